Background: an optimization exercise with open tools, aiming at small area and a short achievable clock period. Do not read the settings as production practice.
In this exercise RTL edits were held to simulation tests only and were not proved equivalent to the original.
Order is by start time. A run may have started before the one above it ended, and the first run may already hold edits.
Some runs may be left out. An edit can pass the tests and still lose a function that they never use.

==> design/flow/design.v <==
`timescale 1ns / 1ps
package common;
    localparam REGISTER_FILE_SIZE = 32;  
    localparam logic [9:0] BEQ_INSTRUCTION = {3'b000, 7'b1100011};
    localparam logic [9:0] BNE_INSTRUCTION = {3'b001, 7'b1100011};
    localparam logic [9:0] BLT_INSTRUCTION = {3'b100, 7'b1100011};
    localparam logic [9:0] BGE_INSTRUCTION = {3'b101, 7'b1100011};
    localparam logic [9:0] BLTU_INSTRUCTION = {3'b110, 7'b1100011};
    localparam logic [9:0] BGEU_INSTRUCTION = {3'b111, 7'b1100011}; 
    typedef enum logic [3:0]
    {
        ALU_AND  = 4'b0000,       
        ALU_OR   = 4'b0001,
        ALU_XOR  = 4'b0010,
        ALU_ADD  = 4'b0011,               
        ALU_SUB = 4'b0100,
        ALU_SLT = 4'b0101,   
        ALU_SLTU = 4'b0110,  
        ALU_SLL = 4'b0111,   
        ALU_SRL = 4'b1000,   
        ALU_SRA = 4'b1001,   
        ALU_LUI = 4'b1010,
        B_BNE   = 4'b1011,  
        B_BLT   = 4'b1100,  
        B_BGE   = 4'b1101,  
        B_LTU   = 4'b1110,  
        B_GEU   = 4'b1111   
    } alu_op_type;
    typedef enum logic [1:0]
    {
        FORWARD_NONE,
        FORWARD_FROM_MEM,
        FORWARD_FROM_EX
    } forward_type;
    typedef enum logic [2:0]
    {
        NONE_TYPE,
        R_TYPE,
        I_TYPE,
        S_TYPE,
        B_TYPE,
        U_TYPE,
        J_TYPE
    } encoding_type;
    typedef struct packed
    {
        alu_op_type alu_op;
        encoding_type encoding;
        logic alu_src;
        logic mem_read;
        logic mem_write;
        logic reg_write;
        logic mem_to_reg;
        logic [1:0] mem_size;  
        logic mem_sign;
        logic is_branch;
    } control_type;
    typedef struct packed
    {
        logic [6:0] funct7;
        logic [4:0] rs2;
        logic [4:0] rs1;
        logic [2:0] funct3;
        logic [4:0] rd;
        logic [6:0] opcode;
    } instruction_type;
    typedef struct  packed
    {
        logic [31:0] pc;
        instruction_type instruction;
        logic decpompress_failed;
    } if_id_type;
    typedef struct packed
    {
        logic [4:0] reg_rs1_id;
        logic [4:0] reg_rs2_id;
        logic [4:0] reg_rd_id;
        logic [31:0] data1;
        logic [31:0] data2;
        logic [31:0] immediate_data;
        logic [31:0] pc;  
        control_type control;
        logic decpompress_failed;
        logic instruction_illegal;
    } id_ex_type;
    typedef struct packed
    {
        logic [4:0] reg_rd_id;
        control_type control;
        logic [31:0] alu_data;
        logic [31:0] pc;
        logic [31:0] memory_data;
    } ex_mem_type;
    typedef struct packed
    {
        logic [4:0] reg_rd_id;
        logic [31:0] memory_data;
        logic [31:0] alu_data;
        logic [31:0] pc;
        control_type control;
    } mem_wb_type;
    function [31:0] immediate_extension(instruction_type instruction, encoding_type inst_encoding);
        case (inst_encoding)
            I_TYPE: immediate_extension = { {20{instruction.funct7[6]}}, {instruction.funct7, instruction.rs2} };
            S_TYPE: immediate_extension = { {20{instruction.funct7[6]}}, {instruction.funct7, instruction.rd} };
            B_TYPE: immediate_extension = 
                { {20{instruction.funct7[6]}}, {instruction.funct7[6], instruction.rd[0], instruction.funct7[5:0], instruction.rd[4:1]}, 1'b0 };
            U_TYPE : immediate_extension = {instruction[31:12], 12'b0};
            J_TYPE : immediate_extension = { {12{instruction[31]}}, instruction[19:12], instruction[20], instruction[30:21], 1'b0 };
            default: immediate_extension = { {20{instruction.funct7[6]}}, {instruction.funct7, instruction.rs2} };
        endcase 
    endfunction
endpackage
`timescale 1ns / 1ps
import common::*;
module alu(
    input wire [3:0] control,
    input wire [31:0] left_operand, 
    input wire [31:0] right_operand,
    output logic zero_flag,
    output logic [31:0] result,
    output logic overflow
);
    logic [31:0] temp_result;
    always_comb begin
        case (control)
            ALU_AND:  temp_result = left_operand & right_operand;
            ALU_OR:   temp_result = left_operand | right_operand;
            ALU_XOR:  temp_result = left_operand ^ right_operand;
            ALU_ADD:  temp_result = left_operand + right_operand;
            ALU_SUB:  temp_result = left_operand - right_operand;
            ALU_SLT:  temp_result = ($signed(left_operand) < $signed(right_operand)) ? 32'b1 : 32'b0;
            ALU_SLTU: temp_result = (left_operand < right_operand) ? 32'b1 : 32'b0;
            ALU_SLL:  temp_result = left_operand << right_operand[4:0];
            ALU_SRL:  temp_result = left_operand >> right_operand[4:0];
            ALU_SRA:  temp_result = $signed(left_operand) >>> right_operand[4:0];
            ALU_LUI:  temp_result = right_operand; 
            B_BNE :   temp_result = !(left_operand != right_operand);
            B_BLT :   temp_result = !($signed (left_operand) < $signed (right_operand));
            B_BGE :   temp_result = !($signed (left_operand) >= $signed (right_operand));
            B_LTU :   temp_result = !(left_operand < right_operand);
            B_GEU :   temp_result = !(left_operand >= right_operand);
            default:  temp_result = 32'b0;
        endcase
    end
    always_comb begin
        if (control == ALU_ADD) begin
            overflow = (~(left_operand[31] ^ right_operand[31])) & (left_operand[31] ^ temp_result[31]);
        end
        else if (control == ALU_SUB) begin
            overflow = ((left_operand[31] ^ right_operand[31]) & (left_operand[31] ^ temp_result[31]));
        end
        else begin
            overflow = 1'b0;
        end
    end
    assign zero_flag = temp_result == 0 ? 1'b1 : 1'b0;
    assign result = temp_result;
endmodule
`timescale 1ns / 1ps
import common::*;
module control(
    input common::instruction_type instruction,
    output common::control_type control,
    output logic decode_failed
);  
    always_comb begin
        control = '0;
        decode_failed = 1'b0;
        case (instruction.opcode)
            7'b0110011: begin
                control.encoding = R_TYPE;
                control.reg_write = 1'b1;
                unique casez ({instruction.funct7[5], instruction.funct3})
                    4'b0_000: control.alu_op = ALU_ADD;
                    4'b1_000: control.alu_op = ALU_SUB;
                    4'b?_001: control.alu_op = ALU_SLL;
                    4'b?_010: control.alu_op = ALU_SLT;
                    4'b?_011: control.alu_op = ALU_SLTU;
                    4'b?_100: control.alu_op = ALU_XOR;
                    4'b0_101: control.alu_op = ALU_SRL;
                    4'b1_101: control.alu_op = ALU_SRA;
                    4'b?_110: control.alu_op = ALU_OR;
                    4'b?_111: control.alu_op = ALU_AND;
                    default:  decode_failed = 1'b1;
                endcase
            end
            7'b0010011: begin
                control.encoding = I_TYPE;
                control.reg_write = 1'b1;
                control.alu_src = 1'b1;
                unique casez ({instruction.funct7[5], instruction.funct3})
                    4'b?_000: control.alu_op = ALU_ADD;     
                    4'b?_001: control.alu_op = ALU_SLL;     
                    4'b?_010: control.alu_op = ALU_SLT;     
                    4'b?_011: control.alu_op = ALU_SLTU;    
                    4'b?_100: control.alu_op = ALU_XOR;     
                    4'b0_101: control.alu_op = ALU_SRL;     
                    4'b1_101: control.alu_op = ALU_SRA;     
                    4'b?_110: control.alu_op = ALU_OR;      
                    4'b?_111: control.alu_op = ALU_AND;     
                    default:  decode_failed = 1'b1;
                endcase
            end
            7'b0000011: begin
                control.encoding = I_TYPE;
                control.reg_write = 1'b1;
                control.alu_src = 1'b1;
                control.mem_read = 1'b1;
                control.mem_to_reg = 1'b1;
                control.alu_op = ALU_ADD;    
                unique casez (instruction.funct3)
                    3'b000: control.mem_size = 2'b00;  
                    3'b001: control.mem_size = 2'b01;  
                    3'b010: control.mem_size = 2'b10;  
                    3'b100: control.mem_size = 2'b00;  
                    3'b101: control.mem_size = 2'b01;  
                    default:  decode_failed = 1'b1;
                endcase
                unique casez (instruction.funct3)
                    3'b0??: control.mem_sign = 1'b1;  
                    3'b1??: control.mem_sign = 1'b0;  
                    default:  decode_failed = 1'b1;
                endcase
            end
            7'b1100111: begin
                control.encoding = I_TYPE;
                control.is_branch = 1'b1;
                control.reg_write = 1'b1;
                control.alu_op = ALU_ADD;  
            end
            7'b1101111: begin
                control.encoding = J_TYPE;
                control.is_branch = 1'b0;
                control.reg_write = 1'b1;
                control.alu_op = ALU_ADD;
            end
            7'b0100011: begin
                control.encoding = S_TYPE;
                control.alu_src = 1'b1;
                control.mem_write = 1'b1;
                control.alu_op = ALU_ADD;
                unique casez (instruction.funct3)
                    3'b000: control.mem_size = 2'b00;  
                    3'b001: control.mem_size = 2'b01;  
                    3'b010: control.mem_size = 2'b10;  
                    default:  decode_failed = 1'b1;
                endcase
            end
            7'b1100011: begin
                control.encoding = B_TYPE;
                control.is_branch = 1'b1;  
                control.reg_write = 1'b0;
                control.mem_write = 1'b0;
                unique casez ({instruction.funct3, instruction.opcode})
                    BEQ_INSTRUCTION: control.alu_op = ALU_SUB;  
                    BNE_INSTRUCTION: control.alu_op = B_BNE;  
                    BLT_INSTRUCTION: control.alu_op = B_BLT;  
                    BGE_INSTRUCTION: control.alu_op = B_BGE;
                    BLTU_INSTRUCTION: control.alu_op = B_LTU;
                    BGEU_INSTRUCTION: control.alu_op = B_GEU;
                    default:  decode_failed = 1'b1;
                endcase
            end
            7'b0110111: begin
                control.encoding = U_TYPE;
                control.reg_write = 1'b1;
                control.alu_src = 1'b1;
                control.alu_op = ALU_LUI;    
            end
            7'b0010111: begin
                control.encoding = U_TYPE;
                control.reg_write = 1'b1;
                control.alu_op = ALU_ADD;    
            end
            default: begin
                if (instruction == 32'h00001111 || instruction == 32'h00000000) begin
                    control = '0;
                end
                else begin
                    decode_failed = 1'b1;
                end
            end
        endcase
    end
endmodule
`timescale 1ns / 1ps
import common::*;
module register_file(
    input clk,
    input reset_n,
    input write_en,
    input [4:0] read1_id,
    input [4:0] read2_id,
    input [4:0] write_id,
    input [31:0] write_data,
    output logic [31:0] read1_data,
    output logic [31:0] read2_data
);
    logic [31:0] registers [0:REGISTER_FILE_SIZE-1] ;
    always_ff @(posedge clk) begin
        if (!reset_n) begin
            for (int i = 0; i < REGISTER_FILE_SIZE; i++)
                registers[i] <= '0;
        end 
        else if (write_en && write_id != 0) begin
            registers[write_id] <= write_data;     
        end
    end
    assign read1_data = (read1_id == 0) ? 32'b0 : 
                        (write_en && write_id == read1_id)? write_data:
                                                            registers[read1_id];
    assign read2_data = (read2_id == 0) ? 32'b0 : 
                        (write_en && write_id == read2_id)? write_data :
                                                            registers[read2_id];
endmodule
`timescale 1ns / 1ps
import common::*;
module decode_stage(
    input clk,
    input reset_n,
    input common::instruction_type instruction,
    input logic [31:0] pc_in,
    input logic write_en,
    input logic [4:0] write_id,
    input logic [31:0] write_data,
    output logic [4:0] reg_rd_id,
    output logic [31:0] read_data1,
    output logic [31:0] read_data2,
    output logic [31:0] immediate_data,
    output logic [31:0] pc_out,
    output logic instruction_illegal,
    output common::control_type control_signals
);
    logic decode_failed;
    logic reg_illegal;
    logic [31:0] rf_read_data1;
    logic [31:0] rf_read_data2;
    common::control_type controls;
    register_file rf_inst(
        .clk(clk),
        .reset_n(reset_n),
        .write_en(write_en),
        .read1_id(instruction.rs1),
        .read2_id(instruction.rs2),
        .write_id(write_id),
        .write_data(write_data),
        .read1_data(rf_read_data1),
        .read2_data(rf_read_data2)        
    );
    control inst_control(
        .instruction(instruction),
        .control(controls),
        .decode_failed(decode_failed)
    );
    always_comb begin: check_illegal_regs
        reg_illegal = 1'b0;
        if (((controls.encoding == R_TYPE||controls.encoding == I_TYPE||controls.encoding == U_TYPE||controls.encoding == J_TYPE) 
            && reg_rd_id == 0) || reg_rd_id >= REGISTER_FILE_SIZE) begin
            if(instruction.opcode != 7'b1100111 &&instruction != 32'b00000000_00000_00000_000_00000_0010011)
                reg_illegal = 1'b1;
        end
        if ((controls.encoding == R_TYPE||controls.encoding == I_TYPE||controls.encoding == S_TYPE
        ||controls.encoding == B_TYPE)&&instruction.rs1 >= REGISTER_FILE_SIZE) begin
            reg_illegal = 1'b1;
        end
        if ((controls.encoding == R_TYPE||controls.encoding == S_TYPE||controls.encoding == B_TYPE)
        && instruction.rs2 >= REGISTER_FILE_SIZE) begin
            reg_illegal = 1'b1;
        end
    end
    assign reg_rd_id = instruction.rd;
    assign read_data1 = rf_read_data1;
    assign read_data2 = rf_read_data2;
    assign immediate_data = common::immediate_extension(instruction, controls.encoding);
    assign control_signals = controls;
    assign pc_out = pc_in;
    assign instruction_illegal = decode_failed | reg_illegal;
endmodule
`timescale 1ns / 1ps
import common::*;
module execute_stage(
    input [31:0] data1,
    input [31:0] data2,
    input [31:0] immediate_data,
    input logic [31:0] pc_in,
    input common::control_type control_in,
    input logic [31:0] wb_forward_data,
    input logic [31:0] mem_forward_data,
    input common::forward_type forward_rs1,
    input common::forward_type forward_rs2,
    output common::control_type control_out,
    output logic [31:0] alu_data,
    output logic [31:0] memory_data,
    output logic pc_src,
    output logic [31:0] jalr_target_offset,
    output logic jalr_flag,
    output logic [31:0] pc_out,
    output logic overflow
);
    logic zero_flag;
    logic [31:0] alu_result;
    logic [31:0] left_operand;
    logic [31:0] right_operand;
    logic [31:0] data2_or_imm;
    logic [31:0] store_data;
    always_comb begin: operand_selector
        if (control_in.alu_src)
            data2_or_imm = immediate_data;
        else
            data2_or_imm = data2;
        case (forward_rs1)
            FORWARD_FROM_EX: left_operand = mem_forward_data;
            FORWARD_FROM_MEM: left_operand = wb_forward_data;
            default: left_operand = data1;
        endcase
        case (control_in.encoding)
            R_TYPE, S_TYPE, B_TYPE:
                case (forward_rs2)
                    FORWARD_FROM_EX: right_operand = mem_forward_data;
                    FORWARD_FROM_MEM: right_operand = wb_forward_data;
                    default: right_operand = data2_or_imm;
                endcase
            default: right_operand = data2_or_imm;  
        endcase
        if (control_in.encoding == S_TYPE)
            right_operand = data2_or_imm;  
        case (forward_rs2)
            FORWARD_FROM_EX: store_data = mem_forward_data;
            FORWARD_FROM_MEM: store_data = wb_forward_data;
            default: store_data = data2;
        endcase
    end
    always_comb begin: J_target_address
        alu_data = alu_result;
        jalr_flag = 1'b0;
        jalr_target_offset = '0;
        if (control_in.encoding == I_TYPE && control_in.is_branch) 
        begin
            alu_data = pc_in + 4;
            jalr_flag = 1'b1;
            jalr_target_offset = left_operand + immediate_data;
        end else if (control_in.encoding == J_TYPE)
            alu_data = pc_in + 4;
    end
    alu inst_alu(
        .control(control_in.alu_op),
        .left_operand(left_operand),
        .right_operand(right_operand),
        .zero_flag(zero_flag),
        .result(alu_result),
        .overflow(overflow)
    );
    assign control_out = control_in;
    assign memory_data = (control_in.encoding == S_TYPE) ? store_data : data2;  
    assign pc_src = (control_in.encoding == B_TYPE) ? (zero_flag) : 1'b0;   
    assign pc_out = pc_in;
endmodule
`timescale 1ns / 1ps
import common::*;
module instr_decompressor(
    input logic [15:0] c_instr,
    input is_compressed,
    output common::instruction_type decompressed_instr,
    output logic decompress_failed
);
    logic [6:0] funct7;
    logic [4:0] rs2;
    logic [4:0] rs1;
    logic [2:0] funct3;
    logic [4:0] rd;
    logic [6:0] opcode;
    always_comb begin
        funct7 = 7'b0;
        rs2 = 5'b0;
        rs1 = 5'b0;
        funct3 = 3'b0;
        rd = 5'b0;
        opcode = 7'b0;
        decompress_failed = 1'b0;
        if (is_compressed) begin
            case (c_instr[1:0])
                2'b00: begin
                    case (c_instr[15:13])
                        3'b010: begin
                            {funct7, rs2} = {5'b00000, c_instr[5], c_instr[12:10], c_instr[6], 2'b00};
                            rs1 = {2'b01, c_instr[9:7]};  
                            rd = {2'b01, c_instr[4:2]};  
                            funct3 = 3'b010;  
                            opcode = 7'b0000011;  
                        end
                        3'b110: begin
                            {funct7, rd} = {5'b00000, c_instr[5], c_instr[12:10], c_instr[6], 2'b00}; 
                            rs1 = {2'b01, c_instr[9:7]};  
                            rs2 = {2'b01, c_instr[4:2]};  
                            funct3 = 3'b010;  
                            opcode = 7'b0100011;  
                        end
                        default: begin
                            decompress_failed = 1'b1;
                        end
                    endcase
                end
                2'b01: begin
                    if (c_instr == 16'h1111) begin
                        funct7 = 7'b0000000;
                        rs2 = 5'b00000;
                        rs1 = 5'b00000;
                        funct3 = 3'b001;
                        rd = 5'b00010;
                        opcode = 7'b0010001;
                    end
                    else begin
                        case (c_instr[15:13])
                            3'b000: begin
                                funct7 = {{6{c_instr[12]}}, c_instr[12]};
                                rs2 = c_instr[6:2];
                                rs1 = c_instr[11:7];
                                funct3 = 3'b000;  
                                rd = c_instr[11:7];
                                opcode = 7'b0010011;  
                            end
                            3'b001: begin
                                funct7[6] = c_instr[12];  
                                {funct7[5:0], rs2[4:1]} = {c_instr[8], c_instr[10:9], c_instr[6], 
                                                            c_instr[7], c_instr[2], c_instr[11], c_instr[5:3]};  
                                rs2[0] = c_instr[12];  
                                {rs1, funct3} = {8{c_instr[12]}};
                                rd = 5'd1;  
                                opcode = 7'b1101111;  
                            end
                            3'b010: begin
                                funct7 = {{6{c_instr[12]}}, c_instr[12]};
                                rs2 = c_instr[6:2];
                                rs1 = 5'b0;  
                                funct3 = 3'b000;  
                                rd = c_instr[11:7];
                                opcode = 7'b0010011;  
                            end
                            3'b011: begin
                                if (c_instr[11:7] != 5'd2 && c_instr[11:7] != 5'd0)
                                begin
                                    {funct7, rs2, rs1, funct3} = {{14{c_instr[12]}}, c_instr[12], c_instr[6:2]};  
                                    rd = c_instr[11:7];
                                    opcode = 7'b0110111;  
                                end
                            end
                            3'b100: begin
                                unique casez (c_instr[12:10])
                                    3'b?00: begin
                                        funct7 = {6'b0, c_instr[12]};
                                        rs2 = c_instr[6:2];
                                        rs1 = {2'b01, c_instr[9:7]};  
                                        rd = {2'b01, c_instr[9:7]};  
                                        funct3 = 3'b101;  
                                        opcode = 7'b0010011;  
                                    end
                                    3'b?01: begin
                                        funct7 = {6'b01_0000, c_instr[12]};
                                        rs2 = c_instr[6:2];
                                        rs1 = {2'b01, c_instr[9:7]};  
                                        rd = {2'b01, c_instr[9:7]};  
                                        funct3 = 3'b101;  
                                        opcode = 7'b0010011;  
                                    end
                                    3'b?10: begin
                                        funct7 = {{6{c_instr[12]}}, c_instr[12]};
                                        rs2 = c_instr[6:2];
                                        rs1 = {2'b01, c_instr[9:7]};  
                                        rd = {2'b01, c_instr[9:7]};  
                                        funct3 = 3'b111;  
                                        opcode = 7'b0010011;  
                                    end
                                    3'b011: begin
                                        rs2 = {2'b01, c_instr[4:2]};  
                                        rs1 = {2'b01, c_instr[9:7]};  
                                        rd = {2'b01, c_instr[9:7]};  
                                        opcode = 7'b0110011;  
                                        unique casez (c_instr[6:5])
                                            2'b00: begin
                                                funct7 = 7'b0100000;
                                                funct3 = 3'b000;  
                                            end
                                            2'b01: begin
                                                funct7 = 7'b0000000;
                                                funct3 = 3'b100;  
                                            end
                                            2'b10: begin
                                                funct7 = 7'b0000000;
                                                funct3 = 3'b110;  
                                            end
                                            2'b11: begin
                                                funct7 = 7'b0000000;
                                                funct3 = 3'b111;  
                                            end
                                        endcase
                                    end
                                endcase
                            end
                            3'b101: begin
                                funct7[6] = c_instr[12];  
                                {funct7[5:0], rs2[4:1]} = {c_instr[8], c_instr[10:9], c_instr[6], 
                                                            c_instr[7], c_instr[2], c_instr[11], c_instr[5:3]};  
                                rs2[0] = c_instr[12];  
                                {rs1, funct3} = {8{c_instr[12]}};
                                rd = 5'd0;  
                                opcode = 7'b1101111;  
                            end
                            3'b110: begin
                                funct7[6] = c_instr[12];  
                                funct7[5:0] = {{2{c_instr[12]}}, c_instr[12], c_instr[6:5], c_instr[2]};  
                                rs2 = 5'b00000;  
                                rs1 = {2'b01, c_instr[9:7]};  
                                rd[4:1] = {c_instr[11:10], c_instr[4:3]};  
                                rd[0] = c_instr[12];  
                                funct3 = 3'b000;  
                                opcode = 7'b1100011;  
                            end
                            3'b111: begin
                                funct7[6] = c_instr[12];  
                                funct7[5:0] = {{2{c_instr[12]}}, c_instr[12], c_instr[6:5], c_instr[2]};  
                                rs2 = 5'b00000;  
                                rs1 = {2'b01, c_instr[9:7]};  
                                rd[4:1] = {c_instr[11:10], c_instr[4:3]};  
                                rd[0] = c_instr[12];  
                                funct3 = 3'b001;  
                                opcode = 7'b1100011;  
                            end
                            default: decompress_failed = 1'b1;
                        endcase
                    end
                end
                2'b10: begin
                    case (c_instr[15:13])
                        3'b000: begin
                            funct7 = {6'b0, c_instr[12]};
                            rs2 = c_instr[6:2];
                            rs1 = c_instr[11:7];
                            rd = c_instr[11:7];
                            funct3 = 3'b001;  
                            opcode = 7'b0010011;  
                        end
                        3'b100: begin
                            case (c_instr[12])
                                1'b0: begin
                                    if (c_instr[6:2] == 5'b00000)
                                    begin
                                        if (c_instr[11:7] != 5'b00000)
                                        begin
                                            funct7 = 7'b0000000;
                                            rs2 = 5'b00000;
                                            rs1 = c_instr[11:7];
                                            rd = 5'b00000;  
                                            funct3 = 3'b000;  
                                            opcode = 7'b1100111;  
                                        end
                                    end
                                    else begin
                                        funct7 = 7'b0000000;
                                        rs2 = c_instr[6:2];
                                        rs1 = 5'd0;  
                                        rd = c_instr[11:7];
                                        funct3 = 3'b000;  
                                        opcode = 7'b0110011;  
                                    end
                                end
                                1'b1: begin
                                    if (c_instr[6:2] == 5'b00000)
                                    begin
                                        if (c_instr[11:7] != 5'b00000)
                                        begin
                                            funct7 = 7'b0000000;
                                            rs2 = 5'b00000;
                                            rs1 = c_instr[11:7];
                                            rd = 5'd1;  
                                            funct3 = 3'b000;  
                                            opcode = 7'b1100111;  
                                        end
                                    end
                                    else begin
                                        if (c_instr[11:7] != 5'b00000 && c_instr[6:2] != 5'b00000)
                                        begin
                                            funct7 = 7'b0000000;
                                            rs2 = c_instr[6:2];
                                            rs1 = c_instr[11:7];
                                            rd = c_instr[11:7];
                                            funct3 = 3'b000;  
                                            opcode = 7'b0110011;  
                                        end
                                    end
                                end
                                default: begin
                                    decompress_failed = 1'b1;
                                end
                            endcase
                        end
                        default: begin
                            decompress_failed = 1'b1;
                        end
                    endcase
                end
            endcase
        end
    end
    assign decompressed_instr = {funct7, rs2, rs1, funct3, rd, opcode};
endmodule
`timescale 1ns / 1ps
import common::*;
module fetch_stage(
    input clk,
    input reset_n,
    input common::instruction_type data,
    input pc_src,
    input pc_write,
    input prediction,
    input [31:0] jalr_target_offset,
    input jalr_flag,
    input run_flag,
    output logic [31:0] address,
    output logic [31:0] pc_out,
    output common::instruction_type instruction_out, 
    output logic if_id_flush,
    output logic id_ex_flush,
    output logic decompress_failed,
    output logic run_finished_next,
    output logic is_conditional_branch
);
    logic [31:0] pc_next, pc_reg;
    logic [31:0] branch_offset0, branch_offset0_next;
    logic [31:0] branch_offset1;
    logic [31:0] pc_buff0, pc_buff0_next;
    logic [31:0] pc_buff1;
    logic [31:0] pc_recovery, pc_recovery_next;
    logic prediction_valid, prediction_valid_next;
    logic prediction_buff;
    logic mispredict_taken;  
    logic mispredict_not_taken;  
    logic [15:0] instr_buffer, instr_buffer_next;
    logic buffer_valid, buffer_valid_next;
    logic is_compressed;
    logic [31:0] current_instr;
    logic [31:0] instr_offset, instr_offset_next;
    logic [1:0] offset_cnt, offset_cnt_next;
    common::instruction_type decompressed_instr;
    common::instruction_type instr;
    common::encoding_type instr_type;
    logic if_id_flush_reg, id_ex_flush_reg;
    logic run_finished;
    logic [31:0] pc_normal, pc_branch, pc_mispred1, pc_mispred2;
    typedef enum {IDLE, DIRECT, USE_BUFFER} state_type;
    state_type state, state_next;
    always_ff @(posedge clk or negedge reset_n)
    begin
        if (!reset_n)
        begin
            pc_reg <= '0;
            pc_buff0 <= '0;
            pc_buff1 <= '0;
            pc_recovery <= '0;
            prediction_valid <= 1'b0;
            prediction_buff <= 1'b0;
            branch_offset0 <= '0;
            branch_offset1 <= '0;
            state <= IDLE;
            instr_buffer <= '0;
            buffer_valid <= 1'b0;
            instr_offset <= '0;
            offset_cnt <= 2'd0;
            run_finished <= 1'b0;
        end
        else begin
            pc_reg <= pc_next;
            pc_buff0 <= pc_buff0_next;
            pc_buff1 <= pc_buff0;
            pc_recovery <= pc_recovery_next;
            prediction_valid <= prediction_valid_next;
            prediction_buff <= prediction_valid;
            branch_offset0 <= branch_offset0_next;
            branch_offset1 <= branch_offset0;
            state <= state_next;
            instr_buffer <= instr_buffer_next;
            buffer_valid <= buffer_valid_next;
            instr_offset <= instr_offset_next;
            offset_cnt <= offset_cnt_next;
            run_finished <= run_finished_next;
        end
    end
    always_comb begin: flush_logic
        if_id_flush_reg = pc_src ^ prediction_buff || jalr_flag;
        id_ex_flush_reg = if_id_flush_reg;
    end
    always_comb begin: FSM_logic
        state_next = state;
        case (state)
            IDLE: begin
                if (run_flag)
                begin
                    if (data[1:0] != 2'b11 && data[17:16] == 2'b11)
                            state_next = USE_BUFFER;
                    else
                        state_next = DIRECT;
                end
                else
                    state_next = IDLE;  
            end
            DIRECT: begin
                case (pc_reg[1])
                    1'b0: begin
                        if (data[1:0] != 2'b11 && data[17:16] == 2'b11)
                            state_next = USE_BUFFER;
                        else
                            state_next = DIRECT;
                    end
                    1'b1: state_next = DIRECT;  
                endcase
                if (run_finished)
                    state_next = IDLE;  
            end
            USE_BUFFER: begin
                if (data[17:16] == 2'b11)  
                    state_next = USE_BUFFER;
                else
                    state_next = DIRECT;  
                if (run_finished)
                    state_next = IDLE;  
            end
        endcase
    end
    always_comb begin: buffer_logic
        current_instr = '0;
        instr_buffer_next = '0;
        buffer_valid_next = 1'b0;
        is_compressed = 1'b0;
        case (state)
            IDLE: begin
                current_instr = '0;
                instr_buffer_next = '0;
                buffer_valid_next = 1'b0;
                is_compressed = 1'b0;
            end
            DIRECT: begin
                case (pc_reg[1])
                    1'b0: begin
                        if (data[1:0] != 2'b11)  
                        begin
                            current_instr = {16'b0, data[15:0]};
                            is_compressed = 1'b1;
                            if (data[17:16] == 2'b11)  
                            begin
                                buffer_valid_next = 1'b1;
                                instr_buffer_next = data[31:16];
                            end
                        end
                        else
                            current_instr = data;  
                    end
                    1'b1: begin  
                        current_instr = {16'b0, data[31:16]};
                        is_compressed = 1'b1;
                    end
                endcase
            end
            USE_BUFFER: begin  
                current_instr = {data[15:0], instr_buffer};
                if (data[17:16] == 2'b11)  
                begin
                    buffer_valid_next = 1'b1;
                    instr_buffer_next = data[31:16];
                end
            end
        endcase
        if (if_id_flush_reg)
        begin
            current_instr = '0;
        end
        if (!pc_write)
            current_instr = '0;
    end
    instr_decompressor decompressor(
        .c_instr(current_instr[15:0]),
        .is_compressed(is_compressed && !if_id_flush_reg),  
        .decompressed_instr(decompressed_instr),
        .decompress_failed(decompress_failed)
    );
    always_comb begin: branch_offset_calc
        instr = is_compressed ? decompressed_instr : current_instr;
        case (instr.opcode)
            7'b1100011: instr_type = B_TYPE;
            7'b1101111: instr_type = J_TYPE;
            default: instr_type = R_TYPE;
        endcase
        branch_offset0_next = instr_type != R_TYPE ? common::immediate_extension(instr, instr_type) : 0;
        if (instr_type == B_TYPE) 
        begin
            offset_cnt_next = 2'd2;
            instr_offset_next = 0;
        end
        else if (offset_cnt > 0) begin
            offset_cnt_next = offset_cnt - 2'd1;
            instr_offset_next = is_compressed ? instr_offset + 32'd2 : instr_offset + 32'd4;
        end
        else begin
            offset_cnt_next = 2'd0;
            instr_offset_next = 0;
        end
    end
    always_comb begin: branch_predict_logic
        if (instr_type == B_TYPE || instr_type == J_TYPE)
            pc_buff0_next = pc_reg;
        else
            pc_buff0_next = 0;
        if (instr_type == B_TYPE)
            pc_recovery_next = pc_reg + (is_compressed ? 32'd2 : 32'd4);
        else
            pc_recovery_next = pc_recovery;
        if (instr_type == B_TYPE)
            prediction_valid_next = prediction;
        else
            prediction_valid_next = 1'b0;
        mispredict_taken = pc_src && !prediction_buff;
        mispredict_not_taken = !pc_src && prediction_buff;
    end
    always_comb begin: optimized_pc_update
        run_finished_next = run_finished;
        if (!pc_write) 
            pc_next = pc_reg;  
        else begin
            unique casez ({
                (state == IDLE),
                jalr_flag,
                (current_instr == 32'h00001111),
                mispredict_not_taken,
                (pc_src && prediction_buff && !prediction_valid),
                mispredict_taken,
                (instr_type == J_TYPE),
                (instr_type == B_TYPE)})
                8'b1???????: pc_next = 32'd0;
                8'b01??????: pc_next = jalr_target_offset;
                8'b001?????: begin
                    pc_next = 32'd0;  
                    run_finished_next = 1'b1;  
                end
                8'b0001????: pc_next = pc_recovery_next;
                8'b00001???: pc_next = pc_mispred1;
                8'b000001??: pc_next = pc_mispred2;  
                8'b0000001?: pc_next = pc_branch;
                8'b00000001: pc_next = prediction ? pc_branch : pc_normal;
                default: pc_next = pc_normal;
            endcase
        end
    end
    assign if_id_flush = if_id_flush_reg;
    assign id_ex_flush = id_ex_flush_reg;
    assign pc_out = pc_reg;
    assign address = (buffer_valid) ? pc_reg + 32'd2 : pc_reg;
    assign pc_normal = pc_reg + (is_compressed ? 32'd2 : 32'd4);
    assign pc_branch = pc_reg + branch_offset0_next;
    assign pc_mispred1 = pc_buff1 + branch_offset1 + instr_offset_next;
    assign pc_mispred2 = pc_buff1 + branch_offset1;
    assign instruction_out = is_compressed ? decompressed_instr : current_instr;
    assign is_conditional_branch = instr_type == B_TYPE;
endmodule
`timescale 1ns / 1ps
import common::*;
module forwarding_unit(
    input logic [4:0] rs1_id,
    input logic [4:0] rs2_id,
    input logic [4:0] rd_id_ex,
    input logic [4:0] rd_id_mem,
    input logic reg_write_ex,
    input logic reg_write_mem,
    output common::forward_type forward_rs1,
    output common::forward_type forward_rs2
);
    always_comb begin
        if (rd_id_ex != 0 && rd_id_ex == rs1_id && reg_write_ex) 
            forward_rs1 = FORWARD_FROM_EX;  
        else if (rd_id_mem != 0 && rd_id_mem == rs1_id && reg_write_mem)
            forward_rs1 = FORWARD_FROM_MEM;  
        else
            forward_rs1 = FORWARD_NONE;  
    end
    always_comb begin
        if (rd_id_ex != 0 && rd_id_ex == rs2_id && reg_write_ex) begin
            forward_rs2 = FORWARD_FROM_EX;  
        end 
        else if (rd_id_mem != 0 && rd_id_mem == rs2_id && reg_write_mem) begin
            forward_rs2 = FORWARD_FROM_MEM;  
        end 
        else begin
            forward_rs2 = FORWARD_NONE;  
        end
    end
endmodule
`timescale 1ns / 1ps
module gshare_predictor #(
    parameter GHR_BITS = 8,
    parameter BHT_SIZE = 256
    )(
    input logic clk,
    input logic reset_n,
    input logic [31:0] pc,
    input logic update,             
    input logic actual_taken,       
    output logic prediction         
    );
    logic [GHR_BITS - 1:0] ghr, ghr_d;   
    logic [1:0] bht [0:BHT_SIZE - 1];   
    logic [$clog2(BHT_SIZE) - 1:0] index; 
    logic [1:0] counter;   
    logic [7:0] pc_part;
    logic [31:0] pc_generating_branch;
    assign pc_part = pc[GHR_BITS + 1 : 2];  
    assign index = pc_part ^ ghr_d; 
    assign counter = bht[index];
    assign prediction = counter[1];
    always_ff @(posedge clk or negedge reset_n) begin
        if (!reset_n)
        begin
            ghr <= '0;
            ghr_d <= '0;
            for (int i = 0; i < BHT_SIZE; i ++) begin
                bht[i] <= 2'b01;  
            end
        end
        else begin
            ghr_d <= ghr;  
            if (update) begin
                ghr <= {ghr[GHR_BITS - 2 : 0], actual_taken};
                case (bht[index])
                    2'b00: bht[index] <= actual_taken ? 2'b01 : 2'b00;  
                    2'b01: bht[index] <= actual_taken ? 2'b10 : 2'b00;  
                    2'b10: bht[index] <= actual_taken ? 2'b11 : 2'b01;  
                    2'b11: bht[index] <= actual_taken ? 2'b11 : 2'b10;  
                endcase
            end
        end
    end
endmodule
`timescale 1ns / 1ps
import common::*;
module mem_stage(
    input clk,
    input reset_n,
    input [31:0] alu_data_in,
    input [31:0] memory_data_in,
    input common::control_type control_in,
    input logic [31:0] pc_in,
    output common::control_type control_out,
    output logic [31:0] memory_data_out,
    output logic [31:0] pc_out,
    output logic [31:0] alu_data_out,
    output logic [9:0] dmem_addr,
    output logic dmem_we,
    output logic dmem_re,
    output logic [31:0] dmem_wdata,
    output logic [1:0] dmem_size,
    output logic dmem_sign,
    input [31:0] dmem_rdata
);
    assign dmem_addr = alu_data_in[9:0];
    assign dmem_we = control_in.mem_write;
    assign dmem_re = control_in.mem_read;
    assign dmem_wdata = memory_data_in;
    assign dmem_size = control_in.mem_size;
    assign dmem_sign = control_in.mem_sign;
    assign memory_data_out = dmem_rdata;
    assign alu_data_out = alu_data_in;    
    assign control_out = control_in;
    assign pc_out = pc_in;
endmodule
`timescale 1ns / 1ps
module stall_unit(
    input logic [4:0] rs1_id,
    input logic [4:0] rs2_id,
    input logic [4:0] rd_id,
    input logic mem_read,
    input logic indication,
    output logic pc_write,
    output logic if_id_write,
    output logic id_ex_write,
    output logic id_ex_flush,
    output logic ex_mem_flush
    );
    always_comb begin
        if(mem_read && (rd_id != 0) && ((rd_id == rs1_id) || (rd_id == rs2_id))) begin
            pc_write = 0;
            if_id_write = 0;
            id_ex_write = 1;
            id_ex_flush = 1;
            ex_mem_flush = 0;
        end
        else if (indication) begin  
            pc_write = 0;
            if_id_write = 0;
            id_ex_write = 0;
            id_ex_flush = 0;
            ex_mem_flush = 1;
        end
        else begin
            pc_write = 1;
            if_id_write = 1;
            id_ex_write = 1;
            id_ex_flush = 0;
            ex_mem_flush = 0;
        end
    end
endmodule
`timescale 1ns / 1ps
import common::*;
module cpu(
    input clk,
    input reset_n,
    input start,
    output logic [7:0] imem_addr,
    input [31:0] imem_rdata,
    output logic [9:0] dmem_addr,
    output logic dmem_we,
    output logic dmem_re,
    output logic [31:0] dmem_wdata,
    output logic [1:0] dmem_size,
    output logic dmem_sign,
    input [31:0] dmem_rdata,
    output running,
    output indication
);
    logic run_flag;
    logic run_flag_next;
    logic run_finished;
    logic stall_pc_write;
    logic indication_trigger;
    logic indication_extended;
    logic indication_extended_next;
    logic pc_src;
    logic pc_write;  
    logic if_id_write;  
    logic id_ex_write;  
    logic if_id_flush;  
    logic id_ex_flush;  
    logic ex_mem_flush;  
    logic branch_id_ex_flush;  
    logic stall_id_ex_flush;  
    logic fetch_prediction;
    logic fetch_decpompress_failed;
    logic [31:0] fetch_read_address;
    logic [31:0] fetch_pc;
    logic [31:0] program_mem_read_data;
    logic [31:0] uncompressed_instr;
    logic [4:0] decode_reg_rd_id;
    logic [31:0] decode_data1;
    logic [31:0] decode_data2;
    logic [31:0] decode_pc_out;
    logic [31:0] decode_immediate_data;
    common::control_type decode_control;
    logic decode_instruction_illegal;
    logic [31:0] execute_alu_data;
    common::control_type execute_control;
    logic [31:0] execute_memory_data;
    logic [1:0] execute_forwardA;
    logic [1:0] execute_forwardB;
    logic [31:0] execute_pc_out;
    logic [31:0] execute_jalr_target_offset;
    logic execute_jalr_flag;
    logic execute_overflow;
    logic [31:0] memory_memory_data;
    logic [31:0] memory_alu_data;
    logic [31:0] memory_pc_out;
    common::control_type memory_control;
    logic [4:0] wb_reg_rd_id;
    logic [31:0] wb_result;
    logic wb_write_back_en;
    common::if_id_type if_id_reg;
    common::if_id_type if_id_reg_next;
    common::id_ex_type id_ex_reg;
    common::id_ex_type id_ex_reg_next;
    common::ex_mem_type ex_mem_reg;
    common::ex_mem_type ex_mem_reg_next;
    common::mem_wb_type mem_wb_reg;
    always_ff @(posedge clk or negedge reset_n) begin
        if (!reset_n) begin
            if_id_reg <= '0;
            id_ex_reg <= '0;
            ex_mem_reg <= '0;
            mem_wb_reg <= '0;
        end
        else begin
            if_id_reg <= if_id_reg_next;
            id_ex_reg <= id_ex_reg_next;
            ex_mem_reg <= ex_mem_reg_next;
            mem_wb_reg.reg_rd_id <= ex_mem_reg.reg_rd_id;
            mem_wb_reg.memory_data <= memory_memory_data;
            mem_wb_reg.alu_data <= memory_alu_data;
            mem_wb_reg.control <= memory_control;
            mem_wb_reg.pc <= memory_pc_out;
        end
    end
    always_comb begin
        if(if_id_write) begin
            if_id_reg_next.pc = fetch_pc;
            if_id_reg_next.instruction = uncompressed_instr;
            if_id_reg_next.decpompress_failed = fetch_decpompress_failed;
        end
        else if(if_id_flush) begin
            if_id_reg_next = '0;
        end
        else begin
            if_id_reg_next = if_id_reg;
        end
    end
    always_comb begin
        if(id_ex_write) begin
            id_ex_reg_next.reg_rs1_id = if_id_reg.instruction.rs1;
            id_ex_reg_next.reg_rs2_id = if_id_reg.instruction.rs2;
            id_ex_reg_next.reg_rd_id = decode_reg_rd_id;
            id_ex_reg_next.data1 = decode_data1;
            id_ex_reg_next.data2 = decode_data2;
            id_ex_reg_next.pc = decode_pc_out;
            id_ex_reg_next.immediate_data = decode_immediate_data;
            id_ex_reg_next.control = decode_control;
            id_ex_reg_next.decpompress_failed = if_id_reg.decpompress_failed;
            id_ex_reg_next.instruction_illegal = decode_instruction_illegal;
            if (id_ex_flush)
                id_ex_reg_next = '0;
        end
        else begin
            id_ex_reg_next = id_ex_reg;
        end
    end
    always_comb begin
        if(ex_mem_flush) begin
            ex_mem_reg_next = '0;
        end
        else begin
            ex_mem_reg_next.reg_rd_id = id_ex_reg.reg_rd_id;
            ex_mem_reg_next.control = execute_control;
            ex_mem_reg_next.alu_data = execute_alu_data;
            ex_mem_reg_next.memory_data = execute_memory_data;
            ex_mem_reg_next.pc = execute_pc_out;
        end
    end
    always_ff @(posedge clk or negedge reset_n) begin
        if (!reset_n) begin
            indication_extended <= 0;
        end
        else begin
            indication_extended <= indication_extended_next;
        end
    end
    always_comb begin
        if (indication_trigger) begin
            indication_extended_next = 1;
        end
        else begin
            indication_extended_next = indication_extended;
        end
    end
    always_ff @(posedge clk or negedge reset_n) begin
        if (!reset_n) begin
            run_flag <= 0;
        end
        else begin
            run_flag <= run_flag_next;
        end
    end
    always_comb begin
        if(start && run_finished == 0) begin
            run_flag_next = 1;
        end
        else if(run_finished == 1) begin
            run_flag_next = 0;
        end
        else begin
            run_flag_next = run_flag;
        end
    end
    fetch_stage inst_fetch_stage(
        .clk(clk), 
        .reset_n(reset_n),
        .data(program_mem_read_data),
        .pc_src(pc_src),
        .pc_write(pc_write),
        .prediction(fetch_prediction),
        .jalr_target_offset(execute_jalr_target_offset),
        .jalr_flag(execute_jalr_flag),
        .run_flag(run_flag),
        .address(fetch_read_address),
        .pc_out(fetch_pc),
        .instruction_out(uncompressed_instr),
        .if_id_flush(if_id_flush),
        .id_ex_flush(branch_id_ex_flush),
        .run_finished_next(run_finished),
        .decompress_failed(fetch_decpompress_failed)
    );
    decode_stage inst_decode_stage(
        .clk(clk), 
        .reset_n(reset_n),    
        .instruction(if_id_reg.instruction),
        .pc_in(if_id_reg.pc),
        .write_en(wb_write_back_en),
        .write_id(wb_reg_rd_id),        
        .write_data(wb_result),
        .reg_rd_id(decode_reg_rd_id),
        .read_data1(decode_data1),
        .read_data2(decode_data2),
        .immediate_data(decode_immediate_data),
        .pc_out(decode_pc_out),
        .instruction_illegal(decode_instruction_illegal),
        .control_signals(decode_control)
    );
    execute_stage inst_execute_stage(
        .data1(id_ex_reg.data1),
        .data2(id_ex_reg.data2),
        .immediate_data(id_ex_reg.immediate_data),
        .pc_in(id_ex_reg.pc),
        .control_in(id_ex_reg.control),
        .wb_forward_data(wb_result),
        .mem_forward_data(ex_mem_reg.alu_data),
        .forward_rs1(execute_forwardA),
        .forward_rs2(execute_forwardB),
        .control_out(execute_control),
        .alu_data(execute_alu_data),
        .memory_data(execute_memory_data),
        .jalr_target_offset(execute_jalr_target_offset),
        .jalr_flag(execute_jalr_flag),
        .pc_src(pc_src),
        .pc_out(execute_pc_out),
        .overflow(execute_overflow)
    );
    mem_stage inst_mem_stage(
        .clk(clk), 
        .reset_n(reset_n),
        .pc_in(ex_mem_reg.pc),
        .alu_data_in(ex_mem_reg.alu_data),
        .memory_data_in(ex_mem_reg.memory_data),
        .control_in(ex_mem_reg.control),
        .control_out(memory_control),
        .memory_data_out(memory_memory_data),
        .dmem_addr(dmem_addr),
        .dmem_we(dmem_we),
        .dmem_re(dmem_re),
        .dmem_wdata(dmem_wdata),
        .dmem_size(dmem_size),
        .dmem_sign(dmem_sign),
        .dmem_rdata(dmem_rdata),
        .alu_data_out(memory_alu_data),
        .pc_out(memory_pc_out)
    );
    forwarding_unit inst_forwarding_unit(
        .rs1_id(id_ex_reg.reg_rs1_id),
        .rs2_id(id_ex_reg.reg_rs2_id),
        .rd_id_ex(ex_mem_reg.reg_rd_id),
        .rd_id_mem(mem_wb_reg.reg_rd_id),
        .reg_write_ex(ex_mem_reg.control.reg_write),
        .reg_write_mem(mem_wb_reg.control.reg_write),
        .forward_rs1(execute_forwardA),
        .forward_rs2(execute_forwardB)
    );
    stall_unit inst_stall_unit(
        .rs1_id(if_id_reg.instruction.rs1),
        .rs2_id(if_id_reg.instruction.rs2),
        .rd_id(id_ex_reg.reg_rd_id),
        .mem_read(id_ex_reg.control.mem_read),
        .indication(indication),
        .pc_write(stall_pc_write),
        .if_id_write(if_id_write),
        .id_ex_write(id_ex_write),
        .id_ex_flush(stall_id_ex_flush),
        .ex_mem_flush(ex_mem_flush)
    );
    gshare_predictor inst_gshare_predictor(
        .clk(clk),
        .reset_n(reset_n),
        .pc(execute_pc_out),
        .update(execute_control.is_branch),
        .actual_taken(pc_src),
        .prediction(fetch_prediction)
    );
    assign program_mem_read_data = imem_rdata;
    assign imem_addr = fetch_read_address[9:2];
    assign running = run_flag;
    assign wb_reg_rd_id = mem_wb_reg.reg_rd_id;
    assign wb_write_back_en = mem_wb_reg.control.reg_write;
    assign wb_result = mem_wb_reg.control.mem_read ? mem_wb_reg.memory_data : mem_wb_reg.alu_data;
    assign id_ex_flush = branch_id_ex_flush | stall_id_ex_flush;
    assign indication_trigger = id_ex_reg.decpompress_failed | id_ex_reg.instruction_illegal | execute_overflow;
    assign indication = indication_trigger | indication_extended;
    assign pc_write = stall_pc_write & run_flag;
endmodule
==> design/flow/run.sh <==
#!/bin/bash
# synth_recipe.tcl (not shown) runs the flow's synth.tcl, then flattens the netlist and writes it again
# the make line also repeats each setting of config.mk as NAME=value (left out here)
make -C /OpenROAD-flow-scripts/flow DESIGN_CONFIG=/design/flow/config.mk WORK_HOME=/design/flow/orfs CLKGATE_MAP_FILE= SYNTH_SCRIPT=/design/flow/synth_recipe.tcl finish
==> design/flow/config.mk <==
export PLATFORM = sky130hd
export DESIGN_NAME = cpu
export DESIGN_NICKNAME = cpu
export VERILOG_FILES = /design/flow/design.v
export SDC_FILE = /design/flow/constraint.sdc
export NUM_CORES = 4
export LEC_CHECK = 0
export CAP_MARGIN = 20
export CORE_MARGIN = 2
export CORE_UTILIZATION = 40
export SLEW_MARGIN = 20
==> design/flow/constraint.sdc <==
create_clock -name core_clock -period 20.0 [get_ports {clk}]
set_input_delay 4.0000 -clock core_clock [delete_from_list [all_inputs] [get_ports {clk}]]
set_output_delay 4.0000 -clock core_clock [all_outputs]
set_load 0.01 [all_outputs]
==> impl_metrics.json, run 1 <==
{
  "start_util": 0.4025,
  "cp_slowest_cell": "dfrtp_1",
  "drtPass1Iterations": 9,
  "synth_async_sr_flop_share": 0.5246,
  "crit_path_max_fanout": 80,
  "fmax_mhz": 57.78,
  "fp.dieW_um": 561.7,
  "cts_tree": "built",
  "cap_violations": 0,
  "gp_congestion": 1.064,
  "postCtsSetupRepairBufs": 0,
  "cts_sinks": 2154,
  "clk_latency_ns": 0.96,
  "synth_cells": 11950,
  "wl_per_cell_um": 34.89,
  "synth.cell_area_mm2": 0.1244,
  "critPathRequiredTime_ns": 20.82,
  "r2r_cells": 56,
  "grt_util_all_layers": 0.3425,
  "maxSlewViolCount": 0,
  "synth_edf_count": 1024,
  "largest_reg_flops": 1024,
  "routed_via_density": 6.805,
  "port_buffers": 123,
  "setup_viol": 0,
  "ios": 124,
  "cts_resized": 0,
  "h-tree-depth": 4,
  "grt_pass1_wl_um": 779700,
  "clockBufferDepth": 4,
  "detail_route.wirelength_um": 556800,
  "holdPathEnd": "inst_fetch_stage.pc_buff1[25]$_DFF_PN0_",
  "slowest_delay_ns": 0.91,
  "hold_viol": 0,
  "yosys.area.top_type": "edfxtp_1",
  "fin_nets": 11920,
  "antenna_found_initial": 72,
  "cts_root_buf": "clkbuf_16",
  "yosysSeqAreaShare": 0.4770,
  "grt_max_degree": 254,
  "drive_gt1_frac": 0.1607,
  "cp.arrival_ns": 18.12,
  "cp-start-kind": "flop",
  "design.core.area_mm2": 0.3091,
  "final_antenna_net_count": 0,
  "fin_worst_skew_ns": 0.1162,
  "fp.dieH_um": 561.7,
  "status": "finished clean",
  "period_minus_slack_ns": 17.31,
  "avgSynthCellArea_um2": 10.42,
  "timing.critical_path.buf_inv": 6,
  "ys.flop_type": "edfxtp_1",
  "path_clk_slew_ns": 0.07,
  "ctsHoldBuffers": 0,
  "hold_path_class": "reg -> reg",
  "drc": 0,
  "synth-seq-cells": 2154,
  "die-area_mm2": 0.3155,
  "critical-path-top-delay-family": "compound AO/OA/AOI/OAI gates",
  "yosysWarnings": 12,
  "num_vias": 108600,
  "synth.distinct_cells": 102,
  "critical_path_class": "reg -> reg",
  "hpwl_um": 370000,
  "r2r_end": "inst_fetch_stage.pc_reg[30]$_DFFE_PN0N_",
  "yosys-top-cells-area": "edfxtp_1 25%, dfrtp_1 18%, mux4_2 10%, nor2_1 6.1%, dfstp_2 5.4%",
  "period_share": 0.8654,
  "synth.top_cell.area_share": 0.2471,
  "rows": 204,
  "setup_tns_ns": 0,
  "cp-end-kind": "flop",
  "worstHoldPathCells": 0,
  "r2r-start": "ex_mem_reg[101]$_DFF_PN0_",
  "rsz0062_at_grt": "no",
  "tightest_slew_ns": 1.282,
  "slew_headroom": 0.1456,
  "cts_inserted_buffers": 239,
  "grt_pass1_vias": 102300,
  "area_growth_pct": 11.39,
  "regToRegSetupSlack_ns": 2.69,
  "grt_overflow": 0,
  "drt_iter0_markers": 19230,
  "cpMostUsedCell": "a21oi_1",
  "min_from": "inst_fetch_stage.pc_buff0[25]$_DFF_PN0_"
}
-- stage by stage --
step	std cells	worst slack [ns]	utilization	hold slack [ns]	instance area, um^2
floorplan	11980	7.174	-	0.3312	124600
CTS	15910	3.189	0.4471	0.2992	138200
global route	15920	1.927	0.4481	0.3118	138500
global placement	15470	3.206	0.4211	0.3323	130200
detailed placement	15470	3.232	0.4212	0.3347	130200
finish	15960	2.693	0.4484	0.2930	138600
-- logic make-up (layout without fill, tap and decap cells) --
family,Yosys count,after routing,share of synthesized area
multiplexers,879,879,0.1290
buffers and inverters,1264,1088,0.04183
XOR/XNOR,273,273,0.01933
flip-flops,2154,2154,0.4770
AO/OA/AOI/OAI,3310,3310,0.1761
other,1,70,0.00003014
AND/OR/NAND/NOR,3814,3814,0.1311
adder cells (fa/ha/maj),250,250,0.02554
-- cell usage after synthesis, types with 37 or more instances --
master and n:
a211oi_1 107, a21o_1 76, a21oi_1 948, a221oi_1 55
a22o_1 89, a22oi_1 243, a31oi_1 56, and2_1 72
and3_1 52, buf_1 116, buf_2 68, buf_4 56
clkbuf_1 811, dfrtp_1 874, dfstp_2 256, edfxtp_1 1024
ha_1 242, inv_1 181, mux2_2 107, mux2i_1 202
mux4_2 569, nand2_1 878, nand2b_1 58, nand3_1 232
nand4_1 86, nor2_1 2006, nor2b_1 58, nor3_1 138
nor4_1 100, o211ai_1 129, o21a_1 37, o21ai_0 381
o221ai_1 70, o22ai_1 163, o31ai_1 633, xnor2_1 168
xor2_1 104
-- worst register-to-register path, delay by kind of cell, from the launching register on --
kind / cells / cell delay (ns)
compound gates: 29 / 8.26
simple gates: 15 / 4.38
buf+inv: 6 / 2.11
fa+ha+maj: 5 / 1.36
flops: 1 / 0.91
mux: 1 / 0.15
-- metal layers --
| layer | up-vias | track usage | share of wire |
|---|---|---|---|
| met4 | 38 | 0.1482 | 0.050 |
| li1 | 44130 | - | - |
| met2 | 8341 | 0.4740 | 0.41 |
| met1 | 54560 | 0.4784 | 0.39 |
| met3 | 1527 | 0.1248 | 0.15 |
| met5 | - | 0 | 0.00045 |
-- area by class of cell --
cell class,instances,area (um^2)
Multi-Input combinational cell,8560,61210
Antenna cell,36,90.09
Timing Repair Buffer,455,4018
Clock buffer,321,6679
Fill cell,28480,170500
Inverter,191,718.2
Tap cell,4120,5155
Clock inverter,121,1334
Sequential cell,2154,59390
-- cell usage in the layout, fill, tap and decap left out, drive strengths merged, types with 70 or more instances in the layout --
cell,count
nor3,139
dfrtp,874
o211ai,129
o221ai,70
xor2,104
nand2,878
nor2,2006
mux2,108
a22o,89
buf,329
xnor2,168
edfxtp,1024
inv,199
clkbuf,325
nand3,232
o21ai,404
a21o,76
o31ai,633
a211oi,107
a21oi,949
o22ai,163
clkdlybuf4s50,122
nor4,101
ha,242
clkinv,78
mux2i,202
and2,75
a22oi,243
dfstp,256
mux4,569
nand4,86
-- how the worst max path moves through the flow --
| stage | start | endpoint | slack [ns] | cells after the start |
|---|---|---|---|---|
| 2_1_floorplan | mem_wb_reg[116]$_DFF_PN0_ | inst_fetch_stage.pc_reg[30]$_DFFE_PN0N_ | 7.17 | 60 |
| 3_3_place_gp | ex_mem_reg[101]$_DFF_PN0_ | inst_fetch_stage.pc_reg[30]$_DFFE_PN0N_ | 3.21 | 53 |
| 3_5_place_dp | ex_mem_reg[101]$_DFF_PN0_ | inst_fetch_stage.pc_reg[30]$_DFFE_PN0N_ | 3.23 | 55 |
| 4_1_cts | ex_mem_reg[101]$_DFF_PN0_ | inst_fetch_stage.pc_reg[30]$_DFFE_PN0N_ | 3.19 | 55 |
| 5_1_grt | ex_mem_reg[101]$_DFF_PN0_ | inst_fetch_stage.pc_reg[30]$_DFFE_PN0N_ | 1.93 | 55 |
| 6_report | ex_mem_reg[101]$_DFF_PN0_ | inst_fetch_stage.pc_reg[30]$_DFFE_PN0N_ | 2.69 | 56 |
Power of run 1 is not shown: the default activity estimate is doubtful for this run.
==> inputs of run 2 (changes only) <==
==> design/flow/design.v (replaced) <==
`timescale 1ns / 1ps
module instr_decompressor(
    input logic [15:0] c_instr,
    output logic [31:0] decompressed_instr,
    output logic decompress_failed
);
    logic [6:0] funct7;
    logic [4:0] rs2;
    logic [4:0] rs1;
    logic [2:0] funct3;
    logic [4:0] rd;
    logic [6:0] opcode;
    always_comb begin
        funct7 = 7'b0;
        rs2 = 5'b0;
        rs1 = 5'b0;
        funct3 = 3'b0;
        rd = 5'b0;
        opcode = 7'b0;
        decompress_failed = 1'b0;
        begin
            case (c_instr[1:0])
                2'b00: begin
                    case (c_instr[15:13])
                        3'b010: begin
                            {funct7, rs2} = {5'b00000, c_instr[5], c_instr[12:10], c_instr[6], 2'b00};
                            rs1 = {2'b01, c_instr[9:7]};  
                            rd = {2'b01, c_instr[4:2]};  
                            funct3 = 3'b010;  
                            opcode = 7'b0000011;  
                        end
                        3'b110: begin
                            {funct7, rd} = {5'b00000, c_instr[5], c_instr[12:10], c_instr[6], 2'b00}; 
                            rs1 = {2'b01, c_instr[9:7]};  
                            rs2 = {2'b01, c_instr[4:2]};  
                            funct3 = 3'b010;  
                            opcode = 7'b0100011;  
                        end
                        default: begin
                            decompress_failed = 1'b1;
                        end
                    endcase
                end
                2'b01: begin
                    if (c_instr == 16'h1111) begin
                        funct7 = 7'b0000000;
                        rs2 = 5'b00000;
                        rs1 = 5'b00000;
                        funct3 = 3'b001;
                        rd = 5'b00010;
                        opcode = 7'b0010001;
                    end
                    else begin
                        case (c_instr[15:13])
                            3'b000: begin
                                funct7 = {{6{c_instr[12]}}, c_instr[12]};
                                rs2 = c_instr[6:2];
                                rs1 = c_instr[11:7];
                                funct3 = 3'b000;  
                                rd = c_instr[11:7];
                                opcode = 7'b0010011;  
                            end
                            3'b001: begin
                                funct7[6] = c_instr[12];  
                                {funct7[5:0], rs2[4:1]} = {c_instr[8], c_instr[10:9], c_instr[6], 
                                                            c_instr[7], c_instr[2], c_instr[11], c_instr[5:3]};  
                                rs2[0] = c_instr[12];  
                                {rs1, funct3} = {8{c_instr[12]}};
                                rd = 5'd1;  
                                opcode = 7'b1101111;  
                            end
                            3'b010: begin
                                funct7 = {{6{c_instr[12]}}, c_instr[12]};
                                rs2 = c_instr[6:2];
                                rs1 = 5'b0;  
                                funct3 = 3'b000;  
                                rd = c_instr[11:7];
                                opcode = 7'b0010011;  
                            end
                            3'b011: begin
                                if (c_instr[11:7] != 5'd2 && c_instr[11:7] != 5'd0)
                                begin
                                    {funct7, rs2, rs1, funct3} = {{14{c_instr[12]}}, c_instr[12], c_instr[6:2]};  
                                    rd = c_instr[11:7];
                                    opcode = 7'b0110111;  
                                end
                            end
                            3'b100: begin
                                casez (c_instr[12:10])
                                    3'b?00: begin
                                        funct7 = {6'b0, c_instr[12]};
                                        rs2 = c_instr[6:2];
                                        rs1 = {2'b01, c_instr[9:7]};  
                                        rd = {2'b01, c_instr[9:7]};  
                                        funct3 = 3'b101;  
                                        opcode = 7'b0010011;  
                                    end
                                    3'b?01: begin
                                        funct7 = {6'b01_0000, c_instr[12]};
                                        rs2 = c_instr[6:2];
                                        rs1 = {2'b01, c_instr[9:7]};  
                                        rd = {2'b01, c_instr[9:7]};  
                                        funct3 = 3'b101;  
                                        opcode = 7'b0010011;  
                                    end
                                    3'b?10: begin
                                        funct7 = {{6{c_instr[12]}}, c_instr[12]};
                                        rs2 = c_instr[6:2];
                                        rs1 = {2'b01, c_instr[9:7]};  
                                        rd = {2'b01, c_instr[9:7]};  
                                        funct3 = 3'b111;  
                                        opcode = 7'b0010011;  
                                    end
                                    3'b011: begin
                                        rs2 = {2'b01, c_instr[4:2]};  
                                        rs1 = {2'b01, c_instr[9:7]};  
                                        rd = {2'b01, c_instr[9:7]};  
                                        opcode = 7'b0110011;  
                                        casez (c_instr[6:5])
                                            2'b00: begin
                                                funct7 = 7'b0100000;
                                                funct3 = 3'b000;  
                                            end
                                            2'b01: begin
                                                funct7 = 7'b0000000;
                                                funct3 = 3'b100;  
                                            end
                                            2'b10: begin
                                                funct7 = 7'b0000000;
                                                funct3 = 3'b110;  
                                            end
                                            2'b11: begin
                                                funct7 = 7'b0000000;
                                                funct3 = 3'b111;  
                                            end
                                        endcase
                                    end
                                endcase
                            end
                            3'b101: begin
                                funct7[6] = c_instr[12];  
                                {funct7[5:0], rs2[4:1]} = {c_instr[8], c_instr[10:9], c_instr[6], 
                                                            c_instr[7], c_instr[2], c_instr[11], c_instr[5:3]};  
                                rs2[0] = c_instr[12];  
                                {rs1, funct3} = {8{c_instr[12]}};
                                rd = 5'd0;  
                                opcode = 7'b1101111;  
                            end
                            3'b110: begin
                                funct7[6] = c_instr[12];  
                                funct7[5:0] = {{2{c_instr[12]}}, c_instr[12], c_instr[6:5], c_instr[2]};  
                                rs2 = 5'b00000;  
                                rs1 = {2'b01, c_instr[9:7]};  
                                rd[4:1] = {c_instr[11:10], c_instr[4:3]};  
                                rd[0] = c_instr[12];  
                                funct3 = 3'b000;  
                                opcode = 7'b1100011;  
                            end
                            3'b111: begin
                                funct7[6] = c_instr[12];  
                                funct7[5:0] = {{2{c_instr[12]}}, c_instr[12], c_instr[6:5], c_instr[2]};  
                                rs2 = 5'b00000;  
                                rs1 = {2'b01, c_instr[9:7]};  
                                rd[4:1] = {c_instr[11:10], c_instr[4:3]};  
                                rd[0] = c_instr[12];  
                                funct3 = 3'b001;  
                                opcode = 7'b1100011;  
                            end
                            default: decompress_failed = 1'b1;
                        endcase
                    end
                end
                2'b10: begin
                    case (c_instr[15:13])
                        3'b000: begin
                            funct7 = {6'b0, c_instr[12]};
                            rs2 = c_instr[6:2];
                            rs1 = c_instr[11:7];
                            rd = c_instr[11:7];
                            funct3 = 3'b001;  
                            opcode = 7'b0010011;  
                        end
                        3'b100: begin
                            case (c_instr[12])
                                1'b0: begin
                                    if (c_instr[6:2] == 5'b00000)
                                    begin
                                        if (c_instr[11:7] != 5'b00000)
                                        begin
                                            funct7 = 7'b0000000;
                                            rs2 = 5'b00000;
                                            rs1 = c_instr[11:7];
                                            rd = 5'b00000;  
                                            funct3 = 3'b000;  
                                            opcode = 7'b1100111;  
                                        end
                                    end
                                    else begin
                                        funct7 = 7'b0000000;
                                        rs2 = c_instr[6:2];
                                        rs1 = 5'd0;  
                                        rd = c_instr[11:7];
                                        funct3 = 3'b000;  
                                        opcode = 7'b0110011;  
                                    end
                                end
                                1'b1: begin
                                    if (c_instr[6:2] == 5'b00000)
                                    begin
                                        if (c_instr[11:7] != 5'b00000)
                                        begin
                                            funct7 = 7'b0000000;
                                            rs2 = 5'b00000;
                                            rs1 = c_instr[11:7];
                                            rd = 5'd1;  
                                            funct3 = 3'b000;  
                                            opcode = 7'b1100111;  
                                        end
                                    end
                                    else begin
                                        if (c_instr[11:7] != 5'b00000 && c_instr[6:2] != 5'b00000)
                                        begin
                                            funct7 = 7'b0000000;
                                            rs2 = c_instr[6:2];
                                            rs1 = c_instr[11:7];
                                            rd = c_instr[11:7];
                                            funct3 = 3'b000;  
                                            opcode = 7'b0110011;  
                                        end
                                    end
                                end
                                default: begin
                                    decompress_failed = 1'b1;
                                end
                            endcase
                        end
                        default: begin
                            decompress_failed = 1'b1;
                        end
                    endcase
                end
            endcase
        end
    end
    assign decompressed_instr = {funct7, rs2, rs1, funct3, rd, opcode};
endmodule
`timescale 1ns / 1ps
module cpu(
    input clk,
    input reset_n,
    input start,
    output logic [7:0] imem_addr,
    input [31:0] imem_rdata,
    output logic [9:0] dmem_addr,
    output logic dmem_we,
    output logic dmem_re,
    output logic [31:0] dmem_wdata,
    output logic [1:0] dmem_size,
    output logic dmem_sign,
    input [31:0] dmem_rdata,
    output running,
    output indication
);
    localparam [3:0] ALU_AND = 4'd0, ALU_OR = 4'd1, ALU_XOR = 4'd2, ALU_ADD = 4'd3,
                     ALU_SUB = 4'd4, ALU_SLT = 4'd5, ALU_SLTU = 4'd6, ALU_SLL = 4'd7,
                     ALU_SRL = 4'd8, ALU_SRA = 4'd9, ALU_LUI = 4'd10, B_BNE = 4'd11,
                     B_BLT = 4'd12, B_BGE = 4'd13, B_LTU = 4'd14, B_GEU = 4'd15;
    localparam [2:0] E_NONE = 3'd0, E_R = 3'd1, E_I = 3'd2, E_S = 3'd3,
                     E_B = 3'd4, E_U = 3'd5, E_J = 3'd6;
    localparam [1:0] S_IDLE = 2'd0, S_DIRECT = 2'd1, S_BUF = 2'd2;
    logic run_flag, ind_ext;
    logic [31:0] pc_reg;
    logic [31:0] br_sum0, br_sum1;      
    logic [31:0] pc_recovery;
    logic prediction_valid, prediction_buff;
    logic [1:0] state;
    logic [15:0] instr_buffer;
    logic buffer_valid;
    logic [3:1] instr_offset;
    logic [1:0] offset_cnt;
    logic run_finished;
    logic [31:0] ifid_pc;
    logic [31:0] ifid_instr;
    logic ifid_dfail;
    logic [4:0] idex_rs1, idex_rs2, idex_rd;
    logic [31:0] idex_data1, idex_data2, idex_imm, idex_pc;
    logic [3:0] idex_alu_op;
    logic [2:0] idex_enc;
    logic idex_alu_src, idex_mem_read, idex_mem_write, idex_reg_write;
    logic [1:0] idex_mem_size;
    logic idex_mem_sign, idex_is_branch;
    logic idex_dfail, idex_illegal;
    logic [4:0] exmem_rd;
    logic exmem_mem_read, exmem_mem_write, exmem_reg_write;
    logic [1:0] exmem_mem_size;
    logic exmem_mem_sign;
    logic [31:0] exmem_alu, exmem_mdata;
    logic [4:0] memwb_rd;
    logic memwb_reg_write;
    logic [31:0] memwb_data;
    logic [31:0] wb_result;
    assign wb_result = memwb_data;
    logic fwd1_ex, fwd1_wb, fwd2_ex, fwd2_wb;
    assign fwd1_ex = exmem_rd != 0 && exmem_rd == idex_rs1 && exmem_reg_write;
    assign fwd1_wb = !fwd1_ex && memwb_rd != 0 && memwb_rd == idex_rs1 && memwb_reg_write;
    assign fwd2_ex = exmem_rd != 0 && exmem_rd == idex_rs2 && exmem_reg_write;
    assign fwd2_wb = !fwd2_ex && memwb_rd != 0 && memwb_rd == idex_rs2 && memwb_reg_write;
    logic [31:0] opa, opb, data2_or_imm, store_data;
    always_comb begin
        opa = fwd1_ex ? exmem_alu : fwd1_wb ? wb_result : idex_data1;
        data2_or_imm = idex_alu_src ? idex_imm : idex_data2;
        store_data = fwd2_ex ? exmem_alu : fwd2_wb ? wb_result : idex_data2;
        if ((idex_enc == E_R || idex_enc == E_B) && (fwd2_ex || fwd2_wb))
            opb = fwd2_ex ? exmem_alu : wb_result;
        else
            opb = data2_or_imm;
    end
    logic [31:0] add_res, sub_res, alu_res;
    logic eq, lts, ltu;
    assign add_res = opa + opb;
    assign sub_res = opa - opb;
    assign eq = opa == opb;
    assign ltu = opa < opb;
    assign lts = $signed(opa) < $signed(opb);
    always_comb begin
        case (idex_alu_op)
            ALU_AND:  alu_res = opa & opb;
            ALU_OR:   alu_res = opa | opb;
            ALU_XOR:  alu_res = opa ^ opb;
            ALU_ADD:  alu_res = add_res;
            ALU_SUB:  alu_res = sub_res;
            ALU_SLT:  alu_res = {31'b0, lts};
            ALU_SLTU: alu_res = {31'b0, ltu};
            ALU_SLL:  alu_res = opa << opb[4:0];
            ALU_SRL:  alu_res = opa >> opb[4:0];
            ALU_SRA:  alu_res = $signed(opa) >>> opb[4:0];
            ALU_LUI:  alu_res = opb;
            B_BNE:    alu_res = {31'b0, eq};
            B_BLT:    alu_res = {31'b0, !lts};
            B_BGE:    alu_res = {31'b0, lts};
            B_LTU:    alu_res = {31'b0, !ltu};
            default:  alu_res = {31'b0, ltu};    
        endcase
    end
    logic zero_flag;
    always_comb begin
        case (idex_alu_op)
            ALU_AND:  zero_flag = (opa & opb) == 0;
            ALU_SUB:  zero_flag = eq;
            B_BNE:    zero_flag = !eq;
            B_BLT:    zero_flag = lts;
            B_BGE:    zero_flag = !lts;
            B_LTU:    zero_flag = ltu;
            B_GEU:    zero_flag = !ltu;
            default:  zero_flag = alu_res == 0;
        endcase
    end
    logic overflow;
    always_comb begin
        if (idex_alu_op == ALU_ADD)
            overflow = ~(opa[31] ^ opb[31]) & (opa[31] ^ add_res[31]);
        else if (idex_alu_op == ALU_SUB)
            overflow = (opa[31] ^ opb[31]) & (opa[31] ^ sub_res[31]);
        else
            overflow = 1'b0;
    end
    logic jalr_flag, pc_src;
    logic [31:0] jalr_target, ex_alu_data, ex_mdata;
    assign jalr_flag = idex_enc == E_I && idex_is_branch;
    assign jalr_target = opa + idex_imm;
    assign ex_alu_data = (jalr_flag || idex_enc == E_J) ? idex_pc + 32'd4 : alu_res;
    assign ex_mdata = (idex_enc == E_S) ? store_data : idex_data2;
    assign pc_src = idex_enc == E_B && zero_flag;
    logic ind_trigger;
    assign ind_trigger = idex_dfail | idex_illegal | overflow;
    assign indication = ind_trigger | ind_ext;
    logic load_use;
    assign load_use = idex_mem_read && idex_rd != 0 &&
                      (idex_rd == ifid_instr[19:15] || idex_rd == ifid_instr[24:20]);
    logic stall_pc_write, if_id_write, id_ex_write, stall_id_ex_flush, ex_mem_flush;
    always_comb begin
        if (load_use) begin
            stall_pc_write = 0; if_id_write = 0; id_ex_write = 1; stall_id_ex_flush = 1; ex_mem_flush = 0;
        end else if (indication) begin
            stall_pc_write = 0; if_id_write = 0; id_ex_write = 0; stall_id_ex_flush = 0; ex_mem_flush = 1;
        end else begin
            stall_pc_write = 1; if_id_write = 1; id_ex_write = 1; stall_id_ex_flush = 0; ex_mem_flush = 0;
        end
    end
    logic pc_write, flush, zero_slot;
    assign pc_write = stall_pc_write & run_flag;
    assign flush = (pc_src ^ prediction_buff) | jalr_flag;
    assign zero_slot = flush | !pc_write;
    logic [7:0] ghr, ghr_d;
    logic [1:0] bht [0:255];
    logic [7:0] bht_index;
    logic [1:0] bht_cnt;
    logic prediction;
    assign bht_index = idex_pc[9:2] ^ ghr_d;
    assign bht_cnt = bht[bht_index];
    assign prediction = bht_cnt[1];
    logic [1:0] bht_new;
    always_comb begin
        case (bht_cnt)
            2'b00: bht_new = pc_src ? 2'b01 : 2'b00;
            2'b01: bht_new = pc_src ? 2'b10 : 2'b00;
            2'b10: bht_new = pc_src ? 2'b11 : 2'b01;
            default: bht_new = pc_src ? 2'b11 : 2'b10;
        endcase
    end
    always_ff @(posedge clk or negedge reset_n) begin
        if (!reset_n) begin
            ghr <= '0;
            ghr_d <= '0;
            for (int i = 0; i < 256; i++)
                bht[i] <= 2'b01;
        end else begin
            ghr_d <= ghr;
            if (idex_is_branch) begin
                ghr <= {ghr[6:0], pc_src};
                bht[bht_index] <= bht_new;
            end
        end
    end
    logic [31:0] data;
    assign data = imem_rdata;
    logic lo_c, hi_c;           
    assign lo_c = data[1:0] != 2'b11;
    assign hi_c = data[17:16] != 2'b11;
    logic [1:0] state_next;
    logic [15:0] ibuf_next;
    logic bv_next;
    logic is_c;
    logic [31:0] cur;           
    always_comb begin
        state_next = state;
        case (state)
            S_IDLE:   state_next = run_flag ? ((lo_c && !hi_c) ? S_BUF : S_DIRECT) : S_IDLE;
            S_DIRECT: begin
                state_next = (!pc_reg[1] && lo_c && !hi_c) ? S_BUF : S_DIRECT;
                if (run_finished) state_next = S_IDLE;
            end
            S_BUF: begin
                state_next = !hi_c ? S_BUF : S_DIRECT;
                if (run_finished) state_next = S_IDLE;
            end
            default: state_next = state;
        endcase
        cur = '0;
        ibuf_next = '0;
        bv_next = 1'b0;
        is_c = 1'b0;
        case (state)
            S_DIRECT: begin
                if (!pc_reg[1]) begin
                    if (lo_c) begin
                        cur = {16'b0, data[15:0]};
                        is_c = 1'b1;
                        if (!hi_c) begin
                            bv_next = 1'b1;
                            ibuf_next = data[31:16];
                        end
                    end else
                        cur = data;
                end else begin
                    cur = {16'b0, data[31:16]};
                    is_c = 1'b1;
                end
            end
            S_BUF: begin
                cur = {data[15:0], instr_buffer};
                if (!hi_c) begin
                    bv_next = 1'b1;
                    ibuf_next = data[31:16];
                end
            end
            default: ;
        endcase
    end
    logic [31:0] dec_instr;
    logic dec_failed;
    instr_decompressor decompressor(
        .c_instr(cur[15:0]),
        .decompressed_instr(dec_instr),
        .decompress_failed(dec_failed)
    );
    logic [31:0] raw_instr;
    logic raw_b, raw_j;
    logic [31:0] raw_imm;
    assign raw_instr = is_c ? dec_instr : cur;
    assign raw_b = raw_instr[6:0] == 7'b1100011;
    assign raw_j = raw_instr[6:0] == 7'b1101111;
    assign raw_imm = raw_j ? {{12{raw_instr[31]}}, raw_instr[19:12], raw_instr[20], raw_instr[30:21], 1'b0}
                           : {{20{raw_instr[31]}}, raw_instr[7], raw_instr[30:25], raw_instr[11:8], 1'b0};
    logic is_b, is_j;           
    assign is_b = raw_b & !zero_slot;
    assign is_j = raw_j & !zero_slot;
    logic [31:0] pc_plus2, pc_plus4, pc_normal, pc_branch;
    assign pc_plus2 = pc_reg + 32'd2;
    assign pc_plus4 = pc_reg + 32'd4;
    assign pc_normal = is_c ? pc_plus2 : pc_plus4;
    assign pc_branch = pc_reg + raw_imm;
    logic [1:0] offset_cnt_next;
    logic [3:1] instr_offset_next, raw_offset_next;
    logic [3:1] offset_inc;
    assign offset_inc = instr_offset + (is_c ? 3'd1 : 3'd2);
    always_comb begin
        if (raw_b) raw_offset_next = 3'd0;
        else if (offset_cnt != 0) raw_offset_next = offset_inc;
        else raw_offset_next = 3'd0;
        if (is_b) begin
            offset_cnt_next = 2'd2;
            instr_offset_next = 3'd0;
        end else if (offset_cnt != 0) begin
            offset_cnt_next = offset_cnt - 2'd1;
            instr_offset_next = offset_inc;
        end else begin
            offset_cnt_next = 2'd0;
            instr_offset_next = 3'd0;
        end
    end
    logic [31:0] pc_mispred1;
    assign pc_mispred1 = br_sum1 + {28'b0, raw_offset_next, 1'b0};
    logic end_raw;
    assign end_raw = cur == 32'h00001111;
    logic [31:0] pc_seq;
    always_comb begin
        if (end_raw) pc_seq = 32'd0;
        else if (prediction_buff && !prediction_valid) pc_seq = pc_mispred1;
        else if (raw_j) pc_seq = pc_branch;
        else if (raw_b && prediction) pc_seq = pc_branch;
        else pc_seq = pc_normal;
    end
    logic [31:0] pc_next;
    always_comb begin
        if (!pc_write) pc_next = pc_reg;
        else if (state == S_IDLE) pc_next = 32'd0;
        else if (jalr_flag) pc_next = jalr_target;
        else if (pc_src ^ prediction_buff) pc_next = prediction_buff ? pc_recovery : br_sum1;
        else pc_next = pc_seq;
    end
    logic run_finished_next;
    assign run_finished_next = run_finished |
        (pc_write && state != S_IDLE && !jalr_flag && !(pc_src ^ prediction_buff) && end_raw);
    always_ff @(posedge clk or negedge reset_n) begin
        if (!reset_n) begin
            pc_reg <= '0;
            br_sum0 <= '0;
            br_sum1 <= '0;
            pc_recovery <= '0;
            prediction_valid <= 1'b0;
            prediction_buff <= 1'b0;
            state <= S_IDLE;
            instr_buffer <= '0;
            buffer_valid <= 1'b0;
            instr_offset <= '0;
            offset_cnt <= '0;
            run_finished <= 1'b0;
        end else begin
            pc_reg <= pc_next;
            br_sum0 <= (is_b || is_j) ? pc_branch : 32'd0;
            br_sum1 <= br_sum0;
            if (is_b) pc_recovery <= pc_normal;
            prediction_valid <= is_b ? prediction : 1'b0;
            prediction_buff <= prediction_valid;
            state <= state_next;
            instr_buffer <= ibuf_next;
            buffer_valid <= bv_next;
            instr_offset <= instr_offset_next;
            offset_cnt <= offset_cnt_next;
            run_finished <= run_finished_next;
        end
    end
    assign imem_addr = buffer_valid ? pc_plus2[9:2] : pc_reg[9:2];
    logic [31:0] fetch_instr;
    logic fetch_dfail;
    assign fetch_instr = zero_slot ? 32'd0 : raw_instr;
    assign fetch_dfail = is_c & !flush & (!pc_write | dec_failed);
    always_ff @(posedge clk or negedge reset_n) begin
        if (!reset_n) begin
            run_flag <= 1'b0;
            ind_ext <= 1'b0;
        end else begin
            if (run_finished_next) run_flag <= 1'b0;
            else if (start) run_flag <= 1'b1;
            if (ind_trigger) ind_ext <= 1'b1;
        end
    end
    assign running = run_flag;
    logic [6:0] opcode;
    logic [2:0] funct3;
    logic f7b5;
    assign opcode = ifid_instr[6:0];
    assign funct3 = ifid_instr[14:12];
    assign f7b5 = ifid_instr[30];
    logic [3:0] c_alu_op;
    logic [2:0] c_enc;
    logic c_alu_src, c_mem_read, c_mem_write, c_reg_write, c_mem_sign, c_is_branch;
    logic [1:0] c_mem_size;
    logic decode_failed;
    always_comb begin
        c_alu_op = 4'd0; c_enc = E_NONE; c_alu_src = 0; c_mem_read = 0; c_mem_write = 0;
        c_reg_write = 0; c_mem_size = 2'b00; c_mem_sign = 0; c_is_branch = 0;
        decode_failed = 0;
        case (opcode)
            7'b0110011: begin
                c_enc = E_R; c_reg_write = 1;
                case (funct3)
                    3'b000: c_alu_op = f7b5 ? ALU_SUB : ALU_ADD;
                    3'b001: c_alu_op = ALU_SLL;
                    3'b010: c_alu_op = ALU_SLT;
                    3'b011: c_alu_op = ALU_SLTU;
                    3'b100: c_alu_op = ALU_XOR;
                    3'b101: c_alu_op = f7b5 ? ALU_SRA : ALU_SRL;
                    3'b110: c_alu_op = ALU_OR;
                    default: c_alu_op = ALU_AND;
                endcase
            end
            7'b0010011: begin
                c_enc = E_I; c_reg_write = 1; c_alu_src = 1;
                case (funct3)
                    3'b000: c_alu_op = ALU_ADD;
                    3'b001: c_alu_op = ALU_SLL;
                    3'b010: c_alu_op = ALU_SLT;
                    3'b011: c_alu_op = ALU_SLTU;
                    3'b100: c_alu_op = ALU_XOR;
                    3'b101: c_alu_op = f7b5 ? ALU_SRA : ALU_SRL;
                    3'b110: c_alu_op = ALU_OR;
                    default: c_alu_op = ALU_AND;
                endcase
            end
            7'b0000011: begin
                c_enc = E_I; c_reg_write = 1; c_alu_src = 1; c_mem_read = 1; c_alu_op = ALU_ADD;
                case (funct3)
                    3'b000, 3'b100: c_mem_size = 2'b00;
                    3'b001, 3'b101: c_mem_size = 2'b01;
                    3'b010: c_mem_size = 2'b10;
                    default: decode_failed = 1;
                endcase
                c_mem_sign = !funct3[2];
            end
            7'b1100111: begin
                c_enc = E_I; c_is_branch = 1; c_reg_write = 1; c_alu_op = ALU_ADD;
            end
            7'b1101111: begin
                c_enc = E_J; c_reg_write = 1; c_alu_op = ALU_ADD;
            end
            7'b0100011: begin
                c_enc = E_S; c_alu_src = 1; c_mem_write = 1; c_alu_op = ALU_ADD;
                case (funct3)
                    3'b000: c_mem_size = 2'b00;
                    3'b001: c_mem_size = 2'b01;
                    3'b010: c_mem_size = 2'b10;
                    default: decode_failed = 1;
                endcase
            end
            7'b1100011: begin
                c_enc = E_B; c_is_branch = 1;
                case (funct3)
                    3'b000: c_alu_op = ALU_SUB;
                    3'b001: c_alu_op = B_BNE;
                    3'b100: c_alu_op = B_BLT;
                    3'b101: c_alu_op = B_BGE;
                    3'b110: c_alu_op = B_LTU;
                    3'b111: c_alu_op = B_GEU;
                    default: decode_failed = 1;
                endcase
            end
            7'b0110111: begin
                c_enc = E_U; c_reg_write = 1; c_alu_src = 1; c_alu_op = ALU_LUI;
            end
            7'b0010111: begin
                c_enc = E_U; c_reg_write = 1; c_alu_op = ALU_ADD;
            end
            default: begin
                if (!(ifid_instr == 32'h00001111 || ifid_instr == 32'h00000000))
                    decode_failed = 1;
            end
        endcase
    end
    logic reg_illegal;
    assign reg_illegal = (c_enc == E_R || c_enc == E_I || c_enc == E_U || c_enc == E_J) &&
                         ifid_instr[11:7] == 5'd0 && opcode != 7'b1100111 &&
                         ifid_instr != 32'h00000013;
    logic [31:0] dec_imm;
    always_comb begin
        case (c_enc)
            E_S: dec_imm = {{20{ifid_instr[31]}}, ifid_instr[31:25], ifid_instr[11:7]};
            E_B: dec_imm = {{20{ifid_instr[31]}}, ifid_instr[31], ifid_instr[7], ifid_instr[30:25], ifid_instr[11:8], 1'b0};
            E_U: dec_imm = {ifid_instr[31:12], 12'b0};
            E_J: dec_imm = {{12{ifid_instr[31]}}, ifid_instr[19:12], ifid_instr[20], ifid_instr[30:21], 1'b0};
            default: dec_imm = {{20{ifid_instr[31]}}, ifid_instr[31:20]};
        endcase
    end
    logic [31:0] regs [1:31];
    always_ff @(posedge clk) begin
        if (!reset_n) begin
            for (int i = 1; i < 32; i++)
                regs[i] <= '0;
        end else if (memwb_reg_write && memwb_rd != 0) begin
            regs[memwb_rd] <= wb_result;
        end
    end
    logic [4:0] rs1, rs2;
    logic [31:0] rf1, rf2;
    assign rs1 = ifid_instr[19:15];
    assign rs2 = ifid_instr[24:20];
    assign rf1 = (rs1 == 0) ? 32'd0 : (memwb_reg_write && memwb_rd == rs1) ? wb_result : regs[rs1];
    assign rf2 = (rs2 == 0) ? 32'd0 : (memwb_reg_write && memwb_rd == rs2) ? wb_result : regs[rs2];
    always_ff @(posedge clk or negedge reset_n) begin
        if (!reset_n) begin
            ifid_pc <= '0;
            ifid_instr <= '0;
            ifid_dfail <= 1'b0;
        end else if (if_id_write) begin
            ifid_pc <= pc_reg;
            ifid_instr <= fetch_instr;
            ifid_dfail <= fetch_dfail;
        end else if (flush) begin
            ifid_pc <= '0;
            ifid_instr <= '0;
            ifid_dfail <= 1'b0;
        end
    end
    logic id_ex_flush;
    assign id_ex_flush = flush | stall_id_ex_flush;
    always_ff @(posedge clk or negedge reset_n) begin
        if (!reset_n) begin
            idex_rs1 <= '0; idex_rs2 <= '0; idex_rd <= '0;
            idex_data1 <= '0; idex_data2 <= '0; idex_imm <= '0; idex_pc <= '0;
            idex_alu_op <= '0; idex_enc <= '0; idex_alu_src <= 0; idex_mem_read <= 0;
            idex_mem_write <= 0; idex_reg_write <= 0; idex_mem_size <= '0; idex_mem_sign <= 0;
            idex_is_branch <= 0; idex_dfail <= 0; idex_illegal <= 0;
        end else if (id_ex_write) begin
            if (id_ex_flush) begin
                idex_rs1 <= '0; idex_rs2 <= '0; idex_rd <= '0;
                idex_data1 <= '0; idex_data2 <= '0; idex_imm <= '0; idex_pc <= '0;
                idex_alu_op <= '0; idex_enc <= '0; idex_alu_src <= 0; idex_mem_read <= 0;
                idex_mem_write <= 0; idex_reg_write <= 0; idex_mem_size <= '0; idex_mem_sign <= 0;
                idex_is_branch <= 0; idex_dfail <= 0; idex_illegal <= 0;
            end else begin
                idex_rs1 <= rs1; idex_rs2 <= rs2; idex_rd <= ifid_instr[11:7];
                idex_data1 <= rf1; idex_data2 <= rf2; idex_imm <= dec_imm; idex_pc <= ifid_pc;
                idex_alu_op <= c_alu_op; idex_enc <= c_enc; idex_alu_src <= c_alu_src;
                idex_mem_read <= c_mem_read; idex_mem_write <= c_mem_write;
                idex_reg_write <= c_reg_write; idex_mem_size <= c_mem_size; idex_mem_sign <= c_mem_sign;
                idex_is_branch <= c_is_branch; idex_dfail <= ifid_dfail;
                idex_illegal <= decode_failed | reg_illegal;
            end
        end
    end
    always_ff @(posedge clk or negedge reset_n) begin
        if (!reset_n) begin
            exmem_rd <= '0; exmem_mem_read <= 0; exmem_mem_write <= 0; exmem_reg_write <= 0;
            exmem_mem_size <= '0; exmem_mem_sign <= 0; exmem_alu <= '0; exmem_mdata <= '0;
        end else if (ex_mem_flush) begin
            exmem_rd <= '0; exmem_mem_read <= 0; exmem_mem_write <= 0; exmem_reg_write <= 0;
            exmem_mem_size <= '0; exmem_mem_sign <= 0; exmem_alu <= '0; exmem_mdata <= '0;
        end else begin
            exmem_rd <= idex_rd; exmem_mem_read <= idex_mem_read; exmem_mem_write <= idex_mem_write;
            exmem_reg_write <= idex_reg_write; exmem_mem_size <= idex_mem_size;
            exmem_mem_sign <= idex_mem_sign; exmem_alu <= ex_alu_data; exmem_mdata <= ex_mdata;
        end
    end
    always_ff @(posedge clk or negedge reset_n) begin
        if (!reset_n) begin
            memwb_rd <= '0; memwb_reg_write <= 0; memwb_data <= '0;
        end else begin
            memwb_rd <= exmem_rd; memwb_reg_write <= exmem_reg_write;
            memwb_data <= exmem_mem_read ? dmem_rdata : exmem_alu;
        end
    end
    assign dmem_addr = exmem_alu[9:0];
    assign dmem_we = exmem_mem_write;
    assign dmem_re = exmem_mem_read;
    assign dmem_wdata = exmem_mdata;
    assign dmem_size = exmem_mem_size;
    assign dmem_sign = exmem_mem_sign;
endmodule
==> run 2 against run 1 <==
Effect of this change: largest cell class unchanged; register-to-register slack gained 6.3 ns; cell count shrank 6.7%; global-route usage shrank 0.33 points; highest routed layer unchanged; critical path type is now reg -> out; via count shrank 9.2%; synthesized area shrank 4.9%; flip-flop and latch count shrank 108; core utilization grew 0.25 points; fmax grew 31%; worst setup slack gained 4.1 ns; routed wire length shrank 6.2%; count of clock-buffer cells in the layout shrank 6; hold slack gained 0.053 ns.
==> impl_metrics.json, run 2 <==
{
  "use_met2": 0.5027,
  "fin_worst_skew_ns": 0.1363,
  "min_from": "br_sum0[2]$_DFF_PN0_",
  "cp-start-kind": "flop",
  "fp.dieH_um": 547.9,
  "rows": 199,
  "postCtsSetupRepairBufs": 0,
  "drt_iter0_markers": 14540,
  "period_share": 0.6586,
  "critPathRequiredTime_ns": 16.00,
  "grt_pass1_vias": 95110,
  "fin_hold_ws_ns": 0.3458,
  "r2r-start": "exmem_rd[3]$_DFF_PN0_",
  "gp_congestion": 1.000,
  "yosys.area.top_type": "edfxtp_1",
  "port_buffers": 123,
  "ys.flop_type": "edfxtp_1",
  "dpl_cell_area_mm2": 0.1249,
  "grt_util_all_layers": 0.3392,
  "synth_mux_area_frac": 0.1558,
  "tightest_slew_ns": 1.381,
  "synthSimpleGateAreaFrac": 0.1551,
  "synth_edf_count": 1024,
  "synthAdderAreaFrac": 0.01946,
  "hpwl_um": 339500,
  "grt.met3_usage": 0.08813,
  "clockBufferDepth": 4,
  "h-tree-depth": 4,
  "cap_violations": 0,
  "drive_gt1_frac": 0.1910,
  "cp-endpoint": "indication",
  "synthTopCellsByCount": "1160 x nand2_1, 1041 x and2_1, 1024 x edfxtp_1",
  "busiest_layer": "met2",
  "synth_compound_area_frac": 0.1376,
  "routed_via_density": 6.627,
  "antenna_found_initial": 48,
  "grt_overflow": 0,
  "wl_per_cell_um": 35.08,
  "cts_sinks": 2046,
  "grt_max_degree": 186,
  "nFillCells": 27000,
  "synth_top_family_by_area": "multiplexers",
  "cp-end-kind": "output port",
  "r2r_end": "bht[207][1]$_DFFE_PN0P_",
  "yosysSeqAreaShare": 0.4787,
  "yosysWarnings": 3,
  "ctsHoldBuffers": 0,
  "cts_tree": "built",
  "die-area_mm2": 0.3002,
  "largest_reg_flops": 1024,
  "regToRegSetupSlack_ns": 8.95,
  "setup_tns_ns": 0,
  "synth-seq-cells": 2046,
  "final_cell_mix": "1158 x nand2_1, 1037 x and2_1, 1024 x edfxtp_1",
  "synth_async_sr_flop_share": 0.4995,
  "crit_path_max_fanout": 36,
  "synth_cells": 10970,
  "maxSlewViolCount": 0,
  "synth.distinct_cells": 106,
  "grt_use_met1": 0.4422,
  "rsz0062_at_grt": "no",
  "grt_pass1_wl_um": 732300,
  "setup_viol": 0,
  "synth-xor-area-share": 0.01671,
  "fmax_mhz": 75.92,
  "drc": 0,
  "layout_commonest_cell": "nand2_1",
  "num_vias": 98650,
  "final_antenna_net_count": 0,
  "yosys-top-cells-area": "edfxtp_1 26%, dfrtp_1 16%, mux4_2 9.4%, dfstp_2 5.7%, and2_1 5.5%",
  "start_util": 0.4024,
  "cp.arrival_ns": 9.17,
  "fin_ws_ns": 6.828,
  "area_growth_pct": 12.05,
  "critical_path_class": "reg -> out",
  "avgSynthCellArea_um2": 10.78,
  "fin_nets": 11000,
  "finalInstanceArea_mm2": 0.1326,
  "cts_root_buf": "clkbuf_16",
  "ios": 124,
  "synth.top_cell.area_share": 0.2599,
  "period_minus_slack_ns": 13.17,
  "place_ws_ns": 7.338,
  "cts_inserted_buffers": 224,
  "largest-register": "regs",
  "status": "finished clean",
  "drtPass1Iterations": 10,
  "detail_route.wirelength_um": 522200,
  "slew_headroom": 0.07676,
  "hold_viol": 0,
  "path_clk_slew_ns": 0.06,
  "hold_path_class": "reg -> reg",
  "cts_resized": 0,
  "critPathLaunch": "memwb_rd[2]$_DFF_PN0_",
  "synth.cell_area_mm2": 0.1183,
  "r2r_cells": 26,
  "fp.dieW_um": 547.9,
  "clk_latency_ns": 0.97,
  "design.core.area_mm2": 0.2941,
  "synth_most_common_cell": "nand2_1"
}
[run 2: cell count changes after synthesis, moves of 108 or more]
cell	previous run	this run
a21oi_1	948	552
and2_1	72	1041
dfrtp_1	874	766
mux2_2	107	374
nand2_1	878	1160
nor2_1	2006	644
o21ai_0	381	647
o31ai_1	633	26
[run 2: metal layers]
| layer | vias to the layer above | share of wire |
|---|---|---|
| met5 | - | 0.00042 |
| met4 | 34 | 0.076 |
| met3 | 1629 | 0.11 |
| met2 | 6660 | 0.43 |
| met1 | 49920 | 0.38 |
| li1 | 40410 | - |
[run 2: critical path, cell delays in order (launching register included)]
cell and delay, ns:
dfrtp_1 0.53, or3_1 0.79, o311ai_4 0.58, or4_4 0.24, a21o_1 0.12, buf_4 0.40
nand2_1 0.40, inv_2 0.40, ha_1 0.37, o21ai_0 0.18, a21oi_1 0.41, o211ai_1 0.32
o31ai_1 0.50, a21oi_1 0.34, o211ai_1 0.43, a31o_2 0.22, a21oi_1 0.10, xnor2_1 0.71
a2111oi_1 0.18, buf_4 0.22, nand2_1 0.24, clkdlybuf4s50_1 0.61
[run 2: metrics by stage]
stage	std cells	utilization
floorplan	11000	-
global placement	14450	0.4246
detailed placement	14450	0.4247
CTS	14870	0.4505
global route	14870	0.4508
finish	14890	0.4509
[run 2: layout make-up]
type	instances	area [um^2]	share of cell area
timing repair buffer	486	4085	0.03081
tap	3919	4903	0.03698
multi-input combinational	7837	58700	0.4427
inverter	162	608.1	0.004586
clock buffer	315	6444	0.04860
clock inverter	105	1122	0.008465
antenna	15	37.54	0.0002831
sequential	2046	56690	0.4276
[run 2: worst min-delay path by stage]
stage	end	cells past startpoint	slack, ns
6_report	br_sum1[2]$_DFF_PN0_	0	0.35
5_1_grt	br_sum1[2]$_DFF_PN0_	0	0.35
4_1_cts	br_sum1[2]$_DFF_PN0_	0	0.34
3_5_place_dp	br_sum1[22]$_DFF_PN0_	0	0.33
3_3_place_gp	br_sum1[10]$_DFF_PN0_	0	0.33
2_1_floorplan	br_sum1[0]$_DFF_PN0_	0	0.33
[run 2: cell families after synthesis]
group	after synthesis
simple gates	3722
compound gates	2512
flops	2046
mux	1166
buf+inv	1120
xor+xnor	224
fa+ha+maj	181
other cells	1
Power of run 2 is not shown: the default activity estimate is doubtful for this run.
==> inputs of run 3 (changes only) <==
--- a/design/flow/design.v
+++ b/design/flow/design.v
@@ -1,4 +1,38 @@
 `timescale 1ns / 1ps
+module add_fast #(parameter W = 32) (
+    input  logic [W-1:0] a,
+    input  logic [W-1:0] b,
+    input  logic cin,
+    output logic [W-1:0] sum,
+    output logic cout
+);
+    localparam L = $clog2(W + 1);
+    logic [W:0] g [0:L];
+    logic [W:0] p [0:L];
+    always_comb begin
+        g[0][0] = cin;
+        p[0][0] = 1'b0;
+        for (int i = 0; i < W; i++) begin
+            g[0][i+1] = a[i] & b[i];
+            p[0][i+1] = a[i] ^ b[i];
+        end
+        for (int l = 0; l < L; l++) begin
+            for (int i = 0; i <= W; i++) begin
+                if (((i >> l) & 1) == 1) begin
+                    g[l+1][i] = g[l][i] | (p[l][i] & g[l][((i >> l) << l) - 1]);
+                    p[l+1][i] = p[l][i] & p[l][((i >> l) << l) - 1];
+                end else begin
+                    g[l+1][i] = g[l][i];
+                    p[l+1][i] = p[l][i];
+                end
+            end
+        end
+        for (int i = 0; i < W; i++)
+            sum[i] = p[0][i+1] ^ g[L][i];
+        cout = g[L][W];
+    end
+endmodule
+`timescale 1ns / 1ps
 module instr_decompressor(
     input logic [15:0] c_instr,
     output logic [31:0] decompressed_instr,
@@ -301,10 +335,6 @@
     logic [31:0] wb_result;
     assign wb_result = memwb_data;
     logic fwd1_ex, fwd1_wb, fwd2_ex, fwd2_wb;
-    assign fwd1_ex = exmem_rd != 0 && exmem_rd == idex_rs1 && exmem_reg_write;
-    assign fwd1_wb = !fwd1_ex && memwb_rd != 0 && memwb_rd == idex_rs1 && memwb_reg_write;
-    assign fwd2_ex = exmem_rd != 0 && exmem_rd == idex_rs2 && exmem_reg_write;
-    assign fwd2_wb = !fwd2_ex && memwb_rd != 0 && memwb_rd == idex_rs2 && memwb_reg_write;
     logic [31:0] opa, opb, data2_or_imm, store_data;
     always_comb begin
         opa = fwd1_ex ? exmem_alu : fwd1_wb ? wb_result : idex_data1;
@@ -317,11 +347,12 @@
     end
     logic [31:0] add_res, sub_res, alu_res;
     logic eq, lts, ltu;
-    assign add_res = opa + opb;
-    assign sub_res = opa - opb;
+    logic add_co, sub_co, jalr_co;
+    add_fast #(32) u_alu_add (.a(opa), .b(opb), .cin(1'b0), .sum(add_res), .cout(add_co));
+    add_fast #(32) u_alu_sub (.a(opa), .b(~opb), .cin(1'b1), .sum(sub_res), .cout(sub_co));
     assign eq = opa == opb;
-    assign ltu = opa < opb;
-    assign lts = $signed(opa) < $signed(opb);
+    assign ltu = !sub_co;
+    assign lts = (opa[31] ^ opb[31]) ? opa[31] : sub_res[31];
     always_comb begin
         case (idex_alu_op)
             ALU_AND:  alu_res = opa & opb;
@@ -367,7 +398,7 @@
     logic jalr_flag, pc_src;
     logic [31:0] jalr_target, ex_alu_data, ex_mdata;
     assign jalr_flag = idex_enc == E_I && idex_is_branch;
-    assign jalr_target = opa + idex_imm;
+    add_fast #(32) u_jalr (.a(opa), .b(idex_imm), .cin(1'b0), .sum(jalr_target), .cout(jalr_co));
     assign ex_alu_data = (jalr_flag || idex_enc == E_J) ? idex_pc + 32'd4 : alu_res;
     assign ex_mdata = (idex_enc == E_S) ? store_data : idex_data2;
     assign pc_src = idex_enc == E_B && zero_flag;
@@ -485,13 +516,18 @@
         .decompress_failed(dec_failed)
     );
     logic [31:0] raw_instr;
-    logic raw_b, raw_j;
-    logic [31:0] raw_imm;
     assign raw_instr = is_c ? dec_instr : cur;
-    assign raw_b = raw_instr[6:0] == 7'b1100011;
-    assign raw_j = raw_instr[6:0] == 7'b1101111;
-    assign raw_imm = raw_j ? {{12{raw_instr[31]}}, raw_instr[19:12], raw_instr[20], raw_instr[30:21], 1'b0}
-                           : {{20{raw_instr[31]}}, raw_instr[7], raw_instr[30:25], raw_instr[11:8], 1'b0};
+    logic [31:0] instr32;       
+    logic [15:0] c16;           
+    assign instr32 = (state == S_BUF) ? {data[15:0], instr_buffer} : data;
+    assign c16 = pc_reg[1] ? data[31:16] : data[15:0];
+    logic slot32;               
+    assign slot32 = (state == S_BUF) || (state == S_DIRECT && !pc_reg[1] && !lo_c);
+    logic raw_b, raw_j;
+    assign raw_b = is_c ? (c16[1:0] == 2'b01 && c16[15:14] == 2'b11)
+                        : (slot32 && instr32[6:0] == 7'b1100011);
+    assign raw_j = is_c ? (c16[1:0] == 2'b01 && c16[14:13] == 2'b01)
+                        : (slot32 && instr32[6:0] == 7'b1101111);
     logic is_b, is_j;           
     assign is_b = raw_b & !zero_slot;
     assign is_j = raw_j & !zero_slot;
@@ -499,15 +535,32 @@
     assign pc_plus2 = pc_reg + 32'd2;
     assign pc_plus4 = pc_reg + 32'd4;
     assign pc_normal = is_c ? pc_plus2 : pc_plus4;
-    assign pc_branch = pc_reg + raw_imm;
+    logic [20:0] imm32;
+    logic [11:0] immc;
+    assign imm32 = instr32[3] ? {instr32[31], instr32[19:12], instr32[20], instr32[30:21], 1'b0}
+                              : {{9{instr32[31]}}, instr32[7], instr32[30:25], instr32[11:8], 1'b0};
+    assign immc = c16[14] ? {{4{c16[12]}}, c16[6:5], c16[2], c16[11:10], c16[4:3], 1'b0}
+                          : {c16[12], c16[8], c16[10:9], c16[6], c16[7], c16[2], c16[11], c16[5:3], 1'b0};
+    logic [20:0] t32_lo;
+    logic [11:0] tc_lo;
+    logic t32_co, tc_co;
+    add_fast #(21) u_add32 (.a(pc_reg[20:0]), .b(imm32), .cin(1'b0), .sum(t32_lo), .cout(t32_co));
+    add_fast #(12) u_addc (.a(pc_reg[11:0]), .b(immc), .cin(1'b0), .sum(tc_lo), .cout(tc_co));
+    logic [10:0] hi21_inc, hi21_dec, t32_hi;
+    logic [19:0] hi12_inc, hi12_dec, tc_hi;
+    logic inc_co0, inc_co1, dec_co0, dec_co1;
+    add_fast #(11) u_inc21 (.a(pc_reg[31:21]), .b(11'd0), .cin(1'b1), .sum(hi21_inc), .cout(inc_co0));
+    add_fast #(11) u_dec21 (.a(pc_reg[31:21]), .b({11{1'b1}}), .cin(1'b0), .sum(hi21_dec), .cout(dec_co0));
+    add_fast #(20) u_inc12 (.a(pc_reg[31:12]), .b(20'd0), .cin(1'b1), .sum(hi12_inc), .cout(inc_co1));
+    add_fast #(20) u_dec12 (.a(pc_reg[31:12]), .b({20{1'b1}}), .cin(1'b0), .sum(hi12_dec), .cout(dec_co1));
+    assign t32_hi = (t32_co == imm32[20]) ? pc_reg[31:21] : t32_co ? hi21_inc : hi21_dec;
+    assign tc_hi = (tc_co == immc[11]) ? pc_reg[31:12] : tc_co ? hi12_inc : hi12_dec;
+    assign pc_branch = is_c ? {tc_hi, tc_lo} : {t32_hi, t32_lo};
     logic [1:0] offset_cnt_next;
-    logic [3:1] instr_offset_next, raw_offset_next;
+    logic [3:1] instr_offset_next;
     logic [3:1] offset_inc;
     assign offset_inc = instr_offset + (is_c ? 3'd1 : 3'd2);
     always_comb begin
-        if (raw_b) raw_offset_next = 3'd0;
-        else if (offset_cnt != 0) raw_offset_next = offset_inc;
-        else raw_offset_next = 3'd0;
         if (is_b) begin
             offset_cnt_next = 2'd2;
             instr_offset_next = 3'd0;
@@ -519,10 +572,15 @@
             instr_offset_next = 3'd0;
         end
     end
-    logic [31:0] pc_mispred1;
-    assign pc_mispred1 = br_sum1 + {28'b0, raw_offset_next, 1'b0};
+    logic [31:0] mis_base, mis_p2, mis_p4, pc_mispred1;
+    logic mis_co0, mis_co1, mis_co2;
+    add_fast #(32) u_mis0 (.a(br_sum1), .b({28'b0, instr_offset, 1'b0}), .cin(1'b0), .sum(mis_base), .cout(mis_co0));
+    add_fast #(32) u_mis2 (.a(mis_base), .b(32'd2), .cin(1'b0), .sum(mis_p2), .cout(mis_co1));
+    add_fast #(32) u_mis4 (.a(mis_base), .b(32'd4), .cin(1'b0), .sum(mis_p4), .cout(mis_co2));
+    assign pc_mispred1 = (raw_b || offset_cnt == 0) ? br_sum1 : is_c ? mis_p2 : mis_p4;
     logic end_raw;
-    assign end_raw = cur == 32'h00001111;
+    assign end_raw = (state == S_DIRECT && (pc_reg[1] ? data[31:16] == 16'h1111 : data[15:0] == 16'h1111)) ||
+                     (state == S_BUF && data[15:0] == 16'h0000 && instr_buffer == 16'h1111);
     logic [31:0] pc_seq;
     always_comb begin
         if (end_raw) pc_seq = 32'd0;
@@ -762,6 +820,25 @@
             exmem_mem_sign <= idex_mem_sign; exmem_alu <= ex_alu_data; exmem_mdata <= ex_mdata;
         end
     end
+    logic [4:0] n_exmem_rd, n_idex_rs1, n_idex_rs2;
+    logic n_exmem_rw;
+    assign n_exmem_rd = ex_mem_flush ? 5'd0 : idex_rd;
+    assign n_exmem_rw = ex_mem_flush ? 1'b0 : idex_reg_write;
+    assign n_idex_rs1 = !id_ex_write ? idex_rs1 : id_ex_flush ? 5'd0 : rs1;
+    assign n_idex_rs2 = !id_ex_write ? idex_rs2 : id_ex_flush ? 5'd0 : rs2;
+    logic n_f1ex, n_f2ex;
+    assign n_f1ex = n_exmem_rd != 0 && n_exmem_rd == n_idex_rs1 && n_exmem_rw;
+    assign n_f2ex = n_exmem_rd != 0 && n_exmem_rd == n_idex_rs2 && n_exmem_rw;
+    always_ff @(posedge clk or negedge reset_n) begin
+        if (!reset_n) begin
+            fwd1_ex <= 0; fwd1_wb <= 0; fwd2_ex <= 0; fwd2_wb <= 0;
+        end else begin
+            fwd1_ex <= n_f1ex;
+            fwd2_ex <= n_f2ex;
+            fwd1_wb <= !n_f1ex && exmem_rd != 0 && exmem_rd == n_idex_rs1 && exmem_reg_write;
+            fwd2_wb <= !n_f2ex && exmem_rd != 0 && exmem_rd == n_idex_rs2 && exmem_reg_write;
+        end
+    end
     always_ff @(posedge clk or negedge reset_n) begin
         if (!reset_n) begin
             memwb_rd <= '0; memwb_reg_write <= 0; memwb_data <= '0;
==> run 3 against run 2 <==
Effect of this change: global-route usage is 0.61 points higher; die area grew 0.46%; flip-flop and latch count increased by 4; synthesized cell count rose by 1.9%; sequential share of layout area is 0.083 points lower; critical path type unchanged; non-clock buffer count increased by 2; hold slack lost 0.014 ns; worst setup slack improved by 0.045 ns; via count about the same; largest cell class unchanged; fmax grew 0.34%; count of clock-buffer cells in the layout rose by 7; design area is 0.39% higher.
==> impl_metrics.json, run 3 <==
{
  "final_cell_mix": "1420 x nand2_1, 1024 x edfxtp_1, 1006 x and2_1",
  "synth_async_sr_flop_share": 0.5005,
  "start_util": 0.4012,
  "clockBufferDepth": 4,
  "grt_pass1_wl_um": 742600,
  "cts_tree": "built",
  "slew_headroom": 0.1785,
  "drt_iter0_markers": 14250,
  "r2r-start": "fwd2_ex$_DFF_PN0_",
  "critPathLaunch": "fwd2_ex$_DFF_PN0_",
  "yosys.area.top_type": "edfxtp_1",
  "cts_inserted_buffers": 229,
  "antenna_found_initial": 42,
  "maxSlewViolCount": 0,
  "ys.flop_type": "edfxtp_1",
  "yosysWarnings": 18,
  "synthSimpleGateAreaFrac": 0.1594,
  "drive_gt1_frac": 0.1727,
  "fin_ws_ns": 6.873,
  "hpwl_um": 357000,
  "synth_edf_count": 1024,
  "largest-register": "regs",
  "synth-seq-cells": 2050,
  "multi_input_area_mm2": 0.05887,
  "cp.depth": 25,
  "place_inst": 14650,
  "rsz0062_at_grt": "no",
  "design.core.area_mm2": 0.2963,
  "fin_worst_skew_ns": 0.1155,
  "num_vias": 98570,
  "cp-start-kind": "flop",
  "fp.dieW_um": 549.1,
  "grt_overflow": 0,
  "wl_per_cell_um": 35.18,
  "synth_top_family_by_area": "simple AND/OR/NAND/NOR gates",
  "detail_route.wirelength_um": 531100,
  "tightest_slew_ns": 1.232,
  "synth.top_cell.area_share": 0.2587,
  "die-area_mm2": 0.3016,
  "synth_mux_area_frac": 0.1467,
  "grt_util_all_layers": 0.3453,
  "final_antenna_net_count": 0,
  "synthTopCellsByCount": "1424 x nand2_1, 1024 x edfxtp_1, 1005 x and2_1",
  "period_minus_slack_ns": 13.13,
  "synth_compound_area_frac": 0.1397,
  "port_buffers": 123,
  "cts_sinks": 2050,
  "cp_slowest_cell": "dfrtp_2",
  "gp_congestion": 1.004,
  "grt_max_degree": 141,
  "synth.distinct_cells": 101,
  "hold_viol": 0,
  "synthAdderAreaFrac": 0.02269,
  "cts_resized": 0,
  "yosysSeqAreaShare": 0.4774,
  "crit_path_max_fanout": 37,
  "drc": 0,
  "rows": 200,
  "ctsHoldBuffers": 0,
  "fmax_mhz": 76.18,
  "setup_tns_ns": 0,
  "cts_root_buf": "clkbuf_16",
  "place_ws_ns": 7.880,
  "area_growth_pct": 11.97,
  "cp-end-kind": "output port",
  "synth-xor-area-share": 0.01599,
  "largest_reg_flops": 1024,
  "fp.dieH_um": 549.1,
  "synth_most_common_cell": "nand2_1",
  "cp-endpoint": "indication",
  "layout_commonest_cell": "nand2_1",
  "critical_path_class": "reg -> out",
  "cp.arrival_ns": 9.13,
  "h-tree-depth": 4,
  "avgSynthCellArea_um2": 10.64,
  "period_share": 0.6563,
  "grt_pass1_vias": 95550,
  "critical-path-top-delay-family": "compound AO/OA/AOI/OAI gates",
  "nFillCells": 27600,
  "routed_via_density": 6.530,
  "drtPass1Iterations": 8,
  "synth_cells": 11180,
  "r2r_cells": 36,
  "timing.critical_path.buf_inv": 6,
  "path_clk_slew_ns": 0.06,
  "ios": 124,
  "layout.cells.non_filler": 15100,
  "slowest_delay_ns": 0.77,
  "regToRegSetupSlack_ns": 8.27,
  "clk_latency_ns": 0.96,
  "setup_viol": 0,
  "seq_area_mm2": 0.05680,
  "fin_nets": 11210,
  "yosys-top-cells-area": "edfxtp_1 26%, dfrtp_1 16%, mux4_2 11%, dfstp_2 5.7%, and2_1 5.3%",
  "synth.cell_area_mm2": 0.1189,
  "critPathRequiredTime_ns": 16.00,
  "cap_violations": 0,
  "hold_path_class": "reg -> reg",
  "r2r_end": "fwd1_wb$_DFF_PN0_",
  "status": "finished clean",
  "postCtsSetupRepairBufs": 0
}
## run 3: cell types whose count changed after synthesis, sizes merged, moves of 36 or more
cell / previous run / this run
a21oi: 553 / 458
a221oi: 138 / 64
and2: 1045 / 1009
mux2: 404 / 118
mux2i: 268 / 310
mux4: 494 / 577
nand2: 1160 / 1424
nand3: 316 / 234
nor2: 644 / 562
nor3: 160 / 245
o21ai: 722 / 964
## run 3: cells by family (layout without fill, tap and decap cells)
family	count (synthesis)	after routing
other	1	47
DFF	2050	2050
muxes	1005	1005
AOI/OAI and AO/OA	2626	2626
buffers and inverters	1173	1106
adders and majority gates	203	203
and+or+nand+nor	3902	3902
xor gates and xnor gates	217	217
## run 3: how the worst min path moves through the flow
stage / startpoint / depth (start not counted) / endpoint / slack, ns
final: br_sum0[12]$_DFF_PN0_ / 0 / br_sum1[12]$_DFF_PN0_ / 0.33
after global routing: br_sum0[13]$_DFF_PN0_ / 0 / br_sum1[13]$_DFF_PN0_ / 0.33
after CTS: br_sum0[13]$_DFF_PN0_ / 0 / br_sum1[13]$_DFF_PN0_ / 0.32
after detailed placement: br_sum0[1]$_DFF_PN0_ / 0 / br_sum1[1]$_DFF_PN0_ / 0.34
after global placement: br_sum0[16]$_DFF_PN0_ / 0 / br_sum1[16]$_DFF_PN0_ / 0.33
after floorplan: br_sum0[0]$_DFF_PN0_ / 0 / br_sum1[0]$_DFF_PN0_ / 0.33
## run 3: cell type report
class	instances	area share
inverters	187	0.005283
diodes	15	0.0002820
clock inverters	109	0.009344
multi-input cells	7985	0.4423
flip-flops and latches	2050	0.4267
clock buffers	322	0.04870
well taps	3939	0.03703
repair buffers	488	0.03033
## run 3: per-layer routing
layer / global-route usage / wire length, um / vias to the layer above
met4: 0.2001 / 36850 / 20
met2: 0.5288 / 236100 / 6383
met1: 0.4464 / 200000 / 49800
met3: 0.08354 / 57920 / 1461
met5: 0 / 156 / -
li1: - / - / 40910
## run 3: per-stage QoR
stage                     area, um^2  utilization  hold slack [ns]
final                         133100       0.4492           0.3315
after global routing          133100       0.4491           0.3276
after CTS                     133000       0.4489           0.3210
after detailed placement      125300       0.4228           0.3362
after global placement        125200       0.4227           0.3318
after floorplan               119000            -           0.3312
Power of run 3 is not shown: the default activity estimate is doubtful for this run.
==> inputs of run 4 (changes only) <==
--- a/design/flow/design.v
+++ b/design/flow/design.v
@@ -32,6 +32,21 @@
         cout = g[L][W];
     end
 endmodule
+module add_ripple #(parameter W = 8) (
+    input  logic [W-1:0] a,
+    input  logic [W-1:0] b,
+    input  logic cin,
+    output logic [W-1:0] sum
+);
+    logic [W:0] c;
+    always_comb begin
+        c[0] = cin;
+        for (int i = 0; i < W; i++) begin
+            sum[i] = a[i] ^ b[i] ^ c[i];
+            c[i+1] = (a[i] & b[i]) | (a[i] & c[i]) | (b[i] & c[i]);
+        end
+    end
+endmodule
 `timescale 1ns / 1ps
 module instr_decompressor(
     input logic [15:0] c_instr,
@@ -316,8 +331,8 @@
     logic [31:0] ifid_pc;
     logic [31:0] ifid_instr;
     logic ifid_dfail;
-    logic [4:0] idex_rs1, idex_rs2, idex_rd;
-    logic [31:0] idex_data1, idex_data2, idex_imm, idex_pc;
+    logic [4:0] idex_rd;
+    logic [31:0] ex_a, ex_b, ex_x, idex_pc;    
     logic [3:0] idex_alu_op;
     logic [2:0] idex_enc;
     logic idex_alu_src, idex_mem_read, idex_mem_write, idex_reg_write;
@@ -334,17 +349,9 @@
     logic [31:0] memwb_data;
     logic [31:0] wb_result;
     assign wb_result = memwb_data;
-    logic fwd1_ex, fwd1_wb, fwd2_ex, fwd2_wb;
-    logic [31:0] opa, opb, data2_or_imm, store_data;
-    always_comb begin
-        opa = fwd1_ex ? exmem_alu : fwd1_wb ? wb_result : idex_data1;
-        data2_or_imm = idex_alu_src ? idex_imm : idex_data2;
-        store_data = fwd2_ex ? exmem_alu : fwd2_wb ? wb_result : idex_data2;
-        if ((idex_enc == E_R || idex_enc == E_B) && (fwd2_ex || fwd2_wb))
-            opb = fwd2_ex ? exmem_alu : wb_result;
-        else
-            opb = data2_or_imm;
-    end
+    logic [31:0] opa, opb;
+    assign opa = ex_a;
+    assign opb = ex_b;
     logic [31:0] add_res, sub_res, alu_res;
     logic eq, lts, ltu;
     logic add_co, sub_co, jalr_co;
@@ -362,9 +369,9 @@
             ALU_SUB:  alu_res = sub_res;
             ALU_SLT:  alu_res = {31'b0, lts};
             ALU_SLTU: alu_res = {31'b0, ltu};
-            ALU_SLL:  alu_res = opa << opb[4:0];
-            ALU_SRL:  alu_res = opa >> opb[4:0];
-            ALU_SRA:  alu_res = $signed(opa) >>> opb[4:0];
+            ALU_SLL:  alu_res = shl_res;
+            ALU_SRL:  alu_res = shr_res;
+            ALU_SRA:  alu_res = shr_res;
             ALU_LUI:  alu_res = opb;
             B_BNE:    alu_res = {31'b0, eq};
             B_BLT:    alu_res = {31'b0, !lts};
@@ -373,6 +380,20 @@
             default:  alu_res = {31'b0, ltu};    
         endcase
     end
+    logic [31:0] sh_in, sh_out, shl_res, shr_res;
+    logic sh_left, sh_fill;
+    assign sh_left = idex_alu_op == ALU_SLL;
+    assign sh_fill = idex_alu_op == ALU_SRA && opa[31];
+    always_comb begin
+        for (int i = 0; i < 32; i++)
+            sh_in[i] = sh_left ? opa[31-i] : opa[i];
+    end
+    assign sh_out = $signed({sh_fill, sh_in}) >>> opb[4:0];
+    always_comb begin
+        for (int i = 0; i < 32; i++)
+            shl_res[i] = sh_out[31-i];
+    end
+    assign shr_res = sh_out;
     logic zero_flag;
     always_comb begin
         case (idex_alu_op)
@@ -398,9 +419,9 @@
     logic jalr_flag, pc_src;
     logic [31:0] jalr_target, ex_alu_data, ex_mdata;
     assign jalr_flag = idex_enc == E_I && idex_is_branch;
-    add_fast #(32) u_jalr (.a(opa), .b(idex_imm), .cin(1'b0), .sum(jalr_target), .cout(jalr_co));
+    add_fast #(32) u_jalr (.a(opa), .b(ex_x), .cin(1'b0), .sum(jalr_target), .cout(jalr_co));
     assign ex_alu_data = (jalr_flag || idex_enc == E_J) ? idex_pc + 32'd4 : alu_res;
-    assign ex_mdata = (idex_enc == E_S) ? store_data : idex_data2;
+    assign ex_mdata = ex_x;
     assign pc_src = idex_enc == E_B && zero_flag;
     logic ind_trigger;
     assign ind_trigger = idex_dfail | idex_illegal | overflow;
@@ -423,12 +444,12 @@
     assign flush = (pc_src ^ prediction_buff) | jalr_flag;
     assign zero_slot = flush | !pc_write;
     logic [7:0] ghr, ghr_d;
-    logic [1:0] bht [0:255];
+    logic [1:0] bht [0:255];      
     logic [7:0] bht_index;
     logic [1:0] bht_cnt;
     logic prediction;
     assign bht_index = idex_pc[9:2] ^ ghr_d;
-    assign bht_cnt = bht[bht_index];
+    assign bht_cnt = bht[bht_index] ^ 2'b01;
     assign prediction = bht_cnt[1];
     logic [1:0] bht_new;
     always_comb begin
@@ -444,12 +465,12 @@
             ghr <= '0;
             ghr_d <= '0;
             for (int i = 0; i < 256; i++)
-                bht[i] <= 2'b01;
+                bht[i] <= 2'b00;
         end else begin
             ghr_d <= ghr;
             if (idex_is_branch) begin
                 ghr <= {ghr[6:0], pc_src};
-                bht[bht_index] <= bht_new;
+                bht[bht_index] <= bht_new ^ 2'b01;
             end
         end
     end
@@ -532,8 +553,10 @@
     assign is_b = raw_b & !zero_slot;
     assign is_j = raw_j & !zero_slot;
     logic [31:0] pc_plus2, pc_plus4, pc_normal, pc_branch;
-    assign pc_plus2 = pc_reg + 32'd2;
-    assign pc_plus4 = pc_reg + 32'd4;
+    logic [31:2] pc_inc;
+    assign pc_inc = pc_reg[31:2] + 30'd1;
+    assign pc_plus4 = {pc_inc, pc_reg[1:0]};
+    assign pc_plus2 = pc_reg[1] ? {pc_inc, 1'b0, pc_reg[0]} : {pc_reg[31:2], 1'b1, pc_reg[0]};
     assign pc_normal = is_c ? pc_plus2 : pc_plus4;
     logic [20:0] imm32;
     logic [11:0] immc;
@@ -549,17 +572,19 @@
     logic [10:0] hi21_inc, hi21_dec, t32_hi;
     logic [19:0] hi12_inc, hi12_dec, tc_hi;
     logic inc_co0, inc_co1, dec_co0, dec_co1;
-    add_fast #(11) u_inc21 (.a(pc_reg[31:21]), .b(11'd0), .cin(1'b1), .sum(hi21_inc), .cout(inc_co0));
-    add_fast #(11) u_dec21 (.a(pc_reg[31:21]), .b({11{1'b1}}), .cin(1'b0), .sum(hi21_dec), .cout(dec_co0));
-    add_fast #(20) u_inc12 (.a(pc_reg[31:12]), .b(20'd0), .cin(1'b1), .sum(hi12_inc), .cout(inc_co1));
-    add_fast #(20) u_dec12 (.a(pc_reg[31:12]), .b({20{1'b1}}), .cin(1'b0), .sum(hi12_dec), .cout(dec_co1));
+    add_ripple #(11) u_inc21 (.a(pc_reg[31:21]), .b(11'd0), .cin(1'b1), .sum(hi21_inc));
+    add_ripple #(11) u_dec21 (.a(pc_reg[31:21]), .b({11{1'b1}}), .cin(1'b0), .sum(hi21_dec));
+    add_ripple #(20) u_inc12 (.a(pc_reg[31:12]), .b(20'd0), .cin(1'b1), .sum(hi12_inc));
+    add_ripple #(20) u_dec12 (.a(pc_reg[31:12]), .b({20{1'b1}}), .cin(1'b0), .sum(hi12_dec));
     assign t32_hi = (t32_co == imm32[20]) ? pc_reg[31:21] : t32_co ? hi21_inc : hi21_dec;
     assign tc_hi = (tc_co == immc[11]) ? pc_reg[31:12] : tc_co ? hi12_inc : hi12_dec;
     assign pc_branch = is_c ? {tc_hi, tc_lo} : {t32_hi, t32_lo};
     logic [1:0] offset_cnt_next;
     logic [3:1] instr_offset_next;
-    logic [3:1] offset_inc;
-    assign offset_inc = instr_offset + (is_c ? 3'd1 : 3'd2);
+    logic [3:1] offset_inc, offset_inc2, offset_inc4;
+    assign offset_inc2 = instr_offset + 3'd1;
+    assign offset_inc4 = instr_offset + 3'd2;
+    assign offset_inc = is_c ? offset_inc2 : offset_inc4;
     always_comb begin
         if (is_b) begin
             offset_cnt_next = 2'd2;
@@ -572,12 +597,15 @@
             instr_offset_next = 3'd0;
         end
     end
-    logic [31:0] mis_base, mis_p2, mis_p4, pc_mispred1;
-    logic mis_co0, mis_co1, mis_co2;
-    add_fast #(32) u_mis0 (.a(br_sum1), .b({28'b0, instr_offset, 1'b0}), .cin(1'b0), .sum(mis_base), .cout(mis_co0));
-    add_fast #(32) u_mis2 (.a(mis_base), .b(32'd2), .cin(1'b0), .sum(mis_p2), .cout(mis_co1));
-    add_fast #(32) u_mis4 (.a(mis_base), .b(32'd4), .cin(1'b0), .sum(mis_p4), .cout(mis_co2));
-    assign pc_mispred1 = (raw_b || offset_cnt == 0) ? br_sum1 : is_c ? mis_p2 : mis_p4;
+    logic [4:0] mis_lo2, mis_lo4, mis_lo;
+    logic [31:4] mis_hi_inc;
+    logic [31:0] pc_mispred1;
+    assign mis_lo2 = {1'b0, br_sum1[3:0]} + {1'b0, offset_inc2, 1'b0};
+    assign mis_lo4 = {1'b0, br_sum1[3:0]} + {1'b0, offset_inc4, 1'b0};
+    assign mis_hi_inc = br_sum1[31:4] + 28'd1;
+    assign mis_lo = is_c ? mis_lo2 : mis_lo4;
+    assign pc_mispred1 = (raw_b || offset_cnt == 0) ? br_sum1 :
+                         {mis_lo[4] ? mis_hi_inc : br_sum1[31:4], mis_lo[3:0]};
     logic end_raw;
     assign end_raw = (state == S_DIRECT && (pc_reg[1] ? data[31:16] == 16'h1111 : data[15:0] == 16'h1111)) ||
                      (state == S_BUF && data[15:0] == 16'h0000 && instr_buffer == 16'h1111);
@@ -603,32 +631,30 @@
     always_ff @(posedge clk or negedge reset_n) begin
         if (!reset_n) begin
             pc_reg <= '0;
-            br_sum0 <= '0;
-            br_sum1 <= '0;
-            pc_recovery <= '0;
             prediction_valid <= 1'b0;
             prediction_buff <= 1'b0;
             state <= S_IDLE;
-            instr_buffer <= '0;
             buffer_valid <= 1'b0;
             instr_offset <= '0;
             offset_cnt <= '0;
             run_finished <= 1'b0;
         end else begin
             pc_reg <= pc_next;
-            br_sum0 <= (is_b || is_j) ? pc_branch : 32'd0;
-            br_sum1 <= br_sum0;
-            if (is_b) pc_recovery <= pc_normal;
             prediction_valid <= is_b ? prediction : 1'b0;
             prediction_buff <= prediction_valid;
             state <= state_next;
-            instr_buffer <= ibuf_next;
             buffer_valid <= bv_next;
             instr_offset <= instr_offset_next;
             offset_cnt <= offset_cnt_next;
             run_finished <= run_finished_next;
         end
     end
+    always_ff @(posedge clk) begin
+        br_sum0 <= (is_b || is_j) ? pc_branch : 32'd0;
+        br_sum1 <= br_sum0;
+        if (is_b) pc_recovery <= pc_normal;
+        instr_buffer <= ibuf_next;
+    end
     assign imem_addr = buffer_valid ? pc_plus2[9:2] : pc_reg[9:2];
     logic [31:0] fetch_instr;
     logic fetch_dfail;
@@ -750,21 +776,20 @@
             default: dec_imm = {{20{ifid_instr[31]}}, ifid_instr[31:20]};
         endcase
     end
-    logic [31:0] regs [1:31];
-    always_ff @(posedge clk) begin
-        if (!reset_n) begin
-            for (int i = 1; i < 32; i++)
-                regs[i] <= '0;
-        end else if (memwb_reg_write && memwb_rd != 0) begin
-            regs[memwb_rd] <= wb_result;
+    logic [31:0] regs [0:31];
+    assign regs[0] = 32'd0;
+    for (genvar r = 1; r < 32; r++) begin : g_rf
+        always_ff @(posedge clk) begin
+            if (!reset_n || (memwb_reg_write && memwb_rd == r))
+                regs[r] <= reset_n ? wb_result : 32'd0;
         end
     end
     logic [4:0] rs1, rs2;
     logic [31:0] rf1, rf2;
     assign rs1 = ifid_instr[19:15];
     assign rs2 = ifid_instr[24:20];
-    assign rf1 = (rs1 == 0) ? 32'd0 : (memwb_reg_write && memwb_rd == rs1) ? wb_result : regs[rs1];
-    assign rf2 = (rs2 == 0) ? 32'd0 : (memwb_reg_write && memwb_rd == rs2) ? wb_result : regs[rs2];
+    assign rf1 = (rs1 != 0 && memwb_reg_write && memwb_rd == rs1) ? wb_result : regs[rs1];
+    assign rf2 = (rs2 != 0 && memwb_reg_write && memwb_rd == rs2) ? wb_result : regs[rs2];
     always_ff @(posedge clk or negedge reset_n) begin
         if (!reset_n) begin
             ifid_pc <= '0;
@@ -784,69 +809,71 @@
     assign id_ex_flush = flush | stall_id_ex_flush;
     always_ff @(posedge clk or negedge reset_n) begin
         if (!reset_n) begin
-            idex_rs1 <= '0; idex_rs2 <= '0; idex_rd <= '0;
-            idex_data1 <= '0; idex_data2 <= '0; idex_imm <= '0; idex_pc <= '0;
-            idex_alu_op <= '0; idex_enc <= '0; idex_alu_src <= 0; idex_mem_read <= 0;
-            idex_mem_write <= 0; idex_reg_write <= 0; idex_mem_size <= '0; idex_mem_sign <= 0;
+            idex_pc <= '0;
+            idex_alu_op <= '0; idex_enc <= '0; idex_mem_read <= 0;
+            idex_mem_write <= 0; idex_reg_write <= 0;
             idex_is_branch <= 0; idex_dfail <= 0; idex_illegal <= 0;
         end else if (id_ex_write) begin
             if (id_ex_flush) begin
-                idex_rs1 <= '0; idex_rs2 <= '0; idex_rd <= '0;
-                idex_data1 <= '0; idex_data2 <= '0; idex_imm <= '0; idex_pc <= '0;
-                idex_alu_op <= '0; idex_enc <= '0; idex_alu_src <= 0; idex_mem_read <= 0;
-                idex_mem_write <= 0; idex_reg_write <= 0; idex_mem_size <= '0; idex_mem_sign <= 0;
+                idex_pc <= '0;
+                idex_alu_op <= '0; idex_enc <= '0; idex_mem_read <= 0;
+                idex_mem_write <= 0; idex_reg_write <= 0;
                 idex_is_branch <= 0; idex_dfail <= 0; idex_illegal <= 0;
             end else begin
-                idex_rs1 <= rs1; idex_rs2 <= rs2; idex_rd <= ifid_instr[11:7];
-                idex_data1 <= rf1; idex_data2 <= rf2; idex_imm <= dec_imm; idex_pc <= ifid_pc;
-                idex_alu_op <= c_alu_op; idex_enc <= c_enc; idex_alu_src <= c_alu_src;
+                idex_pc <= ifid_pc;
+                idex_alu_op <= c_alu_op; idex_enc <= c_enc;
                 idex_mem_read <= c_mem_read; idex_mem_write <= c_mem_write;
-                idex_reg_write <= c_reg_write; idex_mem_size <= c_mem_size; idex_mem_sign <= c_mem_sign;
+                idex_reg_write <= c_reg_write;
                 idex_is_branch <= c_is_branch; idex_dfail <= ifid_dfail;
                 idex_illegal <= decode_failed | reg_illegal;
             end
         end
     end
-    always_ff @(posedge clk or negedge reset_n) begin
-        if (!reset_n) begin
-            exmem_rd <= '0; exmem_mem_read <= 0; exmem_mem_write <= 0; exmem_reg_write <= 0;
-            exmem_mem_size <= '0; exmem_mem_sign <= 0; exmem_alu <= '0; exmem_mdata <= '0;
-        end else if (ex_mem_flush) begin
-            exmem_rd <= '0; exmem_mem_read <= 0; exmem_mem_write <= 0; exmem_reg_write <= 0;
-            exmem_mem_size <= '0; exmem_mem_sign <= 0; exmem_alu <= '0; exmem_mdata <= '0;
-        end else begin
-            exmem_rd <= idex_rd; exmem_mem_read <= idex_mem_read; exmem_mem_write <= idex_mem_write;
-            exmem_reg_write <= idex_reg_write; exmem_mem_size <= idex_mem_size;
-            exmem_mem_sign <= idex_mem_sign; exmem_alu <= ex_alu_data; exmem_mdata <= ex_mdata;
+    always_ff @(posedge clk) begin
+        if (id_ex_write) begin
+            idex_rd <= ifid_instr[11:7];
+            idex_alu_src <= c_alu_src; idex_mem_size <= c_mem_size; idex_mem_sign <= c_mem_sign;
         end
     end
-    logic [4:0] n_exmem_rd, n_idex_rs1, n_idex_rs2;
-    logic n_exmem_rw;
-    assign n_exmem_rd = ex_mem_flush ? 5'd0 : idex_rd;
-    assign n_exmem_rw = ex_mem_flush ? 1'b0 : idex_reg_write;
-    assign n_idex_rs1 = !id_ex_write ? idex_rs1 : id_ex_flush ? 5'd0 : rs1;
-    assign n_idex_rs2 = !id_ex_write ? idex_rs2 : id_ex_flush ? 5'd0 : rs2;
-    logic n_f1ex, n_f2ex;
-    assign n_f1ex = n_exmem_rd != 0 && n_exmem_rd == n_idex_rs1 && n_exmem_rw;
-    assign n_f2ex = n_exmem_rd != 0 && n_exmem_rd == n_idex_rs2 && n_exmem_rw;
     always_ff @(posedge clk or negedge reset_n) begin
         if (!reset_n) begin
-            fwd1_ex <= 0; fwd1_wb <= 0; fwd2_ex <= 0; fwd2_wb <= 0;
+            exmem_mem_read <= 0; exmem_mem_write <= 0; exmem_reg_write <= 0;
+        end else if (ex_mem_flush) begin
+            exmem_mem_read <= 0; exmem_mem_write <= 0; exmem_reg_write <= 0;
         end else begin
-            fwd1_ex <= n_f1ex;
-            fwd2_ex <= n_f2ex;
-            fwd1_wb <= !n_f1ex && exmem_rd != 0 && exmem_rd == n_idex_rs1 && exmem_reg_write;
-            fwd2_wb <= !n_f2ex && exmem_rd != 0 && exmem_rd == n_idex_rs2 && exmem_reg_write;
+            exmem_mem_read <= idex_mem_read; exmem_mem_write <= idex_mem_write;
+            exmem_reg_write <= idex_reg_write;
         end
     end
+    always_ff @(posedge clk) begin
+        exmem_rd <= idex_rd; exmem_mem_size <= idex_mem_size;
+        exmem_mem_sign <= idex_mem_sign; exmem_alu <= ex_alu_data; exmem_mdata <= ex_mdata;
+    end
+    logic f1ex, f1wb, f2ex, f2wb;
+    logic [31:0] wb_next, fwd_a, fwd_b;
+    assign f1ex = idex_rd != 0 && idex_rd == rs1 && idex_reg_write;
+    assign f2ex = idex_rd != 0 && idex_rd == rs2 && idex_reg_write;
+    assign f1wb = !f1ex && exmem_rd != 0 && exmem_rd == rs1 && exmem_reg_write;
+    assign f2wb = !f2ex && exmem_rd != 0 && exmem_rd == rs2 && exmem_reg_write;
+    assign wb_next = exmem_mem_read ? dmem_rdata : exmem_alu;
+    assign fwd_a = f1ex ? ex_alu_data : f1wb ? wb_next : rf1;
+    assign fwd_b = f2ex ? ex_alu_data : f2wb ? wb_next : rf2;
+    always_ff @(posedge clk) begin
+        ex_a <= fwd_a;
+        ex_b <= (c_enc == E_R || c_enc == E_B) ? fwd_b : c_alu_src ? dec_imm : rf2;
+        ex_x <= (c_enc == E_S) ? fwd_b : dec_imm;
+    end
     always_ff @(posedge clk or negedge reset_n) begin
         if (!reset_n) begin
-            memwb_rd <= '0; memwb_reg_write <= 0; memwb_data <= '0;
+            memwb_reg_write <= 0;
         end else begin
-            memwb_rd <= exmem_rd; memwb_reg_write <= exmem_reg_write;
-            memwb_data <= exmem_mem_read ? dmem_rdata : exmem_alu;
+            memwb_reg_write <= exmem_reg_write;
         end
     end
+    always_ff @(posedge clk) begin
+        memwb_rd <= exmem_rd;
+        memwb_data <= wb_next;
+    end
     assign dmem_addr = exmem_alu[9:0];
     assign dmem_we = exmem_mem_write;
     assign dmem_re = exmem_mem_read;
==> run 4 against run 3 <==
Effect of this change: worst setup slack improved by 2.1 ns; count of clock-buffer cells in the layout fell by 51; sequential share of layout area rose by 3.3 points; critical endpoint unchanged; non-clock buffer count fell by 69; global-route usage rose by 3.3 points; still clean on timing, DRC and antenna.
==> impl_metrics.json, run 4 <==
{
  "ios": 124,
  "synth-xor-area-share": 0.01787,
  "yosysSeqAreaShare": 0.5216,
  "rows": 186,
  "synth_top_family_by_area": "compound AO/OA/AOI/OAI gates",
  "postCtsSetupRepairBufs": 0,
  "yosys-top-cells-area": "edfxtp_1 30%, dfrtp_1 17%, mux2_2 6.5%, dfxtp_1 5.5%, a22oi_1 3.9%",
  "largest_reg_flops": 992,
  "cap_violations": 0,
  "port_buffers": 123,
  "largest-register": "regs",
  "synth_edf_count": 1032,
  "synth_mux_area_frac": 0.08812,
  "synth.distinct_cells": 90,
  "setup_tns_ns": 0,
  "min_from": "br_sum0[16]$_SDFF_PN0_",
  "cp-end-kind": "output port",
  "hold_viol": 0,
  "cts_sinks": 2003,
  "seq_area_mm2": 0.05387,
  "cp.arrival_ns": 7.01,
  "hpwl_um": 327400,
  "final_antenna_net_count": 0,
  "avgSynthCellArea_um2": 11.01,
  "tightest_slew_ns": 1.275,
  "grt_pass1_vias": 87530,
  "clockBufferDepth": 4,
  "synth_compound_area_frac": 0.1893,
  "layout_commonest_cell": "edfxtp_1",
  "start_util": 0.4023,
  "routed_via_density": 7.201,
  "cts_inserted_buffers": 223,
  "synth-seq-cells": 2003,
  "use_met2": 0.5409,
  "r2r_end": "bht[79][1]$_DFFE_PN0P_",
  "grt_overflow": 0,
  "ctsHoldBuffers": 0,
  "synth.top_cell.area_share": 0.3001,
  "ys.flop_type": "edfxtp_1",
  "path_clk_slew_ns": 0.07,
  "cp-start-kind": "flop",
  "setup_viol": 0,
  "regToRegSetupSlack_ns": 10.32,
  "status": "finished clean",
  "synthAdderAreaFrac": 0.03091,
  "cts_tree": "built",
  "detail_route.wirelength_um": 516500,
  "grt.met3_usage": 0.1446,
  "final_cell_mix": "1032 x edfxtp_1, 765 x nand2_1, 685 x dfrtp_1",
  "maxSlewViolCount": 0,
  "fp.dieW_um": 512.1,
  "period_minus_slack_ns": 11.01,
  "clk_latency_ns": 0.93,
  "wl_per_cell_um": 40.09,
  "nFillCells": 23530,
  "fmax_mhz": 90.81,
  "period_share": 0.5506,
  "synthTopCellsByCount": "1032 x edfxtp_1, 765 x nand2_1, 687 x dfrtp_1",
  "drc": 0,
  "hold_path_class": "reg -> reg",
  "grt_use_met1": 0.4913,
  "slew_headroom": 0.1437,
  "gp_congestion": 1.014,
  "area_growth_pct": 13.35,
  "yosysWarnings": 15,
  "h-tree-depth": 4,
  "critPathRequiredTime_ns": 16.00,
  "fin_worst_skew_ns": 0.09346,
  "grt_pass1_wl_um": 706500,
  "synth_most_common_cell": "edfxtp_1",
  "drt_iter0_markers": 17600,
  "cts_resized": 0,
  "die-area_mm2": 0.2623,
  "r2r_cells": 29,
  "fp.dieH_um": 512.1,
  "drtPass1Iterations": 13,
  "busiest_layer": "met2",
  "holdPathEnd": "br_sum1[16]$_DFF_P_",
  "multi_input_area_mm2": 0.04719,
  "antenna_found_initial": 48,
  "crit_path_max_fanout": 37,
  "critical_path_class": "reg -> out",
  "cts_root_buf": "clkbuf_16",
  "fin_nets": 9604,
  "synth_async_sr_flop_share": 0.3430,
  "design.core.area_mm2": 0.2567,
  "r2r-start": "ex_b[4]$_DFF_P_",
  "yosys.area.top_type": "edfxtp_1",
  "drive_gt1_frac": 0.1568,
  "synth.cell_area_mm2": 0.1033,
  "synthSimpleGateAreaFrac": 0.1164,
  "worstHoldPathCells": 0,
  "num_vias": 92780,
  "rsz0062_at_grt": "no",
  "grt_util_all_layers": 0.3785,
  "synth_cells": 9377,
  "grt_max_degree": 180
}
[run 4: changes by cell type after synthesis, moves of 103 or more]
cell,previous run,this run
o21ai_0,932,300
a22oi_1,214,530
a22o_1,118,390
and2_1,1005,96
a221oi_1,64,308
nand2_1,1424,765
mux4_2,577,17
mux2i_1,308,205
dfstp_2,256,0
dfxtp_1,0,284
mux2_2,115,592
clkbuf_1,773,527
[run 4: worst max path at each step]
stage                          from                  endpoint  cells after the start
global route        ex_b[4]$_DFF_P_                indication                     19
global placement    ex_b[4]$_DFF_P_                indication                     19
floorplan           ex_b[2]$_DFF_P_  pc_recovery[0]$_DFFE_PN_                     29
detailed placement  ex_b[4]$_DFF_P_                indication                     19
CTS                 ex_b[4]$_DFF_P_                indication                     19
finish              ex_b[4]$_DFF_P_                indication                     19
[run 4: critical path, cell delays in order, from the launching register on]
cell,delay (ns)
dfxtp_1,0.31
buf_4,0.37
clkinv_1,0.44
ha_1,0.57
nor3_1,0.12
nor2b_1,0.16
o311a_1,0.44
o21ai_1,0.44
a31oi_1,0.14
or3_1,0.42
a21oi_1,0.45
nor2_1,0.09
or2_2,0.34
inv_1,0.09
fa_1,0.45
xnor2_1,0.19
nand3_1,0.12
nand2_1,0.17
a31o_2,0.15
clkdlybuf4s50_1,0.68
[run 4: logic make-up (layout without fill, tap and decap cells)]
group	after synthesis	count (layout)
and+or+nand+nor	2527	2527
buffers and inverters	903	1001
adders and majority gates	242	242
other	0	25
DFF	2003	2003
xor gates and xnor gates	209	209
muxes	814	814
AOI/OAI and AO/OA	2679	2679
[run 4: layout make-up]
type	instances	area share
clock inverters	133	0.01236
inverters	178	0.005707
repair buffers	419	0.02991
clock buffers	271	0.05201
flip-flops and latches	2003	0.4602
diodes	25	0.0005344
well taps	3384	0.03617
multi-input cells	6471	0.4031
[run 4: routing by layer]
metal	wire, um	part of all wire
met4	36060	0.070
met2	212000	0.41
met3	77650	0.15
met1	190600	0.37
met5	174	0.00034
[run 4: metrics by stage]
step | hold slack (ns) | instances | util | setup slack (ns) | instance area, um^2
2_1_floorplan | 0.3096 | 9377 | - | 9.971 | 103300
3_3_place_gp | 0.3099 | 12450 | 0.4262 | 10.09 | 109400
3_5_place_dp | 0.3121 | 12450 | 0.4263 | 10.05 | 109400
4_1_cts | 0.3229 | 12860 | 0.4556 | 9.090 | 117000
6_report | 0.3190 | 12880 | 0.4560 | 8.988 | 117100
5_1_grt | 0.3273 | 12860 | 0.4558 | 8.744 | 117000
Power of run 4 is not shown: the default activity estimate is doubtful for this run.
==> inputs of run 5 (changes only) <==
--- a/design/flow/design.v
+++ b/design/flow/design.v
@@ -335,7 +335,7 @@
     logic [31:0] ex_a, ex_b, ex_x, idex_pc;    
     logic [3:0] idex_alu_op;
     logic [2:0] idex_enc;
-    logic idex_alu_src, idex_mem_read, idex_mem_write, idex_reg_write;
+    logic idex_mem_read, idex_mem_write, idex_reg_write;
     logic [1:0] idex_mem_size;
     logic idex_mem_sign, idex_is_branch;
     logic idex_dfail, idex_illegal;
@@ -558,32 +558,36 @@
     assign pc_plus4 = {pc_inc, pc_reg[1:0]};
     assign pc_plus2 = pc_reg[1] ? {pc_inc, 1'b0, pc_reg[0]} : {pc_reg[31:2], 1'b1, pc_reg[0]};
     assign pc_normal = is_c ? pc_plus2 : pc_plus4;
-    logic [20:0] imm32;
-    logic [11:0] immc;
-    assign imm32 = instr32[3] ? {instr32[31], instr32[19:12], instr32[20], instr32[30:21], 1'b0}
-                              : {{9{instr32[31]}}, instr32[7], instr32[30:25], instr32[11:8], 1'b0};
-    assign immc = c16[14] ? {{4{c16[12]}}, c16[6:5], c16[2], c16[11:10], c16[4:3], 1'b0}
-                          : {c16[12], c16[8], c16[10:9], c16[6], c16[7], c16[2], c16[11], c16[5:3], 1'b0};
-    logic [20:0] t32_lo;
-    logic [11:0] tc_lo;
-    logic t32_co, tc_co;
-    add_fast #(21) u_add32 (.a(pc_reg[20:0]), .b(imm32), .cin(1'b0), .sum(t32_lo), .cout(t32_co));
-    add_fast #(12) u_addc (.a(pc_reg[11:0]), .b(immc), .cin(1'b0), .sum(tc_lo), .cout(tc_co));
-    logic [10:0] hi21_inc, hi21_dec, t32_hi;
-    logic [19:0] hi12_inc, hi12_dec, tc_hi;
-    logic inc_co0, inc_co1, dec_co0, dec_co1;
+    logic [20:0] imm_j, imm_b;
+    logic [11:0] imm_cj, imm_cb;
+    assign imm_j = {instr32[31], instr32[19:12], instr32[20], instr32[30:21], 1'b0};
+    assign imm_b = {{9{instr32[31]}}, instr32[7], instr32[30:25], instr32[11:8], 1'b0};
+    assign imm_cb = {{4{c16[12]}}, c16[6:5], c16[2], c16[11:10], c16[4:3], 1'b0};
+    assign imm_cj = {c16[12], c16[8], c16[10:9], c16[6], c16[7], c16[2], c16[11], c16[5:3], 1'b0};
+    logic [20:0] tj_lo, tb_lo;
+    logic [11:0] tcj_lo, tcb_lo;
+    logic tj_co, tb_co, tcj_co, tcb_co;
+    add_fast #(21) u_add_j (.a(pc_reg[20:0]), .b(imm_j), .cin(1'b0), .sum(tj_lo), .cout(tj_co));
+    add_fast #(21) u_add_b (.a(pc_reg[20:0]), .b(imm_b), .cin(1'b0), .sum(tb_lo), .cout(tb_co));
+    add_fast #(12) u_add_cj (.a(pc_reg[11:0]), .b(imm_cj), .cin(1'b0), .sum(tcj_lo), .cout(tcj_co));
+    add_fast #(12) u_add_cb (.a(pc_reg[11:0]), .b(imm_cb), .cin(1'b0), .sum(tcb_lo), .cout(tcb_co));
+    logic [10:0] hi21_inc, hi21_dec, tj_hi, tb_hi;
+    logic [19:0] hi12_inc, hi12_dec, tcj_hi, tcb_hi;
     add_ripple #(11) u_inc21 (.a(pc_reg[31:21]), .b(11'd0), .cin(1'b1), .sum(hi21_inc));
     add_ripple #(11) u_dec21 (.a(pc_reg[31:21]), .b({11{1'b1}}), .cin(1'b0), .sum(hi21_dec));
     add_ripple #(20) u_inc12 (.a(pc_reg[31:12]), .b(20'd0), .cin(1'b1), .sum(hi12_inc));
     add_ripple #(20) u_dec12 (.a(pc_reg[31:12]), .b({20{1'b1}}), .cin(1'b0), .sum(hi12_dec));
-    assign t32_hi = (t32_co == imm32[20]) ? pc_reg[31:21] : t32_co ? hi21_inc : hi21_dec;
-    assign tc_hi = (tc_co == immc[11]) ? pc_reg[31:12] : tc_co ? hi12_inc : hi12_dec;
-    assign pc_branch = is_c ? {tc_hi, tc_lo} : {t32_hi, t32_lo};
+    assign tj_hi = (tj_co == imm_j[20]) ? pc_reg[31:21] : tj_co ? hi21_inc : hi21_dec;
+    assign tb_hi = (tb_co == imm_b[20]) ? pc_reg[31:21] : tb_co ? hi21_inc : hi21_dec;
+    assign tcj_hi = (tcj_co == imm_cj[11]) ? pc_reg[31:12] : tcj_co ? hi12_inc : hi12_dec;
+    assign tcb_hi = (tcb_co == imm_cb[11]) ? pc_reg[31:12] : tcb_co ? hi12_inc : hi12_dec;
+    assign pc_branch = is_c ? (c16[14] ? {tcb_hi, tcb_lo} : {tcj_hi, tcj_lo})
+                            : (instr32[3] ? {tj_hi, tj_lo} : {tb_hi, tb_lo});
     logic [1:0] offset_cnt_next;
     logic [3:1] instr_offset_next;
     logic [3:1] offset_inc, offset_inc2, offset_inc4;
-    assign offset_inc2 = instr_offset + 3'd1;
-    assign offset_inc4 = instr_offset + 3'd2;
+    add_ripple #(3) u_off2 (.a(instr_offset), .b(3'd1), .cin(1'b0), .sum(offset_inc2));
+    add_ripple #(3) u_off4 (.a(instr_offset), .b(3'd2), .cin(1'b0), .sum(offset_inc4));
     assign offset_inc = is_c ? offset_inc2 : offset_inc4;
     always_comb begin
         if (is_b) begin
@@ -600,8 +604,8 @@
     logic [4:0] mis_lo2, mis_lo4, mis_lo;
     logic [31:4] mis_hi_inc;
     logic [31:0] pc_mispred1;
-    assign mis_lo2 = {1'b0, br_sum1[3:0]} + {1'b0, offset_inc2, 1'b0};
-    assign mis_lo4 = {1'b0, br_sum1[3:0]} + {1'b0, offset_inc4, 1'b0};
+    add_ripple #(5) u_mis2 (.a({1'b0, br_sum1[3:0]}), .b({1'b0, offset_inc2, 1'b0}), .cin(1'b0), .sum(mis_lo2));
+    add_ripple #(5) u_mis4 (.a({1'b0, br_sum1[3:0]}), .b({1'b0, offset_inc4, 1'b0}), .cin(1'b0), .sum(mis_lo4));
     assign mis_hi_inc = br_sum1[31:4] + 28'd1;
     assign mis_lo = is_c ? mis_lo2 : mis_lo4;
     assign pc_mispred1 = (raw_b || offset_cnt == 0) ? br_sum1 :
@@ -832,7 +836,7 @@
     always_ff @(posedge clk) begin
         if (id_ex_write) begin
             idex_rd <= ifid_instr[11:7];
-            idex_alu_src <= c_alu_src; idex_mem_size <= c_mem_size; idex_mem_sign <= c_mem_sign;
+            idex_mem_size <= c_mem_size; idex_mem_sign <= c_mem_sign;
         end
     end
     always_ff @(posedge clk or negedge reset_n) begin
==> run 5 against run 4 <==
Effect of this change: still clean on timing, DRC and antenna; count of clock-buffer cells in the layout is 2 higher; global-route usage fell by 0.45 points; die area fell by 0.19%; fmax is 9.5% lower; routed wire length shrank 1.5%; first-iteration DRC count up 2.7%; sequential share of layout area is 0.12 points higher.
==> impl_metrics.json, run 5 <==
{
  "antenna_found_initial": 35,
  "maxSlewViolCount": 0,
  "synth_mux_area_frac": 0.05999,
  "hpwl_um": 318300,
  "place_ws_ns": 9.047,
  "drc": 0,
  "cp_slowest_cell": "clkinv_1",
  "path_clk_slew_ns": 0.07,
  "synthSimpleGateAreaFrac": 0.1180,
  "ctsHoldBuffers": 0,
  "holdPathEnd": "br_sum1[7]$_DFF_P_",
  "min_from": "br_sum0[7]$_SDFF_PN0_",
  "slowest_delay_ns": 0.82,
  "period_minus_slack_ns": 12.17,
  "fmax_mhz": 82.16,
  "fp.dieH_um": 511.6,
  "grt_pass1_wl_um": 698900,
  "cap_violations": 0,
  "cts_resized": 0,
  "hold_path_class": "reg -> reg",
  "largest-register": "regs",
  "worstHoldPathCells": 0,
  "grt_overflow": 0,
  "synth-xor-area-share": 0.01895,
  "cp.arrival_ns": 8.17,
  "synth_top_family_by_area": "compound AO/OA/AOI/OAI gates",
  "cts_sinks": 2003,
  "period_share": 0.6085,
  "clk_latency_ns": 0.94,
  "yosys.area.top_type": "edfxtp_1",
  "synthAdderAreaFrac": 0.03391,
  "final_antenna_net_count": 0,
  "area_growth_pct": 13.28,
  "critPathRequiredTime_ns": 16.00,
  "synth.distinct_cells": 94,
  "tightest_slew_ns": 1.355,
  "fin_ws_ns": 7.829,
  "port_buffers": 123,
  "slew_headroom": 0.08680,
  "yosys-top-cells-area": "edfxtp_1 30%, dfrtp_1 17%, dfxtp_1 5.5%, mux2_2 4.0%, a22o_1 3.8%",
  "drt_iter0_markers": 18090,
  "synthTopCellsByCount": "1032 x edfxtp_1, 955 x nand2_1, 687 x dfrtp_1",
  "r2r_end": "bht[132][1]$_DFFE_PN0P_",
  "synth_async_sr_flop_share": 0.3430,
  "layout_commonest_cell": "edfxtp_1",
  "h-tree-depth": 4,
  "r2r_cells": 28,
  "critical_path_class": "reg -> out",
  "num_vias": 94020,
  "detail_route.wirelength_um": 508800,
  "routed_via_density": 7.172,
  "regToRegSetupSlack_ns": 9.25,
  "setup_tns_ns": 0,
  "synth.top_cell.area_share": 0.3006,
  "r2r-start": "ex_b[1]$_DFF_P_",
  "postCtsSetupRepairBufs": 0,
  "cpMostUsedCell": "nor2_1",
  "crit_path_max_fanout": 39,
  "hold_viol": 0,
  "die-area_mm2": 0.2618,
  "fin_nets": 9851,
  "setup_viol": 0,
  "synth_most_common_cell": "edfxtp_1",
  "final_cell_mix": "1032 x edfxtp_1, 955 x nand2_1, 685 x dfrtp_1",
  "cp-end-kind": "output port",
  "fp.dieW_um": 511.6,
  "wl_per_cell_um": 38.82,
  "rsz0062_at_grt": "no",
  "design.core.area_mm2": 0.2565,
  "finalInstanceArea_mm2": 0.1168,
  "ys.flop_type": "edfxtp_1",
  "largest_reg_flops": 992,
  "synth_cells": 9592,
  "start_util": 0.4019,
  "rows": 186,
  "clockBufferDepth": 3,
  "synth.cell_area_mm2": 0.1031,
  "cts_root_buf": "clkbuf_16",
  "cts_tree": "built",
  "synth-seq-cells": 2003,
  "cp-start-kind": "flop",
  "cts_inserted_buffers": 208,
  "synth_edf_count": 1032,
  "drive_gt1_frac": 0.1313,
  "grt_pass1_vias": 87500,
  "fin_worst_skew_ns": 0.1243,
  "gp_congestion": 1.032,
  "yosysSeqAreaShare": 0.5226,
  "cp_cell_sequence": "buf_4 -> clkinv_1 -> ha_1 -> or2_2 -> o211ai_1 -> a21oi_1 -> a21oi_1 -> o2111ai_1 -> and2_1 -> nor2_1 -> nor2_1 -> or2_2 -> inv_1 -> fa_1 -> xor2_1 -> nor2_1 -> a2111oi_0 -> o31ai_1 -> a21o_1 -> clkdlybuf4s50_1",
  "dpl_cell_area_mm2": 0.1093,
  "grt_max_degree": 175,
  "status": "finished clean",
  "nFillCells": 23610,
  "avgSynthCellArea_um2": 10.75,
  "yosysWarnings": 17,
  "grt_util_all_layers": 0.3741,
  "drtPass1Iterations": 10,
  "synth_compound_area_frac": 0.2106,
  "ios": 124
}
==> run 5: cell count changes in the layout (fill, tap and decap cells not counted), sizes merged, moves of 54 or more <==
| cell | change |
|---|---|
| nand2 | +190 |
| a21oi | +69 |
| o21ai | +229 |
| nor2 | -54 |
| a221oi | +65 |
| a22oi | -84 |
| mux2 | -225 |
| a22o | +54 |
==> run 5: per-stage QoR <==
| step | hold slack, ns | instances | util |
|---|---|---|---|
| floorplan | 0.3096 | 9592 | - |
| global placement | 0.3099 | 12690 | 0.4263 |
| detailed placement | 0.3121 | 12690 | 0.4264 |
| CTS | 0.3253 | 13090 | 0.4548 |
| global route | 0.3281 | 13090 | 0.4551 |
| finish | 0.3224 | 13110 | 0.4553 |
==> run 5: how the worst max path moves through the flow <==
stage	to	start	depth (start not counted)	slack (ns)
CTS	indication	ex_b[1]$_DFF_P_	20	8.07
global placement	indication	ex_b[1]$_DFF_P_	20	8.91
finish	indication	ex_b[1]$_DFF_P_	20	7.83
detailed placement	indication	ex_b[1]$_DFF_P_	20	9.05
global route	indication	ex_b[1]$_DFF_P_	20	7.64
floorplan	pc_recovery[0]$_DFFE_PN_	ex_b[1]$_DFF_P_	27	10.89
==> run 5: critical path: cells and delay by family (launching register included) <==
kind / cells / cell delay, ns
fa+ha+maj: 2 / 0.95
buf+inv: 4 / 1.91
flops: 1 / 0.31
compound gates: 7 / 2.81
xor+xnor: 1 / 0.15
simple gates: 6 / 1.10
==> run 5: cells by family after synthesis <==
group,count (synthesis)
AOI/OAI and AO/OA,3047
and+or+nand+nor,2582
DFF,2003
buffers and inverters,914
muxes,559
adders and majority gates,264
xor gates and xnor gates,223
==> run 5: area by class of cell <==
type,count,area (um^2),share of cell area
diodes,20,50.05,0.0004286
well taps,3384,4234,0.03626
multi-input cells,6675,46930,0.4019
repair buffers,444,3677,0.03149
inverters,190,713.2,0.006108
clock buffers,273,5710,0.04891
clock inverters,119,1575,0.01349
flip-flops and latches,2003,53870,0.4614
==> run 5: metal layers <==
metal	global-route usage	share of wire	routed length (um)	vias to the layer above
met4	0.2423	0.082	41520	18
met5	0	0.00025	126	-
li1	-	-	-	37050
met2	0.5225	0.40	204900	8630
met1	0.4933	0.37	188300	46200
met3	0.1242	0.15	73880	2125
Power of run 5 is not shown: the default activity estimate is doubtful for this run.
==> inputs of run 6 (changes only) <==
--- a/design/flow/design.v
+++ b/design/flow/design.v
@@ -32,19 +32,38 @@
         cout = g[L][W];
     end
 endmodule
-module add_ripple #(parameter W = 8) (
+module carry_tree #(parameter W = 31) (
     input  logic [W-1:0] a,
     input  logic [W-1:0] b,
     input  logic cin,
-    output logic [W-1:0] sum
+    output logic cout
 );
-    logic [W:0] c;
-    always_comb begin
-        c[0] = cin;
-        for (int i = 0; i < W; i++) begin
-            sum[i] = a[i] ^ b[i] ^ c[i];
-            c[i+1] = (a[i] & b[i]) | (a[i] & c[i]) | (b[i] & c[i]);
+    localparam L = $clog2(W);
+    localparam N = 1 << L;
+    logic [N-1:0] g [0:L];
+    logic [N-1:0] t [0:L];
+    always_comb begin
+        for (int i = 0; i < N; i++) begin
+            if (i < W) begin
+                g[0][i] = a[i] & b[i];
+                t[0][i] = a[i] | b[i];
+            end else begin
+                g[0][i] = 1'b0;
+                t[0][i] = 1'b1;
+            end
         end
+        g[0][0] = (a[0] & b[0]) | ((a[0] | b[0]) & cin);
+        for (int l = 0; l < L; l++) begin
+            for (int i = 0; i < N; i++) begin
+                g[l+1][i] = 1'b0;
+                t[l+1][i] = 1'b0;
+            end
+            for (int i = 0; i < (N >> (l + 1)); i++) begin
+                g[l+1][i] = g[l][2*i+1] | (t[l][2*i+1] & g[l][2*i]);
+                t[l+1][i] = t[l][2*i+1] & t[l][2*i];
+            end
+        end
+        cout = g[L][0];
     end
 endmodule
 `timescale 1ns / 1ps
@@ -317,6 +336,27 @@
     localparam [2:0] E_NONE = 3'd0, E_R = 3'd1, E_I = 3'd2, E_S = 3'd3,
                      E_B = 3'd4, E_U = 3'd5, E_J = 3'd6;
     localparam [1:0] S_IDLE = 2'd0, S_DIRECT = 2'd1, S_BUF = 2'd2;
+    function automatic logic block_carry(input logic [7:0] g, input logic [7:0] t);
+        logic [3:0] g1, t1;
+        logic [1:0] g2, t2;
+        for (int i = 0; i < 4; i++) begin
+            g1[i] = g[2*i+1] | (t[2*i+1] & g[2*i]);
+            t1[i] = t[2*i+1] & t[2*i];
+        end
+        for (int i = 0; i < 2; i++) begin
+            g2[i] = g1[2*i+1] | (t1[2*i+1] & g1[2*i]);
+            t2[i] = t1[2*i+1] & t1[2*i];
+        end
+        block_carry = g2[1] | (t2[1] & g2[0]);
+    endfunction
+    function automatic logic [31:0] ripple_add(input logic [31:0] a, input logic [31:0] b, input logic cin);
+        logic c;
+        c = cin;
+        for (int i = 0; i < 32; i++) begin
+            ripple_add[i] = a[i] ^ b[i] ^ c;
+            c = (a[i] & b[i]) | (a[i] & c) | (b[i] & c);
+        end
+    endfunction
     logic run_flag, ind_ext;
     logic [31:0] pc_reg;
     logic [31:0] br_sum0, br_sum1;      
@@ -332,7 +372,10 @@
     logic [31:0] ifid_instr;
     logic ifid_dfail;
     logic [4:0] idex_rd;
-    logic [31:0] ex_a, ex_b, ex_x, idex_pc;    
+    logic [31:0] ex_a, ex_b, ex_x, idex_pc;
+    logic [7:0] ex_ga, ex_ta, ex_gs, ex_ts, ex_eq, ex_and;
+    logic ex_a31n, ex_b31n;        
+    logic ex_a31, ex_b31;    
     logic [3:0] idex_alu_op;
     logic [2:0] idex_enc;
     logic idex_mem_read, idex_mem_write, idex_reg_write;
@@ -357,9 +400,15 @@
     logic add_co, sub_co, jalr_co;
     add_fast #(32) u_alu_add (.a(opa), .b(opb), .cin(1'b0), .sum(add_res), .cout(add_co));
     add_fast #(32) u_alu_sub (.a(opa), .b(~opb), .cin(1'b1), .sum(sub_res), .cout(sub_co));
-    assign eq = opa == opb;
-    assign ltu = !sub_co;
-    assign lts = (opa[31] ^ opb[31]) ? opa[31] : sub_res[31];
+    assign ex_a31 = ~ex_a31n;
+    assign ex_b31 = ~ex_b31n;
+    logic c31_add, c31_sub, c32_sub;
+    assign c31_add = block_carry(ex_ga, ex_ta);
+    assign c31_sub = block_carry(ex_gs, ex_ts);
+    assign c32_sub = (ex_a31 & ~ex_b31) | ((ex_a31 | ~ex_b31) & c31_sub);
+    assign eq = &ex_eq;
+    assign ltu = !c32_sub;
+    assign lts = (ex_a31 ^ ex_b31) ? ex_a31 : !c31_sub;
     always_comb begin
         case (idex_alu_op)
             ALU_AND:  alu_res = opa & opb;
@@ -397,22 +446,22 @@
     logic zero_flag;
     always_comb begin
         case (idex_alu_op)
-            ALU_AND:  zero_flag = (opa & opb) == 0;
+            ALU_AND:  zero_flag = !(|ex_and);
             ALU_SUB:  zero_flag = eq;
             B_BNE:    zero_flag = !eq;
             B_BLT:    zero_flag = lts;
             B_BGE:    zero_flag = !lts;
             B_LTU:    zero_flag = ltu;
             B_GEU:    zero_flag = !ltu;
-            default:  zero_flag = alu_res == 0;
+            default:  zero_flag = 1'b0;
         endcase
     end
     logic overflow;
     always_comb begin
         if (idex_alu_op == ALU_ADD)
-            overflow = ~(opa[31] ^ opb[31]) & (opa[31] ^ add_res[31]);
+            overflow = ~(ex_a31 ^ ex_b31) & (ex_a31 ^ c31_add);
         else if (idex_alu_op == ALU_SUB)
-            overflow = (opa[31] ^ opb[31]) & (opa[31] ^ sub_res[31]);
+            overflow = (ex_a31 ^ ex_b31) & (ex_a31 ^ c31_sub);
         else
             overflow = 1'b0;
     end
@@ -423,9 +472,19 @@
     assign ex_alu_data = (jalr_flag || idex_enc == E_J) ? idex_pc + 32'd4 : alu_res;
     assign ex_mdata = ex_x;
     assign pc_src = idex_enc == E_B && zero_flag;
-    logic ind_trigger;
+    logic ind_trigger, ind_int;
     assign ind_trigger = idex_dfail | idex_illegal | overflow;
     assign indication = ind_trigger | ind_ext;
+    logic overflow_int;
+    always_comb begin
+        if (idex_alu_op == ALU_ADD)
+            overflow_int = ~(opa[31] ^ opb[31]) & (opa[31] ^ c31_add);
+        else if (idex_alu_op == ALU_SUB)
+            overflow_int = (opa[31] ^ opb[31]) & (opa[31] ^ c31_sub);
+        else
+            overflow_int = 1'b0;
+    end
+    assign ind_int = idex_dfail | idex_illegal | overflow_int | ind_ext;
     logic load_use;
     assign load_use = idex_mem_read && idex_rd != 0 &&
                       (idex_rd == ifid_instr[19:15] || idex_rd == ifid_instr[24:20]);
@@ -433,7 +492,7 @@
     always_comb begin
         if (load_use) begin
             stall_pc_write = 0; if_id_write = 0; id_ex_write = 1; stall_id_ex_flush = 1; ex_mem_flush = 0;
-        end else if (indication) begin
+        end else if (ind_int) begin
             stall_pc_write = 0; if_id_write = 0; id_ex_write = 0; stall_id_ex_flush = 0; ex_mem_flush = 1;
         end else begin
             stall_pc_write = 1; if_id_write = 1; id_ex_write = 1; stall_id_ex_flush = 0; ex_mem_flush = 0;
@@ -449,7 +508,10 @@
     logic [1:0] bht_cnt;
     logic prediction;
     assign bht_index = idex_pc[9:2] ^ ghr_d;
-    assign bht_cnt = bht[bht_index] ^ 2'b01;
+    logic bw_valid;
+    logic [7:0] bw_index;
+    logic [1:0] bw_cnt;
+    assign bht_cnt = (bw_valid && bw_index == bht_index) ? bw_cnt : (bht[bht_index] ^ 2'b01);
     assign prediction = bht_cnt[1];
     logic [1:0] bht_new;
     always_comb begin
@@ -463,17 +525,22 @@
     always_ff @(posedge clk or negedge reset_n) begin
         if (!reset_n) begin
             ghr <= '0;
-            ghr_d <= '0;
+            bw_valid <= 1'b0;
             for (int i = 0; i < 256; i++)
                 bht[i] <= 2'b00;
         end else begin
-            ghr_d <= ghr;
-            if (idex_is_branch) begin
+            bw_valid <= idex_is_branch;
+            if (idex_is_branch)
                 ghr <= {ghr[6:0], pc_src};
-                bht[bht_index] <= bht_new ^ 2'b01;
-            end
+            if (bw_valid)
+                bht[bw_index] <= bw_cnt ^ 2'b01;
         end
     end
+    always_ff @(posedge clk) begin
+        ghr_d <= ghr;
+        bw_index <= bht_index;
+        bw_cnt <= bht_new;
+    end
     logic [31:0] data;
     assign data = imem_rdata;
     logic lo_c, hi_c;           
@@ -573,10 +640,15 @@
     add_fast #(12) u_add_cb (.a(pc_reg[11:0]), .b(imm_cb), .cin(1'b0), .sum(tcb_lo), .cout(tcb_co));
     logic [10:0] hi21_inc, hi21_dec, tj_hi, tb_hi;
     logic [19:0] hi12_inc, hi12_dec, tcj_hi, tcb_hi;
-    add_ripple #(11) u_inc21 (.a(pc_reg[31:21]), .b(11'd0), .cin(1'b1), .sum(hi21_inc));
-    add_ripple #(11) u_dec21 (.a(pc_reg[31:21]), .b({11{1'b1}}), .cin(1'b0), .sum(hi21_dec));
-    add_ripple #(20) u_inc12 (.a(pc_reg[31:12]), .b(20'd0), .cin(1'b1), .sum(hi12_inc));
-    add_ripple #(20) u_dec12 (.a(pc_reg[31:12]), .b({20{1'b1}}), .cin(1'b0), .sum(hi12_dec));
+    logic [31:0] r_inc21, r_dec21, r_inc12, r_dec12;
+    assign r_inc21 = ripple_add({21'd0, pc_reg[31:21]}, 32'd0, 1'b1);
+    assign hi21_inc = r_inc21[10:0];
+    assign r_dec21 = ripple_add({21'd0, pc_reg[31:21]}, {21'd0, {11{1'b1}}}, 1'b0);
+    assign hi21_dec = r_dec21[10:0];
+    assign r_inc12 = ripple_add({12'd0, pc_reg[31:12]}, 32'd0, 1'b1);
+    assign hi12_inc = r_inc12[19:0];
+    assign r_dec12 = ripple_add({12'd0, pc_reg[31:12]}, {12'd0, {20{1'b1}}}, 1'b0);
+    assign hi12_dec = r_dec12[19:0];
     assign tj_hi = (tj_co == imm_j[20]) ? pc_reg[31:21] : tj_co ? hi21_inc : hi21_dec;
     assign tb_hi = (tb_co == imm_b[20]) ? pc_reg[31:21] : tb_co ? hi21_inc : hi21_dec;
     assign tcj_hi = (tcj_co == imm_cj[11]) ? pc_reg[31:12] : tcj_co ? hi12_inc : hi12_dec;
@@ -586,8 +658,11 @@
     logic [1:0] offset_cnt_next;
     logic [3:1] instr_offset_next;
     logic [3:1] offset_inc, offset_inc2, offset_inc4;
-    add_ripple #(3) u_off2 (.a(instr_offset), .b(3'd1), .cin(1'b0), .sum(offset_inc2));
-    add_ripple #(3) u_off4 (.a(instr_offset), .b(3'd2), .cin(1'b0), .sum(offset_inc4));
+    logic [31:0] r_off2, r_off4, r_mis2, r_mis4;
+    assign r_off2 = ripple_add({29'd0, instr_offset}, 32'd1, 1'b0);
+    assign offset_inc2 = r_off2[2:0];
+    assign r_off4 = ripple_add({29'd0, instr_offset}, 32'd2, 1'b0);
+    assign offset_inc4 = r_off4[2:0];
     assign offset_inc = is_c ? offset_inc2 : offset_inc4;
     always_comb begin
         if (is_b) begin
@@ -604,8 +679,10 @@
     logic [4:0] mis_lo2, mis_lo4, mis_lo;
     logic [31:4] mis_hi_inc;
     logic [31:0] pc_mispred1;
-    add_ripple #(5) u_mis2 (.a({1'b0, br_sum1[3:0]}), .b({1'b0, offset_inc2, 1'b0}), .cin(1'b0), .sum(mis_lo2));
-    add_ripple #(5) u_mis4 (.a({1'b0, br_sum1[3:0]}), .b({1'b0, offset_inc4, 1'b0}), .cin(1'b0), .sum(mis_lo4));
+    assign r_mis2 = ripple_add({28'd0, br_sum1[3:0]}, {28'd0, offset_inc2, 1'b0}, 1'b0);
+    assign mis_lo2 = r_mis2[4:0];
+    assign r_mis4 = ripple_add({28'd0, br_sum1[3:0]}, {28'd0, offset_inc4, 1'b0}, 1'b0);
+    assign mis_lo4 = r_mis4[4:0];
     assign mis_hi_inc = br_sum1[31:4] + 28'd1;
     assign mis_lo = is_c ? mis_lo2 : mis_lo4;
     assign pc_mispred1 = (raw_b || offset_cnt == 0) ? br_sum1 :
@@ -796,35 +873,37 @@
     assign rf2 = (rs2 != 0 && memwb_reg_write && memwb_rd == rs2) ? wb_result : regs[rs2];
     always_ff @(posedge clk or negedge reset_n) begin
         if (!reset_n) begin
-            ifid_pc <= '0;
             ifid_instr <= '0;
             ifid_dfail <= 1'b0;
         end else if (if_id_write) begin
-            ifid_pc <= pc_reg;
             ifid_instr <= fetch_instr;
             ifid_dfail <= fetch_dfail;
         end else if (flush) begin
-            ifid_pc <= '0;
             ifid_instr <= '0;
             ifid_dfail <= 1'b0;
         end
     end
+    always_ff @(posedge clk) begin
+        if (if_id_write)
+            ifid_pc <= pc_reg;
+        else if (flush)
+            ifid_pc <= '0;
+        if (id_ex_write)
+            idex_pc <= id_ex_flush ? 32'd0 : ifid_pc;
+    end
     logic id_ex_flush;
     assign id_ex_flush = flush | stall_id_ex_flush;
     always_ff @(posedge clk or negedge reset_n) begin
         if (!reset_n) begin
-            idex_pc <= '0;
             idex_alu_op <= '0; idex_enc <= '0; idex_mem_read <= 0;
             idex_mem_write <= 0; idex_reg_write <= 0;
             idex_is_branch <= 0; idex_dfail <= 0; idex_illegal <= 0;
         end else if (id_ex_write) begin
             if (id_ex_flush) begin
-                idex_pc <= '0;
                 idex_alu_op <= '0; idex_enc <= '0; idex_mem_read <= 0;
                 idex_mem_write <= 0; idex_reg_write <= 0;
                 idex_is_branch <= 0; idex_dfail <= 0; idex_illegal <= 0;
             end else begin
-                idex_pc <= ifid_pc;
                 idex_alu_op <= c_alu_op; idex_enc <= c_enc;
                 idex_mem_read <= c_mem_read; idex_mem_write <= c_mem_write;
                 idex_reg_write <= c_reg_write;
@@ -862,9 +941,42 @@
     assign wb_next = exmem_mem_read ? dmem_rdata : exmem_alu;
     assign fwd_a = f1ex ? ex_alu_data : f1wb ? wb_next : rf1;
     assign fwd_b = f2ex ? ex_alu_data : f2wb ? wb_next : rf2;
+    logic [31:0] ex_b_next;
+    assign ex_b_next = (c_enc == E_R || c_enc == E_B) ? fwd_b : c_alu_src ? dec_imm : rf2;
+    logic [7:0] blk_add_g, blk_add_t, blk_sub_g, blk_sub_t;
+    always_comb begin
+        for (int k = 0; k < 8; k++) begin
+            logic [3:0] g, t, gs, ts;
+            for (int j = 0; j < 4; j++) begin
+                if (4*k + j < 31) begin
+                    g[j] = fwd_a[4*k+j] & ex_b_next[4*k+j];
+                    t[j] = fwd_a[4*k+j] | ex_b_next[4*k+j];
+                    gs[j] = fwd_a[4*k+j] & ~ex_b_next[4*k+j];
+                    ts[j] = fwd_a[4*k+j] | ~ex_b_next[4*k+j];
+                end else begin
+                    g[j] = 1'b0; t[j] = 1'b1; gs[j] = 1'b0; ts[j] = 1'b1;
+                end
+            end
+            blk_add_g[k] = g[3] | (t[3] & (g[2] | (t[2] & (g[1] | (t[1] & g[0])))));
+            blk_add_t[k] = &t;
+            blk_sub_g[k] = gs[3] | (ts[3] & (gs[2] | (ts[2] & (gs[1] | (ts[1] & gs[0])))));
+            blk_sub_t[k] = &ts;
+        end
+        blk_sub_g[0] = blk_sub_g[0] | blk_sub_t[0];
+    end
     always_ff @(posedge clk) begin
         ex_a <= fwd_a;
-        ex_b <= (c_enc == E_R || c_enc == E_B) ? fwd_b : c_alu_src ? dec_imm : rf2;
+        ex_b <= ex_b_next;
+        ex_a31n <= ~fwd_a[31];
+        ex_b31n <= ~ex_b_next[31];
+        for (int k = 0; k < 8; k++) begin
+            ex_ga[k] <= blk_add_g[k];
+            ex_ta[k] <= blk_add_t[k];
+            ex_gs[k] <= blk_sub_g[k];
+            ex_ts[k] <= blk_sub_t[k];
+            ex_eq[k] <= fwd_a[4*k +: 4] == ex_b_next[4*k +: 4];
+            ex_and[k] <= |(fwd_a[4*k +: 4] & ex_b_next[4*k +: 4]);
+        end
         ex_x <= (c_enc == E_S) ? fwd_b : dec_imm;
     end
     always_ff @(posedge clk or negedge reset_n) begin
--- a/design/flow/config.mk
+++ b/design/flow/config.mk
@@ -7,5 +7,8 @@
 export LEC_CHECK = 0
 export CAP_MARGIN = 20
 export CORE_MARGIN = 2
-export CORE_UTILIZATION = 40
+export CORE_UTILIZATION = 50
+export CTS_BUF_LIST = sky130_fd_sc_hd__clkbuf_16
+export CTS_CLUSTER_DIAMETER = 80
+export CTS_CLUSTER_SIZE = 25
 export SLEW_MARGIN = 20
==> run 6 against run 5 <==
Effect of this change: non-clock buffer count grew 16; hold slack gained 0.012 ns; design area grew 0.42%; cell count shrank 3.1%; critical endpoint is now pc_reg[30]$_DFFE_PN0P_; highest routed layer unchanged; routed wire length grew 10%; register-to-register slack gained 3.2 ns; clock skew shrank 0.068 ns.
==> impl_metrics.json, run 6 <==
{
  "num_vias": 97270,
  "ys.flop_type": "edfxtp_1",
  "critical_path_class": "in -> reg",
  "fin_nets": 10190,
  "h-tree-depth": 4,
  "rsz0062_at_grt": "no",
  "fp.dieH_um": 466.0,
  "cp.arrival_ns": 9.16,
  "die-area_mm2": 0.2171,
  "antenna_found_initial": 53,
  "tightest_slew_ns": 1.362,
  "period_share": 0.4217,
  "cap_violations": 0,
  "setup_viol": 0,
  "synth_edf_count": 1096,
  "start_util": 0.5032,
  "rows": 169,
  "grt_overflow": 0,
  "synth_cells": 9825,
  "grt_max_degree": 84,
  "yosysWarnings": 13,
  "synth-seq-cells": 2062,
  "cts_tree": "built",
  "status": "finished clean",
  "yosys.area.top_type": "edfxtp_1",
  "hold_path_class": "reg -> reg",
  "setup_tns_ns": 0,
  "cp-end-kind": "flop",
  "synth.top_cell.area_share": 0.3084,
  "fmax_mhz": 118.6,
  "slew_headroom": 0.08920,
  "synth.cell_area_mm2": 0.1067,
  "yosys-top-cells-area": "edfxtp_1 31%, dfrtp_1 14%, dfxtp_1 6.6%, a22oi_1 5.0%, ha_1 4.2%",
  "synth_most_common_cell": "edfxtp_1",
  "cts_sinks": 2062,
  "hpwl_um": 364400,
  "cts_root_buf": "clkbuf_16",
  "final_cell_mix": "1096 x edfxtp_1, 734 x nand2_1, 729 x nor2_1",
  "ctsHoldBuffers": 0,
  "routed_via_density": 7.660,
  "cp-start-kind": "input port",
  "yosysSeqAreaShare": 0.5185,
  "detail_route.wirelength_um": 560100,
  "largest-register": "regs",
  "maxSlewViolCount": 0,
  "final_antenna_net_count": 0,
  "layout_commonest_cell": "edfxtp_1",
  "design.core.area_mm2": 0.2121,
  "grt_pass1_wl_um": 759400,
  "cts_inserted_buffers": 130,
  "cts_resized": 0,
  "port_buffers": 123,
  "fin_worst_skew_ns": 0.05610,
  "synth_async_sr_flop_share": 0.2987,
  "drc": 0,
  "path_clk_slew_ns": 0.10,
  "critPathRequiredTime_ns": 20.73,
  "grt_util_all_layers": 0.5048,
  "hold_viol": 0,
  "clk_latency_ns": 0.87,
  "drt_iter0_markers": 19930,
  "synthTopCellsByCount": "1096 x edfxtp_1, 804 x nor2_1, 739 x nand2_1",
  "area_growth_pct": 9.870,
  "crit_path_max_fanout": 14,
  "ios": 124,
  "drive_gt1_frac": 0.1247,
  "fp.dieW_um": 466.0,
  "drtPass1Iterations": 15,
  "period_minus_slack_ns": 8.433,
  "wl_per_cell_um": 44.11,
  "postCtsSetupRepairBufs": 0,
  "grt_pass1_vias": 91590,
  "gp_congestion": 1.086,
  "avgSynthCellArea_um2": 10.86,
  "largest_reg_flops": 992,
  "clockBufferDepth": 3,
  "synth.distinct_cells": 111
}
run 6: changes by cell type after synthesis, sizes merged, moves of 42 or more:
cell    delta
o21ai    -141
nor2     +305
ha       +126
a221oi   -136
dfrtp     -71
buf       -48
a22oi    +269
nand2    -215
a22o     -215
nand3     +48
edfxtp    +64
inv       +42
dfxtp     +66
run 6: per-stage QoR:
step	hold WS (ns)	util	setup slack (ns)	cells	area, um^2
after floorplan	0.3096	-	12.26	9825	106700
after global placement	0.3110	0.5300	10.83	12420	112400
after detailed placement	0.3121	0.5303	10.84	12420	112500
after CTS	0.3340	0.5516	11.70	12660	117000
after global routing	0.3402	0.5525	11.22	12670	117200
final	0.3347	0.5529	11.57	12700	117300
run 6: area by class of cell:
cell class / instances / area, um^2
fill: 18120 / 94830
sequential: 2062 / 55340
multi-input combinational: 6849 / 49020
timing repair buffer: 460 / 3850
tap: 2821 / 3530
clock buffer: 132 / 3303
clock inverter: 106 / 1226
inverter: 234 / 894.6
antenna: 33 / 82.58
run 6: worst paths after layout:
kind | startpoint | endpoint | slack [ns] | cells past startpoint
worst max-delay path | imem_rdata[28] | pc_reg[30]$_DFFE_PN0P_ | 11.57 | 15
worst min-delay path | br_sum0[7]$_SDFF_PN0_ | br_sum1[7]$_DFF_P_ | 0.33 | 0
worst max register to register | idex_pc[3]$_SDFFCE_PN0N_ | pc_reg[27]$_DFFE_PN0P_ | 12.45 | 15
min in group asynchronous | reset_n | bht[253][1]$_DFFE_PN0P_ | 3.10 | 1
max in group asynchronous | reset_n | bht[206][0]$_DFFE_PN0P_ | 13.34 | 5
worst min register to register | br_sum0[7]$_SDFF_PN0_ | br_sum1[7]$_DFF_P_ | 0.33 | 0
run 6: per-layer routing:
metal | wire length [um] | part of all wire | global-route usage | up-vias
li1 | - | - | - | 37560
met1 | 181600 | 0.32 | 0.5867 | 46990
met2 | 229100 | 0.41 | 0.7160 | 9516
met3 | 83600 | 0.15 | 0.2047 | 3155
met4 | 65380 | 0.12 | 0.4470 | 42
met5 | 458 | 0.00082 | 0.007686 | -
run 6: logic make-up after synthesis:
family	share of synthesized area
buffers and inverters	0.03472
AND/OR/NAND/NOR	0.1248
multiplexers	0.06209
adder cells (fa/ha/maj)	0.04713
XOR/XNOR	0.01947
flip-flops	0.5185
AO/OA/AOI/OAI	0.1933
run 6: worst max-delay path, cell delays in order:
cell and delay [ns]:
clkdlybuf4s50_1 0.50, mux2i_1 0.63, clkinv_1 0.59, ha_1 0.51
a21o_1 0.18, a21oi_1 0.24, nand3_1 0.14, a31oi_1 0.49
and2_0 0.71, nor2_1 0.27, a22oi_1 0.20, a21oi_1 0.09
a31oi_1 0.33, a211oi_1 0.14, nand2b_1 0.15
Power of run 6 is not shown: the default activity estimate is doubtful for this run.

==> afterwards: timing with drivers on the ports <==
Ports are ideal in the flow. The routed layouts listed here were re-timed in OpenROAD.
Step 1 assumes that a clkbuf_16 drives the clock port and a buf_2 every other input.
Step 2 adds t to the input delays and takes it off the output delays; t is the mean of the earliest and latest rising clock arrival at the registers after step 1. Input paths then give back, and output paths get back, about the clock's delay inside the block.
Slacks: ideal / step 1 / step 2; pairs: ideal / step 1.
| run | t, ns | slack for setup (ns) | hold slack, ns |
|---|---|---|---|
| run 1 | 1.016 | 2.693 / 2.693 / 2.693 | 0.293 / 0.293 / 0.293 |
| run 2 | 1.008 | 6.828 / 6.725 / 7.150 | 0.346 / 0.346 / 0.346 |
| run 3 | 1.001 | 6.873 / 6.777 / 7.778 | 0.331 / 0.331 / 0.331 |
| run 4 | 0.971 | 8.988 / 8.902 / 9.873 | 0.319 / 0.319 / 0.319 |
| run 5 | 1.002 | 7.829 / 7.719 / 8.721 | 0.322 / 0.322 / 0.322 |
| run 6 | 0.943 | 11.567 / 11.642 / 10.699 | 0.335 / 0.335 / 0.335 |
After both steps every run listed still meets setup and hold. For run 6, which loses most, drivers alone change the setup slack by +0.075 ns; drivers and shift together by -0.868 ns.
